From an optimization exercise on the open Yosys and OpenROAD flow, aimed at small area, a short achievable clock period and few clock cycles; shortcuts taken in it are not production practice.
Where RTL was checked, it was by simulation tests only, not by an equivalence proof against the original.
The runs stand in the order in which they began. Some may have run side by side, so a run need not build on the results above it, and the first need not be the original design.
The series may have gaps, and a smaller design here may also do less where the tests do not look.
Only the layout flow was run in runs 4 to 6; the RTL was not checked for function there.
Power figures rest on the tool's default switching activity, not on a simulated workload.

`flow/config.mk`:
```
export PLATFORM = sky130hd
export DESIGN_NAME = RV32Core
export DESIGN_NICKNAME = RV32Core
export VERILOG_FILES = /design/flow/design.v
export SDC_FILE = /design/flow/constraint.sdc
export NUM_CORES = 4
export LEC_CHECK = 0
export CAP_MARGIN = 20
export CORE_MARGIN = 2
export CORE_UTILIZATION = 30
export SETUP_SLACK_MARGIN = 0.4
export SLEW_MARGIN = 20
```
`flow/constraint.sdc`:
```
create_clock -name core_clock -period 17.0 [get_ports {CPU_CLK}]
set_input_delay 3.4000 -clock core_clock [delete_from_list [all_inputs] [get_ports {CPU_CLK}]]
set_output_delay 3.4000 -clock core_clock [all_outputs]
set_load 0.01 [all_outputs]
```
`flow/design.v`:
```
`timescale 1ns / 1ps
`timescale 1ns / 1ps
 `timescale 1ns / 1ps
module ALU(
    input wire [31:0] Operand1,
    input wire [31:0] Operand2,
    input wire [3:0] AluContrl,
    output reg [31:0] AluOut
    );
    wire signed [31:0] Operand1S = $signed(Operand1);
    wire signed [31:0] Operand2S = $signed(Operand2);
    always@(*)
    case(AluContrl)
        4'd0:        AluOut<=Operand1<<(Operand2[4:0]);
        4'd1:        AluOut<=Operand1>>(Operand2[4:0]);
        4'd2:        AluOut<=Operand1S >>> (Operand2[4:0]);
        4'd3:        AluOut<=Operand1 + Operand2; 
        4'd4:        AluOut<=Operand1 - Operand2;
        4'd5:        AluOut<=Operand1 ^ Operand2;
        4'd6:         AluOut<=Operand1 | Operand2;   
        4'd7:        AluOut<=Operand1 & Operand2;
        4'd8:        AluOut<=Operand1S < Operand2S ? 32'd1:32'd0;
        4'd9:       AluOut<=Operand1 < Operand2 ? 32'd1:32'd0;
        4'd10:        AluOut<={ Operand2[31:12],12'b0 };
        default:    AluOut <= 32'hxxxxxxxx;                          
    endcase
endmodule
`timescale 1ns / 1ps
 `timescale 1ns / 1ps
module BranchDecisionMaking(
    input wire [2:0] BranchTypeE,
    input wire [31:0] Operand1,Operand2,
    output reg BranchE
    );
wire signed [31:0] Operand1S = $signed(Operand1);
wire signed [31:0] Operand2S = $signed(Operand2);
    always@(*)
    case(BranchTypeE)
    3'd1:    if(Operand1==Operand2)      BranchE<=1'b1;   
            else                        BranchE<=1'b0;
    3'd2:    if(Operand1!=Operand2)      BranchE<=1'b1;   
            else                        BranchE<=1'b0;   
    3'd3:    if(Operand1S<Operand2S)     BranchE<=1'b1;   
            else                        BranchE<=1'b0;
    3'd4:   if(Operand1<Operand2)       BranchE<=1'b1;   
            else                        BranchE<=1'b0;
    3'd5:    if(Operand1S>=Operand2S)    BranchE<=1'b1;   
            else                        BranchE<=1'b0;
    3'd6:   if(Operand1>=Operand2)      BranchE<=1'b1;   
            else                        BranchE<=1'b0;
    default:                            BranchE<=1'b0;   
    endcase
endmodule
`timescale 1ns / 1ps
 `timescale 1ns / 1ps
module ControlUnit(
    input wire [6:0] Op,
    input wire [2:0] Fn3,
    input wire [6:0] Fn7,
    output wire JalD,
    output wire JalrD,
    output reg [2:0] RegWriteD,
    output wire MemToRegD,
    output reg [3:0] MemWriteD,
    output wire LoadNpcD,
    output reg [1:0] RegReadD,
    output reg [2:0] BranchTypeD,
    output reg [3:0] AluContrlD,
    output wire [1:0] AluSrc2D,
    output wire AluSrc1D,
    output reg [2:0] ImmType        
    );
    assign LoadNpcD = JalD | JalrD;
    assign JalD = (Op==7'b1101111)?1'b1:1'b0;
    assign JalrD = (Op==7'b1100111)?1'b1:1'b0;
    assign MemToRegD = (Op==7'b0000011)?1'b1:1'b0;
    assign AluSrc1D = (Op==7'b0010111)?1'b1:1'b0;
    assign AluSrc2D = ( (Op==7'b0010011)&&(Fn3[1:0]==2'b01) )?(2'b01):(((Op==7'b0110011)||(Op==7'b1100011))?2'b00:2'b10);
    always@(*)
    begin
        case(ImmType)
        3'd0: RegReadD = 2'b11;
        3'd1: RegReadD = 2'b10;
        3'd2: RegReadD = 2'b11;
        3'd3: RegReadD = 2'b11;
        3'd4: RegReadD = 2'b00;
        3'd5: RegReadD = 2'b00;
        default:RegReadD = 2'b00;                                      
        endcase
    end   
    always@(*)
    begin
        if(Op==7'b1100011)       
        begin    
            case(Fn3)
            3'b000:BranchTypeD<=3'd1;     
            3'b001:BranchTypeD<=3'd2;     
            3'b100:BranchTypeD<=3'd3;     
            3'b101:BranchTypeD<=3'd5;     
            3'b110:BranchTypeD<=3'd4;     
            default:BranchTypeD<=3'd6;     
            endcase
        end
        else BranchTypeD <= 3'd0;
    end
    always@(*)
    case(Op)
        7'b0010011:begin    
            RegWriteD<=3'd3;
            MemWriteD<=4'b0000;
            ImmType<=3'd1;
            case(Fn3)
                3'b000:AluContrlD<=4'd3;   
                3'b001:AluContrlD<=4'd0;   
                3'b010:AluContrlD<=4'd8;   
                3'b011:AluContrlD<=4'd9;    
                3'b100:AluContrlD<=4'd5;     
                3'b101:
                    if(Fn7[5]==1)
                        AluContrlD<=4'd2;    
                    else
                        AluContrlD<=4'd1;    
                3'b110:AluContrlD<=4'd6;    
                default:AluContrlD<=4'd7;     
            endcase
        end
        7'b0110011:begin     
            RegWriteD<=3'd3;
            MemWriteD<=4'b0000;
            ImmType<=3'd0;
            case(Fn3)
                3'b000:begin
                    if(Fn7[5]==1)
                        AluContrlD<=4'd4;    
                    else
                        AluContrlD<=4'd3;    
                end
                3'b001:AluContrlD<=4'd0;     
                3'b010:AluContrlD<=4'd8;     
                3'b011:AluContrlD<=4'd9;     
                3'b100:AluContrlD<=4'd5;     
                3'b101:begin
                    if(Fn7[5]==1)
                        AluContrlD<=4'd2;    
                    else
                        AluContrlD<=4'd1;    
                end  
                3'b110:AluContrlD<=4'd6;     
                default:AluContrlD<=4'd7;     
            endcase
        end
        7'b0000011:begin    
            MemWriteD<=4'b0000;
            AluContrlD<=4'd3;
            ImmType<=3'd1;
            case(Fn3)
                3'b000:RegWriteD<=3'd1;     
                3'b001:RegWriteD<=3'd2;     
                3'b010:RegWriteD<=3'd3;     
                3'b100:RegWriteD<=3'd4;     
                default:RegWriteD<=3'd5;     
            endcase
        end
        7'b0100011:begin    
            RegWriteD<=3'b0;
            AluContrlD<=4'd3;
            ImmType<=3'd2; 
            case(Fn3)
                3'b000:MemWriteD<=4'b0001;     
                3'b001:MemWriteD<=4'b0011;     
                default:MemWriteD<=4'b1111;    
            endcase
        end
        7'b0110111:begin     
            RegWriteD<=3'd3;
            MemWriteD<=4'b0000;
            AluContrlD<=4'd10;
            ImmType<=3'd4;     
        end 
        7'b0010111:begin     
            RegWriteD<=3'd3;
            MemWriteD<=4'b0000;
            AluContrlD<=4'd3;
            ImmType<=3'd4;
        end
        7'b1101111:begin     
            RegWriteD<=3'd3;
            MemWriteD<=4'b0000;
            AluContrlD<=4'd3;
            ImmType<=3'd5;       
        end
        7'b1100111:begin     
            RegWriteD<=3'd3;
            MemWriteD<=4'b0000;
            AluContrlD<=4'd3;
            ImmType<=3'd1;         
        end
        7'b1100011:begin     
            RegWriteD<=3'b0;
            MemWriteD<=4'b0000;
            ImmType<=3'd3;
            AluContrlD<=4'd3;   
        end
        default:begin        
            RegWriteD<=3'b0;
            MemWriteD<=4'b0000;
            AluContrlD<=4'd3;
            ImmType<=3'd1;
        end
    endcase
endmodule
`timescale 1ns / 1ps
 `timescale 1ns / 1ps
module DataExt(
    input wire [31:0] IN,
    input wire [1:0] LoadedBytesSelect,
    input wire [2:0] RegWriteW,
    output reg [31:0] OUT
    );
    wire [31:0] LB_IN;
    wire [31:0] LH_IN;
    assign LB_IN = (IN >> (LoadedBytesSelect * 32'h08)) & 32'h000000ff;
    assign LH_IN = (IN >> (LoadedBytesSelect * 32'h08)) & 32'h0000ffff;
    always @(*)
    begin
        case(RegWriteW)
            3'd1:	OUT<={{24{LB_IN[7]}},LB_IN[7:0]};
            3'd2:    OUT<={{16{LH_IN[15]}},LH_IN[15:0]};
            3'd3:    OUT<=IN;
            3'd4:   OUT<={24'b0,LB_IN[7:0]};
            3'd5:   OUT<={16'b0,LH_IN[15:0]};
            default:OUT = 32'hxxxxxxxx;
        endcase
    end
endmodule
`timescale 1ns / 1ps
 `timescale 1ns / 1ps
module ImmOperandUnit(
    input wire [31:7] In,
    input wire [2:0] Type,
    output reg [31:0] Out
    );
    always@(*)
    begin
        case(Type)
            3'd1: Out<={ {21{In[31]}}, In[30:20] };
            3'd2: Out<={ {21{In[31]}}, In[30:25], In[11:7] };
            3'd3: Out<={ {20{In[31]}}, In[7], In[30:25], In[11:8], 1'b0 };
            3'd4: Out<={ In[31:12], 12'b0 };
            3'd5: Out<={ {12{In[31]}}, In[19:12], In[20], In[30:21], 1'b0 };
            default:Out<=32'hxxxxxxxx;
        endcase
    end
endmodule
`timescale 1ns / 1ps
module RegisterFile(
    input wire clk,
    input wire rst,
    input wire WE3,
    input wire [4:0] A1,
    input wire [4:0] A2,
    input wire [4:0] A3,
    input wire [31:0] WD3,
    output wire [31:0] RD1,
    output wire [31:0] RD2
    );
    reg [31:0] RegFile[31:1];
    integer i;
    always@(negedge clk or posedge rst) 
    begin 
        if(rst)                                 for(i=1;i<32;i=i+1) RegFile[i][31:0]<=32'b0;
        else if( (WE3==1'b1) && (A3!=5'b0) )    RegFile[A3]<=WD3;   
    end
    assign RD1= (A1==5'b0)?32'b0:RegFile[A1];
    assign RD2= (A2==5'b0)?32'b0:RegFile[A2];
endmodule
`timescale 1ns / 1ps
module NPC_Generator(
    input wire [31:0] PCF,JalrTarget, BranchTarget, JalTarget,
    input wire BranchE,JalD,JalrE,
    output reg [31:0] PC_In,
    input wire PredictF,
    input wire [31:0] PrNPCF,
    input wire [1:0] PrWrong,
    input wire [31:0] PCE
    );
    always @(*)
    begin
        if(JalrE)
            PC_In <= JalrTarget;
        else if(PrWrong[0])
            PC_In <= BranchTarget;
        else if(PrWrong[1])
            PC_In <= PCE + 4;
        else if(JalD)
            PC_In <= JalTarget;
        else if(PredictF)
            PC_In <= PrNPCF;
        else
            PC_In <= PCF+4;
    end
endmodule
`timescale 1ns / 1ps
module HarzardUnit(
    input wire CpuRst, ICacheMiss, DCacheMiss, 
    input wire BranchE, JalrE, JalD, 
    input wire [4:0] Rs1D, Rs2D, Rs1E, Rs2E, RdE, RdM, RdW,
    input wire [1:0] RegReadE,
    input wire [2:0] MemToRegE, RegWriteM, RegWriteW,
    output reg StallF, FlushF, StallD, FlushD, StallE, FlushE, StallM, FlushM, StallW, FlushW,
    output reg [1:0] Forward1E, Forward2E,
    input wire PredictE,
    input wire [31:0] PrNPCE,
    input wire [31:0] BrNPC,
    output wire [1:0] PrWrong
    );
    assign PrWrong[0] = (BranchE && !PredictE) || (BranchE && PredictE && BrNPC != PrNPCE);
    assign PrWrong[1] = !BranchE && PredictE;
    always @ (*)
        if(CpuRst)
            {StallF,FlushF,StallD,FlushD,StallE,FlushE,StallM,FlushM,StallW,FlushW} <= 10'b0101010101;
        else if(DCacheMiss | ICacheMiss)
            {StallF,FlushF,StallD,FlushD,StallE,FlushE,StallM,FlushM,StallW,FlushW} <= 10'b1010101010;
        else if(PrWrong != 0 | JalrE)
            {StallF,FlushF,StallD,FlushD,StallE,FlushE,StallM,FlushM,StallW,FlushW} <= 10'b0001010000;
        else if(MemToRegE & ((RdE==Rs1D)||(RdE==Rs2D)) )
            {StallF,FlushF,StallD,FlushD,StallE,FlushE,StallM,FlushM,StallW,FlushW} <= 10'b1010010000;
        else if(JalD)
            {StallF,FlushF,StallD,FlushD,StallE,FlushE,StallM,FlushM,StallW,FlushW} <= 10'b0001000000;
        else
            {StallF,FlushF,StallD,FlushD,StallE,FlushE,StallM,FlushM,StallW,FlushW} <= 10'b0000000000;
    always@(*)begin
        if( (RegWriteM!=3'b0) && (RegReadE[1]!=0) && (RdM==Rs1E) &&(RdM!=5'b0) )
            Forward1E<=2'b10;
        else if( (RegWriteW!=3'b0) && (RegReadE[1]!=0) && (RdW==Rs1E) &&(RdW!=5'b0) )
            Forward1E<=2'b01;
        else
            Forward1E<=2'b00;
    end
    always@(*)begin
        if( (RegWriteM!=3'b0) && (RegReadE[0]!=0) && (RdM==Rs2E) &&(RdM!=5'b0) )
            Forward2E<=2'b10;
        else if( (RegWriteW!=3'b0) && (RegReadE[0]!=0) && (RdW==Rs2E) &&(RdW!=5'b0) )
            Forward2E<=2'b01;
        else
            Forward2E<=2'b00;
    end      
endmodule
`timescale 1ns / 1ps
module BHT(
    input wire clk,
    input wire rst,
    input wire [31:0] PCF,
    input wire [31:0] PCE,
    input wire BranchE,
    input wire [31:0] BranchTarget,
    output reg PredictF,
    output wire [31:0] PredictTarget
    );
    localparam LEN = 4;
    localparam SIZE = 1 << LEN;
    reg [31:0] BranchPC [0:SIZE-1];
    reg [31:0] PredictPC [0:SIZE-1];
    reg [1:0] State [0:SIZE-1];
    wire [LEN-1:0] PCF_Index = PCF[LEN+1:2];
    wire [LEN-1:0] PCE_Index = PCE[LEN+1:2];
    assign PredictTarget = PredictPC[PCF_Index];
    always @ (*) begin
        if (State[PCF_Index][1] && (BranchPC[PCF_Index] == PCF))
            PredictF <= 1;
        else
            PredictF <= 0;
    end
    integer i;
    always @ (negedge clk or posedge rst) begin
        if (rst) begin
            for (i = 0; i < SIZE; i = i + 1) begin
                BranchPC[i] <= 0;
                PredictPC[i] <= 0;
                State[i] <= 0;
            end
        end
        else if (BranchE) begin
            BranchPC[PCE_Index] <= PCE;
            PredictPC[PCE_Index] <= BranchTarget;
            if (BranchPC[PCE_Index] == PCE) begin
                case(State[PCE_Index])
                    2'b00: State[PCE_Index] <= 2'b01;
                    2'b01: State[PCE_Index] <= 2'b11;
                    2'b10: State[PCE_Index] <= 2'b11;
                    2'b11: State[PCE_Index] <= 2'b11;
                endcase
            end
            else begin
                State[PCE_Index] <= 2'b10;
            end
        end
        else if (!BranchE && (BranchPC[PCE_Index] == PCE)) begin
            case(State[PCE_Index])
                2'b00: State[PCE_Index] <= 2'b00;
                2'b01: State[PCE_Index] <= 2'b00;
                2'b10: State[PCE_Index] <= 2'b00;
                2'b11: State[PCE_Index] <= 2'b10;
            endcase
        end
    end
endmodule
`timescale 1ns / 1ps
module IFSegReg(
    input wire clk,
    input wire en, clear,
    input wire [31:0] PC_In,
    output reg [31:0] PCF
    );
    always@(posedge clk)
        if(en) begin
            if(clear)
                PCF <= 0;
            else
                PCF <= PC_In;
        end
endmodule
`timescale 1ns / 1ps
module IDSegReg(
    input wire clk,
    input wire clear,
    input wire en,
    input wire [31:0] A,
    output wire [31:0] RD,
    output wire [31:0] IMemAddr,
    input wire [31:0] RD_raw,
    input wire [31:0] PCF,
    output reg [31:0] PCD,
    input wire PredictF,
    output reg PredictD,
    input wire [31:0] PrNPCF,
    output reg [31:0] PrNPCD
    );
    always @ (posedge clk) begin
        if (en) begin
            if (clear) begin
                PredictD <= 0;
                PrNPCD <= 0;
            end
            else begin
                PredictD <= PredictF;
                PrNPCD <= PrNPCF;
            end
        end
    end
    always@(posedge clk)
        if(en)
            PCD <= clear ? 0: PCF;
    assign IMemAddr = A;
    reg stall_ff;
    reg clear_ff;
    reg [31:0] RD_old;
    always @ (posedge clk)
    begin
        stall_ff<=~en;
        clear_ff<=clear;
        RD_old<=RD_raw;
    end
    assign RD = stall_ff ? RD_old : (clear_ff ? 32'b0 : RD_raw );
endmodule
`timescale 1ns / 1ps
module EXSegReg(
    input wire clk,
    input wire en,
    input wire clear,
    input wire [31:0] PCD,
    output reg [31:0] PCE, 
    input wire [31:0] JalNPC,
    output reg [31:0] BrNPC, 
    input wire [31:0] ImmD,
    output reg [31:0] ImmE,
    input wire [4:0] RdD,
    output reg [4:0] RdE,
    input wire [4:0] Rs1D,
    output reg [4:0] Rs1E,
    input wire [4:0] Rs2D,
    output reg [4:0] Rs2E,
    input wire [31:0] RegOut1D,
    output reg [31:0] RegOut1E,
    input wire [31:0] RegOut2D,
    output reg [31:0] RegOut2E,
    input wire JalrD,
    output reg JalrE,
    input wire [2:0] RegWriteD,
    output reg [2:0] RegWriteE,
    input wire MemToRegD,
    output reg MemToRegE,
    input wire [3:0] MemWriteD,
    output reg [3:0] MemWriteE,
    input wire LoadNpcD,
    output reg LoadNpcE,
    input wire [1:0] RegReadD,
    output reg [1:0] RegReadE, 
    input wire [2:0] BranchTypeD,
    output reg [2:0] BranchTypeE,
    input wire [4:0] AluContrlD,
    output reg [4:0] AluContrlE,
    input wire AluSrc1D,
    output reg AluSrc1E,
    input wire [1:0] AluSrc2D,
    output reg [1:0] AluSrc2E,
    input wire PredictD,
    output reg PredictE,
    input wire [31:0] PrNPCD,
    output reg [31:0] PrNPCE
    );
    always@(posedge clk) begin
        if(en)
            if(clear)
                begin
                PCE<=32'b0; 
                BrNPC<=32'b0; 
                ImmE<=32'b0;
                RdE<=32'b0;
                Rs1E<=5'b0;
                Rs2E<=5'b0;
                RegOut1E<=32'b0;
                RegOut2E<=32'b0;
                JalrE<=1'b0;
                RegWriteE<=1'b0;
                MemToRegE<=1'b0;
                MemWriteE<=1'b0;
                LoadNpcE<=1'b0;
                RegReadE<=2'b00;
                BranchTypeE <= 3'b0;
                AluContrlE<=5'b0;
                AluSrc1E<=1'b0; 
                AluSrc2E<=2'b0;
                PredictE <= 0;
                PrNPCE <= 0;
            end else begin
                PCE<=PCD; 
                BrNPC<=JalNPC; 
                ImmE<=ImmD;
                RdE<=RdD;
                Rs1E<=Rs1D;
                Rs2E<=Rs2D;
                RegOut1E<=RegOut1D;
                RegOut2E<=RegOut2D;
                JalrE<=JalrD;
                RegWriteE<=RegWriteD;
                MemToRegE<=MemToRegD;
                MemWriteE<=MemWriteD;
                LoadNpcE<=LoadNpcD;
                RegReadE<=RegReadD;
                BranchTypeE <= BranchTypeD;
                AluContrlE<=AluContrlD;
                AluSrc1E<=AluSrc1D;
                AluSrc2E<=AluSrc2D;         
                PredictE <= PredictD;
                PrNPCE <= PrNPCD;
            end
        end
endmodule
`timescale 1ns / 1ps
module MEMSegReg(
    input wire clk,
    input wire en,
    input wire clear,
    input wire [31:0] AluOutE,
    output reg [31:0] AluOutM, 
    input wire [31:0] ForwardData2,
    output reg [31:0] StoreDataM, 
    input wire [4:0] RdE,
    output reg [4:0] RdM,
    input wire [31:0] PCE,
    output reg [31:0] PCM,
    input wire [2:0] RegWriteE,
    output reg [2:0] RegWriteM,
    input wire MemToRegE,
    output reg MemToRegM,
    input wire [3:0] MemWriteE,
    output reg [3:0] MemWriteM,
    input wire LoadNpcE,
    output reg LoadNpcM
    );
    always@(posedge clk)
        if(en) begin
            AluOutM    <= clear ?     0 : AluOutE;
            StoreDataM <= clear ?     0 : ForwardData2;
            RdM        <= clear ?  5'h0 : RdE;
            PCM        <= clear ?     0 : PCE;
            RegWriteM  <= clear ?  3'h0 : RegWriteE;
            MemToRegM  <= clear ?  1'b0 : MemToRegE;
            MemWriteM  <= clear ?  4'b0 : MemWriteE;
            LoadNpcM   <= clear ?     0 : LoadNpcE;
        end
endmodule
`timescale 1ns / 1ps
module WBSegReg(
    input wire clk,
    input wire en,
    input wire clear,
    input wire [31:0] A,
    input wire [31:0] WD,
    input wire [3:0] WE,
    output wire [31:0] RD,
    output reg [1:0] LoadedBytesSelect,
    output wire [31:0] DMemAddr,
    output wire [3:0] DMemWE,
    output wire [31:0] DMemWD,
    input wire [31:0] RD_raw,
    input wire [31:0] ResultM,
    output reg [31:0] ResultW,
    input wire [4:0] RdM,
    output reg [4:0] RdW,
    input wire [2:0] RegWriteM,
    output reg [2:0] RegWriteW,
    input wire MemToRegM,
    output reg MemToRegW
    );
    always@(posedge clk)
        if(en) begin
            LoadedBytesSelect <= clear ? 2'b00 : A[1:0];
            RegWriteW         <= clear ?  1'b0 : RegWriteM;
            MemToRegW         <= clear ?  1'b0 : MemToRegM;
            ResultW           <= clear ?     0 : ResultM;
            RdW               <= clear ?  5'b0 : RdM;
        end
    wire [3:0] WE_shift = WE<<A[1:0];
    wire [31:0] WD_shift = WD<<(8*A[1:0]);
    assign DMemAddr = A;
    assign DMemWE = WE_shift;
    assign DMemWD = WD_shift;
    reg stall_ff;
    reg clear_ff;
    reg [31:0] RD_old;
    always @ (posedge clk)
    begin
        stall_ff<=~en;
        clear_ff<=clear;
        RD_old<=RD_raw;
    end
    assign RD = stall_ff ? RD_old : (clear_ff ? 32'b0 : RD_raw );
endmodule
`timescale 1ns / 1ps
module RV32Core(
    input wire CPU_CLK,
    input wire CPU_RST,
    output wire [31:0] IMemAddr,
    input wire [31:0] IMemData,
    output wire [31:0] DMemAddr,
    output wire [3:0] DMemWE,
    output wire [31:0] DMemWD,
    input wire [31:0] DMemRD
    );
    wire StallF, FlushF, StallD, FlushD, StallE, FlushE, StallM, FlushM, StallW, FlushW;
    wire [31:0] PC_In;
    wire [31:0] PCF;
    wire [31:0] Instr, PCD;
    wire JalD, JalrD, LoadNpcD, MemToRegD, AluSrc1D;
    wire [2:0] RegWriteD;
    wire [3:0] MemWriteD;
    wire [1:0] RegReadD;
    wire [2:0] BranchTypeD;
    wire [4:0] AluContrlD;
    wire [1:0] AluSrc2D;
    wire [2:0] RegWriteW;
    wire [4:0] RdW;
    wire [31:0] RegWriteData;
    wire [31:0] DM_RD_Ext;
    wire [2:0] ImmType;
    wire [31:0] ImmD;
    wire [31:0] JalNPC;
    wire [31:0] BrNPC; 
    wire [31:0] ImmE;
    wire [6:0] OpCodeD, Funct7D;
    wire [2:0] Funct3D;
    wire [4:0] Rs1D, Rs2D, RdD;
    wire [4:0] Rs1E, Rs2E, RdE;
    wire [31:0] RegOut1D;
    wire [31:0] RegOut1E;
    wire [31:0] RegOut2D;
    wire [31:0] RegOut2E;
    wire JalrE;
    wire [2:0] RegWriteE;
    wire MemToRegE;
    wire [3:0] MemWriteE;
    wire LoadNpcE;
    wire [1:0] RegReadE;
    wire [2:0] BranchTypeE;
    wire [3:0] AluContrlE;
    wire AluSrc1E;
    wire [1:0] AluSrc2E;
    wire [31:0] Operand1;
    wire [31:0] Operand2;
    wire BranchE;
    wire [31:0] AluOutE;
    wire [31:0] AluOutM; 
    wire [31:0] ForwardData1;
    wire [31:0] ForwardData2;
    wire [31:0] PCE;
    wire [31:0] StoreDataM; 
    wire [4:0] RdM;
    wire [31:0] PCM;
    wire [2:0] RegWriteM;
    wire MemToRegM;
    wire [3:0] MemWriteM;
    wire LoadNpcM;
    wire [31:0] DM_RD;
    wire [31:0] ResultM;
    wire [31:0] ResultW;
    wire MemToRegW;
    wire [1:0] Forward1E;
    wire [1:0] Forward2E;
    wire [1:0] LoadedBytesSelect;
    assign {Funct7D, Rs2D, Rs1D, Funct3D, RdD, OpCodeD} = Instr;
    assign JalNPC=ImmD+PCD;
    assign ForwardData1 = Forward1E[1]?(AluOutM):( Forward1E[0]?RegWriteData:RegOut1E );
    assign Operand1 = AluSrc1E?PCE:ForwardData1;
    assign ForwardData2 = Forward2E[1]?(AluOutM):( Forward2E[0]?RegWriteData:RegOut2E );
    assign Operand2 = AluSrc2E[1]?(ImmE):( AluSrc2E[0]?Rs2E:ForwardData2 );
    assign ResultM = LoadNpcM ? (PCM+4) : AluOutM;
    assign RegWriteData = ~MemToRegW?ResultW:DM_RD_Ext;
    wire PredictF, PredictD, PredictE;
    wire [1:0] PrWrong;
    wire [31:0] PrNPCF, PrNPCD, PrNPCE;
    BHT BTB1(
        .clk(CPU_CLK),
        .rst(CPU_RST),
        .PCF(PCF),
        .PCE(PCE),
        .BranchE(BranchE),
        .BranchTarget(BrNPC),
        .PredictF(PredictF),
        .PredictTarget(PrNPCF)
    );
    NPC_Generator NPC_Generator1(
        .PCF(PCF),
        .JalrTarget(AluOutE), 
        .BranchTarget(BrNPC), 
        .JalTarget(JalNPC),
        .BranchE(BranchE),
        .JalD(JalD),
        .JalrE(JalrE),
        .PC_In(PC_In),
        .PredictF(PredictF),
        .PrNPCF(PrNPCF),
        .PrWrong(PrWrong),
        .PCE(PCE)
    );
    IFSegReg IFSegReg1(
        .clk(CPU_CLK),
        .en(~StallF),
        .clear(FlushF), 
        .PC_In(PC_In),
        .PCF(PCF)
    );
    IDSegReg IDSegReg1(
        .clk(CPU_CLK),
        .clear(FlushD),
        .en(~StallD),
        .A(PCF),
        .RD(Instr),
        .IMemAddr(IMemAddr),
        .RD_raw(IMemData),
        .PCF(PCF),
        .PCD(PCD),
        .PredictF(PredictF),
        .PredictD(PredictD),
        .PrNPCF(PrNPCF),
        .PrNPCD(PrNPCD)
    );
    ControlUnit ControlUnit1(
        .Op(OpCodeD),
        .Fn3(Funct3D),
        .Fn7(Funct7D),
        .JalD(JalD),
        .JalrD(JalrD),
        .RegWriteD(RegWriteD),
        .MemToRegD(MemToRegD),
        .MemWriteD(MemWriteD),
        .LoadNpcD(LoadNpcD),
        .RegReadD(RegReadD),
        .BranchTypeD(BranchTypeD),
        .AluContrlD(AluContrlD),
        .AluSrc1D(AluSrc1D),
        .AluSrc2D(AluSrc2D),
        .ImmType(ImmType)
    );
    ImmOperandUnit ImmOperandUnit1(
        .In(Instr[31:7]),
        .Type(ImmType),
        .Out(ImmD)
    );
    RegisterFile RegisterFile1(
        .clk(CPU_CLK),
        .rst(CPU_RST),
        .WE3(|RegWriteW),
        .A1(Rs1D),
        .A2(Rs2D),
        .A3(RdW),
        .WD3(RegWriteData),
        .RD1(RegOut1D),
        .RD2(RegOut2D)
    );
    EXSegReg EXSegReg1(
        .clk(CPU_CLK),
        .en(~StallE),
        .clear(FlushE),
        .PCD(PCD),
        .PCE(PCE), 
        .JalNPC(JalNPC),
        .BrNPC(BrNPC), 
        .ImmD(ImmD),
        .ImmE(ImmE),
        .RdD(RdD),
        .RdE(RdE),
        .Rs1D(Rs1D),
        .Rs1E(Rs1E),
        .Rs2D(Rs2D),
        .Rs2E(Rs2E),
        .RegOut1D(RegOut1D),
        .RegOut1E(RegOut1E),
        .RegOut2D(RegOut2D),
        .RegOut2E(RegOut2E),
        .JalrD(JalrD),
        .JalrE(JalrE),
        .RegWriteD(RegWriteD),
        .RegWriteE(RegWriteE),
        .MemToRegD(MemToRegD),
        .MemToRegE(MemToRegE),
        .MemWriteD(MemWriteD),
        .MemWriteE(MemWriteE),
        .LoadNpcD(LoadNpcD),
        .LoadNpcE(LoadNpcE),
        .RegReadD(RegReadD),
        .RegReadE(RegReadE),
        .BranchTypeD(BranchTypeD),
        .BranchTypeE(BranchTypeE),
        .AluContrlD(AluContrlD),
        .AluContrlE(AluContrlE),
        .AluSrc1D(AluSrc1D),
        .AluSrc1E(AluSrc1E),
        .AluSrc2D(AluSrc2D),
        .AluSrc2E(AluSrc2E),
        .PredictD(PredictD),
        .PredictE(PredictE),
        .PrNPCD(PrNPCD),
        .PrNPCE(PrNPCE)
    	); 
    ALU ALU1(
        .Operand1(Operand1),
        .Operand2(Operand2),
        .AluContrl(AluContrlE),
        .AluOut(AluOutE)
    	);
    BranchDecisionMaking BranchDecisionMaking1(
        .BranchTypeE(BranchTypeE),
        .Operand1(Operand1),
        .Operand2(Operand2),
        .BranchE(BranchE)
        );
    MEMSegReg MEMSegReg1(
        .clk(CPU_CLK),
        .en(~StallM),
        .clear(FlushM),
        .AluOutE(AluOutE),
        .AluOutM(AluOutM), 
        .ForwardData2(ForwardData2),
        .StoreDataM(StoreDataM), 
        .RdE(RdE),
        .RdM(RdM),
        .PCE(PCE),
        .PCM(PCM),
        .RegWriteE(RegWriteE),
        .RegWriteM(RegWriteM),
        .MemToRegE(MemToRegE),
        .MemToRegM(MemToRegM),
        .MemWriteE(MemWriteE),
        .MemWriteM(MemWriteM),
        .LoadNpcE(LoadNpcE),
        .LoadNpcM(LoadNpcM)
    );
    WBSegReg WBSegReg1(
        .clk(CPU_CLK),
        .en(~StallW),
        .clear(FlushW),
        .A(AluOutM),
        .WD(StoreDataM),
        .WE(MemWriteM),
        .RD(DM_RD),
        .LoadedBytesSelect(LoadedBytesSelect),
        .DMemAddr(DMemAddr),
        .DMemWE(DMemWE),
        .DMemWD(DMemWD),
        .RD_raw(DMemRD),
        .ResultM(ResultM),
        .ResultW(ResultW), 
        .RdM(RdM),
        .RdW(RdW),
        .RegWriteM(RegWriteM),
        .RegWriteW(RegWriteW),
        .MemToRegM(MemToRegM),
        .MemToRegW(MemToRegW)
    );
    DataExt DataExt1(
        .IN(DM_RD),
        .LoadedBytesSelect(LoadedBytesSelect),
        .RegWriteW(RegWriteW),
        .OUT(DM_RD_Ext)
    );
    HarzardUnit HarzardUnit1(
        .CpuRst(CPU_RST),
        .BranchE(BranchE),
        .JalrE(JalrE),
        .JalD(JalD),
        .Rs1D(Rs1D),
        .Rs2D(Rs2D),
        .Rs1E(Rs1E),
        .Rs2E(Rs2E),
        .RegReadE(RegReadE),
        .MemToRegE(MemToRegE),
        .RdE(RdE),
        .RdM(RdM),
        .RegWriteM(RegWriteM),
        .RdW(RdW),
        .RegWriteW(RegWriteW),
        .ICacheMiss(1'b0),
        .DCacheMiss(1'b0),
        .StallF(StallF),
        .FlushF(FlushF),
        .StallD(StallD),
        .FlushD(FlushD),
        .StallE(StallE),
        .FlushE(FlushE),
        .StallM(StallM),
        .FlushM(FlushM),
        .StallW(StallW),
        .FlushW(FlushW),
        .Forward1E(Forward1E),
        .Forward2E(Forward2E),
        .PredictE(PredictE),
        .PrNPCE(PrNPCE),
        .BrNPC(BrNPC),
        .PrWrong(PrWrong)
    	);    
endmodule
```
`flow/run.sh`:
```
#!/bin/bash
# synth_recipe.tcl (not shown) runs the flow's synth.tcl, then flattens the netlist and writes it again
# the make line also repeats each setting of config.mk as NAME=value (left out here)
make -C /OpenROAD-flow-scripts/flow DESIGN_CONFIG=/design/flow/config.mk WORK_HOME=/design/flow/orfs CLKGATE_MAP_FILE= SYNTH_SCRIPT=/design/flow/synth_recipe.tcl finish
```
==> results.sh, run 1 <==
export IMPL_status="complete, no violations"
export IMPL_via_count_of_the_first_global_routing_pass=116400
export IMPL_chip_width_um=663.4
export IMPL_worstSetupPathType="in2reg"
export IMPL_cts_inserted_buffers=295
export IMPL_syn_instance_count=13290
export IMPL_ctsLongestPathBuffers=4
export IMPL_placement_cell_area_um2=142300
export IMPL_dp_final_hpwl_mm=441.9
export IMPL_worst_r2r_path_depth=24
export IMPL_crit_path_end="BTB1.PredictPC[1][22]"
export IMPL_top_level_ports=166
export IMPL_route_detailed_wl_per_inst_um=36.32
export IMPL_synthMostInstantiatedCell="sky130_fd_sc_hd__dfrtn_1"
export IMPL_yosys_area_top_type_share=0.3929
export IMPL_synth_cell_area_um2=130400
export IMPL_grt_pass1_wl_mm=940.6
export IMPL_synth_common_cells="sky130_fd_sc_hd__dfrtn_1 (2,048), sky130_fd_sc_hd__nand2_1 (1,497), sky130_fd_sc_hd__o21ai_0 (1,313)"
export IMPL_worst_pin_slew_ns=1.304
export IMPL_peakVddDrop_mv=0.08258
export IMPL_final_nets=13720
export IMPL_starting_utilization_of_the_core_area=0.3008
export IMPL_part_of_the_yosys_area_used_for_sequential_elements=0.4791
export IMPL_power_per_cell_area_nw_per_um2=99.04
export IMPL_hold_path_class="reg2reg"
export IMPL_source_of_the_worst_register_to_register_timing_path="WBSegReg1.RdW[1]"
export IMPL_crit_slowest_cell="sky130_fd_sc_hd__or4_4"
export IMPL_drt_drc_violations_left=0
export IMPL_post_layout_total_power_mw=15.61
export IMPL_worstPathMaxFanout=8
export IMPL_primary_flip_flop_cell_chosen_by_synthesis_mapping="sky130_fd_sc_hd__dfrtn_1"
export IMPL_layout_cell_area_non_filler_um2=157600
export IMPL_tritoncts="done"
export IMPL_final_setup_violation_count=0
export IMPL_row_count=242
export IMPL_hold_viol_final=0
export IMPL_clock_latency_ns=1.00
export IMPL_core_outline_area_um2=433600
export IMPL_synth_edf_count=97
export IMPL_r2r_end="BTB1.PredictPC[1][22]"
export IMPL_cp_startpoint="DMemRD[15]"
export IMPL_globalRoute_totalOverflow=0
export IMPL_cp_end_kind="flop"
export IMPL_die_height_um=663.4
export IMPL_antenna_found_initial=67
export IMPL_first_iter_violations=21160
export IMPL_grt_setup_unrepaired="true"
export IMPL_maxCapViolCount=0
export IMPL_placer_congestion=1.035
export IMPL_worst_endpoint_arrival_ns=9.02
export IMPL_vias=125400
export IMPL_fin_worst_skew_ns=0.1428
export IMPL_startpoint_type="primary input"
export IMPL_regToRegSetupSlack_ns=1.08
export IMPL_yosysWarningCount=21
export IMPL_largest_register="RegisterFile1.RegFile"
export IMPL_grtUsageTotal=0.2985
export IMPL_max_slew_margin=0.1307
export IMPL_synthArstFlopShare=0.7997
export IMPL_top_regs="RegisterFile1.RegFile: 992 flops, BTB1.BranchPC: 512 flops, BTB1.PredictPC: 512 flops"
export IMPL_route_detailed_vias_per_inst=6.419
export IMPL_largest_register_ffs=992
export IMPL_grt_max_degree=157
export IMPL_post_route_cells_drive_above_1_share=0.2057
export IMPL_clock_pin_slew_of_the_registers_on_the_worst_case_setup_and_hold_paths_ns=0.06
export IMPL_yosys_area_top_type="sky130_fd_sc_hd__dfrtn_1"
export IMPL_clock_sink_count=2561
export IMPL_slew_viol_final=0
export IMPL_wl_mm=709.8
export IMPL_cellLeakagePower_nw=68.88
export IMPL_firstDrtPassIters=12
export IMPL_cp_data_required_time_ns=9.22
export IMPL_number_of_flip_flops_and_latches_in_the_synthesized_netlist=2561
export IMPL_synth_area_per_cell_um2=9.815
export IMPL_area_overhead_vs_synth_pct=20.82
export IMPL_number_of_nets_still_failing_antenna_checks_after_routing=0
export IMPL_critical_path_max_stage_delay_ns=0.55
export IMPL_synth_distinct_cells=103
export IMPL_cts_root_buffer_cell="sky130_fd_sc_hd__clkbuf_16"
export IMPL_numPortBuffers=165
export IMPL_area_of_the_die_um2=440100
export IMPL_cts_htree_levels=5
export IMPL_yosys_top_cells_area="sky130_fd_sc_hd__dfrtn_1 (39%), sky130_fd_sc_hd__mux2_2 (8.3%), sky130_fd_sc_hd__dfxtp_1 (6.4%)"
## per-layer routing
layer	wire length (µm)	vias to the layer above	part of all wire	global-route usage
met5	290	-	0.00041	0.002279
met4	70690	36	0.10	0.2195
met3	100200	3115	0.14	0.1097
met2	283700	10590	0.40	0.4237
met1	254900	61880	0.36	0.3696
li1	-	49820	-	-
## layout by cell type (no fill, tap or decap), types with 143 or more instances in the layout
cell,instances
sky130_fd_sc_hd__nand4_1,221
sky130_fd_sc_hd__dfrtn_1,2048
sky130_fd_sc_hd__inv_1,182
sky130_fd_sc_hd__dfxtp_1,406
sky130_fd_sc_hd__a21oi_1,366
sky130_fd_sc_hd__a22o_1,338
sky130_fd_sc_hd__clkdlybuf4s50_1,143
sky130_fd_sc_hd__buf_4,785
sky130_fd_sc_hd__xnor2_1,145
sky130_fd_sc_hd__mux2_4,151
sky130_fd_sc_hd__a222oi_1,148
sky130_fd_sc_hd__and2_1,195
sky130_fd_sc_hd__o21ai_0,1298
sky130_fd_sc_hd__nand2_1,1457
sky130_fd_sc_hd__clkbuf_16,365
sky130_fd_sc_hd__mux2_2,814
sky130_fd_sc_hd__nor2_1,615
sky130_fd_sc_hd__a221oi_1,336
sky130_fd_sc_hd__a22oi_1,798
sky130_fd_sc_hd__nand3_1,251
sky130_fd_sc_hd__nor3_1,181
sky130_fd_sc_hd__mux2i_1,199
## power by group
part	internal [mW]	switching, mW	leakage, nW
clock	3.89	2.87	4.91
combinational	0.731	1.70	36.0
sequential	6.24	0.177	28.0
total	10.9	4.75	68.9
## final cells by class
| cell class | count | area (µm²) |
|---|---|---|
| fill | 43140 | 276000 |
| multi-input combinational | 9287 | 64660 |
| sequential | 2561 | 62510 |
| timing repair buffer | 1176 | 12280 |
| clock buffer | 422 | 8647 |
| tap | 5734 | 7174 |
| clock inverter | 104 | 1401 |
| inverter | 197 | 765.7 |
| antenna | 61 | 152.6 |
## worst min path at each step
stage	start	endpoint	slack, ns	cells past startpoint
global placement	BTB1.PredictPC[0][24]	BTB1.PredictPC[0][24]	0.42	2
detailed placement	IDSegReg1.PrNPCD[17]	EXSegReg1.PrNPCE[17]	0.43	1
global route	IDSegReg1.PrNPCD[12]	EXSegReg1.PrNPCE[12]	0.45	1
CTS	MEMSegReg1.PCM[1]	WBSegReg1.ResultW[1]	0.42	2
finish	IDSegReg1.PCD[30]	EXSegReg1.PCE[30]	0.42	1
floorplan	BTB1.PredictPC[0][24]	BTB1.PredictPC[0][24]	0.41	2
## kinds of logic after synthesis
kind of cell	count (synthesis)	synth area share
AOI/OAI and AO/OA	4167	0.2196
xor gates and xnor gates	235	0.01578
adders and majority gates	141	0.01368
buffers and inverters	1449	0.04448
DFF	2561	0.4791
muxes	1177	0.1011
and+or+nand+nor	3559	0.1263
## stage by stage
step / setup TNS, ns / cells / setup WS [ns] / hold slack (ns) / utilization
final: 0 / 19540 / 0.2028 / 0.4152 / 0.3634
after global routing: 0 / 19510 / 0.1600 / 0.4507 / 0.3633
after CTS: 0 / 19330 / 0.3999 / 0.4231 / 0.3544
after detailed placement: -1267.33 / 18750 / -1.338 / 0.4261 / 0.3281
after global placement: -1319.02 / 18750 / -1.378 / 0.4180 / 0.3281
after floorplan: -4026.09 / 13290 / -1.727 / 0.4052 / -
## repair_timing
action | CTS | global route
endpoints found under the setup margin | 1056 | 1005
gates cloned | 14 | 90
hold buffers | 0 | 0
pin swaps | 23 | 16
setup buffers | 35 | 61
resized for setup | 172 | 296
## worst max-delay path: cells and delay by family
kind            cells  cell delay (ns)
compound gates      5             1.02
fa+ha+maj           1             0.28
buf+inv            10             1.43
mux                 3             1.18
simple gates        7             1.64
Testbench counts, summed over its fixed seeds: cycles 66,167.
==> run 2: changes to the inputs <==
==> flow/design.v (replaced) <==
`timescale 1ns / 1ps
module ALU(
    input wire [31:0] a,
    input wire [31:0] b,
    input wire sub,            
    input wire sel_sum,        
    input wire sel_sll,
    input wire sel_srl,        
    input wire sra,
    input wire sel_xor,
    input wire sel_or,
    input wire sel_and,
    input wire sel_slt,
    input wire sel_sltu,
    input wire sel_link,
    input wire [31:0] link,
    output wire [31:0] sum,
    output wire lt,
    output wire ltu,
    output wire eq,
    output wire [31:0] out
    );
    wire [31:0] bx = sub ? ~b : b;
    wire [32:0] s = {1'b0, a} + {1'b0, bx} + {32'b0, sub};
    assign sum = s[31:0];
    assign ltu = ~s[32];
    assign lt = (a[31] ^ b[31]) ? a[31] : s[31];
    assign eq = (a == b);
    wire [4:0] sh = b[4:0];
    wire [31:0] sll = a << sh;
    wire [31:0] srl = $signed({sra & a[31], a}) >>> sh;
    assign out = ({32{sel_sum}} & sum)
               | ({32{sel_sll}} & sll)
               | ({32{sel_srl}} & srl)
               | ({32{sel_xor}} & (a ^ b))
               | ({32{sel_or}}  & (a | b))
               | ({32{sel_and}} & (a & b))
               | {31'b0, (sel_slt & lt) | (sel_sltu & ltu)}
               | ({32{sel_link}} & link);
endmodule
`timescale 1ns / 1ps
module RegisterFile(
    input wire clk,
    input wire rst,
    input wire we,
    input wire [4:0] wa,
    input wire [31:0] wd,
    input wire [4:0] ra1,
    input wire [4:0] ra2,
    output wire [31:0] rd1,
    output wire [31:0] rd2
    );
    reg [31:0] rf [1:31];
    reg [31:1] vld;
    always @(posedge clk)
        if (we && wa != 5'd0) rf[wa] <= wd;
    always @(posedge clk or posedge rst)
        if (rst) vld <= 31'b0;
        else if (we && wa != 5'd0) vld[wa] <= 1'b1;
    wire [31:0] v = {vld, 1'b0};
    assign rd1 = (ra1 != 5'd0 && v[ra1]) ? rf[ra1] : 32'b0;
    assign rd2 = (ra2 != 5'd0 && v[ra2]) ? rf[ra2] : 32'b0;
endmodule
`timescale 1ns / 1ps
module RV32Core(
    input wire CPU_CLK,
    input wire CPU_RST,
    output wire [31:0] IMemAddr,
    input wire [31:0] IMemData,
    output wire [31:0] DMemAddr,
    output wire [3:0] DMemWE,
    output wire [31:0] DMemWD,
    input wire [31:0] DMemRD
    );
    wire clk = CPU_CLK;
    wire rst = CPU_RST;
    reg  [12:0] pcF;
    reg         validD;
    reg  [12:0] pcD;
    reg         validE;
    reg  [4:0]  rdE;
    reg         wrE, ldE, stE, brE, jalrE, predE;
    reg  [2:0]  f3E;
    reg  [12:0] altE;
    reg  [31:0] immE, regAE, regBE;
    reg         aR_E, aM_E, aW_E, aAlt_E;
    reg         bR_E, bM_E, bW_E, bImm_E;
    reg         subE, sSum_E, sSll_E, sSrl_E, sraE, sXor_E, sOr_E, sAnd_E, sSlt_E, sSltu_E, sLink_E;
    reg  [31:0] resM, stdM;
    reg  [3:0]  weM;
    reg  [4:0]  rdM;
    reg         wrM, ldM;
    reg  [2:0]  f3M;
    reg  [31:0] resW;
    reg  [4:0]  rdW;
    reg         wrW, ldW;
    reg  [2:0]  f3W;
    reg  [1:0]  a10W;
    assign IMemAddr = {17'b0, pcF, 2'b00};
    wire [31:0] ins = IMemData;
    wire [4:0] op  = ins[6:2];
    wire [2:0] f3  = ins[14:12];
    wire [4:0] rdD  = ins[11:7];
    wire [4:0] rs1D = ins[19:15];
    wire [4:0] rs2D = ins[24:20];
    wire isLUI   = (op == 5'b01101);
    wire isAUIPC = (op == 5'b00101);
    wire isJAL   = (op == 5'b11011);
    wire isJALR  = (op == 5'b11001);
    wire isBR    = (op == 5'b11000);
    wire isLD    = (op == 5'b00000);
    wire isST    = (op == 5'b01000);
    wire isOPI   = (op == 5'b00100);
    wire isOP    = (op == 5'b01100);
    wire use1 = isJALR | isBR | isLD | isST | isOPI | isOP;
    wire use2 = isBR | isST | isOP;
    wire wrD  = (isLUI | isAUIPC | isJAL | isJALR | isLD | isOPI | isOP) & (rdD != 5'd0);
    wire hazE = validE & ldE & ((use1 & (rs1D == rdE)) | (use2 & (rs2D == rdE)));
    wire hazM = ldM & ((use1 & (rs1D == rdM)) | (use2 & (rs2D == rdM)));
    wire stallD = validD & (hazE | hazM);
    wire [31:0] immI = {{20{ins[31]}}, ins[31:20]};
    wire [31:0] immS = {{20{ins[31]}}, ins[31:25], ins[11:7]};
    wire [31:0] immU = {ins[31:12], 12'b0};
    wire [12:0] immBw = {ins[31], ins[31], ins[31], ins[7], ins[30:25], ins[11:9]};
    wire [12:0] immJw = {ins[14:12], ins[20], ins[30:22]};
    wire [12:0] brT  = pcD + immBw;
    wire [12:0] jalT = pcD + immJw;
    wire predD  = isBR & ins[31];                
    wire idRedir = validD & ~stallD & (isJAL | predD);
    wire [12:0] idTarget = isJAL ? jalT : brT;
    wire [31:0] rf1, rf2, wbData;
    RegisterFile RegisterFile1(
        .clk(clk), .rst(rst),
        .we(wrW), .wa(rdW), .wd(wbData),
        .ra1(rs1D), .ra2(rs2D),
        .rd1(rf1), .rd2(rf2));
    wire bypA = wrW & (rdW == rs1D);
    wire bypB = wrW & (rdW == rs2D);
    wire [31:0] regAD = bypA ? wbData : rf1;
    wire [31:0] regBD = bypB ? wbData : rf2;
    wire fA_M = use1 & wrE & validE & (rdE == rs1D);
    wire fA_W = use1 & wrM & (rdM == rs1D) & ~fA_M;
    wire fB_M = use2 & wrE & validE & (rdE == rs2D);
    wire fB_W = use2 & wrM & (rdM == rs2D) & ~fB_M;
    wire useImm = ~(isOP | isBR);
    wire [31:0] immD = isST ? immS : ((isLUI | isAUIPC) ? immU : immI);
    wire [12:0] altD = isAUIPC ? pcD : ((isBR & ~predD) ? brT : pcF);
    wire opx = isOP | isOPI;
    wire [31:0] altX = {17'b0, altE, 2'b00};
    wire [31:0] fwdA = ({32{aR_E}} & regAE) | ({32{aM_E}} & resM) | ({32{aW_E}} & resW) | ({32{aAlt_E}} & altX);
    wire [31:0] fwdB = ({32{bR_E}} & regBE) | ({32{bM_E}} & resM) | ({32{bW_E}} & resW);
    wire [31:0] op2  = bImm_E ? immE : fwdB;
    wire [31:0] sum, aluOut;
    wire lt, ltu, eq;
    ALU ALU1(
        .a(fwdA), .b(op2), .sub(subE),
        .sel_sum(sSum_E), .sel_sll(sSll_E), .sel_srl(sSrl_E), .sra(sraE),
        .sel_xor(sXor_E), .sel_or(sOr_E), .sel_and(sAnd_E),
        .sel_slt(sSlt_E), .sel_sltu(sSltu_E), .sel_link(sLink_E), .link(altX),
        .sum(sum), .lt(lt), .ltu(ltu), .eq(eq), .out(aluOut));
    wire cond = (f3E[2] ? (f3E[1] ? ltu : lt) : eq) ^ f3E[0];
    wire exRedir = validE & ((brE & (cond ^ predE)) | jalrE);
    wire [12:0] exTarget = jalrE ? sum[14:2] : altE;
    wire [31:0] stData = fwdB << {sum[1:0], 3'b000};
    wire [3:0] stMask = (f3E[1:0] == 2'b00) ? 4'b0001 : ((f3E[1:0] == 2'b01) ? 4'b0011 : 4'b1111);
    assign DMemAddr = resM;
    assign DMemWE   = weM;
    assign DMemWD   = stdM;
    wire [31:0] ldS = DMemRD >> {a10W, 3'b000};
    wire [31:0] ldV = f3W[1] ? DMemRD :
                      (f3W[0] ? {{16{~f3W[2] & ldS[15]}}, ldS[15:0]}
                              : {{24{~f3W[2] & ldS[7]}}, ldS[7:0]});
    assign wbData = ldW ? ldV : resW;
    always @(posedge clk or posedge rst)
        if (rst) begin
            pcF    <= 13'd0;
            validD <= 1'b0;
            validE <= 1'b0;
        end else begin
            pcF    <= exRedir ? exTarget : (stallD ? pcD : (idRedir ? idTarget : pcF + 13'd1));
            validD <= ~exRedir & ~idRedir & ~stallD;
            validE <= validD & ~stallD & ~exRedir;
        end
    always @(posedge clk) begin
        pcD <= pcF;
        rdE   <= rdD;
        wrE   <= wrD;
        ldE   <= isLD;
        stE   <= isST;
        brE   <= isBR;
        jalrE <= isJALR;
        predE <= predD;
        f3E   <= f3;
        altE  <= altD;
        immE  <= immD;
        regAE <= regAD;
        regBE <= regBD;
        aM_E  <= fA_M;
        aW_E  <= fA_W;
        aR_E  <= ~fA_M & ~fA_W & ~isLUI & ~isAUIPC;
        aAlt_E <= isAUIPC;
        bM_E  <= fB_M;
        bW_E  <= fB_W;
        bR_E  <= ~fB_M & ~fB_W;
        bImm_E <= useImm;
        subE    <= isBR | (isOP & (f3 == 3'b000) & ins[30]) | (opx & (f3[2:1] == 2'b01));
        sSum_E  <= (opx & (f3 == 3'b000)) | isLD | isST | isLUI | isAUIPC;
        sSll_E  <= opx & (f3 == 3'b001);
        sSrl_E  <= opx & (f3 == 3'b101);
        sraE    <= ins[30];
        sXor_E  <= opx & (f3 == 3'b100);
        sOr_E   <= opx & (f3 == 3'b110);
        sAnd_E  <= opx & (f3 == 3'b111);
        sSlt_E  <= opx & (f3 == 3'b010);
        sSltu_E <= opx & (f3 == 3'b011);
        sLink_E <= isJAL | isJALR;
        resM <= aluOut;
        stdM <= stData;
        weM  <= (validE & stE) ? (stMask << sum[1:0]) : 4'b0000;
        rdM  <= rdE;
        wrM  <= validE & wrE;
        ldM  <= validE & ldE;
        f3M  <= f3E;
        resW <= resM;
        rdW  <= rdM;
        wrW  <= wrM;
        ldW  <= ldM;
        f3W  <= f3M;
        a10W <= resM[1:0];
    end
endmodule
==> run 2 against run 1 <==
Utilization is 1.6 points lower. Sequential power is about 40% lower. Final area is 51% lower. Non-clock buffer count is 903 lower. Critical path type unchanged. Largest power group is now registers.
==> results.sh, run 2 <==
export IMPL_power_per_cell_area_nw_per_um2=114.0
export IMPL_die_height_um=477.8
export IMPL_cp_end_kind="flop"
export IMPL_synth_distinct_cells=87
export IMPL_area_overhead_vs_synth_pct=14.77
export IMPL_power_report_internal_total_mw=6.203
export IMPL_worstPathMaxFanout=68
export IMPL_drt_drc_violations_left=0
export IMPL_first_iter_violations=5780
export IMPL_route_detailed_wl_per_inst_um=29.83
export IMPL_dp_cells=7635
export IMPL_chip_width_um=477.8
export IMPL_grt_setup_unrepaired="false"
export IMPL_top_level_ports=166
export IMPL_synth_cell_area_um2=67350
export IMPL_max_slew_margin=0.1293
export IMPL_grt_max_degree=108
export IMPL_part_of_the_yosys_area_used_for_sequential_elements=0.5411
export IMPL_cellLeakagePower_nw=27.05
export IMPL_clock_power_share=0.368
export IMPL_fmax_mhz=134.4
export IMPL_grt_pass1_wl_mm=333.5
export IMPL_route_detailed_vias_per_inst=5.719
export IMPL_total_switching_power_mw=2.613
export IMPL_largest_register_ffs=992
export IMPL_clock_latency_ns=0.79
export IMPL_power_share_combinational=0.197
export IMPL_crit_chain="buf_8, buf_4, buf_4, buf_4, mux4_2, mux4_2, mux2i_1, o22ai_1"
export IMPL_fin_worst_skew_ns=0.03799
export IMPL_cts_htree_levels=4
export IMPL_cp_startpoint="IMemData[16]"
export IMPL_synthAdderAreaFrac=0.02467
export IMPL_yosys_area_share_xor_xnor=0.01587
export IMPL_ctsLongestPathBuffers=3
export IMPL_yosys_area_top_type="sky130_fd_sc_hd__edfxtp_1"
export IMPL_final_setup_tns_ns=0
export IMPL_antenna_found_initial=7
export IMPL_netSwitchingFraction=0.2964
export IMPL_critical_path_max_stage_delay_ns=0.88
export IMPL_final_common_cell="sky130_fd_sc_hd__edfxtp_1"
export IMPL_startpoint_type="primary input"
export IMPL_clock_pin_slew_of_the_registers_on_the_worst_case_setup_and_hold_paths_ns=0.06
export IMPL_timing_hold_worst_endpoint="f3W[1]"
export IMPL_hold_start="f3M[1]"
export IMPL_worst_r2r_path_depth=14
export IMPL_regToRegSetupSlack_ns=10.75
export IMPL_synth_mux_area_fraction=0.2506
export IMPL_firstDrtPassIters=8
export IMPL_slew_viol_final=0
export IMPL_synth_area_per_cell_um2=14.25
export IMPL_status="complete, no violations"
export IMPL_via_count_of_the_first_global_routing_pass=44500
export IMPL_tritoncts="done"
export IMPL_wl_mm=235.7
export IMPL_mostFrequentLayoutCells="sky130_fd_sc_hd__edfxtp_1 (992), sky130_fd_sc_hd__mux4_2 (573), sky130_fd_sc_hd__mux2i_1 (344), sky130_fd_sc_hd__nor2_1 (286), sky130_fd_sc_hd__nand2_1 (282)"
export IMPL_globalRoute_totalOverflow=0
export IMPL_syn_instance_count=4726
export IMPL_hold_path_class="reg2reg"
export IMPL_maxCapViolCount=0
export IMPL_sequential_group_share_of_total_power=0.434
export IMPL_most_used_cell_cp="sky130_fd_sc_hd__buf_4"
export IMPL_numPortBuffers=144
export IMPL_yosysWarningCount=2
export IMPL_yosys_area_top_type_share=0.4423
export IMPL_dp_final_hpwl_mm=149.3
export IMPL_vias=45190
export IMPL_cts_repair_resized=0
export IMPL_dominant_combinational_cell_family_by_area_after_synthesis="multiplexers"
export IMPL_cts_setup_buffers=0
export IMPL_cts_root_buffer_cell="sky130_fd_sc_hd__clkbuf_16"
export IMPL_peakVddDrop_mv=0.1095
export IMPL_number_of_nets_still_failing_antenna_checks_after_routing=0
export IMPL_period_share=0.4376
export IMPL_clock_sink_count=1313
export IMPL_r2r_end="pcF[8]"
export IMPL_placer_congestion=0.9667
export IMPL_worstSetupPathType="in2reg"
export IMPL_worst_endpoint_arrival_ns=8.02
export IMPL_source_of_the_worst_register_to_register_timing_path="bImm_E"
export IMPL_hold_viol_final=0
export IMPL_synth_edf_count=992
export IMPL_stdcell_count=7901
export IMPL_final_setup_violation_count=0
export IMPL_cts_hold_repair_buffers=0
export IMPL_worst_hold_path_cell_count=0
export IMPL_row_count=173
export IMPL_final_nets=5004
export IMPL_synthArstFlopShare=0.03503
export IMPL_area_of_the_die_um2=228300
export IMPL_starting_utilization_of_the_core_area=0.3024
export IMPL_crit_slowest_cell="sky130_fd_sc_hd__buf_4"
export IMPL_synth_common_cells="sky130_fd_sc_hd__edfxtp_1 (992), sky130_fd_sc_hd__mux4_2 (573), sky130_fd_sc_hd__mux2i_1 (345)"
export IMPL_cts_inserted_buffers=145
export IMPL_fin_worst_hold_slack_ns=0.3314
export IMPL_synth_compound_gate_area_share=0.08254
export IMPL_post_route_cells_drive_above_1_share=0.2126
export IMPL_synthSimpleGateAreaFrac=0.05495
export IMPL_cp_data_required_time_ns=17.58
export IMPL_yosys_top_cells_area="sky130_fd_sc_hd__edfxtp_1 (44%), sky130_fd_sc_hd__mux4_2 (19%), sky130_fd_sc_hd__dfxtp_1 (8.2%)"
export IMPL_period_minus_slack_ns=7.439
export IMPL_core_outline_area_um2=222700
export IMPL_largest_register="RegisterFile1.rf"
export IMPL_worst_pin_slew_ns=1.292
export IMPL_number_of_flip_flops_and_latches_in_the_synthesized_netlist=1313
export IMPL_primary_flip_flop_cell_chosen_by_synthesis_mapping="sky130_fd_sc_hd__edfxtp_1"
export IMPL_synthMostInstantiatedCell="sky130_fd_sc_hd__edfxtp_1"
export IMPL_grtUsageTotal=0.2016
-- run 2: cell count changes after synthesis, moves of 560 or more --
cell	previous run	this run
sky130_fd_sc_hd__a22oi_1	802	66
sky130_fd_sc_hd__clkbuf_1	918	210
sky130_fd_sc_hd__dfrtn_1	2048	0
sky130_fd_sc_hd__edfxtp_1	97	992
sky130_fd_sc_hd__mux2_2	956	43
sky130_fd_sc_hd__mux4_2	13	573
sky130_fd_sc_hd__nand2_1	1497	283
sky130_fd_sc_hd__o21ai_0	1313	189
-- run 2: power groups by stage --
stage          clock, mW  sequential, mW  combinational (mW)
2_1_floorplan          0            3.82                1.07
3_3_place_gp           0            3.88                1.70
3_5_place_dp           0            3.88                1.71
4_1_cts             3.27            3.82                1.72
5_1_grt             3.41            3.84                1.86
6_report            3.25            3.83                1.74
-- run 2: layout make-up --
type                            count  area [µm²]
Fill cell                       21160      145400
Sequential cell                  1313       36450
Multi-Input combinational cell   2932       29230
Clock buffer                      193        4045
Tap cell                         2975        3722
Timing Repair Buffer              273        2466
Clock inverter                     72       849.6
Inverter                          142       534.3
Antenna cell                        1       2.502
-- run 2: cells by family after synthesis --
| family | after synthesis |
|---|---|
| AO/OA/AOI/OAI | 859 |
| XOR/XNOR | 122 |
| adder cells (fa/ha/maj) | 131 |
| buffers and inverters | 499 |
| flip-flops | 1313 |
| multiplexers | 963 |
| other | 1 |
| AND/OR/NAND/NOR | 838 |
-- run 2: metrics by stage --
stage	utilization	worst slack (ns)	cell area (µm²)	power (mW)
3_3_place_gp	0.3250	8.609	72390	5.581
6_report	0.3470	9.561	77300	8.815
4_1_cts	0.3470	9.475	77290	8.813
2_1_floorplan	-	10.46	67420	4.887
5_1_grt	0.3470	9.225	77300	9.096
3_5_place_dp	0.3250	8.663	72400	5.597
-- run 2: metal layers --
metal | vias up | wire [µm] | track usage
met3 | 530 | 20670 | 0.03742
li1 | 18870 | - | -
met2 | 2405 | 111200 | 0.3245
met5 | - | 13 | 0
met1 | 23390 | 91750 | 0.2635
met4 | 2 | 12060 | 0.09182
-- run 2: worst max path at each step --
stage | to | slack, ns | depth (start not counted)
3_3_place_gp | regBE[20] | 8.61 | 8
5_1_grt | regBE[20] | 9.23 | 8
4_1_cts | regBE[20] | 9.47 | 8
6_report | regAE[27] | 9.56 | 8
3_5_place_dp | regBE[20] | 8.66 | 8
2_1_floorplan | pcF[10] | 10.46 | 14
-- run 2: worst max-delay path, delay by kind of cell --
family	cells	cell delay, ns
buffers and inverters	4	2.88
AO/OA/AOI/OAI	1	0.23
multiplexers	3	1.32
Testbench counts for the RTL of run 2, summed over its fixed seeds: cycles 73,844.
==> run 3: changes to the inputs <==
--- a/flow/config.mk
+++ b/flow/config.mk
@@ -5,6 +5,7 @@
 export SDC_FILE = /design/flow/constraint.sdc
 export NUM_CORES = 4
 export LEC_CHECK = 0
+export ABC_CLOCK_PERIOD_IN_PS = 5000
 export CAP_MARGIN = 20
 export CORE_MARGIN = 2
 export CORE_UTILIZATION = 30
==> run 3 against run 2 <==
Via count unchanged. Sequential cell count unchanged. Clock skew unchanged. Register-to-register slack about the same. Final area unchanged. Global-route usage unchanged. Routed wire length unchanged. Synthesized cell count unchanged. Final cell count unchanged. Critical path type unchanged. Critical endpoint unchanged.
==> results.sh, run 3 <==
export IMPL_status="complete, no violations"
export IMPL_hold_viol_final=0
export IMPL_cts_setup_buffers=0
export IMPL_clock_power_share=0.368
export IMPL_clock_sink_count=1313
export IMPL_placement_cell_area_um2=72400
export IMPL_layout_cell_area_non_filler_um2=77300
export IMPL_fin_worst_skew_ns=0.03799
export IMPL_synth_compound_gate_area_share=0.08254
export IMPL_regToRegSetupSlack_ns=10.75
export IMPL_chip_width_um=477.8
export IMPL_power_report_internal_total_mw=6.203
export IMPL_grt_setup_unrepaired="false"
export IMPL_maxCapViolCount=0
export IMPL_grt_max_degree=108
export IMPL_area_of_the_die_um2=228300
export IMPL_peakVddDrop_mv=0.1095
export IMPL_cp_startpoint="IMemData[16]"
export IMPL_cellLeakagePower_nw=27.05
export IMPL_primary_flip_flop_cell_chosen_by_synthesis_mapping="sky130_fd_sc_hd__edfxtp_1"
export IMPL_numPortBuffers=144
export IMPL_max_slew_margin=0.1293
export IMPL_crit_path_end="regAE[27]"
export IMPL_hold_path_class="reg2reg"
export IMPL_grtUsageTotal=0.2016
export IMPL_cts_inserted_buffers=145
export IMPL_most_used_cell_cp="sky130_fd_sc_hd__buf_4"
export IMPL_cts_htree_levels=4
export IMPL_cp_end_kind="flop"
export IMPL_crit_slowest_cell="sky130_fd_sc_hd__buf_4"
export IMPL_synth_common_cells="sky130_fd_sc_hd__edfxtp_1 (992), sky130_fd_sc_hd__mux4_2 (573), sky130_fd_sc_hd__mux2i_1 (345)"
export IMPL_syn_instance_count=4726
export IMPL_worstSetupPathType="in2reg"
export IMPL_critical_path_max_stage_delay_ns=0.88
export IMPL_period_share=0.4376
export IMPL_worst_r2r_path_depth=14
export IMPL_total_switching_power_mw=2.613
export IMPL_cp_data_required_time_ns=17.58
export IMPL_vias=45190
export IMPL_netSwitchingFraction=0.2964
export IMPL_ctsLongestPathBuffers=3
export IMPL_dr_wl_met3_mm=20.67
export IMPL_firstDrtPassIters=8
export IMPL_die_height_um=477.8
export IMPL_power_per_cell_area_nw_per_um2=114.0
export IMPL_synthSimpleGateAreaFrac=0.05495
export IMPL_yosysWarningCount=2
export IMPL_largest_register="RegisterFile1.rf"
export IMPL_cts_root_buffer_cell="sky130_fd_sc_hd__clkbuf_16"
export IMPL_synthMostInstantiatedCell="sky130_fd_sc_hd__edfxtp_1"
export IMPL_wl_mm=235.7
export IMPL_post_layout_total_power_mw=8.815
export IMPL_yosys_area_top_type="sky130_fd_sc_hd__edfxtp_1"
export IMPL_crit_chain="buf_8, buf_4, buf_4, buf_4, mux4_2, mux4_2, mux2i_1, o22ai_1"
export IMPL_period_minus_slack_ns=7.439
export IMPL_route_detailed_vias_per_inst=5.719
export IMPL_largest_register_ffs=992
export IMPL_startpoint_type="primary input"
export IMPL_yosys_area_top_type_share=0.4423
export IMPL_clock_latency_ns=0.79
export IMPL_synthArstFlopShare=0.03503
export IMPL_synthAdderAreaFrac=0.02467
export IMPL_yosys_top_cells_area="sky130_fd_sc_hd__edfxtp_1 (44%), sky130_fd_sc_hd__mux4_2 (19%), sky130_fd_sc_hd__dfxtp_1 (8.2%)"
export IMPL_synth_edf_count=992
export IMPL_yosys_area_share_xor_xnor=0.01587
export IMPL_clock_pin_slew_of_the_registers_on_the_worst_case_setup_and_hold_paths_ns=0.06
export IMPL_starting_utilization_of_the_core_area=0.3024
export IMPL_source_of_the_worst_register_to_register_timing_path="bImm_E"
export IMPL_number_of_flip_flops_and_latches_in_the_synthesized_netlist=1313
export IMPL_drt_met1_wl_mm=91.75
export IMPL_final_setup_violation_count=0
export IMPL_dp_final_hpwl_mm=149.3
export IMPL_dr_wl_met2_mm=111.2
export IMPL_synth_mux_area_fraction=0.2506
export IMPL_power_share_combinational=0.197
export IMPL_final_common_cell="sky130_fd_sc_hd__edfxtp_1"
export IMPL_route_detailed_wl_per_inst_um=29.83
export IMPL_drt_drc_violations_left=0
export IMPL_cts_repair_resized=0
export IMPL_cts_hold_repair_buffers=0
export IMPL_fmax_mhz=134.4
export IMPL_worstPathMaxFanout=68
export IMPL_sequential_group_share_of_total_power=0.434
export IMPL_final_nets=5004
export IMPL_slew_viol_final=0
export IMPL_dominant_combinational_cell_family_by_area_after_synthesis="multiplexers"
export IMPL_synth_area_per_cell_um2=14.25
export IMPL_worst_endpoint_arrival_ns=8.02
export IMPL_mostFrequentLayoutCells="sky130_fd_sc_hd__edfxtp_1 (992), sky130_fd_sc_hd__mux4_2 (573), sky130_fd_sc_hd__mux2i_1 (344), sky130_fd_sc_hd__nor2_1 (286), sky130_fd_sc_hd__nand2_1 (282)"
export IMPL_synth_distinct_cells=87
export IMPL_via_count_of_the_first_global_routing_pass=44500
export IMPL_r2r_end="pcF[8]"
export IMPL_part_of_the_yosys_area_used_for_sequential_elements=0.5411
export IMPL_first_iter_violations=5780
export IMPL_final_setup_tns_ns=0
export IMPL_top_level_ports=166
export IMPL_synth_cell_area_um2=67350
export IMPL_worst_pin_slew_ns=1.292
export IMPL_globalRoute_totalOverflow=0
export IMPL_core_outline_area_um2=222700
export IMPL_area_overhead_vs_synth_pct=14.77
export IMPL_tritoncts="done"
export IMPL_row_count=173
export IMPL_placer_congestion=0.9667
export IMPL_number_of_nets_still_failing_antenna_checks_after_routing=0
export IMPL_grt_pass1_wl_mm=333.5
export IMPL_top_metal_used="met5"
export IMPL_antenna_found_initial=7
export IMPL_post_route_cells_drive_above_1_share=0.2126
[run 3: layer usage]
metal,GRT usage,vias to the layer above
met2,0.3245,2405
met5,0,-
met3,0.03742,530
met4,0.09182,2
li1,-,18870
met1,0.2635,23390
[run 3: power groups by stage]
| stage | Sequential (mW) | Clock, mW | Combinational, mW |
|---|---|---|---|
| final | 3.83 | 3.25 | 1.74 |
| after global routing | 3.84 | 3.41 | 1.86 |
| after CTS | 3.82 | 3.27 | 1.72 |
| after detailed placement | 3.88 | 0 | 1.71 |
| after global placement | 3.88 | 0 | 1.70 |
| after floorplan | 3.82 | 0 | 1.07 |
[run 3: cell type report]
| class | instances | area, µm² |
|---|---|---|
| clock inverters | 72 | 849.6 |
| repair buffers | 273 | 2466 |
| well taps | 2975 | 3722 |
| multi-input cells | 2932 | 29230 |
| flip-flops and latches | 1313 | 36450 |
| clock buffers | 193 | 4045 |
| fillers | 21160 | 145400 |
| diodes | 1 | 2.502 |
| inverters | 142 | 534.3 |
[run 3: kinds of logic after synthesis]
logic type | count (synthesis)
XOR/XNOR | 122
AO/OA/AOI/OAI | 859
adder cells (fa/ha/maj) | 131
flip-flops | 1313
other | 1
multiplexers | 963
buffers and inverters | 499
AND/OR/NAND/NOR | 838
[run 3: worst min path at each step]
stage	startpoint	end	slack, ns	cells after the start
after floorplan	f3M[0]	f3W[0]	0.31	0
after global placement	f3M[1]	f3W[1]	0.31	0
after detailed placement	f3M[1]	f3W[1]	0.31	0
after CTS	f3M[2]	f3W[2]	0.33	0
after global routing	f3M[2]	f3W[2]	0.33	0
final	f3M[1]	f3W[1]	0.33	0
[run 3: critical path, delay by kind of cell]
family | cells | cell delay [ns]
AO/OA/AOI/OAI | 1 | 0.23
buffers and inverters | 4 | 2.88
multiplexers | 3 | 1.32
[run 3: through the flow]
stage	cells	setup WS [ns]	hold slack (ns)	utilization
global route	7901	9.225	0.3329	0.3470
floorplan	4744	10.46	0.3096	-
global placement	7634	8.609	0.3097	0.3250
CTS	7900	9.475	0.3308	0.3470
detailed placement	7635	8.663	0.3146	0.3250
finish	7901	9.561	0.3314	0.3470
==> run 4: changes to the inputs <==
--- a/flow/design.v
+++ b/flow/design.v
@@ -57,9 +57,18 @@
     always @(posedge clk or posedge rst)
         if (rst) vld <= 31'b0;
         else if (we && wa != 5'd0) vld[wa] <= 1'b1;
-    wire [31:0] v = {vld, 1'b0};
-    assign rd1 = (ra1 != 5'd0 && v[ra1]) ? rf[ra1] : 32'b0;
-    assign rd2 = (ra2 != 5'd0 && v[ra2]) ? rf[ra2] : 32'b0;
+    reg [31:0] r1, r2;
+    integer k;
+    always @(*) begin
+        r1 = 32'b0;
+        r2 = 32'b0;
+        for (k = 1; k < 32; k = k + 1) begin
+            r1 = r1 | ({32{(ra1 == k) & vld[k]}} & rf[k]);
+            r2 = r2 | ({32{(ra2 == k) & vld[k]}} & rf[k]);
+        end
+    end
+    assign rd1 = r1;
+    assign rd2 = r2;
 endmodule
 `timescale 1ns / 1ps
 module RV32Core(
@@ -77,6 +86,9 @@
     reg  [12:0] pcF;
     reg         validD;
     reg  [12:0] pcD;
+    reg         predFD;      
+    reg         lbValid;
+    reg  [12:0] lbPC, lbTgt;
     reg         validE;
     reg  [4:0]  rdE;
     reg         wrE, ldE, stE, brE, jalrE, predE;
@@ -126,7 +138,8 @@
     wire [12:0] brT  = pcD + immBw;
     wire [12:0] jalT = pcD + immJw;
     wire predD  = isBR & ins[31];                
-    wire idRedir = validD & ~stallD & (isJAL | predD);
+    wire idRedir = validD & ~stallD & (isJAL | (predD & ~predFD));
+    wire hitF = lbValid & (pcF == lbPC);
     wire [12:0] idTarget = isJAL ? jalT : brT;
     wire [31:0] rf1, rf2, wbData;
     RegisterFile RegisterFile1(
@@ -144,7 +157,7 @@
     wire fB_W = use2 & wrM & (rdM == rs2D) & ~fB_M;
     wire useImm = ~(isOP | isBR);
     wire [31:0] immD = isST ? immS : ((isLUI | isAUIPC) ? immU : immI);
-    wire [12:0] altD = isAUIPC ? pcD : ((isBR & ~predD) ? brT : pcF);
+    wire [12:0] altD = isAUIPC ? pcD : ((isBR & ~predD) ? brT : (predFD ? pcD + 13'd1 : pcF));
     wire opx = isOP | isOPI;
     wire [31:0] altX = {17'b0, altE, 2'b00};
     wire [31:0] fwdA = ({32{aR_E}} & regAE) | ({32{aM_E}} & resM) | ({32{aW_E}} & resW) | ({32{aAlt_E}} & altX);
@@ -176,13 +189,20 @@
             pcF    <= 13'd0;
             validD <= 1'b0;
             validE <= 1'b0;
+            lbValid <= 1'b0;
         end else begin
-            pcF    <= exRedir ? exTarget : (stallD ? pcD : (idRedir ? idTarget : pcF + 13'd1));
+            pcF    <= exRedir ? exTarget : (stallD ? pcD : (idRedir ? idTarget : (hitF ? lbTgt : pcF + 13'd1)));
+            if (idRedir & predD & ~exRedir) lbValid <= 1'b1;
             validD <= ~exRedir & ~idRedir & ~stallD;
             validE <= validD & ~stallD & ~exRedir;
         end
     always @(posedge clk) begin
         pcD <= pcF;
+        predFD <= hitF;
+        if (idRedir & predD & ~exRedir) begin
+            lbPC  <= pcD;
+            lbTgt <= brT;
+        end
         rdE   <= rdD;
         wrE   <= wrD;
         ldE   <= isLD;
==> flow/flow/run.sh (new file) <==
#!/bin/bash
set -euo pipefail
bash standard.sh SETUP_SLACK_MARGIN=12 finish > standard_flow.log 2>&1
==> flow/standard.sh (new file) <==
#!/bin/bash
# synth_recipe.tcl (not shown) runs the flow's synth.tcl, then flattens the netlist and writes it again
# the make line also repeats each setting of config.mk as NAME=value (left out here)
make -C /OpenROAD-flow-scripts/flow DESIGN_CONFIG=/design/flow/config.mk WORK_HOME=/design/flow/orfs CLKGATE_MAP_FILE= SYNTH_SCRIPT=/design/flow/synth_recipe.tcl "${@:-finish}"
==> flow/config.mk (replaced) <==
export PLATFORM = sky130hd
export DESIGN_NAME = RV32Core
export DESIGN_NICKNAME = RV32Core
export VERILOG_FILES = /design/flow/design.v
export SDC_FILE = /design/flow/constraint.sdc
export NUM_CORES = 4
export LEC_CHECK = 0
export CAP_MARGIN = 40
export CORE_MARGIN = 2
export CORE_UTILIZATION = 30
export SETUP_SLACK_MARGIN = 0.4
export SLEW_MARGIN = 40
removed: flow/run.sh
==> run 4 against run 3 <==
Still clean on timing, DRC and antenna. Power is essentially flat. Fmax increased by 42%. Routed wire length increased by 40%. Die area fell by 5.5%. Non-clock buffer count rose by 289. Hold slack worse by 0.0033 ns. First-iteration DRC count is 94% higher. Critical path type unchanged. Critical endpoint is now regAE[30]. Largest cell class unchanged. Largest power group unchanged.
==> results.sh, run 4 <==
export IMPL_startpoint_type="primary input"
export IMPL_die_height_um=464.5
export IMPL_grtUsageTotal=0.2889
export IMPL_mostFrequentLayoutCells="sky130_fd_sc_hd__edfxtp_1 (1,018), sky130_fd_sc_hd__a22oi_1 (382), sky130_fd_sc_hd__nand2_1 (348), sky130_fd_sc_hd__a22o_1 (287), sky130_fd_sc_hd__nor2_1 (255)"
export IMPL_syn_instance_count=5422
export IMPL_cellLeakagePower_nw=28.80
export IMPL_critical_path_max_stage_delay_ns=0.59
export IMPL_n_fill_cell=20010
export IMPL_area_overhead_vs_synth_pct=25.54
export IMPL_r2r_end="lbTgt[0]"
export IMPL_power_report_internal_total_mw=6.183
export IMPL_top_level_ports=166
export IMPL_source_of_the_worst_register_to_register_timing_path="bR_E"
export IMPL_final_common_cell="sky130_fd_sc_hd__edfxtp_1"
export IMPL_worst_hold_path_cell_count=0
export IMPL_grt_pass1_wl_mm=436.7
export IMPL_row_count=169
export IMPL_cts_root_buffer_cell="sky130_fd_sc_hd__clkbuf_16"
export IMPL_starting_utilization_of_the_core_area=0.3009
export IMPL_period_minus_slack_ns=5.237
export IMPL_core_outline_area_um2=211500
export IMPL_final_setup_violation_count=0
export IMPL_synth_common_cells="sky130_fd_sc_hd__edfxtp_1 (1,018), sky130_fd_sc_hd__clkbuf_1 (407), sky130_fd_sc_hd__a22oi_1 (402)"
export IMPL_wl_mm=329.2
export IMPL_synthArstFlopShare=0.03505
export IMPL_timing_final_ws_setup_ns=11.76
export IMPL_vias=57600
export IMPL_synth_area_per_cell_um2=11.73
export IMPL_yosys_top_cells_area="sky130_fd_sc_hd__edfxtp_1 (48%), sky130_fd_sc_hd__dfxtp_1 (8.7%), sky130_fd_sc_hd__a22oi_1 (4.7%)"
export IMPL_crit_chain="buf_4, nor2_2, and3_4, buf_4, a22oi_1, nand4_1, nor3_2, a21oi_1"
export IMPL_first_iter_violations=11200
export IMPL_hold_start="f3M[0]"
export IMPL_cp_data_required_time_ns=17.67
export IMPL_post_layout_total_power_mw=8.821
export IMPL_cts_htree_levels=4
export IMPL_post_route_cells_drive_above_1_share=0.2210
export IMPL_timing_hold_worst_endpoint="f3W[0]"
export IMPL_clock_latency_ns=0.84
export IMPL_fin_worst_skew_ns=0.05961
export IMPL_worstSetupPathType="in2reg"
export IMPL_detailedPlace_worstSlack_ns=9.728
export IMPL_worst_endpoint_arrival_ns=5.91
export IMPL_yosys_area_top_type="sky130_fd_sc_hd__edfxtp_1"
export IMPL_sequential_group_share_of_total_power=0.444
export IMPL_crit_slowest_cell="sky130_fd_sc_hd__buf_4"
export IMPL_route_detailed_vias_per_inst=6.668
export IMPL_worst_pin_slew_ns=0.9988
export IMPL_via_count_of_the_first_global_routing_pass=52890
export IMPL_synthMostInstantiatedCell="sky130_fd_sc_hd__edfxtp_1"
export IMPL_dp_final_hpwl_mm=187.7
export IMPL_peakVddDrop_mv=0.1038
export IMPL_period_share=0.3081
export IMPL_globalRoute_totalOverflow=0
export IMPL_ctsLongestPathBuffers=3
export IMPL_most_used_cell_cp="sky130_fd_sc_hd__buf_4"
export IMPL_fin_worst_hold_slack_ns=0.3281
export IMPL_antenna_found_initial=15
export IMPL_placer_congestion=1.003
export IMPL_route_detailed_wl_per_inst_um=38.11
export IMPL_largest_register="RegisterFile1.rf"
export IMPL_yosysWarningCount=2
export IMPL_synth_distinct_cells=87
export IMPL_firstDrtPassIters=13
export IMPL_grt_setup_unrepaired="true"
export IMPL_fmax_mhz=190.9
export IMPL_number_of_flip_flops_and_latches_in_the_synthesized_netlist=1341
export IMPL_slew_viol_final=0
export IMPL_numPortBuffers=144
export IMPL_largest_register_ffs=992
export IMPL_number_of_nets_still_failing_antenna_checks_after_routing=0
export IMPL_status="complete, no violations"
export IMPL_grt_max_degree=73
export IMPL_netSwitchingFraction=0.2991
export IMPL_yosys_area_top_type_share=0.4805
export IMPL_primary_flip_flop_cell_chosen_by_synthesis_mapping="sky130_fd_sc_hd__edfxtp_1"
export IMPL_area_of_the_die_um2=215800
export IMPL_hold_path_class="reg2reg"
export IMPL_cp_end_kind="flop"
export IMPL_clock_power_share=0.371
export IMPL_chip_width_um=464.5
export IMPL_synth_edf_count=1018
export IMPL_worstPathMaxFanout=21
export IMPL_total_switching_power_mw=2.638
export IMPL_synth_cell_area_um2=63630
export IMPL_regToRegSetupSlack_ns=11.93
export IMPL_part_of_the_yosys_area_used_for_sequential_elements=0.5858
export IMPL_clock_sink_count=1341
export IMPL_hold_viol_final=0
export IMPL_final_setup_tns_ns=0
export IMPL_power_per_cell_area_nw_per_um2=110.4
export IMPL_tritoncts="done"
export IMPL_cts_inserted_buffers=143
export IMPL_drt_drc_violations_left=0
export IMPL_final_nets=5886
export IMPL_max_slew_margin=0.3342
export IMPL_power_share_combinational=0.185
export IMPL_clock_pin_slew_of_the_registers_on_the_worst_case_setup_and_hold_paths_ns=0.06
export IMPL_maxCapViolCount=0
export IMPL_worst_r2r_path_depth=18
## run 4: kinds of logic (layout without fill, tap and decap cells)
family,after synthesis,in the layout,synth area share
AO/OA/AOI/OAI,1790,1790,0.2102
flip-flops,1341,1341,0.5858
AND/OR/NAND/NOR,1224,1232,0.09058
buffers and inverters,600,957,0.03669
multiplexers,182,183,0.02948
XOR/XNOR,153,153,0.02106
adder cells (fa/ha/maj),131,131,0.02612
other,1,30,0.00005894
## run 4: repair_timing
item | 4_1_cts | 5_1_grt
setup buffers | 134 | 87
pin swaps | 92 | 124
gates resized for setup | 635 | 198
endpoints found under the setup margin | 950 | 381
gates cloned | 16 | 11
hold buffers | 0 | 0
## run 4: worst max-delay path: cells and delay by family
family	cells	cell delay, ns
simple gates	4	1.12
buf+inv	2	0.76
compound gates	2	0.55
## run 4: worst max path at each step
stage	from	to	slack [ns]
final	IMemData[18]	regAE[30]	11.76
after global routing	IMemData[4]	pcF[7]	11.91
after CTS	IMemData[22]	regBE[5]	12.00
after detailed placement	IMemData[21]	regBE[18]	9.73
after global placement	IMemData[21]	regBE[1]	9.48
after floorplan	IMemData[4]	lbPC[0]	11.57
## run 4: layer usage
layer	up-vias	GRT usage	routed length [µm]
met2	5994	0.4184	133400
met5	-	0.0008913	244
met3	1849	0.1326	54760
met1	27700	0.3355	107300
met4	16	0.2082	33480
li1	22040	-	-
## run 4: cell type report
| class | instances | area (µm²) | area share |
|---|---|---|---|
| repair buffers | 562 | 6221 | 0.07788 |
| flip-flops and latches | 1341 | 37370 | 0.4679 |
| well taps | 2821 | 3530 | 0.04419 |
| multi-input cells | 3508 | 27310 | 0.3419 |
| repair inverters | 2 | 15.01 | 0.0001880 |
| clock inverters | 82 | 1028 | 0.01288 |
| inverters | 131 | 523.0 | 0.006548 |
| diodes | 11 | 27.53 | 0.0003446 |
| clock buffers | 180 | 3844 | 0.04812 |
## run 4: per-stage QoR
step / instances / instance area (µm²) / utilization
after floorplan: 5440 / 65930 / -
after global placement: 8104 / 69610 / 0.3292
after detailed placement: 8116 / 69960 / 0.3309
after CTS: 8528 / 78060 / 0.3692
after global routing: 8627 / 79850 / 0.3776
final: 8638 / 79870 / 0.3777
## run 4: power by group through the flow
stage / logic (mW) / registers [mW] / clock network [mW]
after floorplan: 0.868 / 3.90 / 0
after global placement: 1.38 / 3.99 / 0
after detailed placement: 1.39 / 3.99 / 0
after CTS: 1.51 / 3.90 / 3.26
after global routing: 1.72 / 3.92 / 3.39
final: 1.63 / 3.91 / 3.27
==> run 5: changes to the inputs <==
--- a/flow/design.v
+++ b/flow/design.v
@@ -57,18 +57,9 @@
     always @(posedge clk or posedge rst)
         if (rst) vld <= 31'b0;
         else if (we && wa != 5'd0) vld[wa] <= 1'b1;
-    reg [31:0] r1, r2;
-    integer k;
-    always @(*) begin
-        r1 = 32'b0;
-        r2 = 32'b0;
-        for (k = 1; k < 32; k = k + 1) begin
-            r1 = r1 | ({32{(ra1 == k) & vld[k]}} & rf[k]);
-            r2 = r2 | ({32{(ra2 == k) & vld[k]}} & rf[k]);
-        end
-    end
-    assign rd1 = r1;
-    assign rd2 = r2;
+    wire [31:0] v = {vld, 1'b0};
+    assign rd1 = (ra1 != 5'd0 && v[ra1]) ? rf[ra1] : 32'b0;
+    assign rd2 = (ra2 != 5'd0 && v[ra2]) ? rf[ra2] : 32'b0;
 endmodule
 `timescale 1ns / 1ps
 module RV32Core(
==> run 5 against run 4 <==
Still clean. Critical path type unchanged. Power is 5.7% higher. Synthesized cell count fell by 9.8%. Clock-buffer cell count increased by 13. Final area grew 3.9%. Critical endpoint is now RegisterFile1.rf[17][25].
==> results.sh, run 5 <==
export IMPL_yosys_top_cells_area="sky130_fd_sc_hd__edfxtp_1 (45%), sky130_fd_sc_hd__mux4_2 (19%), sky130_fd_sc_hd__dfxtp_1 (8.1%)"
export IMPL_area_overhead_vs_synth_pct=21.35
export IMPL_synth_common_cells="sky130_fd_sc_hd__edfxtp_1 (1,018), sky130_fd_sc_hd__mux4_2 (562), sky130_fd_sc_hd__nand2_1 (349)"
export IMPL_cts_root_buffer_cell="sky130_fd_sc_hd__clkbuf_16"
export IMPL_worst_r2r_path_depth=16
export IMPL_cp_data_required_time_ns=17.62
export IMPL_number_of_flip_flops_and_latches_in_the_synthesized_netlist=1341
export IMPL_grt_max_degree=65
export IMPL_yosys_area_top_type="sky130_fd_sc_hd__edfxtp_1"
export IMPL_hold_start="f3M[2]"
export IMPL_clock_sink_count=1341
export IMPL_route_detailed_wl_per_inst_um=30.54
export IMPL_power_per_cell_area_nw_per_um2=112.3
export IMPL_route_detailed_vias_per_inst=5.812
export IMPL_ctsLongestPathBuffers=3
export IMPL_regToRegSetupSlack_ns=12.06
export IMPL_critical_path_top_delay_family="buffers and inverters"
export IMPL_placer_congestion=0.9700
export IMPL_largest_register="RegisterFile1.rf"
export IMPL_synth_distinct_cells=80
export IMPL_hold_viol_final=0
export IMPL_mostFrequentLayoutCells="sky130_fd_sc_hd__edfxtp_1 (1,018), sky130_fd_sc_hd__mux4_2 (562), sky130_fd_sc_hd__nand2_1 (345), sky130_fd_sc_hd__nor2_1 (298), sky130_fd_sc_hd__mux2i_1 (254)"
export IMPL_peakVddDrop_mv=0.1072
export IMPL_syn_instance_count=4889
export IMPL_top_level_ports=166
export IMPL_period_share=0.2972
export IMPL_post_route_cells_drive_above_1_share=0.2796
export IMPL_worst_endpoint_arrival_ns=5.67
export IMPL_drt_drc_violations_left=0
export IMPL_cellLeakagePower_nw=28.80
export IMPL_grt_setup_unrepaired="true"
export IMPL_tritoncts="done"
export IMPL_numPortBuffers=144
export IMPL_hold_path_class="reg2reg"
export IMPL_antenna_found_initial=12
export IMPL_first_iter_violations=5848
export IMPL_wl_mm=252.9
export IMPL_maxCapViolCount=0
export IMPL_final_setup_tns_ns=0
export IMPL_r2r_end="lbPC[4]"
export IMPL_fmax_mhz=197.9
export IMPL_worst_hold_path_cell_count=0
export IMPL_part_of_the_yosys_area_used_for_sequential_elements=0.5452
export IMPL_number_of_nets_still_failing_antenna_checks_after_routing=0
export IMPL_cts_inserted_buffers=147
export IMPL_status="complete, no violations"
export IMPL_largest_register_ffs=992
export IMPL_firstDrtPassIters=7
export IMPL_cp_end_kind="flop"
export IMPL_crit_slowest_cell="sky130_fd_sc_hd__dlygate4sd2_1"
export IMPL_grtUsageTotal=0.2119
export IMPL_crit_chain="dlygate4sd2_1, mux2i_1, nor2_1, a21oi_4, nor3_4, nor2_2, o31ai_4, buf_12, buf_4, a21o_2, o21ai_2, inv_6"
export IMPL_final_nets=5346
export IMPL_via_count_of_the_first_global_routing_pass=46830
export IMPL_cts_htree_levels=4
export IMPL_slew_viol_final=0
export IMPL_n_fill_cell=21310
export IMPL_synth_cell_area_um2=68370
export IMPL_worst_pin_slew_ns=0.9510
export IMPL_max_slew_margin=0.3593
export IMPL_timing_final_ws_setup_ns=11.95
export IMPL_chip_width_um=481.4
export IMPL_post_layout_total_power_mw=9.319
export IMPL_die_height_um=481.4
export IMPL_critical_path_max_stage_delay_ns=0.30
export IMPL_fin_worst_skew_ns=0.03392
export IMPL_synth_area_per_cell_um2=13.98
export IMPL_starting_utilization_of_the_core_area=0.3011
export IMPL_synthArstFlopShare=0.03505
export IMPL_row_count=175
export IMPL_source_of_the_worst_register_to_register_timing_path="bR_E"
export IMPL_clock_latency_ns=0.81
export IMPL_core_outline_area_um2=227100
export IMPL_clock_pin_slew_of_the_registers_on_the_worst_case_setup_and_hold_paths_ns=0.06
export IMPL_primary_flip_flop_cell_chosen_by_synthesis_mapping="sky130_fd_sc_hd__edfxtp_1"
export IMPL_final_setup_violation_count=0
export IMPL_dp_final_hpwl_mm=152.3
export IMPL_globalRoute_totalOverflow=0
export IMPL_period_minus_slack_ns=5.052
export IMPL_yosys_area_top_type_share=0.4471
export IMPL_detailedPlace_worstSlack_ns=8.913
export IMPL_synth_edf_count=1018
export IMPL_area_of_the_die_um2=231700
export IMPL_fin_util=0.3654
export IMPL_grt_pass1_wl_mm=352.2
export IMPL_timing_hold_worst_endpoint="f3W[2]"
export IMPL_synthMostInstantiatedCell="sky130_fd_sc_hd__edfxtp_1"
export IMPL_yosysWarningCount=2
export IMPL_final_common_cell="sky130_fd_sc_hd__edfxtp_1"
export IMPL_vias=48140
export IMPL_critical_path_buf_inv_count=4
export IMPL_startpoint_type="primary input"
export IMPL_worstPathMaxFanout=31
export IMPL_worstSetupPathType="in2reg"
[run 5: cell count changes in the layout (fill, tap and decap cells not counted), sizes merged, moves of 99 or more]
cell,previous run,this run
mux4,1,562
a22oi,402,71
a22o,287,6
a221oi,291,38
mux2i,148,303
buf,415,283
nand3,156,57
nand4,112,13
[run 5: worst max path at each step]
stage	from	endpoint	slack (ns)	cells past startpoint
2_1_floorplan	IMemData[23]	pcF[12]	11.42	15
3_3_place_gp	IMemData[15]	regAE[23]	8.66	8
3_5_place_dp	IMemData[15]	regAE[17]	8.91	8
6_report	DMemRD[23]	RegisterFile1.rf[17][25]	11.95	12
4_1_cts	IMemData[15]	regAE[25]	11.99	8
5_1_grt	IMemData[9]	pcF[10]	11.92	15
[run 5: cells by family after synthesis]
| kind of cell | count (synthesis) | synth area share |
|---|---|---|
| other | 1 | 0.00005485 |
| multiplexers | 895 | 0.2346 |
| AO/OA/AOI/OAI | 945 | 0.08865 |
| buffers and inverters | 500 | 0.02912 |
| AND/OR/NAND/NOR | 924 | 0.05860 |
| XOR/XNOR | 152 | 0.01947 |
| adder cells (fa/ha/maj) | 131 | 0.02430 |
| flip-flops | 1341 | 0.5452 |
[run 5: metrics by stage]
stage,hold WS (ns),instances,area [µm²]
detailed placement,0.3168,7819,73900
floorplan,0.3096,4907,69510
global placement,0.3182,7812,73710
global route,0.3261,8280,82960
finish,0.3135,8282,82960
CTS,0.3137,8223,81840
[run 5: area by class of cell]
cell class / count / area (µm²) / share of cell area
Sequential cell: 1341 / 37370 / 0.4505
Multi-Input combinational cell: 3072 / 31040 / 0.3742
Timing Repair Buffer: 438 / 5145 / 0.06201
Clock buffer: 193 / 4019 / 0.04844
Tap cell: 3009 / 3765 / 0.04538
Clock inverter: 78 / 825.8 / 0.009954
Inverter: 133 / 670.6 / 0.008083
Timing Repair inverter: 16 / 115.1 / 0.001387
Antenna cell: 2 / 5.005 / 0.00006032
[run 5: repair_timing]
item | 4_1_cts | 5_1_grt
resized for setup | 539 | 106
pin swaps | 36 | 42
gates cloned | 44 | 13
hold endpoints to repair | 0 | 0
hold buffers | 0 | 0
setup buffers | 89 | 37
setup endpoints to repair | 1054 | 465
[run 5: worst reg2reg max path, cell delays in order (launching register included)]
cell and delay, ns:
sky130_fd_sc_hd__dfxtp_1 0.31, sky130_fd_sc_hd__buf_8 0.17, sky130_fd_sc_hd__a222oi_1 0.51, sky130_fd_sc_hd__a21oi_1 0.22
sky130_fd_sc_hd__xnor2_1 0.17, sky130_fd_sc_hd__ha_1 0.43, sky130_fd_sc_hd__nand3_1 0.33, sky130_fd_sc_hd__nor3_1 0.48
sky130_fd_sc_hd__nand3_4 0.20, sky130_fd_sc_hd__a21o_1 0.24, sky130_fd_sc_hd__a21oi_1 0.15, sky130_fd_sc_hd__o31a_1 0.39
sky130_fd_sc_hd__o21a_1 0.26, sky130_fd_sc_hd__or3_1 0.13, sky130_fd_sc_hd__and3_4 0.21, sky130_fd_sc_hd__buf_12 0.16
sky130_fd_sc_hd__and3_4 0.29
[run 5: power by group]
group          internal [mW]  switching [mW]
combinational          0.844            1.30
clock                   1.89            1.36
sequential              3.75           0.180
total                   6.48            2.84
[run 5: layer usage]
| layer | routed length (µm) | track usage | vias to the layer above |
|---|---|---|---|
| met5 | 42 | 0 | - |
| met4 | 14590 | 0.1095 | 6 |
| met3 | 23230 | 0.04302 | 570 |
| met2 | 117700 | 0.3362 | 2794 |
| met1 | 97380 | 0.2739 | 24920 |
| li1 | - | - | 19850 |
==> run 6: changes to the inputs <==
--- a/flow/design.v
+++ b/flow/design.v
@@ -57,9 +57,18 @@
     always @(posedge clk or posedge rst)
         if (rst) vld <= 31'b0;
         else if (we && wa != 5'd0) vld[wa] <= 1'b1;
-    wire [31:0] v = {vld, 1'b0};
-    assign rd1 = (ra1 != 5'd0 && v[ra1]) ? rf[ra1] : 32'b0;
-    assign rd2 = (ra2 != 5'd0 && v[ra2]) ? rf[ra2] : 32'b0;
+    reg [31:0] r1, r2;
+    integer k;
+    always @(*) begin
+        r1 = 32'b0;
+        r2 = 32'b0;
+        for (k = 1; k < 32; k = k + 1) begin
+            r1 = r1 | ({32{(ra1 == k) & vld[k]}} & rf[k]);
+            r2 = r2 | ({32{(ra2 == k) & vld[k]}} & rf[k]);
+        end
+    end
+    assign rd1 = r1;
+    assign rd2 = r2;
 endmodule
 `timescale 1ns / 1ps
 module RV32Core(
@@ -86,8 +95,8 @@
     reg  [2:0]  f3E;
     reg  [12:0] altE;
     reg  [31:0] immE, regAE, regBE;
-    reg         aR_E, aM_E, aW_E, aAlt_E;
-    reg         bR_E, bM_E, bW_E, bImm_E;
+    reg         aR_E, aM_E, aW_E, aV_E, aAlt_E;
+    reg         bR_E, bM_E, bW_E, bV_E, bImm_E;
     reg         subE, sSum_E, sSll_E, sSrl_E, sraE, sXor_E, sOr_E, sAnd_E, sSlt_E, sSltu_E, sLink_E;
     reg  [31:0] resM, stdM;
     reg  [3:0]  weM;
@@ -99,6 +108,9 @@
     reg         wrW, ldW;
     reg  [2:0]  f3W;
     reg  [1:0]  a10W;
+    reg  [31:0] valR;        
+    reg  [4:0]  rdR;
+    reg         wrR;
     assign IMemAddr = {17'b0, pcF, 2'b00};
     wire [31:0] ins = IMemData;
     wire [4:0] op  = ins[6:2];
@@ -128,31 +140,36 @@
     wire [12:0] immJw = {ins[14:12], ins[20], ins[30:22]};
     wire [12:0] brT  = pcD + immBw;
     wire [12:0] jalT = pcD + immJw;
-    wire predD  = isBR & ins[31];                
+    wire predD  = isBR & (ins[31] | (f3 == 3'b001) | (f3 == 3'b111));
     wire idRedir = validD & ~stallD & (isJAL | (predD & ~predFD));
+    wire backD = isBR & ins[31];
     wire hitF = lbValid & (pcF == lbPC);
     wire [12:0] idTarget = isJAL ? jalT : brT;
     wire [31:0] rf1, rf2, wbData;
     RegisterFile RegisterFile1(
         .clk(clk), .rst(rst),
-        .we(wrW), .wa(rdW), .wd(wbData),
+        .we(wrR), .wa(rdR), .wd(valR),
         .ra1(rs1D), .ra2(rs2D),
         .rd1(rf1), .rd2(rf2));
-    wire bypA = wrW & (rdW == rs1D);
-    wire bypB = wrW & (rdW == rs2D);
-    wire [31:0] regAD = bypA ? wbData : rf1;
-    wire [31:0] regBD = bypB ? wbData : rf2;
+    wire bypA = wrR & (rdR == rs1D);
+    wire bypB = wrR & (rdR == rs2D);
+    wire [31:0] regAD = bypA ? valR : rf1;
+    wire [31:0] regBD = bypB ? valR : rf2;
     wire fA_M = use1 & wrE & validE & (rdE == rs1D);
     wire fA_W = use1 & wrM & (rdM == rs1D) & ~fA_M;
+    wire fA_R = use1 & wrW & (rdW == rs1D) & ~fA_M & ~fA_W;
     wire fB_M = use2 & wrE & validE & (rdE == rs2D);
     wire fB_W = use2 & wrM & (rdM == rs2D) & ~fB_M;
+    wire fB_R = use2 & wrW & (rdW == rs2D) & ~fB_M & ~fB_W;
     wire useImm = ~(isOP | isBR);
     wire [31:0] immD = isST ? immS : ((isLUI | isAUIPC) ? immU : immI);
     wire [12:0] altD = isAUIPC ? pcD : ((isBR & ~predD) ? brT : (predFD ? pcD + 13'd1 : pcF));
     wire opx = isOP | isOPI;
     wire [31:0] altX = {17'b0, altE, 2'b00};
-    wire [31:0] fwdA = ({32{aR_E}} & regAE) | ({32{aM_E}} & resM) | ({32{aW_E}} & resW) | ({32{aAlt_E}} & altX);
-    wire [31:0] fwdB = ({32{bR_E}} & regBE) | ({32{bM_E}} & resM) | ({32{bW_E}} & resW);
+    wire [31:0] fwdA = ({32{aR_E}} & regAE) | ({32{aM_E}} & resM) | ({32{aW_E}} & resW)
+                     | ({32{aV_E}} & valR) | ({32{aAlt_E}} & altX);
+    wire [31:0] fwdB = ({32{bR_E}} & regBE) | ({32{bM_E}} & resM) | ({32{bW_E}} & resW)
+                     | ({32{bV_E}} & valR);
     wire [31:0] op2  = bImm_E ? immE : fwdB;
     wire [31:0] sum, aluOut;
     wire lt, ltu, eq;
@@ -183,14 +200,14 @@
             lbValid <= 1'b0;
         end else begin
             pcF    <= exRedir ? exTarget : (stallD ? pcD : (idRedir ? idTarget : (hitF ? lbTgt : pcF + 13'd1)));
-            if (idRedir & predD & ~exRedir) lbValid <= 1'b1;
+            if (idRedir & backD & ~exRedir) lbValid <= 1'b1;
             validD <= ~exRedir & ~idRedir & ~stallD;
             validE <= validD & ~stallD & ~exRedir;
         end
     always @(posedge clk) begin
         pcD <= pcF;
         predFD <= hitF;
-        if (idRedir & predD & ~exRedir) begin
+        if (idRedir & backD & ~exRedir) begin
             lbPC  <= pcD;
             lbTgt <= brT;
         end
@@ -208,11 +225,13 @@
         regBE <= regBD;
         aM_E  <= fA_M;
         aW_E  <= fA_W;
-        aR_E  <= ~fA_M & ~fA_W & ~isLUI & ~isAUIPC;
+        aV_E  <= fA_R;
+        aR_E  <= ~fA_M & ~fA_W & ~fA_R & ~isLUI & ~isAUIPC;
         aAlt_E <= isAUIPC;
         bM_E  <= fB_M;
         bW_E  <= fB_W;
-        bR_E  <= ~fB_M & ~fB_W;
+        bV_E  <= fB_R;
+        bR_E  <= ~fB_M & ~fB_W & ~fB_R;
         bImm_E <= useImm;
         subE    <= isBR | (isOP & (f3 == 3'b000) & ins[30]) | (opx & (f3[2:1] == 2'b01));
         sSum_E  <= (opx & (f3 == 3'b000)) | isLD | isST | isLUI | isAUIPC;
@@ -238,5 +257,8 @@
         ldW  <= ldM;
         f3W  <= f3M;
         a10W <= resM[1:0];
+        valR <= wbData;
+        rdR  <= rdW;
+        wrR  <= wrW;
     end
 endmodule
==> flow/flow/run.sh (replaced) <==
#!/bin/bash
set -euo pipefail
bash standard.sh SETUP_SLACK_MARGIN=12.5 finish > standard_flow.log 2>&1
--- a/flow/config.mk
+++ b/flow/config.mk
@@ -5,8 +5,8 @@
 export SDC_FILE = /design/flow/constraint.sdc
 export NUM_CORES = 4
 export LEC_CHECK = 0
-export CAP_MARGIN = 40
+export CAP_MARGIN = 20
 export CORE_MARGIN = 2
 export CORE_UTILIZATION = 30
 export SETUP_SLACK_MARGIN = 0.4
-export SLEW_MARGIN = 40
+export SLEW_MARGIN = 20
==> run 6 against run 5 <==
Still clean on timing, DRC and antenna. Final area increased by 5.3%. Clock-buffer cell count decreased by 10. Non-clock buffer count increased by 462. Largest cell class unchanged. Largest power group unchanged.
==> results.sh, run 6 <==
export IMPL_status="complete, no violations"
export IMPL_drt_drc_violations_left=0
export IMPL_dp_cells=8279
export IMPL_cellLeakagePower_nw=31.83
export IMPL_top_level_ports=166
export IMPL_part_of_the_yosys_area_used_for_sequential_elements=0.5882
export IMPL_synthArstFlopShare=0.03403
export IMPL_wl_mm=364.1
export IMPL_total_switching_power_mw=2.764
export IMPL_power_report_internal_total_mw=6.385
export IMPL_grt_max_degree=65
export IMPL_power_per_cell_area_nw_per_um2=104.7
export IMPL_cp_data_required_time_ns=17.66
export IMPL_cp_end_kind="flop"
export IMPL_core_outline_area_um2=214600
export IMPL_yosysWarningCount=2
export IMPL_worst_endpoint_arrival_ns=6.00
export IMPL_post_route_cells_drive_above_1_share=0.2986
export IMPL_worstSetupPathType="in2reg"
export IMPL_critical_path_buf_inv_count=7
export IMPL_area_of_the_die_um2=219500
export IMPL_clock_latency_ns=0.84
export IMPL_dp_final_hpwl_mm=191.2
export IMPL_mostFrequentLayoutCells="sky130_fd_sc_hd__edfxtp_1 (1,018), sky130_fd_sc_hd__buf_4 (440), sky130_fd_sc_hd__a22oi_1 (413), sky130_fd_sc_hd__nand2_1 (361), sky130_fd_sc_hd__a22o_1 (289)"
export IMPL_primary_flip_flop_cell_chosen_by_synthesis_mapping="sky130_fd_sc_hd__edfxtp_1"
export IMPL_starting_utilization_of_the_core_area=0.3016
export IMPL_yosys_top_cells_area="sky130_fd_sc_hd__edfxtp_1 (47%), sky130_fd_sc_hd__dfxtp_1 (9.8%), sky130_fd_sc_hd__a22oi_1 (5.3%)"
export IMPL_crit_slowest_cell="sky130_fd_sc_hd__nor3_4"
export IMPL_tritoncts="done"
export IMPL_peakVddDrop_mv=0.1237
export IMPL_route_detailed_vias_per_inst=6.860
export IMPL_chip_width_um=468.5
export IMPL_hold_viol_final=0
export IMPL_period_minus_slack_ns=5.342
export IMPL_synth_area_per_cell_um2=11.67
export IMPL_number_of_flip_flops_and_latches_in_the_synthesized_netlist=1381
export IMPL_crit_chain="buf_12, buf_12, clkinvlp_4, buf_8, nor3_4, buf_4, and3_4, buf_6, buf_12, a22o_1, a221oi_2, nand3_2, nor3_4, a21oi_1"
export IMPL_maxCapViolCount=0
export IMPL_largest_register="RegisterFile1.rf"
export IMPL_yosys_area_top_type_share=0.4723
export IMPL_globalRoute_totalOverflow=0
export IMPL_grt_setup_unrepaired="true"
export IMPL_worstPathMaxFanout=5
export IMPL_synth_cell_area_um2=64730
export IMPL_final_setup_tns_ns=0
export IMPL_slew_viol_final=0
export IMPL_area_overhead_vs_synth_pct=34.99
export IMPL_final_common_cell="sky130_fd_sc_hd__edfxtp_1"
export IMPL_critical_path_max_stage_delay_ns=0.61
export IMPL_netSwitchingFraction=0.3021
export IMPL_route_detailed_wl_per_inst_um=39.73
export IMPL_numPortBuffers=144
export IMPL_ctsLongestPathBuffers=3
export IMPL_most_used_cell_cp="sky130_fd_sc_hd__buf_12"
export IMPL_fmax_mhz=187.2
export IMPL_via_count_of_the_first_global_routing_pass=56840
export IMPL_final_setup_violation_count=0
export IMPL_row_count=170
export IMPL_first_iter_violations=14230
export IMPL_number_of_nets_still_failing_antenna_checks_after_routing=0
export IMPL_synth_edf_count=1018
export IMPL_worst_pin_slew_ns=1.217
export IMPL_placer_congestion=0.9831
export IMPL_synthMostInstantiatedCell="sky130_fd_sc_hd__edfxtp_1"
export IMPL_die_height_um=468.5
export IMPL_clock_power_share=0.363
export IMPL_max_slew_margin=0.1888
export IMPL_grtUsageTotal=0.3191
export IMPL_largest_register_ffs=992
export IMPL_firstDrtPassIters=13
export IMPL_synth_distinct_cells=84
export IMPL_hold_path_class="reg2reg"
export IMPL_yosys_area_top_type="sky130_fd_sc_hd__edfxtp_1"
export IMPL_cts_htree_levels=4
export IMPL_fin_worst_skew_ns=0.06729
export IMPL_power_share_combinational=0.193
export IMPL_cts_inserted_buffers=143
export IMPL_fin_worst_hold_slack_ns=0.3282
export IMPL_sequential_group_share_of_total_power=0.444
export IMPL_final_nets=6363
export IMPL_stdcell_count=9162
export IMPL_cts_root_buffer_cell="sky130_fd_sc_hd__clkbuf_16"
export IMPL_startpoint_type="primary input"
export IMPL_period_share=0.3142
export IMPL_vias=62850
export IMPL_synth_common_cells="sky130_fd_sc_hd__edfxtp_1 (1,018), sky130_fd_sc_hd__a22oi_1 (456), sky130_fd_sc_hd__clkbuf_1 (379)"
export IMPL_syn_instance_count=5547
export IMPL_clock_pin_slew_of_the_registers_on_the_worst_case_setup_and_hold_paths_ns=0.06
export IMPL_grt_pass1_wl_mm=482.5
export IMPL_critical_path_top_delay_family="simple AND/OR/NAND/NOR gates"
export IMPL_n_fill_cell=19510
export IMPL_antenna_found_initial=35
export IMPL_clock_sink_count=1381
==> run 6: cell count changes after synthesis, sizes merged, moves of 126 or more <==
cell | before | now
a221oi | 38 | 298
a22o | 6 | 293
a22oi | 71 | 456
clkbuf | 253 | 379
mux2i | 303 | 121
mux4 | 562 | 1
nand3 | 55 | 197
==> run 6: worst paths after layout <==
kind	startpoint	endpoint	slack [ns]	cells past startpoint
worst min-delay path	f3M[1]	f3W[1]	0.33	0
max in group asynchronous	CPU_RST	pcF[5]	13.19	3
worst min register to register	f3M[1]	f3W[1]	0.33	0
worst max-delay path	IMemData[23]	regBE[26]	11.66	14
worst max register to register	bR_E	lbPC[6]	12.29	18
min in group asynchronous	CPU_RST	pcF[3]	3.30	3
==> run 6: stage by stage <==
stage                       util  instance area, µm²  worst slack [ns]  power, mW
after global routing      0.4067               87280             11.64      9.346
after floorplan                -               67490             11.69      4.850
final                     0.4071               87370             11.66      9.148
after detailed placement  0.3310               71040             9.329      5.486
after CTS                 0.3968               85160             12.06      8.938
after global placement    0.3310               71030             9.368      5.477
==> run 6: per-layer routing <==
layer | up-vias | wire length, µm | GRT usage
met5 | - | 1201 | 0.008874
met4 | 50 | 33660 | 0.2120
met2 | 7258 | 136800 | 0.4214
met1 | 30070 | 123200 | 0.3900
li1 | 23320 | - | -
met3 | 2146 | 69170 | 0.1805
==> run 6: worst reg2reg max path, delay by kind of cell (launching register included) <==
kind | cells | cell delay, ns
fa+ha+maj | 1 | 0.39
buf+inv | 2 | 0.41
simple gates | 3 | 0.57
flops | 1 | 0.31
compound gates | 10 | 2.40
xor+xnor | 2 | 0.32
==> run 6: logic make-up (layout without fill, tap and decap cells) <==
| group | count (synthesis) | in the layout | synth area share |
|---|---|---|---|
| AOI/OAI and AO/OA | 1859 | 1860 | 0.2128 |
| xor gates and xnor gates | 162 | 162 | 0.02192 |
| adders and majority gates | 131 | 131 | 0.02567 |
| buffers and inverters | 573 | 1281 | 0.03476 |
| DFF | 1381 | 1381 | 0.5882 |
| muxes | 135 | 135 | 0.02138 |
| other | 1 | 58 | 0.00005794 |
| and+or+nand+nor | 1305 | 1316 | 0.09524 |
==> run 6: what timing repair did <==
item / 4_1_cts / 5_1_grt
setup buffers: 386 / 126
gates cloned: 63 / 4
hold buffers: 0 / 0
pin swaps: 341 / 216
gates resized for setup: 1527 / 211
endpoints found under the setup margin: 288 / 236
hold endpoints to repair: 0 / 0
==> run 6: layout make-up <==
cell class	instances	area, µm²	share of cell area
sequential	1381	38280	0.4381
multi-input combinational	3623	29070	0.3328
antenna	39	97.59	0.001117
tap	2838	3551	0.04064
timing repair buffer	900	11050	0.1265
clock buffer	183	3900	0.04464
clock inverter	81	959.7	0.01098
inverter	117	462.9	0.005299
==> run 6: power by group through the flow <==
stage | sequential, mW | combinational (mW) | clock [mW]
4_1_cts | 4.05 | 1.60 | 3.29
6_report | 4.07 | 1.76 | 3.32
3_5_place_dp | 4.13 | 1.35 | 0
5_1_grt | 4.07 | 1.84 | 3.44
3_3_place_gp | 4.13 | 1.35 | 0
2_1_floorplan | 4.04 | 0.807 | 0
==> run 7: changes to the inputs <==
--- a/flow/design.v
+++ b/flow/design.v
@@ -71,6 +71,47 @@
     assign rd2 = r2;
 endmodule
 `timescale 1ns / 1ps
+module NPC_Generator(
+    input wire [12:0] a,
+    input wire [12:0] b,
+    output wire [12:0] s
+    );
+    wire [12:0] p0 = a ^ b;
+    wire [12:0] g0 = a & b;
+    wire [12:0] g1, p1, g2, p2, g3, p3, g4;
+    genvar i;
+    generate
+        for (i = 0; i < 13; i = i + 1) begin : lvl
+            if (i >= 1) begin
+                assign g1[i] = g0[i] | (p0[i] & g0[i-1]);
+                assign p1[i] = p0[i] & p0[i-1];
+            end else begin
+                assign g1[i] = g0[i];
+                assign p1[i] = p0[i];
+            end
+            if (i >= 2) begin
+                assign g2[i] = g1[i] | (p1[i] & g1[i-2]);
+                assign p2[i] = p1[i] & p1[i-2];
+            end else begin
+                assign g2[i] = g1[i];
+                assign p2[i] = p1[i];
+            end
+            if (i >= 4) begin
+                assign g3[i] = g2[i] | (p2[i] & g2[i-4]);
+                assign p3[i] = p2[i] & p2[i-4];
+            end else begin
+                assign g3[i] = g2[i];
+                assign p3[i] = p2[i];
+            end
+            if (i >= 8)
+                assign g4[i] = g3[i] | (p3[i] & g3[i-8]);
+            else
+                assign g4[i] = g3[i];
+        end
+    endgenerate
+    assign s = p0 ^ {g4[11:0], 1'b0};
+endmodule
+`timescale 1ns / 1ps
 module RV32Core(
     input wire CPU_CLK,
     input wire CPU_RST,
@@ -138,10 +179,11 @@
     wire [31:0] immU = {ins[31:12], 12'b0};
     wire [12:0] immBw = {ins[31], ins[31], ins[31], ins[7], ins[30:25], ins[11:9]};
     wire [12:0] immJw = {ins[14:12], ins[20], ins[30:22]};
-    wire [12:0] brT  = pcD + immBw;
-    wire [12:0] jalT = pcD + immJw;
+    wire [12:0] brT, jalT;
+    NPC_Generator AddB(.a(pcD), .b(immBw), .s(brT));
+    NPC_Generator AddJ(.a(pcD), .b(immJw), .s(jalT));
     wire predD  = isBR & (ins[31] | (f3 == 3'b001) | (f3 == 3'b111));
-    wire idRedir = validD & ~stallD & (isJAL | (predD & ~predFD));
+    wire idRedir = validD & (isJAL | (predD & ~predFD));    
     wire backD = isBR & ins[31];
     wire hitF = lbValid & (pcF == lbPC);
     wire [12:0] idTarget = isJAL ? jalT : brT;
@@ -199,15 +241,16 @@
             validE <= 1'b0;
             lbValid <= 1'b0;
         end else begin
-            pcF    <= exRedir ? exTarget : (stallD ? pcD : (idRedir ? idTarget : (hitF ? lbTgt : pcF + 13'd1)));
-            if (idRedir & backD & ~exRedir) lbValid <= 1'b1;
+            pcF    <= (~exRedir & ~stallD & idRedir) ? idTarget
+                    : (exRedir ? exTarget : (stallD ? pcD : (hitF ? lbTgt : pcF + 13'd1)));
+            if (validD & backD & ~predFD) lbValid <= 1'b1;
             validD <= ~exRedir & ~idRedir & ~stallD;
             validE <= validD & ~stallD & ~exRedir;
         end
     always @(posedge clk) begin
         pcD <= pcF;
         predFD <= hitF;
-        if (idRedir & backD & ~exRedir) begin
+        if (validD & backD & ~predFD) begin
             lbPC  <= pcD;
             lbTgt <= brT;
         end
==> flow/flow/run.sh (replaced) <==
#!/bin/bash
set -euo pipefail
bash standard.sh SETUP_SLACK_MARGIN=12.5 TNS_END_PERCENT=0 finish > standard_flow.log 2>&1
==> run 7 against run 6 <==
Still clean on timing, DRC and antenna. Clock-buffer cell count shrank 8. Utilization shrank 3.5 points. Clock power is essentially flat. Sequential share of layout area grew 3.5 points. Critical path depth shrank 3. Sequential power is essentially flat. Critical path type unchanged.
==> results.sh, run 7 <==
export IMPL_synth_edf_count=1018
export IMPL_number_of_flip_flops_and_latches_in_the_synthesized_netlist=1381
export IMPL_r2r_end="pcF[11]"
export IMPL_n_fill_cell=20650
export IMPL_area_overhead_vs_synth_pct=23.58
export IMPL_number_of_nets_still_failing_antenna_checks_after_routing=0
export IMPL_crit_slowest_cell="sky130_fd_sc_hd__nor3_4"
export IMPL_area_of_the_die_um2=221500
export IMPL_worst_hold_path_cell_count=0
export IMPL_power_per_cell_area_nw_per_um2=112.6
export IMPL_clock_latency_ns=0.82
export IMPL_cts_inserted_buffers=146
export IMPL_largest_register="RegisterFile1.rf"
export IMPL_synth_distinct_cells=88
export IMPL_fin_util=0.3724
export IMPL_fin_worst_skew_ns=0.05056
export IMPL_row_count=171
export IMPL_crit_chain="buf_6, buf_12, and2_4, buf_4, and3_4, buf_12, a22o_1, a221oi_2, nand4_1, nor3_4, a21oi_1"
export IMPL_post_layout_total_power_mw=9.089
export IMPL_yosys_area_top_type_share=0.4680
export IMPL_cellLeakagePower_nw=28.65
export IMPL_multiInputGateArea_um2=27210
export IMPL_post_route_cells_drive_above_1_share=0.1976
export IMPL_part_of_the_yosys_area_used_for_sequential_elements=0.5829
export IMPL_route_detailed_vias_per_inst=6.736
export IMPL_source_of_the_worst_register_to_register_timing_path="bImm_E"
export IMPL_worst_endpoint_arrival_ns=5.71
export IMPL_startpoint_type="primary input"
export IMPL_worstPathMaxFanout=23
export IMPL_die_height_um=470.6
export IMPL_final_setup_violation_count=0
export IMPL_layout_area_seq_um2=38220
export IMPL_synth_common_cells="sky130_fd_sc_hd__edfxtp_1 (1,018), sky130_fd_sc_hd__a22oi_1 (414), sky130_fd_sc_hd__nand2_1 (389)"
export IMPL_core_outline_area_um2=216700
export IMPL_status="complete, no violations"
export IMPL_critical_path_depth=11
export IMPL_fmax_mhz=197.0
export IMPL_maxCapViolCount=0
export IMPL_cts_root_buffer_cell="sky130_fd_sc_hd__clkbuf_16"
export IMPL_vias=59360
export IMPL_primary_flip_flop_cell_chosen_by_synthesis_mapping="sky130_fd_sc_hd__edfxtp_1"
export IMPL_worst_r2r_path_depth=15
export IMPL_antenna_found_initial=21
export IMPL_yosysWarningCount=2
export IMPL_max_slew_margin=0.2170
export IMPL_ctsLongestPathBuffers=3
export IMPL_starting_utilization_of_the_core_area=0.3014
export IMPL_final_setup_tns_ns=0
export IMPL_wl_mm=335.4
export IMPL_hold_path_class="reg2reg"
export IMPL_cts_htree_levels=4
export IMPL_period_share=0.2986
export IMPL_final_nets=6012
export IMPL_placement_cell_area_um2=70350
export IMPL_synth_cell_area_um2=65320
export IMPL_synthArstFlopShare=0.03403
export IMPL_largest_register_ffs=992
export IMPL_cp_end_kind="flop"
export IMPL_drt_drc_violations_left=0
export IMPL_via_count_of_the_first_global_routing_pass=54890
export IMPL_route_detailed_wl_per_inst_um=38.06
export IMPL_worst_pin_slew_ns=1.174
export IMPL_cp_startpoint="IMemData[20]"
export IMPL_first_iter_violations=12310
export IMPL_yosys_area_top_type="sky130_fd_sc_hd__edfxtp_1"
export IMPL_critical_path_buf_inv_count=4
export IMPL_clock_pin_slew_of_the_registers_on_the_worst_case_setup_and_hold_paths_ns=0.06
export IMPL_grt_pass1_wl_mm=449.4
export IMPL_mostFrequentLayoutCells="sky130_fd_sc_hd__edfxtp_1 (1,018), sky130_fd_sc_hd__a22oi_1 (411), sky130_fd_sc_hd__nand2_1 (386), sky130_fd_sc_hd__a22o_1 (306), sky130_fd_sc_hd__buf_4 (277)"
export IMPL_placer_congestion=0.9945
export IMPL_dp_final_hpwl_mm=191.3
export IMPL_layout_cell_area_non_filler_um2=80720
export IMPL_hold_viol_final=0
export IMPL_grt_max_degree=65
export IMPL_period_minus_slack_ns=5.077
export IMPL_synth_area_per_cell_um2=11.78
export IMPL_regToRegSetupSlack_ns=12.06
export IMPL_clock_sink_count=1381
export IMPL_grtUsageTotal=0.2884
export IMPL_final_common_cell="sky130_fd_sc_hd__edfxtp_1"
export IMPL_slew_viol_final=0
export IMPL_top_level_ports=166
export IMPL_chip_width_um=470.6
export IMPL_worstSetupPathType="in2reg"
export IMPL_cts_hold_repair_buffers=0
export IMPL_globalRoute_totalOverflow=0
export IMPL_yosys_top_cells_area="sky130_fd_sc_hd__edfxtp_1 (47%), sky130_fd_sc_hd__dfxtp_1 (9.7%), sky130_fd_sc_hd__a22oi_1 (4.8%)"
export IMPL_critical_path_max_stage_delay_ns=0.53
export IMPL_numPortBuffers=144
export IMPL_critical_path_top_delay_family="simple AND/OR/NAND/NOR gates"
export IMPL_crit_path_end="regBE[1]"
export IMPL_synthMostInstantiatedCell="sky130_fd_sc_hd__edfxtp_1"
export IMPL_peakVddDrop_mv=0.1111
export IMPL_firstDrtPassIters=12
export IMPL_most_used_cell_cp="sky130_fd_sc_hd__buf_12"
export IMPL_grt_setup_unrepaired="true"
export IMPL_syn_instance_count=5544
export IMPL_tritoncts="done"
export IMPL_cp_data_required_time_ns=17.64
run 7: cell count changes in the layout (fill, tap and decap cells not counted), moves of 41 or more:
cell | before | now
sky130_fd_sc_hd__buf_12 | 139 | 77
sky130_fd_sc_hd__buf_4 | 440 | 277
sky130_fd_sc_hd__mux2i_1 | 119 | 160
sky130_fd_sc_hd__buf_6 | 147 | 23
sky130_fd_sc_hd__a221oi_2 | 214 | 60
sky130_fd_sc_hd__buf_16 | 68 | 14
sky130_fd_sc_hd__a221oi_1 | 71 | 249
run 7: final cells by class:
type,instances,area share
Multi-Input combinational cell,3610,0.3371
Timing Repair Buffer,558,0.07853
Inverter,118,0.005596
Antenna cell,21,0.0006510
Clock inverter,95,0.01276
Sequential cell,1381,0.4735
Tap cell,2854,0.04424
Clock buffer,175,0.04760
run 7: how the worst min path moves through the flow:
stage	from	end	slack [ns]
global placement	ldM	ldW	0.34
CTS	f3M[2]	f3W[2]	0.35
detailed placement	f3M[2]	f3W[2]	0.34
floorplan	f3M[0]	f3W[0]	0.31
global route	f3M[2]	f3W[2]	0.35
finish	f3M[2]	f3W[2]	0.36
run 7: stage by stage:
step / instances / worst slack (ns) / hold WS (ns)
finish: 8812 / 11.92 / 0.3569
global route: 8793 / 12.02 / 0.3537
CTS: 8745 / 12.15 / 0.3519
detailed placement: 8277 / 9.539 / 0.3373
global placement: 8277 / 9.566 / 0.3404
floorplan: 5562 / 11.64 / 0.3096
run 7: per-layer routing:
layer	wire, µm	share of wire	global-route usage
met5	252	0.00075	0.004975
met4	29430	0.088	0.1867
met3	58990	0.18	0.1296
met2	128600	0.38	0.3892
met1	118100	0.35	0.3686
run 7: worst register-to-register path: cells and delay by family, from the launching register on:
kind / cells / cell delay, ns
AND/OR/NAND/NOR: 4 / 1.78
AO/OA/AOI/OAI: 6 / 1.58
buffers and inverters: 4 / 0.68
flip-flops: 1 / 0.51
adder cells (fa/ha/maj): 1 / 0.32
run 7: logic make-up after synthesis:
| family | synth area share |
|---|---|
| flops | 0.5829 |
| xor+xnor | 0.02170 |
| buf+inv | 0.03479 |
| compound gates | 0.2042 |
| simple gates | 0.09532 |
| mux | 0.03555 |
| fa+ha+maj | 0.02544 |
| other cells | 0.00005741 |
run 7: where the power goes:
group,total (mW),internal [mW],switching (mW)
Combinational,1.75,0.642,1.10
Sequential,4.05,3.84,0.213
Clock,3.29,1.85,1.44
run 7: timing repair:
item,in CTS,in global routing
setup buffers,180,41
gates resized for setup,910,106
pin swaps,148,73
setup endpoints to repair,284,274
cloned,18,5
Testbench counts for the RTL of run 7, summed over its fixed seeds: cycles 70,777.
==> run 8: changes to the inputs <==
--- a/flow/design.v
+++ b/flow/design.v
@@ -47,6 +47,9 @@
     input wire [31:0] wd,
     input wire [4:0] ra1,
     input wire [4:0] ra2,
+    input wire byp1,             
+    input wire byp2,             
+    input wire [31:0] bypd,
     output wire [31:0] rd1,
     output wire [31:0] rd2
     );
@@ -58,13 +61,15 @@
         if (rst) vld <= 31'b0;
         else if (we && wa != 5'd0) vld[wa] <= 1'b1;
     reg [31:0] r1, r2;
+    reg [31:1] rdy;
     integer k;
     always @(*) begin
-        r1 = 32'b0;
-        r2 = 32'b0;
+        r1 = {32{byp1}} & bypd;
+        r2 = {32{byp2}} & bypd;
         for (k = 1; k < 32; k = k + 1) begin
-            r1 = r1 | ({32{(ra1 == k) & vld[k]}} & rf[k]);
-            r2 = r2 | ({32{(ra2 == k) & vld[k]}} & rf[k]);
+            rdy[k] = vld[k] & ~(we & (wa == k));
+            r1 = r1 | ({32{(ra1 == k) & rdy[k]}} & rf[k]);
+            r2 = r2 | ({32{(ra2 == k) & rdy[k]}} & rf[k]);
         end
     end
     assign rd1 = r1;
@@ -187,16 +192,15 @@
     wire backD = isBR & ins[31];
     wire hitF = lbValid & (pcF == lbPC);
     wire [12:0] idTarget = isJAL ? jalT : brT;
-    wire [31:0] rf1, rf2, wbData;
+    wire [31:0] regAD, regBD, wbData;
+    wire bypA = wrR & (rdR == rs1D);
+    wire bypB = wrR & (rdR == rs2D);
     RegisterFile RegisterFile1(
         .clk(clk), .rst(rst),
         .we(wrR), .wa(rdR), .wd(valR),
         .ra1(rs1D), .ra2(rs2D),
-        .rd1(rf1), .rd2(rf2));
-    wire bypA = wrR & (rdR == rs1D);
-    wire bypB = wrR & (rdR == rs2D);
-    wire [31:0] regAD = bypA ? valR : rf1;
-    wire [31:0] regBD = bypB ? valR : rf2;
+        .byp1(bypA), .byp2(bypB), .bypd(valR),
+        .rd1(regAD), .rd2(regBD));
     wire fA_M = use1 & wrE & validE & (rdE == rs1D);
     wire fA_W = use1 & wrM & (rdM == rs1D) & ~fA_M;
     wire fA_R = use1 & wrW & (rdW == rs1D) & ~fA_M & ~fA_W;
==> run 8 against run 7 <==
Die area down 0.96%. Fmax down 3.7%. Setup slack worse by 0.19 ns. Clock power up 3%. Final cell count down 2.6%. Sequential cell count unchanged. Register-to-register slack worse by 0.16 ns. Global-route usage down 0.51 points. Power up 2.1%. Combinational power up 3%. Hold slack worse by 0.028 ns. First-iteration DRC count down 2.4%.
==> results.sh, run 8 <==
export IMPL_cts_htree_levels=4
export IMPL_worst_pin_slew_ns=1.202
export IMPL_largest_register="RegisterFile1.rf"
export IMPL_dp_final_hpwl_mm=182.9
export IMPL_number_of_flip_flops_and_latches_in_the_synthesized_netlist=1381
export IMPL_area_of_the_die_um2=219300
export IMPL_area_overhead_vs_synth_pct=18.38
export IMPL_synth_edf_count=1018
export IMPL_period_minus_slack_ns=5.269
export IMPL_maxCapViolCount=0
export IMPL_cts_inserted_buffers=146
export IMPL_grt_pass1_wl_mm=435.5
export IMPL_worstPathMaxFanout=32
export IMPL_starting_utilization_of_the_core_area=0.3017
export IMPL_source_of_the_worst_register_to_register_timing_path="valR[0]"
export IMPL_placer_congestion=0.9988
export IMPL_chip_width_um=468.3
export IMPL_row_count=170
export IMPL_wl_mm=323.3
export IMPL_globalRoute_totalOverflow=0
export IMPL_hold_start="f3M[2]"
export IMPL_final_common_cell="sky130_fd_sc_hd__edfxtp_1"
export IMPL_primary_flip_flop_cell_chosen_by_synthesis_mapping="sky130_fd_sc_hd__edfxtp_1"
export IMPL_clock_latency_ns=0.81
export IMPL_antenna_found_initial=25
export IMPL_yosys_area_top_type_share=0.4726
export IMPL_first_iter_violations=12010
export IMPL_period_share=0.3100
export IMPL_core_outline_area_um2=214400
export IMPL_die_height_um=468.3
export IMPL_clock_sink_count=1381
export IMPL_placement_cell_area_um2=70110
export IMPL_clock_pin_slew_of_the_registers_on_the_worst_case_setup_and_hold_paths_ns=0.06
export IMPL_part_of_the_yosys_area_used_for_sequential_elements=0.5886
export IMPL_via_count_of_the_first_global_routing_pass=53640
export IMPL_ctsLongestPathBuffers=3
export IMPL_startpoint_type="primary input"
export IMPL_synth_common_cells="sky130_fd_sc_hd__edfxtp_1 (1,018), sky130_fd_sc_hd__a22oi_1 (757), sky130_fd_sc_hd__nand2_1 (382)"
export IMPL_synthMostInstantiatedCell="sky130_fd_sc_hd__edfxtp_1"
export IMPL_peakVddDrop_mv=0.09922
export IMPL_hold_path_class="reg2reg"
export IMPL_status="complete, no violations"
export IMPL_slew_viol_final=0
export IMPL_tritoncts="done"
export IMPL_firstDrtPassIters=7
export IMPL_drt_drc_violations_left=0
export IMPL_hold_viol_final=0
export IMPL_worst_endpoint_arrival_ns=5.96
export IMPL_grt_max_degree=61
export IMPL_grtUsageTotal=0.2833
export IMPL_fin_worst_skew_ns=0.03354
export IMPL_grt_setup_unrepaired="true"
export IMPL_mostFrequentLayoutCells="sky130_fd_sc_hd__edfxtp_1 (1,018), sky130_fd_sc_hd__a22oi_1 (755), sky130_fd_sc_hd__nand2_1 (375), sky130_fd_sc_hd__dfxtp_1 (276), sky130_fd_sc_hd__o21ai_0 (231)"
export IMPL_vias=57380
export IMPL_numPortBuffers=144
export IMPL_cp_end_kind="flop"
export IMPL_synthArstFlopShare=0.03403
export IMPL_power_per_cell_area_nw_per_um2=121.2
export IMPL_route_detailed_wl_per_inst_um=37.69
export IMPL_layout_cell_area_non_filler_um2=76570
export IMPL_max_slew_margin=0.1986
export IMPL_final_nets=5805
export IMPL_largest_register_ffs=992
export IMPL_fmax_mhz=189.8
export IMPL_top_level_ports=166
export IMPL_cp_startpoint="IMemData[15]"
export IMPL_synth_area_per_cell_um2=11.80
export IMPL_cp_data_required_time_ns=17.69
export IMPL_final_setup_tns_ns=0
export IMPL_worstSetupPathType="in2reg"
export IMPL_synth_distinct_cells=91
export IMPL_yosys_top_cells_area="sky130_fd_sc_hd__edfxtp_1 (47%), sky130_fd_sc_hd__dfxtp_1 (9.8%), sky130_fd_sc_hd__a22oi_1 (8.8%)"
export IMPL_cts_hold_repair_buffers=0
export IMPL_yosys_area_top_type="sky130_fd_sc_hd__edfxtp_1"
export IMPL_route_detailed_vias_per_inst=6.689
export IMPL_cellLeakagePower_nw=26.18
export IMPL_synth_cell_area_um2=64680
export IMPL_cts_root_buffer_cell="sky130_fd_sc_hd__clkbuf_16"
export IMPL_yosysWarningCount=2
export IMPL_post_route_cells_drive_above_1_share=0.1368
export IMPL_final_setup_violation_count=0
export IMPL_syn_instance_count=5481
export IMPL_number_of_nets_still_failing_antenna_checks_after_routing=0
-- run 8: cell types whose count changed after synthesis, moves of 67 or more --
cell / previous run / this run
sky130_fd_sc_hd__o21ai_0: 156 / 240
sky130_fd_sc_hd__a221oi_1: 310 / 204
sky130_fd_sc_hd__nor2_1: 305 / 225
sky130_fd_sc_hd__a21oi_1: 233 / 166
sky130_fd_sc_hd__a22oi_1: 414 / 757
sky130_fd_sc_hd__a22o_1: 306 / 199
-- run 8: worst paths after layout --
check | to | slack (ns) | cells past startpoint
max reg2reg | pcF[11] | 11.90 | 20
min | f3W[2] | 0.33 | 0
min in group asynchronous | RegisterFile1.vld[9] | 3.12 | 2
max in group asynchronous | pcF[6] | 13.22 | 2
min reg2reg | f3W[2] | 0.33 | 0
max | regAE[7] | 11.73 | 8
-- run 8: power breakdown --
group          internal (mW)  switching, mW
sequential              3.86          0.236
clock                   1.93           1.46
combinational          0.631           1.17
total                   6.42           2.86
-- run 8: per-layer routing --
layer | global-route usage | up-vias | share of wire
met5 | 0 | - | 0.00059
met4 | 0.1768 | 22 | 0.083
met3 | 0.1236 | 1609 | 0.17
met2 | 0.4061 | 5832 | 0.40
met1 | 0.3478 | 27850 | 0.34
li1 | - | 22080 | -
-- run 8: logic make-up (layout without fill, tap and decap cells) --
logic type / count (synthesis) / count (layout) / share of synthesized area
other cells: 1 / 30 / 0.00005797
compound gates: 1876 / 1877 / 0.2120
buf+inv: 535 / 763 / 0.03294
xor+xnor: 157 / 157 / 0.02126
simple gates: 1252 / 1254 / 0.09453
flops: 1381 / 1381 / 0.5886
mux: 148 / 148 / 0.02497
fa+ha+maj: 131 / 131 / 0.02569
-- run 8: cell type report --
cell class                 count  area (µm²)
clock buffer                 200        4104
multi-input combinational   3586       25780
inverter                     124       476.7
clock inverter                70       895.9
tap                         2838        3551
antenna                       11       27.53
sequential                  1381       38190
timing repair buffer         369        3547
fill                       20830      137800
-- run 8: critical path, stage by stage --
cell and delay (ns):
sky130_fd_sc_hd__buf_4 0.20, sky130_fd_sc_hd__or3b_2 0.58, sky130_fd_sc_hd__nor3_2 0.17, sky130_fd_sc_hd__buf_4 0.82, sky130_fd_sc_hd__a22o_1 0.27, sky130_fd_sc_hd__a221oi_1 0.06, sky130_fd_sc_hd__nand3_1 0.14, sky130_fd_sc_hd__or4_1 0.28
-- run 8: through the flow --
| stage | hold WS (ns) | total power, mW | setup WS, ns | cells | utilization |
|---|---|---|---|---|---|
| 6_report | 0.3290 | 9.279 | 11.73 | 8579 | 0.3571 |
| 5_1_grt | 0.3329 | 9.509 | 11.80 | 8569 | 0.3570 |
| 4_1_cts | 0.3296 | 9.178 | 12.00 | 8566 | 0.3565 |
| 3_5_place_dp | 0.3150 | 5.802 | 9.762 | 8256 | 0.3270 |
| 3_3_place_gp | 0.3124 | 5.794 | 9.791 | 8256 | 0.3270 |
| 2_1_floorplan | 0.3096 | 5.027 | 11.39 | 5499 | - |
-- run 8: timing repair --
action / 4_1_cts / 5_1_grt
gates cloned: 7 / 1
setup buffers: 33 / 1
gates resized for setup: 492 / 19
endpoints found under the setup margin: 292 / 266
pin swaps: 25 / 8
Testbench counts for the RTL of run 8, summed over its fixed seeds: cycles 70,777.
==> run 9: changes to the inputs <==
--- a/flow/design.v
+++ b/flow/design.v
@@ -47,9 +47,6 @@
     input wire [31:0] wd,
     input wire [4:0] ra1,
     input wire [4:0] ra2,
-    input wire byp1,             
-    input wire byp2,             
-    input wire [31:0] bypd,
     output wire [31:0] rd1,
     output wire [31:0] rd2
     );
@@ -61,15 +58,13 @@
         if (rst) vld <= 31'b0;
         else if (we && wa != 5'd0) vld[wa] <= 1'b1;
     reg [31:0] r1, r2;
-    reg [31:1] rdy;
     integer k;
     always @(*) begin
-        r1 = {32{byp1}} & bypd;
-        r2 = {32{byp2}} & bypd;
+        r1 = 32'b0;
+        r2 = 32'b0;
         for (k = 1; k < 32; k = k + 1) begin
-            rdy[k] = vld[k] & ~(we & (wa == k));
-            r1 = r1 | ({32{(ra1 == k) & rdy[k]}} & rf[k]);
-            r2 = r2 | ({32{(ra2 == k) & rdy[k]}} & rf[k]);
+            r1 = r1 | ({32{(ra1 == k) & vld[k]}} & rf[k]);
+            r2 = r2 | ({32{(ra2 == k) & vld[k]}} & rf[k]);
         end
     end
     assign rd1 = r1;
@@ -192,15 +187,16 @@
     wire backD = isBR & ins[31];
     wire hitF = lbValid & (pcF == lbPC);
     wire [12:0] idTarget = isJAL ? jalT : brT;
-    wire [31:0] regAD, regBD, wbData;
-    wire bypA = wrR & (rdR == rs1D);
-    wire bypB = wrR & (rdR == rs2D);
+    wire [31:0] rf1, rf2, wbData;
     RegisterFile RegisterFile1(
         .clk(clk), .rst(rst),
         .we(wrR), .wa(rdR), .wd(valR),
         .ra1(rs1D), .ra2(rs2D),
-        .byp1(bypA), .byp2(bypB), .bypd(valR),
-        .rd1(regAD), .rd2(regBD));
+        .rd1(rf1), .rd2(rf2));
+    wire bypA = wrR & (rdR == rs1D);
+    wire bypB = wrR & (rdR == rs2D);
+    wire [31:0] regAD = bypA ? valR : rf1;
+    wire [31:0] regBD = bypB ? valR : rf2;
     wire fA_M = use1 & wrE & validE & (rdE == rs1D);
     wire fA_W = use1 & wrM & (rdM == rs1D) & ~fA_M;
     wire fA_R = use1 & wrW & (rdW == rs1D) & ~fA_M & ~fA_W;
==> flow/flow/run.sh (replaced) <==
#!/bin/bash
set -euo pipefail
bash standard.sh SETUP_SLACK_MARGIN=13 TNS_END_PERCENT=0 finish > standard_flow.log 2>&1
==> run 9 against run 8 <==
Final area rose by 5.4%. Die area rose by 0.97%. Critical path type unchanged. Clock skew rose by 0.017 ns. Clock-buffer cell count fell by 25. Sequential power fell by 1%. Clock power fell by 3%. Critical endpoint is now regBE[1]. Power fell by 2.1%. Synthesized cell count rose by 1.1%.
==> results.sh, run 9 <==
export IMPL_power_report_internal_total_mw=6.329
export IMPL_yosys_top_cells_area="sky130_fd_sc_hd__edfxtp_1 (47%), sky130_fd_sc_hd__dfxtp_1 (9.7%), sky130_fd_sc_hd__a22oi_1 (4.8%)"
export IMPL_hold_start="f3M[2]"
export IMPL_cts_htree_levels=4
export IMPL_vias=59360
export IMPL_dp_final_hpwl_mm=191.3
export IMPL_mostFrequentLayoutCells="sky130_fd_sc_hd__edfxtp_1 (1,018), sky130_fd_sc_hd__a22oi_1 (411), sky130_fd_sc_hd__nand2_1 (386), sky130_fd_sc_hd__a22o_1 (306), sky130_fd_sc_hd__buf_4 (277)"
export IMPL_synth_area_per_cell_um2=11.78
export IMPL_most_used_cell_cp="sky130_fd_sc_hd__buf_12"
export IMPL_n_fill_cell=20650
export IMPL_period_share=0.2986
export IMPL_number_of_nets_still_failing_antenna_checks_after_routing=0
export IMPL_cts_root_buffer_cell="sky130_fd_sc_hd__clkbuf_16"
export IMPL_yosys_area_top_type_share=0.4680
export IMPL_yosys_area_top_type="sky130_fd_sc_hd__edfxtp_1"
export IMPL_fin_worst_skew_ns=0.05056
export IMPL_firstDrtPassIters=12
export IMPL_grt_setup_unrepaired="true"
export IMPL_first_iter_violations=12310
export IMPL_sequential_group_share_of_total_power=0.446
export IMPL_cp_data_required_time_ns=17.64
export IMPL_total_switching_power_mw=2.760
export IMPL_power_share_combinational=0.192
export IMPL_yosys_area_share_xor_xnor=0.02170
export IMPL_maxCapViolCount=0
export IMPL_syn_instance_count=5544
export IMPL_worst_endpoint_arrival_ns=5.71
export IMPL_multiInputGateArea_um2=27210
export IMPL_grt_max_degree=65
export IMPL_detailedPlace_worstSlack_ns=9.539
export IMPL_layout_area_seq_um2=38220
export IMPL_peakVddDrop_mv=0.1111
export IMPL_tritoncts="done"
export IMPL_grt_pass1_wl_mm=449.4
export IMPL_cts_inserted_buffers=146
export IMPL_largest_register_ffs=992
export IMPL_timing_final_ws_setup_ns=11.92
export IMPL_period_minus_slack_ns=5.077
export IMPL_starting_utilization_of_the_core_area=0.3014
export IMPL_ctsLongestPathBuffers=3
export IMPL_dominant_combinational_cell_family_by_area_after_synthesis="compound AO/OA/AOI/OAI gates"
export IMPL_slew_viol_final=0
export IMPL_grtUsageTotal=0.2884
export IMPL_primary_flip_flop_cell_chosen_by_synthesis_mapping="sky130_fd_sc_hd__edfxtp_1"
export IMPL_wl_mm=335.4
export IMPL_final_nets=6012
export IMPL_area_of_the_die_um2=221500
export IMPL_critical_path_max_stage_delay_ns=0.53
export IMPL_clock_sink_count=1381
export IMPL_crit_chain="buf_6, buf_12, and2_4, buf_4, and3_4, buf_12, a22o_1, a221oi_2, nand4_1, nor3_4, a21oi_1"
export IMPL_worst_pin_slew_ns=1.174
export IMPL_max_slew_margin=0.2170
export IMPL_drt_drc_violations_left=0
export IMPL_hold_viol_final=0
export IMPL_largest_register="RegisterFile1.rf"
export IMPL_fin_worst_hold_slack_ns=0.3569
export IMPL_final_common_cell="sky130_fd_sc_hd__edfxtp_1"
export IMPL_route_detailed_wl_per_inst_um=38.06
export IMPL_via_count_of_the_first_global_routing_pass=54890
export IMPL_synth_edf_count=1018
export IMPL_route_detailed_vias_per_inst=6.736
export IMPL_final_setup_tns_ns=0
export IMPL_top_level_ports=166
export IMPL_part_of_the_yosys_area_used_for_sequential_elements=0.5829
export IMPL_core_outline_area_um2=216700
export IMPL_clock_power_share=0.362
export IMPL_fmax_mhz=197.0
export IMPL_cp_end_kind="flop"
export IMPL_die_height_um=470.6
export IMPL_antenna_found_initial=21
export IMPL_post_route_cells_drive_above_1_share=0.1976
export IMPL_globalRoute_totalOverflow=0
export IMPL_synth_common_cells="sky130_fd_sc_hd__edfxtp_1 (1,018), sky130_fd_sc_hd__a22oi_1 (414), sky130_fd_sc_hd__nand2_1 (389)"
export IMPL_worstPathMaxFanout=23
export IMPL_stdcell_count=8812
export IMPL_dp_cells=8277
export IMPL_netSwitchingFraction=0.3036
export IMPL_hold_path_class="reg2reg"
export IMPL_synth_compound_gate_area_share=0.2042
export IMPL_clock_latency_ns=0.82
export IMPL_final_setup_violation_count=0
export IMPL_placer_congestion=0.9945
export IMPL_chip_width_um=470.6
export IMPL_synth_distinct_cells=88
export IMPL_worstSetupPathType="in2reg"
export IMPL_synthMostInstantiatedCell="sky130_fd_sc_hd__edfxtp_1"
export IMPL_layout_cell_area_non_filler_um2=80720
export IMPL_power_per_cell_area_nw_per_um2=112.6
export IMPL_synth_mux_area_fraction=0.03555
export IMPL_area_overhead_vs_synth_pct=23.58
export IMPL_yosysWarningCount=2
export IMPL_crit_slowest_cell="sky130_fd_sc_hd__nor3_4"
export IMPL_synthAdderAreaFrac=0.02544
export IMPL_synthSimpleGateAreaFrac=0.09532
export IMPL_row_count=171
export IMPL_number_of_flip_flops_and_latches_in_the_synthesized_netlist=1381
export IMPL_cp_startpoint="IMemData[20]"
export IMPL_cellLeakagePower_nw=28.65
export IMPL_cts_hold_repair_buffers=0
export IMPL_status="complete, no violations"
export IMPL_synth_cell_area_um2=65320
export IMPL_placement_cell_area_um2=70350
export IMPL_source_of_the_worst_register_to_register_timing_path="bImm_E"
export IMPL_clock_pin_slew_of_the_registers_on_the_worst_case_setup_and_hold_paths_ns=0.06
export IMPL_synthArstFlopShare=0.03403
export IMPL_numPortBuffers=144
export IMPL_startpoint_type="primary input"
run 9: cell types whose count changed after synthesis, sizes merged, moves of 47 or more:
cell	change
mux2i	+47
clkbuf	+50
and3	+64
o21ai	-72
nor2	+80
a22o	+107
a221oi	+107
a222oi	+61
a22oi	-344
a21oi	+66
run 9: final cells by class:
class,count,share of cell area
Timing Repair Buffer,558,0.07853
Antenna cell,21,0.0006510
Multi-Input combinational cell,3610,0.3371
Inverter,118,0.005596
Sequential cell,1381,0.4735
Clock buffer,175,0.04760
Clock inverter,95,0.01276
Tap cell,2854,0.04424
run 9: critical path, delay by kind of cell:
family          cells  cell delay, ns
buf+inv             4            0.58
compound gates      3            0.61
simple gates        4            1.09
run 9: power groups by stage:
stage	clock network, mW	logic [mW]	registers (mW)
after floorplan	0	0.866	4.06
after global placement	0	1.48	4.14
after detailed placement	0	1.49	4.14
after CTS	3.29	1.65	4.04
after global routing	3.42	1.83	4.06
final	3.29	1.75	4.05
run 9: path summary, 6_finish.rpt:
| check | slack (ns) | to | cells after the start |
|---|---|---|---|
| max in group asynchronous | 13.33 | pcF[2] | 3 |
| min reg2reg | 0.36 | f3W[2] | 0 |
| max reg2reg | 12.06 | pcF[11] | 15 |
| min in group asynchronous | 3.11 | lbValid | 3 |
| max | 11.92 | regBE[1] | 11 |
| min | 0.36 | f3W[2] | 0 |
run 9: kinds of logic (layout without fill, tap and decap cells):
| kind of cell | Yosys count | count (layout) |
|---|---|---|
| mux | 211 | 211 |
| xor+xnor | 161 | 161 |
| other cells | 1 | 40 |
| compound gates | 1770 | 1770 |
| buf+inv | 573 | 946 |
| flops | 1381 | 1381 |
| fa+ha+maj | 131 | 131 |
| simple gates | 1316 | 1318 |
run 9: repair_timing:
action	4_1_cts	5_1_grt
gates cloned	18	5
gates resized for setup	910	106
endpoints found under the setup margin	349	344
setup buffers	180	41
pin swaps	148	73
run 9: per-stage QoR:
stage / utilization / total power, mW
floorplan: - / 4.929
global placement: 0.3246 / 5.620
detailed placement: 0.3246 / 5.628
CTS: 0.3679 / 8.982
global route: 0.3722 / 9.302
finish: 0.3724 / 9.089
run 9: metal layers:
layer / part of all wire / track usage
met5: 0.00075 / 0.004975
met1: 0.35 / 0.3686
met4: 0.088 / 0.1867
met2: 0.38 / 0.3892
met3: 0.18 / 0.1296
Testbench counts for the RTL of run 9, summed over its fixed seeds: cycles 70,777.
==> run 10: changes to the inputs <==
--- a/flow/design.v
+++ b/flow/design.v
@@ -47,6 +47,9 @@
     input wire [31:0] wd,
     input wire [4:0] ra1,
     input wire [4:0] ra2,
+    input wire byp1,             
+    input wire byp2,             
+    input wire [31:0] bypd,
     output wire [31:0] rd1,
     output wire [31:0] rd2
     );
@@ -58,13 +61,15 @@
         if (rst) vld <= 31'b0;
         else if (we && wa != 5'd0) vld[wa] <= 1'b1;
     reg [31:0] r1, r2;
+    reg [31:1] rdy;
     integer k;
     always @(*) begin
-        r1 = 32'b0;
-        r2 = 32'b0;
+        r1 = {32{byp1}} & bypd;
+        r2 = {32{byp2}} & bypd;
         for (k = 1; k < 32; k = k + 1) begin
-            r1 = r1 | ({32{(ra1 == k) & vld[k]}} & rf[k]);
-            r2 = r2 | ({32{(ra2 == k) & vld[k]}} & rf[k]);
+            rdy[k] = vld[k] & ~(we & (wa == k));
+            r1 = r1 | ({32{(ra1 == k) & rdy[k]}} & rf[k]);
+            r2 = r2 | ({32{(ra2 == k) & rdy[k]}} & rf[k]);
         end
     end
     assign rd1 = r1;
@@ -187,16 +192,15 @@
     wire backD = isBR & ins[31];
     wire hitF = lbValid & (pcF == lbPC);
     wire [12:0] idTarget = isJAL ? jalT : brT;
-    wire [31:0] rf1, rf2, wbData;
+    wire [31:0] regAD, regBD, wbData;
+    wire bypA = wrR & (rdR == rs1D);
+    wire bypB = wrR & (rdR == rs2D);
     RegisterFile RegisterFile1(
         .clk(clk), .rst(rst),
         .we(wrR), .wa(rdR), .wd(valR),
         .ra1(rs1D), .ra2(rs2D),
-        .rd1(rf1), .rd2(rf2));
-    wire bypA = wrR & (rdR == rs1D);
-    wire bypB = wrR & (rdR == rs2D);
-    wire [31:0] regAD = bypA ? valR : rf1;
-    wire [31:0] regBD = bypB ? valR : rf2;
+        .byp1(bypA), .byp2(bypB), .bypd(valR),
+        .rd1(regAD), .rd2(regBD));
     wire fA_M = use1 & wrE & validE & (rdE == rs1D);
     wire fA_W = use1 & wrM & (rdM == rs1D) & ~fA_M;
     wire fA_R = use1 & wrW & (rdW == rs1D) & ~fA_M & ~fA_W;
==> flow/flow/run.sh (replaced) <==
#!/bin/bash
set -euo pipefail
bash standard.sh SETUP_SLACK_MARGIN=12.5 TNS_END_PERCENT=0 finish > standard_flow.log 2>&1
--- a/flow/config.mk
+++ b/flow/config.mk
@@ -8,5 +8,7 @@
 export CAP_MARGIN = 20
 export CORE_MARGIN = 2
 export CORE_UTILIZATION = 30
+export CTS_CLUSTER_DIAMETER = 100
+export CTS_CLUSTER_SIZE = 20
 export SETUP_SLACK_MARGIN = 0.4
 export SLEW_MARGIN = 20
==> run 10 against run 9 <==
Final cell count shrank 4.0%. Hold slack worse by 0.023 ns. Largest power group unchanged. Still clean on timing, DRC and antenna. Highest routed layer unchanged. Non-clock buffer count decreased by 191. Fmax decreased by 5.6%. Final area fell by 8.2%. Setup slack got worse by 0.30 ns. Sequential cell count is the same. Clock-buffer cell count shrank 38. Power is 11% lower. Via count fell by 4.3%. Utilization shrank 2.7 points.
==> results.sh, run 10 <==
export IMPL_status="complete, no violations"
export IMPL_maxCapViolCount=0
export IMPL_yosys_area_top_type="sky130_fd_sc_hd__edfxtp_1"
export IMPL_grt_setup_unrepaired="true"
export IMPL_die_height_um=468.3
export IMPL_synth_cell_area_um2=64680
export IMPL_row_count=170
export IMPL_power_per_cell_area_nw_per_um2=108.9
export IMPL_numPortBuffers=144
export IMPL_firstDrtPassIters=10
export IMPL_hold_viol_final=0
export IMPL_yosys_area_top_type_share=0.4726
export IMPL_cp_data_required_time_ns=17.63
export IMPL_number_of_flip_flops_and_latches_in_the_synthesized_netlist=1381
export IMPL_tritoncts="done"
export IMPL_wl_mm=320.3
export IMPL_n_fill_cell=21090
export IMPL_placer_congestion=0.9988
export IMPL_grt_pass1_wl_mm=432.3
export IMPL_final_common_cell="sky130_fd_sc_hd__edfxtp_1"
export IMPL_top_level_ports=166
export IMPL_cts_htree_levels=3
export IMPL_vias=56790
export IMPL_grtUsageTotal=0.2809
export IMPL_grt_max_degree=61
export IMPL_worst_endpoint_arrival_ns=6.01
export IMPL_worst_hold_path_cell_count=0
export IMPL_yosys_top_cells_area="sky130_fd_sc_hd__edfxtp_1 (47%), sky130_fd_sc_hd__dfxtp_1 (9.8%), sky130_fd_sc_hd__a22oi_1 (8.8%)"
export IMPL_period_share=0.3164
export IMPL_synth_distinct_cells=91
export IMPL_antenna_found_initial=14
export IMPL_synthArstFlopShare=0.03403
export IMPL_core_outline_area_um2=214400
export IMPL_cts_inserted_buffers=81
export IMPL_synth_area_per_cell_um2=11.80
export IMPL_drt_drc_violations_left=0
export IMPL_cts_root_buffer_cell="sky130_fd_sc_hd__clkbuf_16"
export IMPL_largest_register="RegisterFile1.rf"
export IMPL_final_setup_violation_count=0
export IMPL_final_setup_tns_ns=0
export IMPL_starting_utilization_of_the_core_area=0.3017
export IMPL_number_of_nets_still_failing_antenna_checks_after_routing=0
export IMPL_fmax_mhz=185.9
export IMPL_clock_latency_ns=0.78
export IMPL_part_of_the_yosys_area_used_for_sequential_elements=0.5886
export IMPL_primary_flip_flop_cell_chosen_by_synthesis_mapping="sky130_fd_sc_hd__edfxtp_1"
export IMPL_clock_pin_slew_of_the_registers_on_the_worst_case_setup_and_hold_paths_ns=0.09
export IMPL_fin_worst_skew_ns=0.06052
export IMPL_peakVddDrop_mv=0.07852
export IMPL_route_detailed_vias_per_inst=6.712
export IMPL_cellLeakagePower_nw=24.76
export IMPL_period_minus_slack_ns=5.380
export IMPL_worstPathMaxFanout=25
export IMPL_dp_final_hpwl_mm=182.9
export IMPL_syn_instance_count=5481
export IMPL_synth_common_cells="sky130_fd_sc_hd__edfxtp_1 (1,018), sky130_fd_sc_hd__a22oi_1 (757), sky130_fd_sc_hd__nand2_1 (382)"
export IMPL_chip_width_um=468.3
export IMPL_worst_pin_slew_ns=1.179
export IMPL_final_nets=5738
export IMPL_area_of_the_die_um2=219300
export IMPL_worst_r2r_path_depth=19
export IMPL_via_count_of_the_first_global_routing_pass=52950
export IMPL_ctsLongestPathBuffers=3
export IMPL_cp_end_kind="flop"
export IMPL_synth_edf_count=1018
export IMPL_mostFrequentLayoutCells="sky130_fd_sc_hd__edfxtp_1 (1,018), sky130_fd_sc_hd__a22oi_1 (757), sky130_fd_sc_hd__nand2_1 (375), sky130_fd_sc_hd__dfxtp_1 (277), sky130_fd_sc_hd__o21ai_0 (231)"
export IMPL_worstSetupPathType="in2reg"
export IMPL_startpoint_type="primary input"
export IMPL_post_route_cells_drive_above_1_share=0.1147
export IMPL_clock_sink_count=1381
export IMPL_globalRoute_totalOverflow=0
export IMPL_hold_path_class="reg2reg"
export IMPL_first_iter_violations=11860
export IMPL_area_overhead_vs_synth_pct=14.50
export IMPL_synthMostInstantiatedCell="sky130_fd_sc_hd__edfxtp_1"
export IMPL_largest_register_ffs=992
export IMPL_max_slew_margin=0.2142
export IMPL_slew_viol_final=0
export IMPL_route_detailed_wl_per_inst_um=37.86
export IMPL_post_layout_total_power_mw=8.066
export IMPL_yosysWarningCount=2
[run 10: changes by cell type after synthesis, sizes merged, moves of 50 or more]
cell / change
a21oi: -66
a221oi: -107
a222oi: -61
a22o: -107
a22oi: +344
and3: -64
clkbuf: -50
nor2: -80
o21ai: +72
[run 10: power by group]
part | leakage [nW] | internal [mW] | total, mW | switching [mW]
clock network | 1.17 | 0.937 | 2.17 | 1.23
registers | 12.5 | 3.86 | 4.10 | 0.237
logic | 11.1 | 0.645 | 1.80 | 1.16
[run 10: layout make-up]
type	count	area [µm²]	share of cell area
sequential	1381	38200	0.5159
timing repair buffer	367	3538	0.04778
antenna	15	37.54	0.0005068
inverter	124	474.2	0.006403
tap	2838	3551	0.04795
clock buffer	137	2262	0.03055
multi-input combinational	3586	25760	0.3478
clock inverter	12	232.7	0.003142
[run 10: kinds of logic after synthesis]
family / share of synthesized area
muxes: 0.02497
and+or+nand+nor: 0.09453
DFF: 0.5886
AOI/OAI and AO/OA: 0.2120
xor gates and xnor gates: 0.02126
buffers and inverters: 0.03294
adders and majority gates: 0.02569
other: 0.00005797
[run 10: per-stage QoR]
step	util	hold slack (ns)	setup slack [ns]	area [µm²]	instances
2_1_floorplan	-	0.3096	11.39	64790	5499
4_1_cts	0.3449	0.3346	11.95	73960	8444
5_1_grt	0.3453	0.3386	11.75	74020	8446
6_report	0.3454	0.3342	11.62	74060	8460
3_3_place_gp	0.3270	0.3124	9.791	70110	8256
3_5_place_dp	0.3270	0.3150	9.762	70110	8256
[run 10: path summary, 6_finish.rpt]
check,startpoint,to,slack [ns]
setup / recovery,IMemData[15],regAE[2],11.62
max in group asynchronous,CPU_RST,pcF[8],13.21
setup reg to reg,regBE[0],pcF[6],11.81
min in group asynchronous,CPU_RST,RegisterFile1.vld[9],3.14
hold / removal,f3M[2],f3W[2],0.33
hold reg to reg,f3M[2],f3W[2],0.33
[run 10: per-layer routing]
layer  routed length, µm  part of all wire  vias up  global-route usage
met4               25560             0.080       12              0.1692
met2              131500              0.41     5686              0.4085
met5                 103           0.00032        -            0.002165
met1              110500              0.34    27730              0.3479
met3               52720              0.16     1489              0.1133
li1                    -                 -    21870                   -
[run 10: what timing repair did]
| item | in CTS | in global routing |
|---|---|---|
| pin swaps | 24 | 3 |
| buffers inserted | 32 | 1 |
| gates resized for setup | 449 | 13 |
| hold buffers | 0 | 0 |
| gates cloned | 7 | 0 |
| endpoints found under the setup margin | 292 | 269 |
[run 10: worst max-delay path: stages]
cell	delay, ns
sky130_fd_sc_hd__buf_4	0.20
sky130_fd_sc_hd__or3_4	0.45
sky130_fd_sc_hd__nor3_2	0.18
sky130_fd_sc_hd__buf_4	0.32
sky130_fd_sc_hd__buf_4	0.68
sky130_fd_sc_hd__a221oi_1	0.26
sky130_fd_sc_hd__nand4_1	0.15
sky130_fd_sc_hd__or3_1	0.33
Testbench counts for the RTL of run 10, summed over its fixed seeds: cycles 70,777.
==> run 11: changes to the inputs <==
--- a/flow/config.mk
+++ b/flow/config.mk
@@ -9,6 +9,6 @@
 export CORE_MARGIN = 2
 export CORE_UTILIZATION = 30
 export CTS_CLUSTER_DIAMETER = 100
-export CTS_CLUSTER_SIZE = 20
+export CTS_CLUSTER_SIZE = 24
 export SETUP_SLACK_MARGIN = 0.4
 export SLEW_MARGIN = 20
==> run 11 against run 10 <==
Sequential share of layout area grew 0.22 points. Combinational power is essentially flat. Critical endpoint is now regBE[19]. Final area shrank 0.42%. Largest power group unchanged. Critical path depth grew 1. Global-route usage is essentially flat. Still clean on timing, DRC and antenna. Clock-buffer cell count shrank 22. Via count shrank 0.28%. Highest routed layer unchanged. Hold slack gained 0.0031 ns. Routed wire length is essentially flat.
==> results.sh, run 11 <==
export IMPL_worstPathMaxFanout=32
export IMPL_final_setup_tns_ns=0
export IMPL_cellLeakagePower_nw=24.62
export IMPL_placer_congestion=0.9988
export IMPL_clock_pin_slew_of_the_registers_on_the_worst_case_setup_and_hold_paths_ns=0.11
export IMPL_hold_path_class="reg2reg"
export IMPL_route_detailed_wl_per_inst_um=37.95
export IMPL_grtUsageTotal=0.2804
export IMPL_worst_endpoint_arrival_ns=5.95
export IMPL_tritoncts="done"
export IMPL_starting_utilization_of_the_core_area=0.3017
export IMPL_chip_width_um=468.3
export IMPL_synth_distinct_cells=91
export IMPL_crit_chain="buf_8, buf_12, or3_1, nor3_2, buf_4, a22o_1, a221oi_1, nand4_1, or3_1"
export IMPL_core_outline_area_um2=214400
export IMPL_met2_track_usage_gr=0.4076
export IMPL_syn_instance_count=5481
export IMPL_firstDrtPassIters=10
export IMPL_area_overhead_vs_synth_pct=14.01
export IMPL_yosys_area_top_type_share=0.4726
export IMPL_cts_htree_levels=3
export IMPL_period_share=0.3134
export IMPL_multiInputGateArea_um2=25740
export IMPL_largest_register_ffs=992
export IMPL_critical_path_top_delay_family="simple AND/OR/NAND/NOR gates"
export IMPL_grt_pass1_wl_mm=431.4
export IMPL_synth_common_cells="sky130_fd_sc_hd__edfxtp_1 (1,018), sky130_fd_sc_hd__a22oi_1 (757), sky130_fd_sc_hd__nand2_1 (382)"
export IMPL_cts_root_buffer_cell="sky130_fd_sc_hd__clkbuf_16"
export IMPL_critical_path_buf_inv_count=3
export IMPL_n_fill_cell=21090
export IMPL_yosys_top_cells_area="sky130_fd_sc_hd__edfxtp_1 (47%), sky130_fd_sc_hd__dfxtp_1 (9.8%), sky130_fd_sc_hd__a22oi_1 (8.8%)"
export IMPL_final_common_cell="sky130_fd_sc_hd__edfxtp_1"
export IMPL_most_used_cell_cp="sky130_fd_sc_hd__or3_1"
export IMPL_globalRoute_totalOverflow=0
export IMPL_fin_worst_skew_ns=0.08208
export IMPL_synth_edf_count=1018
export IMPL_layout_area_seq_um2=38200
export IMPL_cp_data_required_time_ns=17.62
export IMPL_synthArstFlopShare=0.03403
export IMPL_final_setup_violation_count=0
export IMPL_antenna_found_initial=24
export IMPL_slew_viol_final=0
export IMPL_top_level_ports=166
export IMPL_via_count_of_the_first_global_routing_pass=52760
export IMPL_cts_inserted_buffers=70
export IMPL_cp_end_kind="flop"
export IMPL_number_of_nets_still_failing_antenna_checks_after_routing=0
export IMPL_yosysWarningCount=2
export IMPL_die_height_um=468.3
export IMPL_power_per_cell_area_nw_per_um2=107.4
export IMPL_max_slew_margin=0.2088
export IMPL_maxCapViolCount=0
export IMPL_mostFrequentLayoutCells="sky130_fd_sc_hd__edfxtp_1 (1,018), sky130_fd_sc_hd__a22oi_1 (757), sky130_fd_sc_hd__nand2_1 (375), sky130_fd_sc_hd__dfxtp_1 (277), sky130_fd_sc_hd__o21ai_0 (231)"
export IMPL_area_of_the_die_um2=219300
export IMPL_part_of_the_yosys_area_used_for_sequential_elements=0.5886
export IMPL_row_count=170
export IMPL_startpoint_type="primary input"
export IMPL_globalRoute_busiestLayer="met2"
export IMPL_clock_sink_count=1381
export IMPL_synthMostInstantiatedCell="sky130_fd_sc_hd__edfxtp_1"
export IMPL_gr_usage_met3=0.1179
export IMPL_largest_register="RegisterFile1.rf"
export IMPL_crit_slowest_cell="sky130_fd_sc_hd__buf_4"
export IMPL_fmax_mhz=187.7
export IMPL_number_of_flip_flops_and_latches_in_the_synthesized_netlist=1381
export IMPL_period_minus_slack_ns=5.328
export IMPL_status="complete, no violations"
export IMPL_grt_setup_unrepaired="true"
export IMPL_first_iter_violations=11460
export IMPL_peakVddDrop_mv=0.08876
export IMPL_post_route_cells_drive_above_1_share=0.1133
export IMPL_route_detailed_vias_per_inst=6.713
export IMPL_numPortBuffers=144
export IMPL_primary_flip_flop_cell_chosen_by_synthesis_mapping="sky130_fd_sc_hd__edfxtp_1"
export IMPL_dp_final_hpwl_mm=182.9
export IMPL_worstSetupPathType="in2reg"
export IMPL_grt_max_degree=61
export IMPL_fin_util=0.3440
export IMPL_worst_pin_slew_ns=1.157
export IMPL_yosys_area_top_type="sky130_fd_sc_hd__edfxtp_1"
export IMPL_synth_cell_area_um2=64680
export IMPL_final_nets=5727
export IMPL_post_layout_total_power_mw=7.922
export IMPL_hold_viol_final=0
export IMPL_drt_drc_violations_left=0
export IMPL_synth_area_per_cell_um2=11.80
export IMPL_grt_util_met1=0.3435
export IMPL_ctsLongestPathBuffers=3
export IMPL_vias=56630
export IMPL_clock_latency_ns=0.76
export IMPL_wl_mm=320.1
export IMPL_critical_path_max_stage_delay_ns=0.82
-- run 11: cell counts after synthesis --
No cell type changed its count.
-- run 11: repair_timing --
action | 4_1_cts | 5_1_grt
setup buffers | 32 | 1
resized for setup | 456 | 10
gates cloned | 7 | 0
setup endpoints to repair | 292 | 270
pin swaps | 24 | 3
hold buffers | 0 | 0
-- run 11: final timing paths --
kind	startpoint	endpoint	slack [ns]	depth (start not counted)
setup / recovery	IMemData[22]	regBE[19]	11.67	9
hold / removal	f3M[2]	f3W[2]	0.34	0
setup reg to reg	bImm_E	validD	11.77	17
hold reg to reg	f3M[2]	f3W[2]	0.34	0
max in group asynchronous	CPU_RST	pcF[8]	13.19	2
min in group asynchronous	CPU_RST	RegisterFile1.vld[9]	3.14	2
-- run 11: through the flow --
step,instance area [µm²],worst slack [ns],cells,hold WS (ns)
2_1_floorplan,64790,11.39,5499,0.3096
3_3_place_gp,70110,9.791,8256,0.3124
3_5_place_dp,70110,9.762,8256,0.3150
4_1_cts,73670,11.94,8424,0.3386
5_1_grt,73730,11.73,8427,0.3425
6_report,73750,11.67,8435,0.3373
-- run 11: power breakdown --
part	switching, mW	internal, mW
logic	1.16	0.647
clock network	1.19	0.828
registers	0.237	3.86
total	2.59	5.33
-- run 11: area by class of cell --
class,count,share of cell area
repair buffers,367,0.04841
clock buffers,115,0.02662
well taps,2838,0.04815
multi-input cells,3586,0.3490
clock inverters,14,0.002935
flip-flops and latches,1381,0.5181
diodes,10,0.0003393
inverters,124,0.006464
-- run 11: layer usage --
layer	routed length (µm)	part of all wire
met1	109900	0.34
met2	130800	0.41
met3	53180	0.17
met4	26090	0.082
met5	100	0.00031
-- run 11: cells by family (layout without fill, tap and decap cells) --
logic type | Yosys count | count (layout) | synth area share
flip-flops | 1381 | 1381 | 0.5886
adder cells (fa/ha/maj) | 131 | 131 | 0.02569
other | 1 | 29 | 0.00005797
XOR/XNOR | 157 | 157 | 0.02126
buffers and inverters | 535 | 620 | 0.03294
multiplexers | 148 | 148 | 0.02497
AO/OA/AOI/OAI | 1876 | 1877 | 0.2120
AND/OR/NAND/NOR | 1252 | 1254 | 0.09453
==> run 12: changes to the inputs <==
--- a/flow/config.mk
+++ b/flow/config.mk
@@ -7,7 +7,7 @@
 export LEC_CHECK = 0
 export CAP_MARGIN = 20
 export CORE_MARGIN = 2
-export CORE_UTILIZATION = 30
+export CORE_UTILIZATION = 50
 export CTS_CLUSTER_DIAMETER = 100
 export CTS_CLUSTER_SIZE = 24
 export SETUP_SLACK_MARGIN = 0.4
==> run 12 against run 11 <==
Final cell count is 13% lower. Critical path depth is 1 lower. Clock power hardly changed. Utilization is 23 points higher. Hold slack worse by 0.0035 ns. Fmax is 5.5% higher. Setup slack better by 0.28 ns. Register-to-register slack better by 0.28 ns. Sequential share of layout area is 0.17 points higher. Sequential cell count stayed put.
==> results.sh, run 12 <==
export IMPL_fin_worst_skew_ns=0.09757
export IMPL_yosysWarningCount=2
export IMPL_yosys_top_cells_area="sky130_fd_sc_hd__edfxtp_1 (47%), sky130_fd_sc_hd__dfxtp_1 (9.8%), sky130_fd_sc_hd__a22oi_1 (8.8%)"
export IMPL_top_level_ports=166
export IMPL_crit_chain="buf_6, or3b_2, nor3_2, buf_6, buf_6, a221oi_1, nand4_1, or3_1"
export IMPL_part_of_the_yosys_area_used_for_sequential_elements=0.5886
export IMPL_primary_flip_flop_cell_chosen_by_synthesis_mapping="sky130_fd_sc_hd__edfxtp_1"
export IMPL_dp_final_hpwl_mm=182.8
export IMPL_starting_utilization_of_the_core_area=0.5053
export IMPL_dp_cells=7165
export IMPL_cts_htree_levels=3
export IMPL_synth_area_per_cell_um2=11.80
export IMPL_antenna_found_initial=19
export IMPL_number_of_flip_flops_and_latches_in_the_synthesized_netlist=1381
export IMPL_period_share=0.2972
export IMPL_synth_common_cells="sky130_fd_sc_hd__edfxtp_1 (1,018), sky130_fd_sc_hd__a22oi_1 (757), sky130_fd_sc_hd__nand2_1 (382)"
export IMPL_globalRoute_totalOverflow=0
export IMPL_route_detailed_wl_per_inst_um=43.08
export IMPL_layout_area_seq_um2=38200
export IMPL_via_count_of_the_first_global_routing_pass=52910
export IMPL_fmax_mhz=198.0
export IMPL_max_slew_margin=0.2082
export IMPL_vias=56990
export IMPL_crit_slowest_cell="sky130_fd_sc_hd__or3b_2"
export IMPL_synthArstFlopShare=0.03403
export IMPL_synth_distinct_cells=91
export IMPL_grtUsageTotal=0.4681
export IMPL_multiInputGateArea_um2=26020
export IMPL_hold_viol_final=0
export IMPL_met2_track_usage_gr=0.6738
export IMPL_final_nets=5795
export IMPL_cp_data_required_time_ns=17.66
export IMPL_worstPathMaxFanout=19
export IMPL_clock_sink_count=1381
export IMPL_row_count=131
export IMPL_mostFrequentLayoutCells="sky130_fd_sc_hd__edfxtp_1 (1,018), sky130_fd_sc_hd__a22oi_1 (755), sky130_fd_sc_hd__nand2_1 (375), sky130_fd_sc_hd__dfxtp_1 (278), sky130_fd_sc_hd__o21ai_0 (231)"
export IMPL_peakVddDrop_mv=0.1082
export IMPL_cts_root_buffer_cell="sky130_fd_sc_hd__clkbuf_16"
export IMPL_cp_end_kind="flop"
export IMPL_final_setup_violation_count=0
export IMPL_critical_path_max_stage_delay_ns=0.54
export IMPL_hold_path_class="reg2reg"
export IMPL_number_of_nets_still_failing_antenna_checks_after_routing=0
export IMPL_grt_util_met1=0.5770
export IMPL_post_route_cells_drive_above_1_share=0.1309
export IMPL_tritoncts="done"
export IMPL_firstDrtPassIters=11
export IMPL_largest_register_ffs=992
export IMPL_numPortBuffers=144
export IMPL_drt_drc_violations_left=0
export IMPL_grt_pass1_wl_mm=428.2
export IMPL_power_per_cell_area_nw_per_um2=108.5
export IMPL_clock_pin_slew_of_the_registers_on_the_worst_case_setup_and_hold_paths_ns=0.10
export IMPL_cts_inserted_buffers=71
export IMPL_core_outline_area_um2=128000
export IMPL_cts_hold_repair_buffers=0
export IMPL_chip_width_um=363.7
export IMPL_gr_usage_met3=0.1903
export IMPL_worst_endpoint_arrival_ns=5.72
export IMPL_most_used_cell_cp="sky130_fd_sc_hd__buf_6"
export IMPL_clock_latency_ns=0.77
export IMPL_maxCapViolCount=0
export IMPL_detailedPlace_worstSlack_ns=9.579
export IMPL_ctsLongestPathBuffers=3
export IMPL_synthMostInstantiatedCell="sky130_fd_sc_hd__edfxtp_1"
export IMPL_synth_edf_count=1018
export IMPL_timing_final_ws_setup_ns=11.95
export IMPL_cellLeakagePower_nw=25.28
export IMPL_startpoint_type="primary input"
export IMPL_syn_instance_count=5481
export IMPL_status="complete, no violations"
export IMPL_wl_mm=317.9
export IMPL_fin_util=0.5741
export IMPL_n_fill_cell=10580
export IMPL_largest_register="RegisterFile1.rf"
export IMPL_worst_pin_slew_ns=1.188
export IMPL_post_layout_total_power_mw=7.974
export IMPL_placer_congestion=1.052
export IMPL_route_detailed_vias_per_inst=7.722
export IMPL_first_iter_violations=11660
export IMPL_slew_viol_final=0
export IMPL_worstSetupPathType="in2reg"
export IMPL_final_common_cell="sky130_fd_sc_hd__edfxtp_1"
export IMPL_area_overhead_vs_synth_pct=13.62
export IMPL_stdcell_count=7380
export IMPL_die_height_um=363.7
export IMPL_grt_max_degree=62
export IMPL_period_minus_slack_ns=5.052
export IMPL_area_of_the_die_um2=132300
export IMPL_globalRoute_busiestLayer="met2"
export IMPL_yosys_area_top_type_share=0.4726
export IMPL_final_setup_tns_ns=0
export IMPL_synth_cell_area_um2=64680
export IMPL_yosys_area_top_type="sky130_fd_sc_hd__edfxtp_1"
export IMPL_grt_setup_unrepaired="true"
-- run 12: metal layers --
metal | vias to the layer above | routed length, µm | part of all wire
met4 | 30 | 28790 | 0.091
li1 | 21950 | - | -
met1 | 27610 | 107100 | 0.34
met2 | 5766 | 130400 | 0.41
met3 | 1633 | 51270 | 0.16
met5 | - | 316 | 0.00099
-- run 12: power breakdown --
part,switching (mW),leakage [nW],internal [mW]
registers,0.215,12.5,3.86
clock network,1.16,1.06,0.854
logic,1.21,11.7,0.674
-- run 12: final timing paths --
check / slack, ns / cells after the start / endpoint / startpoint
hold reg to reg: 0.33 / 0 / f3W[1] / f3M[1]
setup / recovery: 11.95 / 8 / regAE[1] / IMemData[16]
min in group asynchronous: 3.11 / 2 / pcF[3] / CPU_RST
max in group asynchronous: 13.39 / 2 / pcF[0] / CPU_RST
setup reg to reg: 12.05 / 18 / pcF[12] / bImm_E
hold / removal: 0.33 / 0 / f3W[1] / f3M[1]
-- run 12: through the flow --
stage | area (µm²) | hold WS [ns]
after floorplan | 64790 | 0.3096
after global routing | 73480 | 0.3423
after detailed placement | 68860 | 0.3150
final | 73490 | 0.3338
after global placement | 68850 | 0.3106
after CTS | 72940 | 0.3359
-- run 12: worst max-delay path: cells and delay by family --
family                 cells  cell delay [ns]
AND/OR/NAND/NOR            4             1.11
buffers and inverters      3             0.97
AO/OA/AOI/OAI              1             0.14
-- run 12: repair_timing --
action,CTS,global route
gates resized for setup,559,85
setup buffers,60,19
endpoints found under the setup margin,300,262
pin swaps,38,34
cloned,6,4
-- run 12: cells by family after synthesis --
| kind of cell | share of synthesized area |
|---|---|
| multiplexers | 0.02497 |
| buffers and inverters | 0.03294 |
| AO/OA/AOI/OAI | 0.2120 |
| other | 0.00005797 |
| flip-flops | 0.5886 |
| adder cells (fa/ha/maj) | 0.02569 |
| XOR/XNOR | 0.02126 |
| AND/OR/NAND/NOR | 0.09453 |
-- run 12: final cells by class --
cell class,count,share of cell area
well taps,1729,0.02944
flip-flops and latches,1381,0.5198
clock inverters,14,0.003116
inverters,124,0.006435
multi-input cells,3585,0.3540
clock buffers,106,0.02697
repair buffers,435,0.06005
diodes,6,0.0002043
==> run 13: changes to the inputs <==
--- a/flow/config.mk
+++ b/flow/config.mk
@@ -7,8 +7,9 @@
 export LEC_CHECK = 0
 export CAP_MARGIN = 20
 export CORE_MARGIN = 2
-export CORE_UTILIZATION = 50
+export CORE_UTILIZATION = 30
 export CTS_CLUSTER_DIAMETER = 100
 export CTS_CLUSTER_SIZE = 24
+export PLACE_DENSITY = 0.7
 export SETUP_SLACK_MARGIN = 0.4
 export SLEW_MARGIN = 20
==> run 13 against run 12 <==
Clock power barely moved. Critical path depth rose by 1. Routed wire length fell by 1.7%. Combinational power hardly changed. Largest cell class unchanged.
==> results.sh, run 13 <==
export IMPL_vias=58090
export IMPL_post_route_cells_drive_above_1_share=0.1313
export IMPL_placer_congestion=1.017
export IMPL_post_layout_total_power_mw=7.986
export IMPL_grt_pass1_wl_mm=420.8
export IMPL_synth_distinct_cells=91
export IMPL_chip_width_um=468.3
export IMPL_cp_data_required_time_ns=17.59
export IMPL_max_slew_margin=0.1894
export IMPL_top_level_ports=166
export IMPL_dr_wl_met2_mm=123.3
export IMPL_first_iter_violations=12360
export IMPL_yosys_area_top_type="sky130_fd_sc_hd__edfxtp_1"
export IMPL_number_of_flip_flops_and_latches_in_the_synthesized_netlist=1381
export IMPL_tritoncts="done"
export IMPL_largest_register_ffs=992
export IMPL_syn_instance_count=5481
export IMPL_die_height_um=468.3
export IMPL_hold_viol_final=0
export IMPL_worstPathMaxFanout=32
export IMPL_clock_pin_slew_of_the_registers_on_the_worst_case_setup_and_hold_paths_ns=0.10
export IMPL_primary_flip_flop_cell_chosen_by_synthesis_mapping="sky130_fd_sc_hd__edfxtp_1"
export IMPL_maxCapViolCount=0
export IMPL_hold_path_class="reg2reg"
export IMPL_row_count=170
export IMPL_final_setup_violation_count=0
export IMPL_crit_path_end="regAE[5]"
export IMPL_area_overhead_vs_synth_pct=15.82
export IMPL_starting_utilization_of_the_core_area=0.3017
export IMPL_cp_end_kind="flop"
export IMPL_synth_area_per_cell_um2=11.80
export IMPL_r2r_end="pcF[11]"
export IMPL_via_count_of_the_first_global_routing_pass=53280
export IMPL_worst_r2r_path_depth=20
export IMPL_cellLeakagePower_nw=25.14
export IMPL_period_minus_slack_ns=5.164
export IMPL_fin_worst_skew_ns=0.07003
export IMPL_final_nets=5790
export IMPL_firstDrtPassIters=10
export IMPL_synth_common_cells="sky130_fd_sc_hd__edfxtp_1 (1,018), sky130_fd_sc_hd__a22oi_1 (757), sky130_fd_sc_hd__nand2_1 (382)"
export IMPL_cp_startpoint="IMemData[16]"
export IMPL_final_setup_tns_ns=0
export IMPL_clock_latency_ns=0.78
export IMPL_synthArstFlopShare=0.03403
export IMPL_worst_endpoint_arrival_ns=5.76
export IMPL_yosys_top_cells_area="sky130_fd_sc_hd__edfxtp_1 (47%), sky130_fd_sc_hd__dfxtp_1 (9.8%), sky130_fd_sc_hd__a22oi_1 (8.8%)"
export IMPL_peakVddDrop_mv=0.07720
export IMPL_worst_pin_slew_ns=1.216
export IMPL_antenna_found_initial=38
export IMPL_startpoint_type="primary input"
export IMPL_top_metal_used="met5"
export IMPL_grt_max_degree=61
export IMPL_status="complete, no violations"
export IMPL_core_outline_area_um2=214400
export IMPL_slew_viol_final=0
export IMPL_route_detailed_vias_per_inst=6.831
export IMPL_largest_register="RegisterFile1.rf"
export IMPL_dp_final_hpwl_mm=175.4
export IMPL_synth_edf_count=1018
export IMPL_cts_inserted_buffers=71
export IMPL_mostFrequentLayoutCells="sky130_fd_sc_hd__edfxtp_1 (1,018), sky130_fd_sc_hd__a22oi_1 (752), sky130_fd_sc_hd__nand2_1 (377), sky130_fd_sc_hd__dfxtp_1 (271), sky130_fd_sc_hd__o21ai_0 (232)"
export IMPL_numPortBuffers=144
export IMPL_number_of_nets_still_failing_antenna_checks_after_routing=0
export IMPL_ctsLongestPathBuffers=3
export IMPL_area_of_the_die_um2=219300
export IMPL_clock_sink_count=1381
export IMPL_globalRoute_totalOverflow=0
export IMPL_wl_mm=312.6
export IMPL_period_share=0.3038
export IMPL_regToRegSetupSlack_ns=12.15
export IMPL_worstSetupPathType="in2reg"
export IMPL_grtUsageTotal=0.2706
export IMPL_source_of_the_worst_register_to_register_timing_path="valR[2]"
export IMPL_yosys_area_top_type_share=0.4726
export IMPL_power_per_cell_area_nw_per_um2=106.6
export IMPL_final_common_cell="sky130_fd_sc_hd__edfxtp_1"
export IMPL_synth_cell_area_um2=64680
export IMPL_yosysWarningCount=2
export IMPL_cts_root_buffer_cell="sky130_fd_sc_hd__clkbuf_16"
export IMPL_fmax_mhz=193.6
export IMPL_grt_setup_unrepaired="true"
export IMPL_drt_drc_violations_left=0
export IMPL_dr_wl_met3_mm=58.66
export IMPL_part_of_the_yosys_area_used_for_sequential_elements=0.5886
export IMPL_fin_worst_hold_slack_ns=0.3383
export IMPL_synthMostInstantiatedCell="sky130_fd_sc_hd__edfxtp_1"
export IMPL_cts_hold_repair_buffers=0
export IMPL_cts_htree_levels=3
export IMPL_drt_met1_wl_mm=100.3
export IMPL_route_detailed_wl_per_inst_um=36.76
[run 13: metal layers]
layer | vias up | global-route usage
met5 | - | 0.01320
met4 | 34 | 0.1770
met3 | 1941 | 0.1345
met2 | 6599 | 0.3815
met1 | 27550 | 0.3229
li1 | 21960 | -
[run 13: metrics by stage]
stage          utilization  cells  area (µm²)  setup slack (ns)
6_report            0.3494   8504       74920             11.84
5_1_grt             0.3491   8481       74860             11.90
4_1_cts             0.3447   8438       73900             11.95
3_5_place_dp        0.3268   8252       70070             9.926
3_3_place_gp        0.3268   8252       70070             9.939
2_1_floorplan            -   5499       64790             11.39
[run 13: logic make-up (layout without fill, tap and decap cells)]
group	Yosys count	in the layout	share of synthesized area
xor+xnor	157	157	0.02126
other cells	1	43	0.00005797
mux	148	148	0.02497
buf+inv	535	676	0.03294
fa+ha+maj	131	131	0.02569
simple gates	1252	1253	0.09453
compound gates	1876	1877	0.2120
flops	1381	1381	0.5886
[run 13: worst min-delay path by stage]
stage	start	endpoint	slack, ns	cells past startpoint
5_1_grt	f3M[2]	f3W[2]	0.34	0
6_report	f3M[1]	f3W[1]	0.34	0
2_1_floorplan	f3M[0]	f3W[0]	0.31	0
4_1_cts	f3M[1]	f3W[1]	0.34	0
3_5_place_dp	f3M[0]	f3W[0]	0.31	0
3_3_place_gp	f3M[2]	f3W[2]	0.32	0
[run 13: worst max-delay path, stage by stage]
cell                       delay [ns]
sky130_fd_sc_hd__buf_6           0.17
sky130_fd_sc_hd__nor2_1          0.07
sky130_fd_sc_hd__nand2_1         0.21
sky130_fd_sc_hd__nor3_2          0.07
sky130_fd_sc_hd__buf_6           0.30
sky130_fd_sc_hd__a22o_1          0.33
sky130_fd_sc_hd__a221oi_1        0.36
sky130_fd_sc_hd__nand3_1         0.11
sky130_fd_sc_hd__or4_1           0.61
[run 13: final cells by class]
| class | instances | area (µm²) |
|---|---|---|
| well taps | 2838 | 3551 |
| clock inverters | 17 | 301.5 |
| diodes | 24 | 60.06 |
| multi-input cells | 3585 | 26030 |
| inverters | 124 | 470.5 |
| flip-flops and latches | 1381 | 38220 |
| fillers | 20710 | 139500 |
| clock buffers | 105 | 1936 |
| repair buffers | 430 | 4347 |
[run 13: where the power goes]
part | leakage (nW) | internal (mW) | total [mW] | switching, mW
clock network | 1.06 | 0.832 | 2.03 | 1.20
logic | 11.6 | 0.674 | 1.86 | 1.18
registers | 12.5 | 3.86 | 4.10 | 0.245
[run 13: repair_timing]
item,CTS,global route
cloned,7,4
setup buffers,57,38
setup endpoints to repair,292,271
pin swaps,23,28
hold endpoints to repair,0,0
gates resized for setup,449,145
==> run 14: changes to the inputs <==
--- a/flow/config.mk
+++ b/flow/config.mk
@@ -7,9 +7,9 @@
 export LEC_CHECK = 0
 export CAP_MARGIN = 20
 export CORE_MARGIN = 2
-export CORE_UTILIZATION = 30
+export CORE_UTILIZATION = 60
 export CTS_CLUSTER_DIAMETER = 100
 export CTS_CLUSTER_SIZE = 24
-export PLACE_DENSITY = 0.7
+export PLACE_DENSITY = 0.68
 export SETUP_SLACK_MARGIN = 0.4
 export SLEW_MARGIN = 20
==> run 14 against run 13 <==
Still clean on timing, DRC and antenna. Power shrank 0.43%. Combinational power about the same. Clock skew increased by 0.014 ns. Sequential power hardly changed. Via count fell by 0.29%. Area after synthesis did not move. Fmax decreased by 0.22%. Final cell count is 17% lower. Critical path type unchanged. Critical endpoint is now regAE[13]. Largest cell class unchanged.
==> results.sh, run 14 <==
export IMPL_dp_final_hpwl_mm=172.8
export IMPL_first_iter_violations=12590
export IMPL_grt_max_degree=61
export IMPL_synth_area_per_cell_um2=11.80
export IMPL_grt_pass1_wl_mm=412.3
export IMPL_status="complete, no violations"
export IMPL_part_of_the_yosys_area_used_for_sequential_elements=0.5886
export IMPL_clock_sink_count=1381
export IMPL_wl_mm=302.8
export IMPL_area_of_the_die_um2=110400
export IMPL_route_detailed_wl_per_inst_um=43.02
export IMPL_sequential_group_share_of_total_power=0.512
export IMPL_via_count_of_the_first_global_routing_pass=53400
export IMPL_ctsLongestPathBuffers=3
export IMPL_yosys_top_cells_area="sky130_fd_sc_hd__edfxtp_1 (47%), sky130_fd_sc_hd__dfxtp_1 (9.8%), sky130_fd_sc_hd__a22oi_1 (8.8%)"
export IMPL_power_report_internal_total_mw=5.380
export IMPL_cellLeakagePower_nw=24.87
export IMPL_firstDrtPassIters=14
export IMPL_worstPathMaxFanout=32
export IMPL_area_overhead_vs_synth_pct=12.09
export IMPL_number_of_nets_still_failing_antenna_checks_after_routing=0
export IMPL_n_fill_cell=7931
export IMPL_timing_final_ws_setup_ns=11.82
export IMPL_cts_hold_repair_buffers=0
export IMPL_crit_slowest_cell="sky130_fd_sc_hd__buf_6"
export IMPL_fin_worst_hold_slack_ns=0.3373
export IMPL_period_minus_slack_ns=5.176
export IMPL_starting_utilization_of_the_core_area=0.6042
export IMPL_synth_common_cells="sky130_fd_sc_hd__edfxtp_1 (1,018), sky130_fd_sc_hd__a22oi_1 (757), sky130_fd_sc_hd__nand2_1 (382)"
export IMPL_chip_width_um=332.3
export IMPL_cts_inserted_buffers=71
export IMPL_synthArstFlopShare=0.03403
export IMPL_post_route_cells_drive_above_1_share=0.1230
export IMPL_synth_cell_area_um2=64680
export IMPL_synthMostInstantiatedCell="sky130_fd_sc_hd__edfxtp_1"
export IMPL_cp_data_required_time_ns=17.62
export IMPL_drt_drc_violations_left=0
export IMPL_tritoncts="done"
export IMPL_hold_start="f3M[0]"
export IMPL_detailedPlace_worstSlack_ns=9.904
export IMPL_worst_endpoint_arrival_ns=5.79
export IMPL_final_nets=5766
export IMPL_hold_path_class="reg2reg"
export IMPL_clock_pin_slew_of_the_registers_on_the_worst_case_setup_and_hold_paths_ns=0.10
export IMPL_top_level_ports=166
export IMPL_antenna_found_initial=19
export IMPL_cp_end_kind="flop"
export IMPL_cts_htree_levels=3
export IMPL_fin_worst_skew_ns=0.08432
export IMPL_grtUsageTotal=0.5330
export IMPL_peakVddDrop_mv=0.1136
export IMPL_critical_path_max_stage_delay_ns=0.59
export IMPL_largest_register="RegisterFile1.rf"
export IMPL_synth_edf_count=1018
export IMPL_regToRegSetupSlack_ns=12.06
export IMPL_period_share=0.3045
export IMPL_syn_instance_count=5481
export IMPL_globalRoute_totalOverflow=0
export IMPL_slew_viol_final=0
export IMPL_globalRoute_busiestLayer="met2"
export IMPL_number_of_flip_flops_and_latches_in_the_synthesized_netlist=1381
export IMPL_worst_r2r_path_depth=20
export IMPL_maxCapViolCount=0
export IMPL_crit_chain="buf_4, or3b_2, nor3_2, buf_6, a22o_1, a221oi_1, nand4_1, or3_1"
export IMPL_netSwitchingFraction=0.3235
export IMPL_grt_util_met1=0.6397
export IMPL_worstSetupPathType="in2reg"
export IMPL_row_count=120
export IMPL_yosysWarningCount=2
export IMPL_die_height_um=332.3
export IMPL_met2_track_usage_gr=0.7433
export IMPL_synth_distinct_cells=91
export IMPL_power_per_cell_area_nw_per_um2=109.7
export IMPL_clock_power_share=0.251
export IMPL_cts_root_buffer_cell="sky130_fd_sc_hd__clkbuf_16"
export IMPL_yosys_area_top_type_share=0.4726
export IMPL_clock_latency_ns=0.74
export IMPL_core_outline_area_um2=107100
export IMPL_power_share_combinational=0.237
export IMPL_final_setup_violation_count=0
export IMPL_fmax_mhz=193.2
export IMPL_route_detailed_vias_per_inst=8.230
export IMPL_hold_viol_final=0
export IMPL_numPortBuffers=144
export IMPL_worst_hold_path_cell_count=0
export IMPL_final_common_cell="sky130_fd_sc_hd__edfxtp_1"
export IMPL_placer_congestion=1.042
export IMPL_worst_pin_slew_ns=1.225
export IMPL_gr_usage_met3=0.2586
export IMPL_vias=57920
export IMPL_total_switching_power_mw=2.572
export IMPL_yosys_area_top_type="sky130_fd_sc_hd__edfxtp_1"
export IMPL_r2r_end="pcF[1]"
export IMPL_primary_flip_flop_cell_chosen_by_synthesis_mapping="sky130_fd_sc_hd__edfxtp_1"
export IMPL_grt_setup_unrepaired="true"
export IMPL_max_slew_margin=0.1745
export IMPL_timing_hold_worst_endpoint="f3W[0]"
export IMPL_mostFrequentLayoutCells="sky130_fd_sc_hd__edfxtp_1 (1,018), sky130_fd_sc_hd__a22oi_1 (755), sky130_fd_sc_hd__nand2_1 (377), sky130_fd_sc_hd__dfxtp_1 (282), sky130_fd_sc_hd__o21ai_0 (231)"
export IMPL_source_of_the_worst_register_to_register_timing_path="bR_E"
export IMPL_final_setup_tns_ns=0
export IMPL_startpoint_type="primary input"
export IMPL_largest_register_ffs=992
[run 14: cell count changes in the layout (fill, tap and decap cells not counted), sizes merged, moves of 2 or more]
cell | before | now
clkdlybuf4s50 | 66 | 82
clkbuf | 115 | 123
inv | 131 | 127
diode | 24 | 10
dlygate4sd2 | 50 | 34
clkinv | 10 | 8
buf | 295 | 274
[run 14: routing by layer]
layer	up-vias	wire length, µm	part of all wire
met2	6508	120500	0.40
met3	2187	54420	0.18
met4	42	31970	0.11
met5	-	658	0.0022
met1	27280	95240	0.31
li1	21900	-	-
[run 14: metrics by stage]
step / cells / power (mW) / cell area, µm² / util
floorplan: 5499 / 5.027 / 64790 / -
global placement: 6826 / 5.757 / 68350 / 0.6385
detailed placement: 6826 / 5.775 / 68360 / 0.6385
CTS: 7005 / 7.767 / 71910 / 0.6717
global route: 7028 / 8.102 / 72480 / 0.6771
finish: 7037 / 7.952 / 72500 / 0.6773
[run 14: cell type report]
type	count	area [µm²]	area share
well taps	1403	1755	0.02421
diodes	10	25.02	0.0003451
flip-flops and latches	1381	38180	0.5266
multi-input cells	3585	25920	0.3575
inverters	124	478.0	0.006592
clock buffers	116	1988	0.02742
repair buffers	406	3930	0.05420
clock inverters	12	221.5	0.003055
[run 14: power by group through the flow]
stage / clock (mW) / sequential, mW / combinational, mW
after floorplan: 0 / 4.11 / 0.922
after global placement: 0 / 4.15 / 1.61
after detailed placement: 0 / 4.15 / 1.62
after CTS: 1.96 / 4.06 / 1.75
after global routing: 2.07 / 4.08 / 1.96
final: 1.99 / 4.07 / 1.88
[run 14: how the worst max path moves through the flow]
stage	startpoint	endpoint	slack (ns)	depth (start not counted)
after floorplan	IMemData[23]	pcF[12]	11.39	13
after detailed placement	IMemData[16]	regAE[25]	9.90	8
after global placement	IMemData[17]	regAE[18]	9.89	8
after CTS	IMemData[22]	pcF[12]	11.97	14
final	IMemData[15]	regAE[13]	11.82	8
after global routing	IMemData[22]	pcF[12]	11.92	14
[run 14: repair_timing]
item | in CTS | in global routing
setup buffers | 44 | 20
setup endpoints to repair | 296 | 271
pin swaps | 33 | 25
cloned | 7 | 2
gates resized for setup | 406 | 109
[run 14: cell families (layout without fill, tap and decap cells)]
family | after synthesis | after routing | share of synthesized area
xor+xnor | 157 | 157 | 0.02126
compound gates | 1876 | 1877 | 0.2120
flops | 1381 | 1381 | 0.5886
simple gates | 1252 | 1253 | 0.09453
buf+inv | 535 | 658 | 0.03294
other cells | 1 | 29 | 0.00005797
mux | 148 | 148 | 0.02497
fa+ha+maj | 131 | 131 | 0.02569
[run 14: worst max-delay path, delay by kind of cell]
family,cells,cell delay [ns]
AO/OA/AOI/OAI,2,0.31
buffers and inverters,2,0.78
AND/OR/NAND/NOR,4,1.24
==> run 15: changes to the inputs <==
--- a/flow/config.mk
+++ b/flow/config.mk
@@ -7,9 +7,9 @@
 export LEC_CHECK = 0
 export CAP_MARGIN = 20
 export CORE_MARGIN = 2
-export CORE_UTILIZATION = 60
+export CORE_UTILIZATION = 50
 export CTS_CLUSTER_DIAMETER = 100
 export CTS_CLUSTER_SIZE = 24
-export PLACE_DENSITY = 0.68
+export PLACE_DENSITY = 0.7
 export SETUP_SLACK_MARGIN = 0.4
 export SLEW_MARGIN = 20
==> run 15 against run 14 <==
Still clean. Die area up 20%. Sequential share of layout area down 0.88 points. Sequential cell count unchanged. Critical path depth up 1. Largest power group unchanged.
==> results.sh, run 15 <==
export IMPL_first_iter_violations=12970
export IMPL_chip_width_um=363.7
export IMPL_cts_root_buffer_cell="sky130_fd_sc_hd__clkbuf_16"
export IMPL_critical_path_buf_inv_count=3
export IMPL_area_overhead_vs_synth_pct=13.96
export IMPL_cp_data_required_time_ns=17.61
export IMPL_met2_track_usage_gr=0.6394
export IMPL_globalRoute_busiestLayer="met2"
export IMPL_placer_congestion=1.023
export IMPL_maxCapViolCount=0
export IMPL_cts_hold_repair_buffers=0
export IMPL_hold_viol_final=0
export IMPL_grt_setup_unrepaired="true"
export IMPL_vias=58110
export IMPL_hold_start="f3M[0]"
export IMPL_synthMostInstantiatedCell="sky130_fd_sc_hd__edfxtp_1"
export IMPL_drt_drc_violations_left=0
export IMPL_synthArstFlopShare=0.03403
export IMPL_area_of_the_die_um2=132300
export IMPL_synth_common_cells="sky130_fd_sc_hd__edfxtp_1 (1,018), sky130_fd_sc_hd__a22oi_1 (757), sky130_fd_sc_hd__nand2_1 (382)"
export IMPL_final_setup_tns_ns=0
export IMPL_cp_startpoint="IMemData[16]"
export IMPL_syn_instance_count=5481
export IMPL_cts_inserted_buffers=69
export IMPL_slew_viol_final=0
export IMPL_antenna_found_initial=22
export IMPL_starting_utilization_of_the_core_area=0.5053
export IMPL_worstSetupPathType="in2reg"
export IMPL_tritoncts="done"
export IMPL_clock_power_share=0.246
export IMPL_part_of_the_yosys_area_used_for_sequential_elements=0.5886
export IMPL_synth_edf_count=1018
export IMPL_netSwitchingFraction=0.3236
export IMPL_largest_register_ffs=992
export IMPL_number_of_flip_flops_and_latches_in_the_synthesized_netlist=1381
export IMPL_status="complete, no violations"
export IMPL_route_detailed_vias_per_inst=7.864
export IMPL_power_share_combinational=0.236
export IMPL_max_slew_margin=0.2051
export IMPL_cp_end_kind="flop"
export IMPL_final_common_cell="sky130_fd_sc_hd__edfxtp_1"
export IMPL_cts_htree_levels=3
export IMPL_post_layout_total_power_mw=7.857
export IMPL_fmax_mhz=193.0
export IMPL_numPortBuffers=144
export IMPL_critical_path_max_stage_delay_ns=0.79
export IMPL_fin_worst_skew_ns=0.05749
export IMPL_clock_pin_slew_of_the_registers_on_the_worst_case_setup_and_hold_paths_ns=0.10
export IMPL_largest_register="RegisterFile1.rf"
export IMPL_ctsLongestPathBuffers=3
export IMPL_final_nets=5788
export IMPL_worstPathMaxFanout=13
export IMPL_yosys_area_top_type="sky130_fd_sc_hd__edfxtp_1"
export IMPL_yosys_area_top_type_share=0.4726
export IMPL_mostFrequentLayoutCells="sky130_fd_sc_hd__edfxtp_1 (1,018), sky130_fd_sc_hd__a22oi_1 (753), sky130_fd_sc_hd__nand2_1 (374), sky130_fd_sc_hd__dfxtp_1 (279), sky130_fd_sc_hd__o21ai_0 (234)"
export IMPL_grt_max_degree=56
export IMPL_worst_endpoint_arrival_ns=5.79
export IMPL_synth_area_per_cell_um2=11.80
export IMPL_yosysWarningCount=2
export IMPL_wl_mm=310.8
export IMPL_grtUsageTotal=0.4544
export IMPL_period_minus_slack_ns=5.181
export IMPL_row_count=131
export IMPL_startpoint_type="primary input"
export IMPL_globalRoute_totalOverflow=0
export IMPL_total_switching_power_mw=2.542
export IMPL_grt_pass1_wl_mm=416.8
export IMPL_critical_path_top_delay_family="simple AND/OR/NAND/NOR gates"
export IMPL_sequential_group_share_of_total_power=0.518
export IMPL_source_of_the_worst_register_to_register_timing_path="bV_E"
export IMPL_via_count_of_the_first_global_routing_pass=53030
export IMPL_core_outline_area_um2=128000
export IMPL_grt_util_met1=0.5318
export IMPL_dp_final_hpwl_mm=168.6
export IMPL_synth_cell_area_um2=64680
export IMPL_top_level_ports=166
export IMPL_peakVddDrop_mv=0.08945
export IMPL_gr_usage_met3=0.2099
export IMPL_firstDrtPassIters=12
export IMPL_primary_flip_flop_cell_chosen_by_synthesis_mapping="sky130_fd_sc_hd__edfxtp_1"
export IMPL_number_of_nets_still_failing_antenna_checks_after_routing=0
export IMPL_hold_path_class="reg2reg"
export IMPL_period_share=0.3048
export IMPL_clock_sink_count=1381
export IMPL_post_route_cells_drive_above_1_share=0.1272
export IMPL_final_setup_violation_count=0
export IMPL_crit_chain="buf_4, buf_8, nor2_1, nand2_2, nor3_4, bufbuf_16, a22oi_1, nand4_1, or3_1"
export IMPL_route_detailed_wl_per_inst_um=42.06
export IMPL_worst_pin_slew_ns=1.177
export IMPL_power_per_cell_area_nw_per_um2=106.6
export IMPL_clock_latency_ns=0.74
export IMPL_power_report_internal_total_mw=5.315
export IMPL_yosys_top_cells_area="sky130_fd_sc_hd__edfxtp_1 (47%), sky130_fd_sc_hd__dfxtp_1 (9.8%), sky130_fd_sc_hd__a22oi_1 (8.8%)"
export IMPL_synth_distinct_cells=91
export IMPL_crit_slowest_cell="sky130_fd_sc_hd__nor3_4"
export IMPL_die_height_um=363.7
export IMPL_cellLeakagePower_nw=25.28
[run 15: cell counts after synthesis]
No cell type changed its count.
[run 15: path summary, 6_finish.rpt]
kind | end | slack, ns | depth (start not counted)
hold / removal | f3W[0] | 0.34 | 0
setup / recovery | regAE[29] | 11.82 | 9
setup reg to reg | pcF[1] | 12.01 | 21
max in group asynchronous | pcF[7] | 13.27 | 3
min in group asynchronous | pcF[0] | 3.18 | 3
hold reg to reg | f3W[0] | 0.34 | 0
[run 15: area by class of cell]
type                            count  area (µm²)
Antenna cell                       18       45.04
Fill cell                       10350       54300
Inverter                          124       478.0
Tap cell                         1729        2163
Timing Repair Buffer              429        4798
Multi-Input combinational cell   3586       26020
Clock buffer                      113        1892
Sequential cell                  1381       38170
Clock inverter                     10       140.1
[run 15: worst register-to-register path, cell delays in order, from the launching register on]
cell and delay, ns:
sky130_fd_sc_hd__dfxtp_1 0.39, sky130_fd_sc_hd__buf_12 0.22, sky130_fd_sc_hd__a22oi_2 0.19, sky130_fd_sc_hd__a31o_4 0.33, sky130_fd_sc_hd__inv_1 0.19, sky130_fd_sc_hd__buf_12 0.22
sky130_fd_sc_hd__nand2_1 0.18, sky130_fd_sc_hd__and2_1 0.21, sky130_fd_sc_hd__fa_2 0.42, sky130_fd_sc_hd__a211oi_1 0.29, sky130_fd_sc_hd__nor2_2 0.14, sky130_fd_sc_hd__o221ai_4 0.20
sky130_fd_sc_hd__buf_12 0.15, sky130_fd_sc_hd__and2_1 0.20, sky130_fd_sc_hd__o211ai_1 0.10, sky130_fd_sc_hd__buf_4 0.18, sky130_fd_sc_hd__o311ai_4 0.29, sky130_fd_sc_hd__o311ai_4 0.23
sky130_fd_sc_hd__a41oi_4 0.29, sky130_fd_sc_hd__buf_12 0.18, sky130_fd_sc_hd__a21boi_1 0.19, sky130_fd_sc_hd__o21ai_1 0.08
[run 15: routing by layer]
| metal | up-vias | share of wire |
|---|---|---|
| met2 | 6489 | 0.40 |
| met4 | 38 | 0.11 |
| met3 | 2120 | 0.18 |
| met1 | 27500 | 0.31 |
| li1 | 21960 | - |
| met5 | - | 0.0037 |
[run 15: kinds of logic after synthesis]
logic type | count (synthesis) | synth area share
compound gates | 1876 | 0.2120
flops | 1381 | 0.5886
simple gates | 1252 | 0.09453
buf+inv | 535 | 0.03294
xor+xnor | 157 | 0.02126
mux | 148 | 0.02497
fa+ha+maj | 131 | 0.02569
other cells | 1 | 0.00005797
[run 15: stage by stage]
stage / cell area (µm²) / hold slack, ns / util / cells / setup slack, ns
floorplan: 64790 / 0.3096 / - / 5499 / 11.39
global placement: 68660 / 0.3125 / 0.5364 / 7139 / 9.633
detailed placement: 68680 / 0.3136 / 0.5365 / 7139 / 9.821
CTS: 73410 / 0.3402 / 0.5735 / 7360 / 12.07
global route: 73670 / 0.3481 / 0.5755 / 7375 / 11.92
finish: 73710 / 0.3406 / 0.5758 / 7390 / 11.82
[run 15: timing repair]
item                       CTS  global route
gates resized for setup    597            24
setup endpoints to repair  307           267
cloned                      19             3
buffers inserted            79             9
pin swaps                   55            10
[run 15: power groups by stage]
stage	combinational (mW)	clock (mW)	sequential [mW]
after detailed placement	1.62	0	4.14
final	1.86	1.93	4.07
after CTS	1.76	1.90	4.05
after global placement	1.60	0	4.14
after global routing	1.93	2.02	4.07
after floorplan	0.922	0	4.11
==> run 16: changes to the inputs <==
--- a/flow/design.v
+++ b/flow/design.v
@@ -27,8 +27,15 @@
     assign lt = (a[31] ^ b[31]) ? a[31] : s[31];
     assign eq = (a == b);
     wire [4:0] sh = b[4:0];
-    wire [31:0] sll = a << sh;
-    wire [31:0] srl = $signed({sra & a[31], a}) >>> sh;
+    function [31:0] rev(input [31:0] x);
+        integer i;
+        for (i = 0; i < 32; i = i + 1) rev[i] = x[31 - i];
+    endfunction
+    wire [31:0] sin = sel_sll ? rev(a) : a;
+    wire [32:0] sx = {sra & ~sel_sll & a[31], sin};
+    wire [32:0] sr = $signed(sx) >>> sh;
+    wire [31:0] srl = sr[31:0];
+    wire [31:0] sll = rev(sr[31:0]);
     assign out = ({32{sel_sum}} & sum)
                | ({32{sel_sll}} & sll)
                | ({32{sel_srl}} & srl)
--- a/flow/config.mk
+++ b/flow/config.mk
@@ -10,6 +10,5 @@
 export CORE_UTILIZATION = 50
 export CTS_CLUSTER_DIAMETER = 100
 export CTS_CLUSTER_SIZE = 24
-export PLACE_DENSITY = 0.7
 export SETUP_SLACK_MARGIN = 0.4
 export SLEW_MARGIN = 20
==> run 16 against run 15 <==
Still clean on timing, DRC and antenna. Register-to-register slack better by 0.02 ns. Final cell count is 3.5% lower. Fmax is 1.7% higher. Highest routed layer unchanged.
==> results.sh, run 16 <==
export IMPL_status="complete, no violations"
export IMPL_total_switching_power_mw=2.469
export IMPL_grt_setup_unrepaired="true"
export IMPL_area_overhead_vs_synth_pct=15.46
export IMPL_core_outline_area_um2=127000
export IMPL_primary_flip_flop_cell_chosen_by_synthesis_mapping="sky130_fd_sc_hd__edfxtp_1"
export IMPL_synth_area_per_cell_um2=12.22
export IMPL_route_detailed_vias_per_inst=7.754
export IMPL_max_slew_margin=0.1641
export IMPL_row_count=131
export IMPL_part_of_the_yosys_area_used_for_sequential_elements=0.5969
export IMPL_cp_end_kind="flop"
export IMPL_worstPathMaxFanout=15
export IMPL_synth_edf_count=1018
export IMPL_power_report_internal_total_mw=5.366
export IMPL_final_setup_tns_ns=0
export IMPL_globalRoute_totalOverflow=0
export IMPL_firstDrtPassIters=10
export IMPL_area_of_the_die_um2=130400
export IMPL_synth_common_cells="sky130_fd_sc_hd__edfxtp_1 (1,018), sky130_fd_sc_hd__a22oi_1 (718), sky130_fd_sc_hd__nand2_1 (353)"
export IMPL_vias=55310
export IMPL_wl_mm=309.3
export IMPL_yosysWarningCount=3
export IMPL_final_setup_violation_count=0
export IMPL_startpoint_type="primary input"
export IMPL_period_minus_slack_ns=5.093
export IMPL_largest_register="RegisterFile1.rf"
export IMPL_tritoncts="done"
export IMPL_yosys_area_top_type_share=0.4792
export IMPL_chip_width_um=361.2
export IMPL_placer_congestion=1.026
export IMPL_yosys_area_top_type="sky130_fd_sc_hd__edfxtp_1"
export IMPL_power_share_combinational=0.225
export IMPL_power_per_cell_area_nw_per_um2=106.4
export IMPL_largest_register_ffs=992
export IMPL_peakVddDrop_mv=0.09109
export IMPL_synth_cell_area_um2=63790
export IMPL_yosys_top_cells_area="sky130_fd_sc_hd__edfxtp_1 (48%), sky130_fd_sc_hd__dfxtp_1 (9.9%), sky130_fd_sc_hd__a22oi_1 (8.5%)"
export IMPL_synthMostInstantiatedCell="sky130_fd_sc_hd__edfxtp_1"
export IMPL_clock_latency_ns=0.73
export IMPL_grt_max_degree=56
export IMPL_mostFrequentLayoutCells="sky130_fd_sc_hd__edfxtp_1 (1,018), sky130_fd_sc_hd__a22oi_1 (709), sky130_fd_sc_hd__nand2_1 (344), sky130_fd_sc_hd__dfxtp_1 (278), sky130_fd_sc_hd__a22o_1 (219)"
export IMPL_n_fill_cell=10260
export IMPL_post_route_cells_drive_above_1_share=0.1513
export IMPL_drt_drc_violations_left=0
export IMPL_final_nets=5601
export IMPL_clock_power_share=0.256
export IMPL_fin_worst_skew_ns=0.04088
export IMPL_fmax_mhz=196.3
export IMPL_syn_instance_count=5220
export IMPL_worst_r2r_path_depth=17
export IMPL_most_used_cell_cp="sky130_fd_sc_hd__buf_4"
export IMPL_cellLeakagePower_nw=25.51
export IMPL_crit_slowest_cell="sky130_fd_sc_hd__or3_1"
export IMPL_top_level_ports=166
export IMPL_clock_sink_count=1381
export IMPL_number_of_nets_still_failing_antenna_checks_after_routing=0
export IMPL_grt_pass1_wl_mm=418.4
export IMPL_die_height_um=361.2
export IMPL_hold_path_class="reg2reg"
export IMPL_sequential_group_share_of_total_power=0.519
export IMPL_critical_path_buf_inv_count=4
export IMPL_number_of_flip_flops_and_latches_in_the_synthesized_netlist=1381
export IMPL_numPortBuffers=144
export IMPL_grtUsageTotal=0.4630
export IMPL_ctsLongestPathBuffers=3
export IMPL_dp_final_hpwl_mm=170.4
export IMPL_maxCapViolCount=0
export IMPL_starting_utilization_of_the_core_area=0.5021
export IMPL_clock_pin_slew_of_the_registers_on_the_worst_case_setup_and_hold_paths_ns=0.10
export IMPL_synth_distinct_cells=83
export IMPL_via_count_of_the_first_global_routing_pass=51310
export IMPL_worst_pin_slew_ns=1.254
export IMPL_detailedPlace_worstSlack_ns=9.566
export IMPL_hold_viol_final=0
export IMPL_cts_inserted_buffers=70
export IMPL_critical_path_top_delay_family="simple AND/OR/NAND/NOR gates"
export IMPL_slew_viol_final=0
export IMPL_route_detailed_wl_per_inst_um=43.37
export IMPL_synthArstFlopShare=0.03403
export IMPL_final_common_cell="sky130_fd_sc_hd__edfxtp_1"
export IMPL_cts_root_buffer_cell="sky130_fd_sc_hd__clkbuf_16"
export IMPL_worstSetupPathType="in2reg"
export IMPL_critical_path_max_stage_delay_ns=0.52
export IMPL_first_iter_violations=10930
export IMPL_cts_hold_repair_buffers=0
export IMPL_cts_htree_levels=3
export IMPL_critical_path_depth=10
export IMPL_netSwitchingFraction=0.3151
export IMPL_cp_data_required_time_ns=17.55
export IMPL_antenna_found_initial=18
export IMPL_period_share=0.2996
export IMPL_timing_final_ws_setup_ns=11.91
export IMPL_worst_endpoint_arrival_ns=5.65
export IMPL_crit_chain="buf_8, nand3b_1, buf_4, nor3_4, buf_12, buf_4, a22o_1, a221oi_1, nand4_1, or3_1"
export IMPL_worst_hold_path_cell_count=0
run 16: logic make-up after synthesis:
| family | Yosys count | share of synthesized area |
|---|---|---|
| AOI/OAI and AO/OA | 1751 | 0.2028 |
| xor gates and xnor gates | 162 | 0.02224 |
| adders and majority gates | 130 | 0.02585 |
| buffers and inverters | 485 | 0.02997 |
| DFF | 1381 | 0.5969 |
| muxes | 162 | 0.03319 |
| other | 1 | 0.00005879 |
| and+or+nand+nor | 1148 | 0.08902 |
run 16: metal layers:
layer / wire, µm / up-vias / track usage
met5: 172 / - / 0
li1: - / 21230 / -
met3: 49150 / 1716 / 0.1901
met4: 32100 / 16 / 0.3553
met1: 100600 / 26720 / 0.5516
met2: 127300 / 5626 / 0.6669
run 16: path summary, 6_finish.rpt:
check	startpoint	endpoint	slack (ns)
worst max-delay path	IMemData[16]	regAE[26]	11.91
worst min-delay path	f3M[1]	f3W[1]	0.34
worst max register to register	bR_E	resM[17]	12.03
worst min register to register	f3M[1]	f3W[1]	0.34
max in group asynchronous	CPU_RST	pcF[12]	13.21
min in group asynchronous	CPU_RST	RegisterFile1.vld[1]	3.19
run 16: repair_timing:
item | CTS | global route
setup endpoints to repair | 296 | 270
setup buffers | 114 | 11
pin swaps | 52 | 33
resized for setup | 674 | 33
gates cloned | 18 | 0
run 16: area by class of cell:
class / instances / area (µm²) / area share
Inverter: 106 / 410.4 / 0.005572
Tap cell: 1662 / 2079 / 0.02823
Multi-Input combinational cell: 3374 / 25460 / 0.3457
Clock buffer: 107 / 1912 / 0.02596
Clock inverter: 12 / 271.5 / 0.003686
Sequential cell: 1381 / 38190 / 0.5185
Timing Repair Buffer: 472 / 5276 / 0.07164
Antenna cell: 19 / 47.55 / 0.0006456
run 16: power by group through the flow:
stage / registers (mW) / clock network, mW / logic, mW
3_5_place_dp: 4.14 / 0 / 1.55
2_1_floorplan: 4.10 / 0 / 0.882
4_1_cts: 4.05 / 1.99 / 1.67
3_3_place_gp: 4.14 / 0 / 1.54
5_1_grt: 4.07 / 2.11 / 1.84
6_report: 4.06 / 2.01 / 1.76
run 16: per-stage QoR:
stage               cells    util  cell area, µm²  power, mW  hold slack (ns)
floorplan            5238       -           64050      4.978           0.3096
global placement     6851  0.5352           67990      5.680           0.3115
detailed placement   6851  0.5352           67990      5.691           0.3193
CTS                  7102  0.5777           73390      7.713           0.3367
global route         7114  0.5794           73600      8.031           0.3453
finish               7133  0.5798           73650      7.835           0.3351
Testbench counts for the RTL of run 16, summed over its fixed seeds: cycles 70,777.
==> run 17: changes to the inputs <==
--- a/flow/design.v
+++ b/flow/design.v
@@ -27,15 +27,8 @@
     assign lt = (a[31] ^ b[31]) ? a[31] : s[31];
     assign eq = (a == b);
     wire [4:0] sh = b[4:0];
-    function [31:0] rev(input [31:0] x);
-        integer i;
-        for (i = 0; i < 32; i = i + 1) rev[i] = x[31 - i];
-    endfunction
-    wire [31:0] sin = sel_sll ? rev(a) : a;
-    wire [32:0] sx = {sra & ~sel_sll & a[31], sin};
-    wire [32:0] sr = $signed(sx) >>> sh;
-    wire [31:0] srl = sr[31:0];
-    wire [31:0] sll = rev(sr[31:0]);
+    wire [31:0] sll = a << sh;
+    wire [31:0] srl = $signed({sra & a[31], a}) >>> sh;
     assign out = ({32{sel_sum}} & sum)
                | ({32{sel_sll}} & sll)
                | ({32{sel_srl}} & srl)
--- a/flow/config.mk
+++ b/flow/config.mk
@@ -7,7 +7,7 @@
 export LEC_CHECK = 0
 export CAP_MARGIN = 20
 export CORE_MARGIN = 2
-export CORE_UTILIZATION = 50
+export CORE_UTILIZATION = 55
 export CTS_CLUSTER_DIAMETER = 100
 export CTS_CLUSTER_SIZE = 24
 export SETUP_SLACK_MARGIN = 0.4
==> run 17 against run 16 <==
Still clean. Sequential cell count is the same. Register-to-register slack lost 0.04 ns. Clock-buffer cell count increased by 7. Setup slack worse by 0.23 ns. Utilization increased by 4.4 points. Via count rose by 3.1%. Area after synthesis grew 1.4%. Clock power shrank 2%. Final cell count is 0.45% higher. First-iteration DRC count up 6.4%. Non-clock buffer count shrank 59. Critical endpoint is now regAE[11]. Highest routed layer unchanged.
==> results.sh, run 17 <==
export IMPL_crit_chain="buf_4, nor2_1, nand2_2, nor3_4, buf_6, a221oi_1, nand4_1, or3_1"
export IMPL_cp_data_required_time_ns=17.56
export IMPL_clock_power_share=0.248
export IMPL_tritoncts="done"
export IMPL_cts_htree_levels=3
export IMPL_globalRoute_totalOverflow=0
export IMPL_maxCapViolCount=0
export IMPL_largest_register_ffs=992
export IMPL_grt_setup_unrepaired="true"
export IMPL_grt_util_met1=0.6179
export IMPL_grt_max_degree=61
export IMPL_slew_viol_final=0
export IMPL_area_overhead_vs_synth_pct=12.18
export IMPL_n_fill_cell=9239
export IMPL_synth_area_per_cell_um2=11.80
export IMPL_netSwitchingFraction=0.3214
export IMPL_primary_flip_flop_cell_chosen_by_synthesis_mapping="sky130_fd_sc_hd__edfxtp_1"
export IMPL_part_of_the_yosys_area_used_for_sequential_elements=0.5886
export IMPL_power_per_cell_area_nw_per_um2=109.0
export IMPL_fin_worst_skew_ns=0.04345
export IMPL_via_count_of_the_first_global_routing_pass=52850
export IMPL_number_of_nets_still_failing_antenna_checks_after_routing=0
export IMPL_largest_register="RegisterFile1.rf"
export IMPL_mostFrequentLayoutCells="sky130_fd_sc_hd__edfxtp_1 (1,018), sky130_fd_sc_hd__a22oi_1 (755), sky130_fd_sc_hd__nand2_1 (377), sky130_fd_sc_hd__dfxtp_1 (278), sky130_fd_sc_hd__o21ai_0 (232)"
export IMPL_regToRegSetupSlack_ns=11.99
export IMPL_area_of_the_die_um2=120400
export IMPL_route_detailed_wl_per_inst_um=43.15
export IMPL_cts_inserted_buffers=69
export IMPL_worst_endpoint_arrival_ns=5.88
export IMPL_row_count=125
export IMPL_crit_slowest_cell="sky130_fd_sc_hd__nor3_4"
export IMPL_met2_track_usage_gr=0.7161
export IMPL_synthMostInstantiatedCell="sky130_fd_sc_hd__edfxtp_1"
export IMPL_chip_width_um=346.9
export IMPL_globalRoute_busiestLayer="met2"
export IMPL_number_of_flip_flops_and_latches_in_the_synthesized_netlist=1381
export IMPL_clock_sink_count=1381
export IMPL_clock_latency_ns=0.70
export IMPL_synth_common_cells="sky130_fd_sc_hd__edfxtp_1 (1,018), sky130_fd_sc_hd__a22oi_1 (757), sky130_fd_sc_hd__nand2_1 (382)"
export IMPL_ctsLongestPathBuffers=3
export IMPL_final_nets=5771
export IMPL_startpoint_type="primary input"
export IMPL_numPortBuffers=144
export IMPL_vias=57050
export IMPL_max_slew_margin=0.1420
export IMPL_die_height_um=346.9
export IMPL_final_common_cell="sky130_fd_sc_hd__edfxtp_1"
export IMPL_peakVddDrop_mv=0.1113
export IMPL_worst_pin_slew_ns=1.287
export IMPL_status="complete, no violations"
export IMPL_synth_edf_count=1018
export IMPL_power_share_combinational=0.238
export IMPL_cellLeakagePower_nw=24.81
export IMPL_synth_cell_area_um2=64680
export IMPL_syn_instance_count=5481
export IMPL_drt_drc_violations_left=0
export IMPL_hold_viol_final=0
export IMPL_cp_end_kind="flop"
export IMPL_yosysWarningCount=2
export IMPL_gr_usage_met3=0.1973
export IMPL_grt_pass1_wl_mm=419.7
export IMPL_worstPathMaxFanout=25
export IMPL_yosys_area_top_type="sky130_fd_sc_hd__edfxtp_1"
export IMPL_firstDrtPassIters=12
export IMPL_post_layout_total_power_mw=7.908
export IMPL_critical_path_max_stage_delay_ns=0.68
export IMPL_post_route_cells_drive_above_1_share=0.1219
export IMPL_dp_final_hpwl_mm=180.7
export IMPL_starting_utilization_of_the_core_area=0.5559
export IMPL_hold_path_class="reg2reg"
export IMPL_wl_mm=309.1
export IMPL_total_switching_power_mw=2.542
export IMPL_power_report_internal_total_mw=5.366
export IMPL_grtUsageTotal=0.4993
export IMPL_yosys_area_top_type_share=0.4726
export IMPL_worstSetupPathType="in2reg"
export IMPL_core_outline_area_um2=116400
export IMPL_antenna_found_initial=17
export IMPL_route_detailed_vias_per_inst=7.962
export IMPL_synth_distinct_cells=91
export IMPL_final_setup_violation_count=0
export IMPL_period_minus_slack_ns=5.322
export IMPL_top_level_ports=166
export IMPL_clock_pin_slew_of_the_registers_on_the_worst_case_setup_and_hold_paths_ns=0.10
export IMPL_synthArstFlopShare=0.03403
export IMPL_sequential_group_share_of_total_power=0.514
export IMPL_yosys_top_cells_area="sky130_fd_sc_hd__edfxtp_1 (47%), sky130_fd_sc_hd__dfxtp_1 (9.8%), sky130_fd_sc_hd__a22oi_1 (8.8%)"
export IMPL_final_setup_tns_ns=0
export IMPL_period_share=0.3131
export IMPL_cts_root_buffer_cell="sky130_fd_sc_hd__clkbuf_16"
export IMPL_fmax_mhz=187.9
export IMPL_first_iter_violations=11630
export IMPL_placer_congestion=1.073
==> run 17: critical path, delay by kind of cell <==
family / cells / cell delay [ns]
AOI/OAI and AO/OA: 1 / 0.20
buffers and inverters: 2 / 0.75
and+or+nand+nor: 5 / 1.50
==> run 17: layout make-up <==
class | count | area [µm²] | area share
timing repair buffer | 413 | 4009 | 0.05525
sequential | 1381 | 38200 | 0.5264
inverter | 124 | 478.0 | 0.006587
clock buffer | 114 | 1948 | 0.02685
tap | 1524 | 1907 | 0.02628
antenna | 13 | 32.53 | 0.0004483
clock inverter | 11 | 136.4 | 0.001880
multi-input combinational | 3585 | 25850 | 0.3563
==> run 17: kinds of logic after synthesis <==
logic type / count (synthesis) / share of synthesized area
compound gates: 1876 / 0.2120
flops: 1381 / 0.5886
simple gates: 1252 / 0.09453
buf+inv: 535 / 0.03294
xor+xnor: 157 / 0.02126
mux: 148 / 0.02497
fa+ha+maj: 131 / 0.02569
other cells: 1 / 0.00005797
==> run 17: power groups by stage <==
| stage | combinational [mW] | sequential (mW) | clock, mW |
|---|---|---|---|
| final | 1.88 | 4.07 | 1.96 |
| after global routing | 1.97 | 4.07 | 2.04 |
| after CTS | 1.78 | 4.05 | 1.93 |
| after detailed placement | 1.64 | 4.15 | 0 |
| after global placement | 1.63 | 4.14 | 0 |
| after floorplan | 0.922 | 4.11 | 0 |
==> run 17: repair_timing <==
item                                    4_1_cts  5_1_grt
endpoints found under the setup margin      310      273
hold buffers                                  0        0
cloned                                        7        2
pin swaps                                    30       17
gates resized for setup                     456       34
setup buffers                                48        8
==> run 17: routing by layer <==
layer  wire length, µm  vias to the layer above
met5               181                        -
li1                  -                    21910
met3             51810                     1662
met4             28970                       20
met1            101600                    27490
met2            126600                     5966
==> run 17: path summary, 6_finish.rpt <==
check | from | endpoint | cells after the start
min reg2reg | f3M[1] | f3W[1] | 0
min | f3M[1] | f3W[1] | 0
min in group asynchronous | CPU_RST | lbValid | 2
max in group asynchronous | CPU_RST | pcF[3] | 2
max | IMemData[16] | regAE[11] | 8
max reg2reg | bImm_E | resM[30] | 21
==> run 17: through the flow <==
stage	hold WS (ns)	worst slack (ns)	std cells	cell area (µm²)	util
after global routing	0.3393	11.76	7152	72530	0.6233
after global placement	0.3127	9.763	6961	68610	0.5896
final	0.3348	11.68	7165	72560	0.6236
after CTS	0.3373	11.96	7141	72280	0.6212
after detailed placement	0.3138	9.773	6961	68610	0.5897
after floorplan	0.3096	11.39	5499	64790	-
Testbench counts for the RTL of run 17, summed over its fixed seeds: cycles 70,777.
==> run 18: changes to the inputs <==
--- a/flow/config.mk
+++ b/flow/config.mk
@@ -7,7 +7,7 @@
 export LEC_CHECK = 0
 export CAP_MARGIN = 20
 export CORE_MARGIN = 2
-export CORE_UTILIZATION = 55
+export CORE_UTILIZATION = 45
 export CTS_CLUSTER_DIAMETER = 100
 export CTS_CLUSTER_SIZE = 24
 export SETUP_SLACK_MARGIN = 0.4
==> run 18 against run 17 <==
Fmax rose by 3.5%. Setup slack improved by 0.18 ns. Hold slack improved by 0.017 ns. Final cell count rose by 5.2%.
==> results.sh, run 18 <==
export IMPL_r2r_end="pcF[11]"
export IMPL_fin_worst_skew_ns=0.07891
export IMPL_placement_cell_area_um2=68950
export IMPL_period_minus_slack_ns=5.143
export IMPL_drt_drc_violations_left=0
export IMPL_post_route_cells_drive_above_1_share=0.1252
export IMPL_synth_area_per_cell_um2=11.80
export IMPL_synth_common_cells="sky130_fd_sc_hd__edfxtp_1 (1,018), sky130_fd_sc_hd__a22oi_1 (757), sky130_fd_sc_hd__nand2_1 (382)"
export IMPL_die_height_um=383.1
export IMPL_final_common_cell="sky130_fd_sc_hd__edfxtp_1"
export IMPL_ctsLongestPathBuffers=3
export IMPL_fmax_mhz=194.4
export IMPL_cts_inserted_buffers=71
export IMPL_mostFrequentLayoutCells="sky130_fd_sc_hd__edfxtp_1 (1,018), sky130_fd_sc_hd__a22oi_1 (752), sky130_fd_sc_hd__nand2_1 (373), sky130_fd_sc_hd__dfxtp_1 (276), sky130_fd_sc_hd__o21ai_0 (232)"
export IMPL_clock_pin_slew_of_the_registers_on_the_worst_case_setup_and_hold_paths_ns=0.11
export IMPL_firstDrtPassIters=12
export IMPL_placer_congestion=1.041
export IMPL_timing_final_ws_setup_ns=11.86
export IMPL_wl_mm=314.4
export IMPL_total_switching_power_mw=2.584
export IMPL_power_share_combinational=0.234
export IMPL_regToRegSetupSlack_ns=12.00
export IMPL_n_fill_cell=12550
export IMPL_yosys_area_top_type="sky130_fd_sc_hd__edfxtp_1"
export IMPL_row_count=139
export IMPL_cp_data_required_time_ns=17.66
export IMPL_largest_register_ffs=992
export IMPL_hold_viol_final=0
export IMPL_first_iter_violations=10840
export IMPL_detailedPlace_worstSlack_ns=9.614
export IMPL_slew_viol_final=0
export IMPL_final_setup_tns_ns=0
export IMPL_clock_sink_count=1381
export IMPL_syn_instance_count=5481
export IMPL_worst_endpoint_arrival_ns=5.80
export IMPL_crit_path_end="regBE[30]"
export IMPL_area_overhead_vs_synth_pct=13.46
export IMPL_synth_distinct_cells=91
export IMPL_grt_max_degree=61
export IMPL_numPortBuffers=144
export IMPL_power_per_cell_area_nw_per_um2=108.1
export IMPL_sequential_group_share_of_total_power=0.513
export IMPL_power_report_internal_total_mw=5.351
export IMPL_worst_pin_slew_ns=1.173
export IMPL_status="complete, no violations"
export IMPL_fin_worst_hold_slack_ns=0.3513
export IMPL_route_detailed_wl_per_inst_um=41.70
export IMPL_route_detailed_vias_per_inst=7.483
export IMPL_cts_hold_repair_buffers=0
export IMPL_layout_cell_area_non_filler_um2=73390
export IMPL_yosysWarningCount=2
export IMPL_netSwitchingFraction=0.3256
export IMPL_tritoncts="done"
export IMPL_cts_htree_levels=3
export IMPL_period_share=0.3026
export IMPL_part_of_the_yosys_area_used_for_sequential_elements=0.5886
export IMPL_synth_edf_count=1018
export IMPL_core_outline_area_um2=143100
export IMPL_via_count_of_the_first_global_routing_pass=52690
export IMPL_cts_root_buffer_cell="sky130_fd_sc_hd__clkbuf_16"
export IMPL_worst_r2r_path_depth=23
export IMPL_number_of_nets_still_failing_antenna_checks_after_routing=0
export IMPL_top_level_ports=166
export IMPL_primary_flip_flop_cell_chosen_by_synthesis_mapping="sky130_fd_sc_hd__edfxtp_1"
export IMPL_cp_end_kind="flop"
export IMPL_maxCapViolCount=0
export IMPL_worstPathMaxFanout=31
export IMPL_grt_setup_unrepaired="true"
export IMPL_worstSetupPathType="in2reg"
export IMPL_globalRoute_totalOverflow=0
export IMPL_grtUsageTotal=0.4158
export IMPL_grt_pass1_wl_mm=424.3
export IMPL_dp_final_hpwl_mm=177.8
export IMPL_cellLeakagePower_nw=25.09
export IMPL_peakVddDrop_mv=0.09285
export IMPL_startpoint_type="primary input"
export IMPL_largest_register="RegisterFile1.rf"
export IMPL_clock_power_share=0.253
export IMPL_area_of_the_die_um2=146800
export IMPL_starting_utilization_of_the_core_area=0.4519
export IMPL_synth_cell_area_um2=64680
export IMPL_antenna_found_initial=18
export IMPL_clock_latency_ns=0.77
export IMPL_number_of_flip_flops_and_latches_in_the_synthesized_netlist=1381
export IMPL_yosys_top_cells_area="sky130_fd_sc_hd__edfxtp_1 (47%), sky130_fd_sc_hd__dfxtp_1 (9.8%), sky130_fd_sc_hd__a22oi_1 (8.8%)"
export IMPL_synthArstFlopShare=0.03403
export IMPL_source_of_the_worst_register_to_register_timing_path="bV_E"
export IMPL_max_slew_margin=0.2083
export IMPL_final_nets=5766
export IMPL_final_setup_violation_count=0
export IMPL_hold_path_class="reg2reg"
export IMPL_chip_width_um=383.1
export IMPL_synthMostInstantiatedCell="sky130_fd_sc_hd__edfxtp_1"
export IMPL_cp_startpoint="IMemData[23]"
export IMPL_vias=56410
export IMPL_yosys_area_top_type_share=0.4726
run 18: cell counts after synthesis:
No cell type changed its count.
run 18: worst min path at each step:
| stage | cells past startpoint | slack, ns | end | start |
|---|---|---|---|---|
| 2_1_floorplan | 0 | 0.31 | f3W[0] | f3M[0] |
| 3_3_place_gp | 0 | 0.32 | f3W[2] | f3M[2] |
| 3_5_place_dp | 0 | 0.32 | f3W[1] | f3M[1] |
| 4_1_cts | 0 | 0.35 | f3W[2] | f3M[2] |
| 5_1_grt | 0 | 0.36 | f3W[2] | f3M[2] |
| 6_report | 0 | 0.35 | f3W[2] | f3M[2] |
run 18: layer usage:
| metal | part of all wire | vias to the layer above | track usage |
|---|---|---|---|
| li1 | - | 21910 | - |
| met1 | 0.33 | 27270 | 0.5043 |
| met2 | 0.42 | 5595 | 0.6052 |
| met3 | 0.16 | 1617 | 0.1593 |
| met4 | 0.091 | 16 | 0.2962 |
| met5 | 0.00054 | - | 0.001653 |
run 18: what timing repair did:
action | CTS | global route
pin swaps | 33 | 24
gates resized for setup | 556 | 40
setup buffers | 48 | 14
hold endpoints to repair | 0 | 0
cloned | 10 | 4
setup endpoints to repair | 311 | 265
run 18: worst max-delay path, stage by stage:
cell and delay, ns:
sky130_fd_sc_hd__buf_6 0.14, sky130_fd_sc_hd__or3_1 0.47, sky130_fd_sc_hd__nor3_2 0.41, sky130_fd_sc_hd__buf_6 0.62, sky130_fd_sc_hd__a22o_1 0.26, sky130_fd_sc_hd__a221oi_1 0.06
sky130_fd_sc_hd__nand4_1 0.15, sky130_fd_sc_hd__or3_1 0.24
run 18: stage by stage:
step	instances	utilization	power [mW]
6_report	7539	0.5127	7.935
3_5_place_dp	7323	0.4817	5.790
4_1_cts	7509	0.5103	7.817
5_1_grt	7528	0.5125	8.149
3_3_place_gp	7323	0.4817	5.777
2_1_floorplan	5499	-	5.027
run 18: logic make-up after synthesis:
| group | count (synthesis) | share of synthesized area |
|---|---|---|
| AO/OA/AOI/OAI | 1876 | 0.2120 |
| flip-flops | 1381 | 0.5886 |
| AND/OR/NAND/NOR | 1252 | 0.09453 |
| buffers and inverters | 535 | 0.03294 |
| XOR/XNOR | 157 | 0.02126 |
| multiplexers | 148 | 0.02497 |
| adder cells (fa/ha/maj) | 131 | 0.02569 |
| other | 1 | 0.00005797 |
run 18: power groups by stage:
| stage | registers (mW) | logic (mW) | clock network (mW) |
|---|---|---|---|
| 6_report | 4.07 | 1.85 | 2.01 |
| 5_1_grt | 4.08 | 1.94 | 2.13 |
| 4_1_cts | 4.05 | 1.76 | 2.01 |
| 3_5_place_dp | 4.15 | 1.64 | 0 |
| 3_3_place_gp | 4.15 | 1.63 | 0 |
| 2_1_floorplan | 4.11 | 0.922 | 0 |
run 18: area by class of cell:
type	count	area (µm²)	share of cell area
flip-flops and latches	1381	38190	0.5204
multi-input cells	3585	25890	0.3528
repair buffers	406	4194	0.05715
well taps	1903	2381	0.03244
clock buffers	111	1937	0.02639
inverters	124	478.0	0.006513
clock inverters	17	287.8	0.003921
diodes	12	30.03	0.0004092

## what the ideal ports hide
In the flow no input, the clock included, has a driving cell. The finished layouts below were timed again as built, in two steps. Step 1, drivers: a clkbuf_16 drives CPU_CLK and a buf_2 each remaining input, both assumed. Step 2 also shifts input and output timing later by t, the mid clock arrival at the registers, as if the neighbouring blocks saw the same clock. Three values: ideal, step 1, step 2; two values: the first two.
| run | t, ns | setup slack, ns | worst data-port slew with drivers (ns) | cell pins on the clock port's net |
|---|---|---|---|---|
| run 2 | 0.853 | 9.561 / 9.548 / 8.695 | 0.25 | 1 |
| run 3 | 0.853 | 9.561 / 9.548 / 8.695 | 0.25 | 1 |
| run 4 | 0.900 | 11.763 / 11.792 / 10.892 | 0.12 | 1 |
| run 5 | 0.887 | 11.948 / 11.829 / 10.942 | 0.24 | 1 |
| run 6 | 0.903 | 11.658 / 11.704 / 10.801 | 0.19 | 1 |
| run 7 | 0.887 | 11.923 / 11.950 / 11.062 | 0.15 | 1 |
| run 8 | 0.886 | 11.731 / 11.796 / 10.910 | 0.13 | 1 |
| run 9 | 0.887 | 11.923 / 11.950 / 11.062 | 0.15 | 1 |
| run 10 | 0.845 | 11.620 / 11.686 / 10.842 | 0.14 | 1 |
| run 11 | 0.809 | 11.672 / 11.725 / 10.915 | 0.14 | 1 |
| run 12 | 0.800 | 11.948 / 11.989 / 11.189 | 0.09 | 1 |
| run 13 | 0.834 | 11.836 / 11.872 / 11.053 | 0.19 | 1 |
| run 14 | 0.776 | 11.824 / 11.857 / 11.081 | 0.08 | 1 |
| run 15 | 0.792 | 11.819 / 11.873 / 11.081 | 0.09 | 1 |
| run 16 | 0.786 | 11.907 / 11.922 / 11.136 | 0.08 | 1 |
| run 17 | 0.770 | 11.678 / 11.732 / 10.963 | 0.10 | 1 |
| run 18 | 0.823 | 11.857 / 11.903 / 11.080 | 0.09 | 1 |
After both steps every run listed still meets setup and hold. The setup slack of run 5, which loses most, moves by -0.119 ns with the drivers and by -1.006 ns with both steps.
